Background: an optimization exercise with open tools, aiming at small area and a short achievable clock period. Do not read the settings as production practice.
RTL that was checked went through simulation tests only; none was proved equivalent to the original.
Runs are listed by start time; runs that overlapped did not see each other's results, and the first one shown may already differ from the original design.
The series may have gaps, and a smaller design here may also do less where the tests do not look.
The RTL of run 2 was laid out without a check of its function.
Power and IR drop assume default switching activity.

## design.v

```verilog
`timescale 1ns / 1ps
module mux2 #(parameter WIDTH = 8)
  (input  [WIDTH-1:0] d0, d1,
   input              s,
   output [WIDTH-1:0] y);
  assign y = s ? d1 : d0;
endmodule
`timescale 1ns / 1ps
module adder(input  [31:0] a, b,
             output [31:0] y);
  assign y = a + b;
endmodule
`timescale 1ns / 1ps
module sl2(input  [31:0] a,
           output [31:0] y);
  assign y = a << 2;
endmodule
`timescale 1ns / 1ps
module signext(input  [15:0] a,
               output [31:0] y);
  assign y = {{16{a[15]}}, a};
endmodule
`timescale 1ns / 1ps
module zeroimm( input [15:0] a,
                output [31:0] y
    );
    assign y = {{16{1'b0}}, a};
endmodule
`timescale 1ns / 1ps
module flopr #(parameter WIDTH = 8)
  (input clk, reset,
   input  [WIDTH-1:0] d,
   output reg [WIDTH-1:0] q);
  always @(posedge clk or posedge reset)
    if (reset)
      q <= 0;
    else
      q <= d;
endmodule
`timescale 1ns / 1ps
module RegisterFile(
        input clk,WE3,
        input [4:0] A1,A2,A3,
        input [31:0] WD3,
        output [31:0] RD1,RD2
    );
    reg [31:0] RegFile[31:0];
    always @(posedge clk)
        if(WE3) RegFile[A3] <= WD3;
    assign RD1 = (A1 !=0 ) ? (RegFile[A1]) : 0;
    assign RD2 = (A2 !=0 ) ? (RegFile[A2]) : 0;
endmodule
`timescale 1ns / 1ps
module ALU(
    input [31:0] A, B,
    input [5:0] ALUControl,    
    input [4:0] shamt,         
    output reg [31:0] result,
    output ZeroFlag
);
    always @(*) begin
        case (ALUControl)
            6'b100000: result = A + B;              
            6'b100001: result = A + B;              
            6'b100010: result = A - B;              
            6'b100011: result = A - B;              
            6'b100100: result = A & B;              
            6'b100101: result = A | B;              
            6'b100110: result = A ^ B;              
            6'b100111: result = ~(A | B);           
            6'b101010: result = ($signed(A) < $signed(B)) ? 32'b1 : 32'b0;  
            6'b000000: result = B << shamt;         
            6'b000010: result = B >> shamt;         
            6'b000011: result = $signed(B) >>> shamt;  
            6'b000100: result = B << A[4:0];        
            6'b000110: result = B >> A[4:0];        
            6'b000111: result = $signed(B) >>> A[4:0];
            default:   result = 32'bx;              
        endcase
    end
    assign ZeroFlag = (result == 32'b0);
endmodule
`timescale 1ns / 1ps
module aludec(
    input [5:0] funct,
    input [1:0] aluop,
    output reg [5:0] alucontrol  
);
    always @(*) 
        case (aluop)
            2'b00: alucontrol = 6'b100000;  
            2'b01: alucontrol = 6'b100010;  
            2'b10: alucontrol = funct;                
            default: alucontrol = 6'bxxxxxx;   
        endcase
endmodule
`timescale 1ns / 1ps
module maindec(
    input  [5:0] op,
    output memtoreg, memwrite,
    output branch, alusrc,
    output regdst, regwrite,
    output jump,
    output [1:0] aluop
);
    reg [8:0] controls;
    assign {regwrite, regdst, alusrc,
            branch, memwrite,
            memtoreg, jump, aluop} = controls;
    always @(*) begin
        case(op)
            6'b000000: controls = 9'b110000010;  
            6'b100011: controls = 9'b101001000;  
            6'b101011: controls = 9'b001010000;  
            6'b000100: controls = 9'b000100001;  
            6'b001000: controls = 9'b101000000;  
            6'b000010: controls = 9'b000000100;  
            default:   controls = 9'bxxxxxxxxx;  
        endcase
    end
endmodule
`timescale 1ns / 1ps
module controller(
    input [5:0] op, funct,
    input zero,
    output memtoreg, memwrite,
    output pcsrc, alusrc,
    output regdst, regwrite,
    output jump,
    output [5:0] alucontrol,
    input [4:0] shamt
);
    wire [1:0] aluop;
    wire branch;
    maindec md(
        .op(op),
        .memtoreg(memtoreg),
        .memwrite(memwrite),
        .branch(branch),
        .alusrc(alusrc),
        .regdst(regdst),
        .regwrite(regwrite),
        .jump(jump),
        .aluop(aluop)
    );
    aludec ad(
        .funct(funct),
        .aluop(aluop),
        .alucontrol(alucontrol)
    );
    assign pcsrc = branch & zero;
endmodule
`timescale 1ns / 1ps
module datapath(
        input clk,reset,
        input memtoreg, pcsrc,
        input alusrc,regdst,
        input regwrite,jump,
        input [5:0] alucontrol,
        output zero,
        output [31:0] pc,
        input [31:0] instr,
        output [31:0] aluout, writedata,
        input [31:0] readdata,
        input [4:0] shamt
    );
    wire [4:0]  writereg;
    wire [31:0] pcnext, pcnextbr, pcplus4, pcbranch;
    wire [31:0] signimm, signimmsh,ZeroImm;
    wire [31:0] srca, srcb;
    wire [31:0] result;
    flopr #(32) pcreg(clk,reset,pcnext,pc);
    adder pcadd1(pc,32'b100,pcplus4);
    sl2 immsh(signimm, signimmsh);
    adder pcadd2(pcplus4, signimmsh, pcbranch);
    mux2 #(32) pcbrmux(pcplus4,pcbranch,pcsrc,pcnextbr);
    mux2 #(32) pcmux(pcnextbr, {pcplus4[31:28],instr[25:0], 2'b00},jump, pcnext);
    RegisterFile rf(clk, regwrite, instr[25:21],instr[20:16], writereg,result, srca, writedata);
    mux2 #(5) wrmux(instr[20:16], instr[15:11],regdst, writereg);
    mux2 #(32) resmux(aluout, readdata, memtoreg, result);
    signext se(instr[15:0], signimm);
    zeroimm ze(instr[15:0], ZeroImm);
    mux2 #(32) srcbmux(writedata, signimm, alusrc,srcb);
    ALU alu(srca, srcb, alucontrol,shamt,aluout, zero);
endmodule
`timescale 1ns / 1ps
module mips(
    input clk, reset,
    output [31:0] pc,
    input [31:0] instr,
    output memwrite,
    output [31:0] aluout, writedata,
    input [31:0] readdata
);
    wire memtoreg, branch;
    wire alusrc, regdst, regwrite, jump;
    wire [5:0] alucontrol;
    wire [4:0] shamt;
    wire pcsrc;
    wire zero;
    assign shamt = (instr[31:26] == 6'b000000) ? instr[10:6] : 5'b00000;
    controller c(
        .op(instr[31:26]),
        .funct(instr[5:0]),
        .zero(zero),
        .memtoreg(memtoreg),
        .memwrite(memwrite),
        .pcsrc(pcsrc),
        .alusrc(alusrc),
        .regdst(regdst),
        .regwrite(regwrite),
        .jump(jump),
        .alucontrol(alucontrol),
        .shamt(shamt)
    );
    datapath dp(
        .clk(clk),
        .reset(reset),
        .memtoreg(memtoreg),
        .pcsrc(pcsrc),
        .alusrc(alusrc),
        .regdst(regdst),
        .regwrite(regwrite),
        .jump(jump),
        .alucontrol(alucontrol),
        .zero(zero),
        .pc(pc),
        .instr(instr),
        .aluout(aluout),
        .writedata(writedata),
        .readdata(readdata),
        .shamt(shamt)
    );
endmodule
```

## run.sh

```bash
#!/bin/bash
# synth_recipe.tcl (not shown) runs the flow's synth.tcl, then flattens the netlist and writes it again
# the make line also repeats each setting of config.mk as NAME=value (left out here)
make -C /OpenROAD-flow-scripts/flow DESIGN_CONFIG=/design/flow/config.mk WORK_HOME=/design/flow/orfs CLKGATE_MAP_FILE= SYNTH_SCRIPT=/design/flow/synth_recipe.tcl finish
```

## config.mk

```make
export PLATFORM = sky130hd
export DESIGN_NAME = mips
export DESIGN_NICKNAME = mips
export VERILOG_FILES = /design/flow/design.v
export SDC_FILE = /design/flow/constraint.sdc
export NUM_CORES = 4
export LEC_CHECK = 0
export CAP_MARGIN = 20
export CORE_MARGIN = 2
export CORE_UTILIZATION = 40
export SETUP_SLACK_MARGIN = 0.3
export SLEW_MARGIN = 20
```

## constraint.sdc

```tcl
create_clock -name core_clock -period 11.5 [get_ports {clk}]
set_input_delay 2.3000 -clock core_clock [delete_from_list [all_inputs] [get_ports {clk}]]
set_output_delay 2.3000 -clock core_clock [all_outputs]
set_load 0.01 [all_outputs]
```

==> results.yml, run 1 <==
run_status:
  status: "timing/DRC/antenna clean"
setup_path:
  crit_start: "instr[16]"
  r2r-start: "dp.rf.RegFile[12][0]$_DFFE_PP_"
  r2r-end: "dp.pcreg.q[28]$_DFF_PP0_"
  crit_required_ps: 9200
  cp-end-kind: "primary output"
  startpoint_type: "primary input"
  timing.critical_path.to: "aluout[31]"
  path_class: "primary input to primary output"
  critPathMaxFanout: 33
  rrSetupSlack_ps: 3770
  cp.arrival_ps: 9030
  reg2regPathDepth: 27
synth:
  synthXorXnorAreaFrac_pct: 1.25
  yosys_warnings: 5
  syn_avg_cell_area_um2: 13.1
  yosysSeqAreaShare_pct: 49.8
  synth-compound-area-share_pct: 11.6
  synth_top_family_by_area: "multiplexers"
  synthSimpleGateAreaFrac_pct: 8.61
  synthCells: 4839
  synth_mux_area_share_pct: 22.5
  synth_fa_ha_area_share_pct: 2.77
  synthFlopType: "edfxtp_1"
  synth_edf_count: 1024
  ys_async_sr_fraction_pct: 2.85
  ys_types: 104
  synth_seq_cells: 1054
  syn-cell-area_mm2: 0.0632
floorplan:
  start_util_pct: 40.4
  die_area_mm2: 0.161
  io_pins: 163
  die_w_um: 402
  coreArea_mm2: 0.157
  rows: 145
  die_h_um: 402
power_and_ir_drop:
  finalPower_mw: 11.9
  ir_worst_vdd_uv: 127
  power_density_mw_per_mm2: 163
  p_leak_nw: 25.6
clock_network:
  insertion_delay_ps: 770
  cts-root-buf: "clkbuf_16"
  cts_buffers: 106
  cts_tree: "yes"
  htree_levels: 3
  cts_num_sinks: 1054
  clk_pin_slew_ps: 60
  holdBufCountCts: 0
  clk_path_buf_depth: 3
timing:
  rsz0062_at_grt: "true"
  slew_headroom_pct: 21.3
  fin_ws_ps: 168
  fin_worst_skew_ps: 57.1
  max_freq_mhz: 88.2
  setup_viol: 0
  worstMarginPinSlew_ps: 1170
  hold_viol_final: 0
  maxSlewViolCount: 0
  setup_tns_ps: 0
  fin_crit_sh_pct: 98.5
  period_needed_ps: 11330
global_route:
  grt_pass1_vias: 46677
  grtUsageTotal_pct: 31.8
  antenna_found_initial: 9
  grt_pass1_wl_um: 362000
  overflow: 0
  grt_max_degree: 72
placement:
  gp_congestion: 1.01
  dp_hpwl_um: 184000
  place_ws_ps: -223
  portBuffers: 160
flow_run:
  max_cap_viol_count: 0
cells_and_area:
  nNetsFinal: 5292
  final_common_cell: "edfxtp_1"
  final_cell_mix: "edfxtp_1 (1024), mux2i_1 (417), mux4_2 (416)"
  utilization_pct: 46.4
  area_growth_pct: 14.9
  layout-drive-gt1-share_pct: 22.4
detailed_routing:
  ant_nets: 0
  drt_iter0_markers: 6069
  via_per_inst: 6.66
  drc: 0
  routedWlPerCell_um: 36.2
  dr.pass1.iters: 7
  num_vias: 48247
  routed_wl_um: 262000
hold_path:
  hp-class: "flip-flop to flip-flop"
area by class of cell:
| cell class | instances | area, µm² |
|---|---|---|
| Clock inverter | 73 | 754 |
| Sequential cell | 1054 | 31500 |
| Inverter | 117 | 440 |
| Tap cell | 2058 | 2570 |
| Multi-Input combinational cell | 3303 | 30100 |
| Fill cell | 13903 | 83900 |
| Timing Repair Buffer | 506 | 4510 |
| Antenna cell | 5 | 12.5 |
| Clock buffer | 123 | 2720 |
sequential cells by signal (all words and copies together), names as in the netlist:
register	cells
dp.rf.RegFile	1024
dp.pcreg.q	30
cells by family after synthesis:
family,count (synthesis)
buf+inv,483
mux,890
xor+xnor,90
fa+ha+maj,138
simple gates,1157
other cells,1
flops,1054
compound gates,1026
metrics by stage:
stage | instances | hold WS (ps) | cell area (µm²)
6_report | 7239 | 622 | 72600
5_1_grt | 7237 | 652 | 72600
4_1_cts | 7232 | 629 | 72600
3_5_place_dp | 7036 | 603 | 69000
3_3_place_gp | 7034 | 589 | 69000
2_1_floorplan | 4840 | 631 | 63200
cell usage after synthesis, types with 29 or more instances:
cell type	instances	area share, %
buf_1	56	0.33
mux2i_1	417	6.6
or3_1	40	0.40
a21oi_1	225	1.8
nor3_1	81	0.64
nand3_1	95	0.75
xor2_1	33	0.46
nor2_1	359	2.1
buf_2	73	0.58
dfrtp_1	30	1.2
a22oi_1	126	1.5
o211ai_1	39	0.46
ha_1	135	2.7
nor2b_1	48	0.47
nand2_1	329	2.0
a221oi_1	61	0.84
nand2b_1	44	0.44
xnor2_1	57	0.79
o221ai_1	40	0.55
o22ai_1	66	0.65
a22o_1	29	0.40
edfxtp_1	1024	49
o21ai_0	83	0.66
a211oi_1	76	0.90
mux4_2	416	15
mux2_2	52	0.93
clkbuf_1	188	1.1
inv_1	104	0.62
a21o_1	37	0.44
worst min path at each step:
stage	from	end	slack [ps]	depth (start not counted)
6_report	dp.pcreg.q[31]$_DFF_PP0_	dp.pcreg.q[31]$_DFF_PP0_	620	2
5_1_grt	dp.pcreg.q[31]$_DFF_PP0_	dp.pcreg.q[31]$_DFF_PP0_	650	2
4_1_cts	dp.pcreg.q[31]$_DFF_PP0_	dp.pcreg.q[31]$_DFF_PP0_	630	2
3_5_place_dp	dp.pcreg.q[31]$_DFF_PP0_	dp.pcreg.q[31]$_DFF_PP0_	600	2
3_3_place_gp	dp.pcreg.q[31]$_DFF_PP0_	dp.pcreg.q[31]$_DFF_PP0_	590	2
2_1_floorplan	dp.pcreg.q[31]$_DFF_PP0_	dp.pcreg.q[31]$_DFF_PP0_	630	2
critical path: stages:
cell and delay (ps):
buf_12 190, buf_12 220, buf_16 250, buf_4 260
mux4_2 540, mux2_2 280, o22ai_1 280, o31a_1 160
buf_4 220, ha_1 350, inv_1 190, o21bai_1 130
a221oi_1 380, nand2_1 110, a21oi_2 200, nor4_1 110
nor3b_2 340, buf_4 180, o41ai_1 70, a21o_1 200
a211o_1 320, a31oi_1 280, xnor2_1 160, a21oi_4 390
buf_12 160, inv_1 50, clkdlybuf4s50_1 470
metal layers:
metal,vias up,wire [µm],global-route usage [%]
met1,24843,97100,39.7
met3,666,22700,5.22
met2,2868,125000,52.6
met4,10,17000,17.6
met5,-,56,0
li1,19860,-,-
repair_timing:
action	4_1_cts	5_1_grt
pin swaps	1	1
buffers inserted	0	2
gates resized for setup	18	4
setup endpoints to repair	3	4
power breakdown:
part	switching [mW]	total [mW]	internal, mW
Clock	1.56	3.49	1.93
Combinational	2.32	3.42	1.10
Sequential	0.0615	4.96	4.90
==> run 2, diff against run 1 <==
==> design.v (replaced) <==
module aoi222(input a0, b0, a1, b1, a2, b2, output y);
    assign y = ~((a0 & b0) | (a1 & b1) | (a2 & b2));
endmodule
module nand2c(input a, b, output y);
    assign y = ~(a & b);
endmodule
module nand4c(input a, b, c, d, output y);
    assign y = ~(a & b & c & d);
endmodule
module or3c(input a, b, c, output y);
    assign y = a | b | c;
endmodule
module rdbit(input [31:1] sel, input [31:1] d, output y);
    wire [10:0] n;
    genvar g;
    generate
        for (g = 0; g < 10; g = g + 1) begin : a
            aoi222 u(.a0(sel[3*g+1]), .b0(d[3*g+1]), .a1(sel[3*g+2]), .b1(d[3*g+2]),
                     .a2(sel[3*g+3]), .b2(d[3*g+3]), .y(n[g]));
        end
    endgenerate
    nand2c u31(.a(sel[31]), .b(d[31]), .y(n[10]));
    wire p0, p1, p2;
    nand4c o0(.a(n[0]), .b(n[1]), .c(n[2]),  .d(n[3]),  .y(p0));
    nand4c o1(.a(n[4]), .b(n[5]), .c(n[6]),  .d(n[7]),  .y(p1));
    nand4c o2(.a(n[8]), .b(n[9]), .c(n[10]), .d(1'b1),  .y(p2));
    or3c   o3(.a(p0), .b(p1), .c(p2), .y(y));
endmodule
module ALU(
    input      [31:0] a, b,
    input      [5:0]  f,
    input             rtype,      
    input             sub,        
    input      [4:0]  sh,         
    output     [31:0] y,
    output            eq          
);
    wire [31:0] bx  = b ^ {32{sub}};
    wire [31:0] sum = a + bx + {31'b0, sub};
    wire        lt  = (a[31] ^ b[31]) ? a[31] : sum[31];
    wire [31:0] x  = a ^ b;
    wire [31:0] o  = a | b;
    wire [31:0] lg = f[1] ? (f[0] ? ~o : x) : (f[0] ? o : (a & b));
    assign eq = ~|x;
    wire        right = f[1];
    wire [31:0] br;
    genvar g;
    generate
        for (g = 0; g < 32; g = g + 1) begin : rev
            assign br[g] = right ? b[g] : b[31-g];
        end
    endgenerate
    wire        fill = f[0] & b[31];
    wire [31:0] s0 = sh[0] ? {fill,       br[31:1]}  : br;
    wire [31:0] s1 = sh[1] ? {{2{fill}},  s0[31:2]}  : s0;
    wire [31:0] s2 = sh[2] ? {{4{fill}},  s1[31:4]}  : s1;
    wire [31:0] s3 = sh[3] ? {{8{fill}},  s2[31:8]}  : s2;
    wire [31:0] s4 = sh[4] ? {{16{fill}}, s3[31:16]} : s3;
    wire [31:0] sl;
    generate
        for (g = 0; g < 32; g = g + 1) begin : rev2
            assign sl[g] = s4[31-g];
        end
    endgenerate
    wire is_sh  = rtype & ~f[5];
    wire is_lg  = rtype & f[5] & f[2];
    wire is_slt = rtype & f[5] & f[3];
    wire is_ar  = ~rtype | (f[5] & ~f[3] & ~f[2]);
    assign y = ({32{is_ar}}           & sum)
             | ({32{is_lg}}           & lg)
             | ({31'b0, is_slt & lt})
             | ({32{is_sh &  right}}  & s4)
             | ({32{is_sh & ~right}}  & sl);
endmodule
module mips(
    input         clk, reset,
    output [31:0] pc,
    input  [31:0] instr,
    output        memwrite,
    output [31:0] aluout, writedata,
    input  [31:0] readdata
);
    wire [5:0] op = instr[31:26];
    wire [5:0] fn = instr[5:0];
    wire rtype = (op == 6'b000000);
    wire lw    = (op == 6'b100011);
    wire sw    = (op == 6'b101011);
    wire beq   = (op == 6'b000100);
    wire addi  = (op == 6'b001000);
    wire jmp   = (op == 6'b000010);
    assign memwrite = sw;
    wire regwrite = rtype | lw | addi;
    wire [31:0] rs, rt;
    wire [4:0]  wa = rtype ? instr[15:11] : instr[20:16];
    wire [31:0] wd = lw ? readdata : aluout;
    reg  [31*32-1:0] rf;    
    wire [31:1] s1, s2;
    genvar g, b;
    generate
        for (g = 1; g < 32; g = g + 1) begin : regs
            always @(posedge clk)
                if (regwrite && wa == g) rf[(g-1)*32 +: 32] <= wd;
            assign s1[g] = (instr[25:21] == g);
            assign s2[g] = (instr[20:16] == g);
        end
        for (b = 0; b < 32; b = b + 1) begin : rd
            wire [31:1] col;
            for (g = 1; g < 32; g = g + 1) begin : c
                assign col[g] = rf[(g-1)*32 + b];
            end
            rdbit r1(.sel(s1), .d(col), .y(rs[b]));
            rdbit r2(.sel(s2), .d(col), .y(rt[b]));
        end
    endgenerate
    assign writedata = rt;
    wire [31:0] simm = {{16{instr[15]}}, instr[15:0]};
    wire [31:0] srcb = rtype | beq ? rt : simm;
    wire        sub  = beq | (rtype & fn[1]);
    wire [4:0]  sh   = fn[2] ? rs[4:0] : instr[10:6];
    wire        eq;
    ALU alu(.a(rs), .b(srcb), .f(fn), .rtype(rtype), .sub(sub), .sh(sh),
            .y(aluout), .eq(eq));
    reg  [31:2] pcr;
    wire [31:2] pcp4 = pcr + 30'd1;
    wire [31:2] pcbr = pcr + simm[29:0] + 30'd1;
    wire [31:2] pcn  = jmp ? {pcp4[31:28], instr[25:0]} :
                       (beq & eq) ? pcbr : pcp4;
    always @(posedge clk or posedge reset)
        if (reset) pcr <= 30'b0;
        else       pcr <= pcn;
    assign pc = {pcr, 2'b00};
endmodule
--- a/config.mk
+++ b/config.mk
@@ -8,5 +8,7 @@
 export CAP_MARGIN = 20
 export CORE_MARGIN = 2
 export CORE_UTILIZATION = 40
-export SETUP_SLACK_MARGIN = 0.3
+export SETUP_SLACK_MARGIN = 3.0
 export SLEW_MARGIN = 20
+export SYNTH_HIERARCHICAL = 1
+export SYNTH_MINIMUM_KEEP_SIZE = 0
==> results.yml, run 2 <==
global_route:
  overflow: 0
  grt_max_degree: 73
  grt_pass1_vias: 40894
  grt_pass1_wl_um: 303000
  grtUsageTotal_pct: 32.3
  antenna_found_initial: 8
placement:
  dp_hpwl_um: 140000
  portBuffers: 160
  gp_congestion: 0.995
  place_area_mm2: 0.0562
  placed_cells: 5631
synth:
  syn_avg_cell_area_um2: 13.5
  ys_top_cells_by_area: "edfxtp_1 (59%), a222oi_1 (13%), ha_1 (3.1%)"
  synthCells: 3773
  synth_edf_count: 992
  synth_most_common_cell: "edfxtp_1"
  synthDominantCellAreaShare_pct: 58.6
  ys_types: 96
  yosysSeqAreaShare_pct: 60.1
  syn-cell-area_mm2: 0.0508
  yosys_warnings: 7
  synth_top_area_cell: "edfxtp_1"
  synth_seq_cells: 1022
  ys_async_sr_fraction_pct: 2.94
  synthFlopType: "edfxtp_1"
  yosys-top-cells-count: "edfxtp_1 (992), a222oi_1 (640), nand2_1 (222)"
setup_path:
  crit_required_ps: 9200
  path_class: "primary input to primary output"
  critPathMaxFanout: 6
  startpoint_type: "primary input"
  crit_slowest_cell: "or3_4"
  cp-end-kind: "primary output"
  cpMostUsedCell: "buf_6"
  rrSetupSlack_ps: 5520
  cp_slowest_stage_delay_ps: 530
  cp.arrival_ps: 7310
  path_cells: "buf_12 > buf_8 > nand2b_4 > nor3_4 > buf_6 > buf_12 > a222oi_1 > nand4_1 > or3_4 > mux2_4 > xor2_1 > ha_2 > nand2_2 > o211ai_1 > a211oi_2 > buf_4 > nor2_4 > a221o_1 > a21oi_2 > mux2_4 > o221ai_4 > buf_6 > buf_6"
timing:
  max_freq_mhz: 104
  hold_viol_final: 0
  maxSlewViolCount: 0
  setup_viol: 0
  rsz0062_at_grt: "true"
  fin_crit_sh_pct: 83.6
  setup_tns_ps: 0
  fin_hold_ws_ps: 661
  slew_headroom_pct: 23.9
  period_needed_ps: 9610
  fin_worst_skew_ps: 39.3
  worstMarginPinSlew_ps: 1140
cells_and_area:
  fillers: 10634
  top_register: "rf"
  ff_latch_area_mm2: 0.0305
  design_area_mm2: 0.0646
  final_common_cell: "edfxtp_1"
  final_cell_mix: "edfxtp_1 (992), a222oi_1 (640), buf_4 (362)"
  utilization_pct: 51.3
  layout-drive-gt1-share_pct: 26.2
  area_growth_pct: 27.0
  final_cells: 6140
  largest_reg_flops: 992
  nNetsFinal: 4588
  multi_input_area_mm2: 0.0219
  reg.largest.list: "rf: 992 flops, pcr: 30 flops"
clock_network:
  insertion_delay_ps: 720
  cts_tree: "yes"
  htree_levels: 3
  clk_path_buf_depth: 3
  cts_num_sinks: 1022
  cts-root-buf: "clkbuf_16"
  cts_buffers: 105
  clk_pin_slew_ps: 60
floorplan:
  start_util_pct: 40.4
  die_w_um: 361
  die_area_mm2: 0.130
  coreArea_mm2: 0.126
  die_h_um: 361
  io_pins: 163
  rows: 130
detailed_routing:
  drt_iter0_markers: 10207
  num_vias: 43619
  drc: 0
  dr.pass1.iters: 12
  ant_nets: 0
  routedWlPerCell_um: 35.5
  via_per_inst: 7.10
  routed_wl_um: 218000
power_and_ir_drop:
  ir_worst_vdd_uv: 113
  p_leak_nw: 21.9
  power_density_mw_per_mm2: 169
run_status:
  status: "timing/DRC/antenna clean"
flow_run:
  max_cap_viol_count: 0
hold_path:
  hp-class: "flip-flop to flip-flop"
## run 2: routing by layer
layer	GRT usage [%]	up-vias	part of all wire, %
met1	43.4	21584	37
met4	17.1	6	6.3
met2	47.7	3626	42
met3	8.61	640	14
met5	0	-	0.016
li1	-	17763	-
## run 2: final cells by class
type                    count  area share, %
clock buffers             113           4.15
diodes                      8         0.0310
repair buffers            626           9.07
multi-input cells        2522           34.0
well taps                1650           3.20
clock inverters            81           1.57
inverters                 118          0.701
flip-flops and latches   1022           47.3
## run 2: worst paths after layout
path                                     end  depth (start not counted)              start
max                               aluout[29]                         23          instr[17]
min                        pcr[29]$_DFF_PP0_                          2  pcr[29]$_DFF_PP0_
max reg2reg                rf[412]$_DFFE_PP_                         19  rf[391]$_DFFE_PP_
min reg2reg                pcr[29]$_DFF_PP0_                          2  pcr[29]$_DFF_PP0_
max in group asynchronous  pcr[27]$_DFF_PP0_                          3              reset
min in group asynchronous  pcr[29]$_DFF_PP0_                          3              reset
## run 2: kinds of logic (layout without fill, tap and decap cells)
family | Yosys count | in the layout | synth area share, %
other cells | 65 | 74 | 0.480
flops | 1022 | 1022 | 60.1
buf+inv | 242 | 938 | 2.02
compound gates | 1151 | 1151 | 19.0
xor+xnor | 104 | 104 | 1.79
mux | 167 | 167 | 4.66
fa+ha+maj | 127 | 127 | 3.15
simple gates | 895 | 907 | 8.84
## run 2: report_power, final
group | internal, mW | switching [mW]
combinational | 0.958 | 1.72
clock | 2.14 | 1.50
sequential | 4.52 | 0.0643
total | 7.62 | 3.28
## run 2: worst max-delay path: cells and delay by family
kind | cells | cell delay [ps]
simple gates | 6 | 1290
xor+xnor | 1 | 160
fa+ha+maj | 1 | 320
mux | 2 | 620
buf+inv | 7 | 1000
compound gates | 6 | 1570
## run 2: Yosys stat by module (local to each module, per instance)
module  copies in the design  flip-flops and latches
mips                       1                    1022
ALU                        1                       0
aoi222                   640                       0
nand4c                   192                       0
or3c                      64                       0
nand2c                    64                       0
rdbit                     64                       0
## run 2: timing repair
item                                    CTS  global route
cloned                                   14             1
setup buffers                           253            39
resized for setup                       598            79
endpoints found under the setup margin  205            32
pin swaps                               262           101
hold buffers                              0             0
## run 2: stage by stage
stage | total power, mW | setup slack (ps)
after floorplan | 5.87 | 2890
after global placement | 6.88 | 203
after detailed placement | 6.89 | 193
after CTS | 10.8 | 1980
after global routing | 11.2 | 1940
final | 10.9 | 1890
==> run 3, diff against run 2 <==
==> design.v (replaced) <==
module aoi222(input a0, b0, a1, b1, a2, b2, output y);
    assign y = ~((a0 & b0) | (a1 & b1) | (a2 & b2));
endmodule
module nand2c(input a, b, output y);
    assign y = ~(a & b);
endmodule
module nand3c(input a, b, c, output y);
    assign y = ~(a & b & c);
endmodule
module nand4c(input a, b, c, d, output y);
    assign y = ~(a & b & c & d);
endmodule
module nor3c(input a, b, c, output y);
    assign y = ~(a | b | c);
endmodule
module rdbit(input [31:1] sel, input [31:1] d, output yn);
    wire [10:0] n;
    genvar g;
    generate
        for (g = 0; g < 10; g = g + 1) begin : a
            aoi222 u(.a0(sel[3*g+1]), .b0(d[3*g+1]), .a1(sel[3*g+2]), .b1(d[3*g+2]),
                     .a2(sel[3*g+3]), .b2(d[3*g+3]), .y(n[g]));
        end
    endgenerate
    nand2c u31(.a(sel[31]), .b(d[31]), .y(n[10]));
    wire p0, p1, p2;
    nand4c o0(.a(n[0]), .b(n[1]), .c(n[2]), .d(n[3]),  .y(p0));
    nand4c o1(.a(n[4]), .b(n[5]), .c(n[6]), .d(n[7]),  .y(p1));
    nand3c o2(.a(n[8]), .b(n[9]), .c(n[10]),           .y(p2));
    nor3c  o3(.a(p0), .b(p1), .c(p2), .y(yn));
endmodule
module mux2c(input s, a1, a0, output y);
    assign y = s ? a1 : a0;
endmodule
module ALU(
    input      [31:0] an, bx,
    input      [5:0]  f,
    input             rtype,      
    input             sub,        
    input      [4:0]  sh,         
    output     [31:0] y,
    output            eq          
);
    wire [31:0] a = ~an;
    wire [31:0] p = a ^ bx;
    wire [31:0] k = a & bx;
    genvar i, l;
    wire [6*32-1:0] G, P;
    assign G[31:0] = {k[31:1], k[0] | (p[0] & sub)};
    assign P[31:0] = p;
    generate
        for (l = 0; l < 5; l = l + 1) begin : lv
            for (i = 0; i < 32; i = i + 1) begin : b
                if (i >= (1 << l)) begin : m
                    assign G[(l+1)*32+i] = G[l*32+i] | (P[l*32+i] & G[l*32+i-(1<<l)]);
                    assign P[(l+1)*32+i] = P[l*32+i] & P[l*32+i-(1<<l)];
                end else begin : c
                    assign G[(l+1)*32+i] = G[l*32+i];
                    assign P[(l+1)*32+i] = P[l*32+i];
                end
            end
        end
    endgenerate
    wire [31:0] c = {G[5*32+30 : 5*32], sub};    
    wire [31:0] o  = a | bx;
    wire [31:0] lg = f[1] ? (f[0] ? ~o : p) : (f[0] ? o : k);
    assign eq = &p;
    wire        right = f[1];
    wire [31:0] br;
    generate
        for (i = 0; i < 32; i = i + 1) begin : rv
            assign br[i] = right ? bx[i] : bx[31-i];
        end
    endgenerate
    wire        fill = f[0] & bx[31];
    wire [31:0] s0 = sh[0] ? {fill,       br[31:1]}  : br;
    wire [31:0] s1 = sh[1] ? {{2{fill}},  s0[31:2]}  : s0;
    wire [31:0] s2 = sh[2] ? {{4{fill}},  s1[31:4]}  : s1;
    wire [31:0] s3 = sh[3] ? {{8{fill}},  s2[31:8]}  : s2;
    wire [31:0] s4 = sh[4] ? {{16{fill}}, s3[31:16]} : s3;
    wire is_sh  = rtype & ~f[5];
    wire is_lg  = rtype & f[5] & f[2];
    wire is_slt = rtype & f[5] & f[3];
    wire is_ar  = ~rtype | (f[5] & ~f[3] & ~f[2]);
    wire [31:0] other;
    generate
        for (i = 0; i < 32; i = i + 1) begin : r
            assign other[i] = (is_lg & lg[i]) | (is_sh & right & s4[i]) | (is_sh & ~right & s4[31-i]);
        end
        for (i = 1; i < 32; i = i + 1) begin : o1
            assign y[i] = c[i] ? ((is_ar & ~p[i]) | other[i]) : ((is_ar & p[i]) | other[i]);
        end
    endgenerate
    wire base0 = (is_ar & (p[0] ^ sub)) | other[0];
    assign y[0] = c[31] ? (base0 | (is_slt & ~p[31] & a[31]))
                        : (base0 | (is_slt & (p[31] | a[31])));
endmodule
module mips(
    input         clk, reset,
    output [31:0] pc,
    input  [31:0] instr,
    output        memwrite,
    output [31:0] aluout, writedata,
    input  [31:0] readdata
);
    wire [5:0] op = instr[31:26];
    wire [5:0] fn = instr[5:0];
    wire rtype = (op == 6'b000000);
    wire lw    = (op == 6'b100011);
    wire sw    = (op == 6'b101011);
    wire beq   = (op == 6'b000100);
    wire addi  = (op == 6'b001000);
    wire jmp   = (op == 6'b000010);
    assign memwrite = sw;
    wire regwrite = rtype | lw | addi;
    wire [31:0] rsn, rtn;    
    wire [31:0] rs = ~rsn, rt = ~rtn;
    wire [4:0]  wa = rtype ? instr[15:11] : instr[20:16];
    wire [31:0] wd = lw ? readdata : aluout;
    reg  [31*32-1:0] rf;    
    wire [31:1] s1, s2;
    genvar g, b;
    generate
        for (g = 1; g < 32; g = g + 1) begin : regs
            always @(posedge clk)
                if (regwrite && wa == g) rf[(g-1)*32 +: 32] <= wd;
            assign s1[g] = (instr[25:21] == g);
            assign s2[g] = (instr[20:16] == g);
        end
        for (b = 0; b < 32; b = b + 1) begin : rd
            wire [31:1] col;
            for (g = 1; g < 32; g = g + 1) begin : c
                assign col[g] = rf[(g-1)*32 + b];
            end
            rdbit r1(.sel(s1), .d(col), .yn(rsn[b]));
            rdbit r2(.sel(s2), .d(col), .yn(rtn[b]));
        end
    endgenerate
    assign writedata = rt;
    wire [31:0] simm = {{16{instr[15]}}, instr[15:0]};
    wire        sub  = beq | (rtype & fn[5] & fn[1] & ~fn[2]);
    wire        usert = rtype | beq;
    wire [31:0] bx, bx0, bx1;    
    assign bx0 = usert ? {32{sub}}  : simm;
    assign bx1 = usert ? {32{~sub}} : simm;
    generate
        for (b = 0; b < 32; b = b + 1) begin : bxm
            mux2c m(.s(rtn[b]), .a1(bx0[b]), .a0(bx1[b]), .y(bx[b]));
        end
    endgenerate
    wire [4:0]  sh   = fn[2] ? rs[4:0] : instr[10:6];
    wire        eq;
    ALU alu(.an(rsn), .bx(bx), .f(fn), .rtype(rtype), .sub(sub), .sh(sh),
            .y(aluout), .eq(eq));
    reg  [31:2] pcr;
    wire [31:2] pcp4 = pcr + 30'd1;
    wire [30:0] pcb1 = {pcr, 1'b1} + {simm[29:0], 1'b1};
    wire [31:2] pcbr = pcb1[30:1];
    wire [31:2] pcn  = jmp ? {pcp4[31:28], instr[25:0]} :
                       (beq & eq) ? pcbr : pcp4;
    always @(posedge clk or posedge reset)
        if (reset) pcr <= 30'b0;
        else       pcr <= pcn;
    assign pc = {pcr, 2'b00};
endmodule
--- a/config.mk
+++ b/config.mk
@@ -8,7 +8,10 @@
 export CAP_MARGIN = 20
 export CORE_MARGIN = 2
 export CORE_UTILIZATION = 40
-export SETUP_SLACK_MARGIN = 3.0
+export CTS_BUF_LIST = sky130_fd_sc_hd__clkbuf_8 sky130_fd_sc_hd__clkbuf_16
+export CTS_CLUSTER_DIAMETER = 100
+export CTS_CLUSTER_SIZE = 30
+export SETUP_SLACK_MARGIN = 2.4
 export SLEW_MARGIN = 20
 export SYNTH_HIERARCHICAL = 1
 export SYNTH_MINIMUM_KEEP_SIZE = 0
==> results.yml, run 3 <==
power_and_ir_drop:
  pwr-share-seq_pct: 46.5
  sw_frac_of_total_pct: 35.0
  p_int_mw: 6.69
  finalPower_mw: 10.3
  switchingPower_mw: 3.60
  clkPwrFrac_pct: 18.3
  p_comb_share_pct: 35.2
  p_leak_nw: 20.9
  power_density_mw_per_mm2: 165
  ir_worst_vdd_uv: 128
synth:
  ys_top_cells_by_area: "edfxtp_1 (58%), a222oi_1 (13%), ha_1 (2.3%)"
  yosysSeqAreaShare_pct: 59.8
  synthXorXnorAreaFrac_pct: 1.18
  yosys_warnings: 7
  syn_avg_cell_area_um2: 13.4
  syn-cell-area_mm2: 0.0511
  ys_types: 105
  synthSimpleGateAreaFrac_pct: 9.47
  synth_most_common_cell: "edfxtp_1"
  ys_async_sr_fraction_pct: 2.94
  synth_top_family_by_area: "compound AO/OA/AOI/OAI gates"
  synth_mux_area_share_pct: 4.92
  synth_seq_cells: 1022
  synthDominantCellAreaShare_pct: 58.3
  synth_edf_count: 992
  yosys-top-cells-count: "edfxtp_1 (992), a222oi_1 (646), nand2_1 (251)"
  synth_fa_ha_area_share_pct: 2.42
  synthCells: 3809
  synthFlopType: "edfxtp_1"
  synth_top_area_cell: "edfxtp_1"
  synth-compound-area-share_pct: 19.8
setup_path:
  crit_slowest_cell: "mux4_2"
  cp-end-kind: "primary output"
  startpoint_type: "primary input"
  cpMostUsedCell: "buf_6"
  crit_start: "instr[20]"
  critPathMaxFanout: 24
  path_class: "primary input to primary output"
  crit_required_ps: 9200
  path_cells: "buf_12 > buf_12 > nand3b_1 > buf_4 > nor2_4 > buf_6 > a222oi_1 > nand4_1 > nor3_2 > buf_6 > mux2_4 > buf_6 > mux4_2 > buf_6 > mux2i_4 > a21boi_4 > a21oi_2 > o32ai_2 > a31oi_1 > o211ai_1 > buf_2"
  rrSetupSlack_ps: 5140
  cp_slowest_stage_delay_ps: 590
  r2r-start: "rf[503]$_DFFE_PP_"
  cp.arrival_ps: 7170
placement:
  place_ws_ps: 162
  portBuffers: 160
  gp_congestion: 1.00
  dp_hpwl_um: 144000
global_route:
  overflow: 0
  antenna_found_initial: 2
  grt_max_degree: 82
  grtUsageTotal_pct: 32.3
  grt_pass1_wl_um: 304000
  grt_pass1_vias: 40395
detailed_routing:
  wl_met1_um: 82100
  drt_iter0_markers: 10513
  routed_wl_um: 220000
  ant_nets: 0
  top_layer_used: "met4"
  num_vias: 43781
  via_per_inst: 7.24
  dr.pass1.iters: 14
  wl_met2_um: 93800
  drc: 0
  routedWlPerCell_um: 36.4
  routed-wl-met3_um: 28800
timing:
  fin_hold_ws_ps: 487
  fin_worst_skew_ps: 40.0
  rsz0062_at_grt: "true"
  max_freq_mhz: 106
  maxSlewViolCount: 0
  fin_crit_sh_pct: 82.4
  slew_headroom_pct: 12.9
  setup_viol: 0
  setup_tns_ps: 0
  hold_viol_final: 0
  fin_ws_ps: 2030
  worstMarginPinSlew_ps: 1310
  period_needed_ps: 9470
cells_and_area:
  nNetsFinal: 4537
  area_growth_pct: 22.2
  largest_reg_flops: 992
  final_common_cell: "edfxtp_1"
  final_cell_mix: "edfxtp_1 (992), a222oi_1 (646), buf_4 (380)"
  layout-drive-gt1-share_pct: 25.9
  reg.largest.list: "rf: 992 flops, pcr: 30 flops"
  top_register: "rf"
clock_network:
  cts-root-buf: "clkbuf_16"
  insertion_delay_ps: 680
  cts_buffers: 42
  clk_pin_slew_ps: 100
  clk_path_buf_depth: 3
  htree_levels: 2
  cts_num_sinks: 1022
  cts_tree: "yes"
flow_run:
  max_cap_viol_count: 0
run_status:
  status: "timing/DRC/antenna clean"
hold_path:
  hp-class: "flip-flop to flip-flop"
  hold_start: "pcr[31]$_DFF_PP0_"
floorplan:
  io_pins: 163
  start_util_pct: 40.1
  coreArea_mm2: 0.127
  rows: 131
  die_w_um: 361
  die_area_mm2: 0.131
  die_h_um: 361
[run 3: cell count changes after synthesis, moves of 34 or more]
cell,previous run,this run
nand4_1,209,146
conb_1,65,1
nand3_1,42,106
nor3_2,0,66
mux2_4,1,35
or3_1,75,9
[run 3: final timing paths]
kind | to | depth (start not counted)
max | aluout[19] | 21
min | pcr[31]$_DFF_PP0_ | 1
max reg2reg | pcr[31]$_DFF_PP0_ | 17
min reg2reg | pcr[31]$_DFF_PP0_ | 1
max in group asynchronous | pcr[13]$_DFF_PP0_ | 3
min in group asynchronous | pcr[30]$_DFF_PP0_ | 3
[run 3: metal layers]
metal	track usage, %	vias up
met4	17.9	0
met5	0	-
met2	48.1	3664
met3	5.63	525
met1	44.8	21874
li1	-	17718
[run 3: cells by family (layout without fill, tap and decap cells)]
logic type | count (synthesis) | in the layout
compound gates | 1217 | 1217
xor+xnor | 69 | 69
fa+ha+maj | 97 | 97
buf+inv | 283 | 846
flops | 1022 | 1022
mux | 180 | 180
other cells | 1 | 3
simple gates | 940 | 949
[run 3: through the flow]
step | std cells | utilization, % | cell area (µm²)
global placement | 5716 | 44.5 | 56600
floorplan | 3810 | - | 51300
detailed placement | 5716 | 44.5 | 56600
global route | 6044 | 49.0 | 62400
finish | 6045 | 49.0 | 62400
CTS | 5971 | 48.2 | 61300
[run 3: area by class of cell]
cell class / count / area (µm²)
diodes: 1 / 2.50
clock buffers: 43 / 1080
clock inverters: 9 / 129
fillers: 11043 / 64800
inverters: 151 / 588
multi-input cells: 2514 / 22000
flip-flops and latches: 1022 / 30500
well taps: 1662 / 2080
repair buffers: 643 / 5950
[run 3: power groups by stage]
stage	Combinational [mW]	Sequential [mW]	Clock, mW
finish	3.62	4.79	1.88
CTS	3.37	4.79	1.89
global route	3.76	4.80	1.99
detailed placement	3.05	4.87	0
global placement	3.04	4.87	0
floorplan	1.62	4.85	0
[run 3: what timing repair did]
action | CTS | global route
pin swaps | 242 | 139
setup buffers | 190 | 71
setup endpoints to repair | 44 | 32
gates resized for setup | 556 | 137
endpoints found under the hold margin | 0 | 0
hold buffers | 0 | 0
cloned | 13 | 2
[run 3: Yosys stat by module (local to each module, per instance), excerpt]
module | cell area [µm²] | cells inside
aoi222 | 10.0 | 1
nor3c | 10.0 | 1
ALU | 7130 | 1056
nand2c | 3.75 | 1
nand4c | 6.26 | 1
mux2c | 15.0 | 1
mips | 35000 | 1761
nand3c | 5.00 | 1
[run 3: worst max-delay path: cells and delay by family]
family                 cells  cell delay, ps
buffers and inverters      8            1280
multiplexers               3            1150
AO/OA/AOI/OAI              6            1340
AND/OR/NAND/NOR            4            1040
==> run 4, diff against run 3 <==
--- a/design.v
+++ b/design.v
@@ -10,30 +10,41 @@
 module nand4c(input a, b, c, d, output y);
     assign y = ~(a & b & c & d);
 endmodule
-module nor3c(input a, b, c, output y);
-    assign y = ~(a | b | c);
-endmodule
-module rdbit(input [31:1] sel, input [31:1] d, output yn);
-    wire [10:0] n;
-    genvar g;
-    generate
-        for (g = 0; g < 10; g = g + 1) begin : a
-            aoi222 u(.a0(sel[3*g+1]), .b0(d[3*g+1]), .a1(sel[3*g+2]), .b1(d[3*g+2]),
-                     .a2(sel[3*g+3]), .b2(d[3*g+3]), .y(n[g]));
-        end
-    endgenerate
-    nand2c u31(.a(sel[31]), .b(d[31]), .y(n[10]));
-    wire p0, p1, p2;
-    nand4c o0(.a(n[0]), .b(n[1]), .c(n[2]), .d(n[3]),  .y(p0));
-    nand4c o1(.a(n[4]), .b(n[5]), .c(n[6]), .d(n[7]),  .y(p1));
-    nand3c o2(.a(n[8]), .b(n[9]), .c(n[10]),           .y(p2));
-    nor3c  o3(.a(p0), .b(p1), .c(p2), .y(yn));
+module mux4c(input [1:0] s, input d0, d1, d2, d3, output y);
+    assign y = s[1] ? (s[0] ? d3 : d2) : (s[0] ? d1 : d0);
 endmodule
 module mux2c(input s, a1, a0, output y);
     assign y = s ? a1 : a0;
 endmodule
+module ao8(input [7:0] h, input [7:0] d, output y);
+    wire n0, n1, n2, n3;
+    aoi222 u0(.a0(h[0]), .b0(d[0]), .a1(h[1]), .b1(d[1]), .a2(h[2]), .b2(d[2]), .y(n0));
+    aoi222 u1(.a0(h[3]), .b0(d[3]), .a1(h[4]), .b1(d[4]), .a2(h[5]), .b2(d[5]), .y(n1));
+    nand2c u2(.a(h[6]), .b(d[6]), .y(n2));
+    nand2c u3(.a(h[7]), .b(d[7]), .y(n3));
+    nand4c u4(.a(n0), .b(n1), .c(n2), .d(n3), .y(y));
+endmodule
+module ao7(input [7:1] h, input [7:1] d, output y);
+    wire n0, n1, n2;
+    aoi222 u0(.a0(h[1]), .b0(d[1]), .a1(h[2]), .b1(d[2]), .a2(h[3]), .b2(d[3]), .y(n0));
+    aoi222 u1(.a0(h[4]), .b0(d[4]), .a1(h[5]), .b1(d[5]), .a2(h[6]), .b2(d[6]), .y(n1));
+    nand2c u2(.a(h[7]), .b(d[7]), .y(n2));
+    nand3c u3(.a(n0), .b(n1), .c(n2), .y(y));
+endmodule
+module ao2222(input l0, q0, l1, q1, l2, q2, l3, q3, output y);
+    assign y = (l0 & q0) | (l1 & q1) | (l2 & q2) | (l3 & q3);
+endmodule
+module rdbit(input [7:0] h, input [3:0] l, input [31:1] d, output y);
+    wire [3:0] q;
+    ao7 g0(.h(h[7:1]), .d({d[28], d[24], d[20], d[16], d[12], d[8], d[4]}), .y(q[0]));
+    ao8 g1(.h(h), .d({d[29], d[25], d[21], d[17], d[13], d[9], d[5], d[1]}), .y(q[1]));
+    ao8 g2(.h(h), .d({d[30], d[26], d[22], d[18], d[14], d[10], d[6], d[2]}), .y(q[2]));
+    ao8 g3(.h(h), .d({d[31], d[27], d[23], d[19], d[15], d[11], d[7], d[3]}), .y(q[3]));
+    ao2222 m(.l0(l[0]), .q0(q[0]), .l1(l[1]), .q1(q[1]), .l2(l[2]), .q2(q[2]), .l3(l[3]), .q3(q[3]), .y(y));
+endmodule
 module ALU(
     input      [31:0] an, bx,
+    input      [31:0] bs,         
     input      [5:0]  f,
     input             rtype,      
     input             sub,        
@@ -69,10 +80,10 @@
     wire [31:0] br;
     generate
         for (i = 0; i < 32; i = i + 1) begin : rv
-            assign br[i] = right ? bx[i] : bx[31-i];
+            assign br[i] = right ? bs[i] : bs[31-i];
         end
     endgenerate
-    wire        fill = f[0] & bx[31];
+    wire        fill = f[0] & bs[31];
     wire [31:0] s0 = sh[0] ? {fill,       br[31:1]}  : br;
     wire [31:0] s1 = sh[1] ? {{2{fill}},  s0[31:2]}  : s0;
     wire [31:0] s2 = sh[2] ? {{4{fill}},  s1[31:4]}  : s1;
@@ -113,27 +124,33 @@
     wire jmp   = (op == 6'b000010);
     assign memwrite = sw;
     wire regwrite = rtype | lw | addi;
-    wire [31:0] rsn, rtn;    
-    wire [31:0] rs = ~rsn, rt = ~rtn;
+    wire [31:0] rs, rt;
     wire [4:0]  wa = rtype ? instr[15:11] : instr[20:16];
     wire [31:0] wd = lw ? readdata : aluout;
     reg  [31*32-1:0] rf;    
-    wire [31:1] s1, s2;
+    wire [7:0]  h1, h2;      
+    wire [3:0]  l1, l2;      
     genvar g, b;
     generate
         for (g = 1; g < 32; g = g + 1) begin : regs
             always @(posedge clk)
                 if (regwrite && wa == g) rf[(g-1)*32 +: 32] <= wd;
-            assign s1[g] = (instr[25:21] == g);
-            assign s2[g] = (instr[20:16] == g);
+        end
+        for (g = 0; g < 8; g = g + 1) begin : hd
+            assign h1[g] = (instr[25:23] == g);
+            assign h2[g] = (instr[20:18] == g);
+        end
+        for (g = 0; g < 4; g = g + 1) begin : ld
+            assign l1[g] = (instr[22:21] == g);
+            assign l2[g] = (instr[17:16] == g);
         end
         for (b = 0; b < 32; b = b + 1) begin : rd
             wire [31:1] col;
             for (g = 1; g < 32; g = g + 1) begin : c
                 assign col[g] = rf[(g-1)*32 + b];
             end
-            rdbit r1(.sel(s1), .d(col), .yn(rsn[b]));
-            rdbit r2(.sel(s2), .d(col), .yn(rtn[b]));
+            rdbit r1(.h(h1), .l(l1), .d(col), .y(rs[b]));
+            rdbit r2(.h(h2), .l(l2), .d(col), .y(rt[b]));
         end
     endgenerate
     assign writedata = rt;
@@ -145,12 +162,12 @@
     assign bx1 = usert ? {32{~sub}} : simm;
     generate
         for (b = 0; b < 32; b = b + 1) begin : bxm
-            mux2c m(.s(rtn[b]), .a1(bx0[b]), .a0(bx1[b]), .y(bx[b]));
+            mux2c m(.s(rt[b]), .a1(bx1[b]), .a0(bx0[b]), .y(bx[b]));
         end
     endgenerate
     wire [4:0]  sh   = fn[2] ? rs[4:0] : instr[10:6];
     wire        eq;
-    ALU alu(.an(rsn), .bx(bx), .f(fn), .rtype(rtype), .sub(sub), .sh(sh),
+    ALU alu(.an(~rs), .bx(bx), .bs(rt), .f(fn), .rtype(rtype), .sub(sub), .sh(sh),
             .y(aluout), .eq(eq));
     reg  [31:2] pcr;
     wire [31:2] pcp4 = pcr + 30'd1;
==> results.yml, run 4 <==
detailed_routing:
  via_per_inst: 7.28
  routed_wl_um: 224000
  routedWlPerCell_um: 36.7
  dr.pass1.iters: 14
  drt_iter0_markers: 11120
  drc: 0
  num_vias: 44540
  ant_nets: 0
timing:
  fin_worst_skew_ps: 27.9
  rsz0062_at_grt: "true"
  setup_tns_ps: 0
  fin_crit_sh_pct: 80.6
  worstMarginPinSlew_ps: 1040
  max_freq_mhz: 108
  maxSlewViolCount: 0
  slew_headroom_pct: 30.6
  hold_viol_final: 0
  period_needed_ps: 9260
  setup_viol: 0
placement:
  portBuffers: 160
  placed_cells: 5952
  gp_congestion: 0.990
  dp_hpwl_um: 131000
synth:
  yosys-top-cells-count: "edfxtp_1 (992), nand2_1 (654), a222oi_1 (518)"
  synth_fa_ha_area_share_pct: 2.40
  synthSimpleGateAreaFrac_pct: 10.9
  synth_most_common_cell: "edfxtp_1"
  synth_top_area_cell: "edfxtp_1"
  ys_async_sr_fraction_pct: 2.94
  syn-cell-area_mm2: 0.0515
  syn_avg_cell_area_um2: 12.7
  ys_top_cells_by_area: "edfxtp_1 (58%), a222oi_1 (10%), nand2_1 (4.8%)"
  synth_edf_count: 992
  synth_top_family_by_area: "compound AO/OA/AOI/OAI gates"
  synthCells: 4058
  ys_types: 85
  synth_mux_area_share_pct: 5.79
  synthXorXnorAreaFrac_pct: 1.26
  synth-compound-area-share_pct: 18.2
  synthDominantCellAreaShare_pct: 57.8
  synthFlopType: "edfxtp_1"
  yosys_warnings: 7
  yosysSeqAreaShare_pct: 59.3
  synth_seq_cells: 1022
global_route:
  grtUsageTotal_pct: 32.3
  grt_max_degree: 67
  grt_pass1_wl_um: 307000
  antenna_found_initial: 12
  grt_pass1_vias: 41185
  overflow: 0
floorplan:
  die_w_um: 363
  rows: 131
  io_pins: 163
  start_util_pct: 40.3
  coreArea_mm2: 0.128
  die_h_um: 363
  die_area_mm2: 0.132
cells_and_area:
  final_cells: 6117
  top_register: "rf"
  nNetsFinal: 4610
  layout-drive-gt1-share_pct: 18.6
  area_growth_pct: 18.5
  utilization_pct: 47.8
  final_common_cell: "edfxtp_1"
  reg.largest.list: "rf: 992 flops, pcr: 30 flops"
  final_cell_mix: "edfxtp_1 (992), nand2_1 (614), a222oi_1 (518)"
  largest_reg_flops: 992
clock_network:
  cts-root-buf: "clkbuf_16"
  insertion_delay_ps: 660
  clk_pin_slew_ps: 110
  htree_levels: 2
  cts_buffers: 41
  cts_num_sinks: 1022
  cts_tree: "yes"
  clk_path_buf_depth: 3
setup_path:
  worst-path-buf-inv: 9
  cp_top_family: "compound AO/OA/AOI/OAI gates"
  path_class: "primary input to primary output"
  cp-end-kind: "primary output"
  crit_start: "instr[20]"
  startpoint_type: "primary input"
  cp.arrival_ps: 6960
  critPathMaxFanout: 20
  cp_slowest_stage_delay_ps: 500
  crit_slowest_cell: "or4_4"
  r2r-start: "rf[416]$_DFFE_PP_"
  crit_required_ps: 9200
  path_cells: "buf_8 > clkinvlp_4 > buf_6 > nor2_4 > buf_12 > buf_6 > a222oi_1 > nand3_1 > a22oi_2 > nand2_2 > mux2_4 > inv_1 > ha_1 > inv_1 > o21ai_0 > nand3_1 > a211oi_2 > nor3_4 > buf_4 > o311a_4 > or4_4 > nand3_4 > clkdlybuf4s15_2"
flow_run:
  max_cap_viol_count: 0
hold_path:
  hp-class: "flip-flop to flip-flop"
  hold_start: "pcr[29]$_DFF_PP0_"
power_and_ir_drop:
  p_leak_nw: 20.3
  ir_worst_vdd_uv: 144
  finalPower_mw: 9.76
  power_density_mw_per_mm2: 160
run_status:
  status: "timing/DRC/antenna clean"
==> run 4: cell types whose count changed in the layout (fill, tap and decap cells not counted), sizes merged, moves of 10 or more <==
cell          change
nand2           +404
buf             -218
a222oi          -128
a22oi           +125
nor3             -86
nor2             -82
nand4            +65
o21ai            -31
mux2             +17
mux4             +15
a21oi            -12
o211ai           -11
dlygate4sd2      +10
dlymetal6s2s     +10
==> run 4: path summary, 6_finish.rpt <==
kind	depth (start not counted)	slack, ps	to
setup / recovery	23	2240	aluout[0]
hold / removal	2	670	pcr[29]$_DFF_PP0_
setup reg to reg	20	6420	rf[446]$_DFFE_PP_
hold reg to reg	2	670	pcr[29]$_DFF_PP0_
max in group asynchronous	3	9150	pcr[27]$_DFF_PP0_
min in group asynchronous	3	2040	pcr[30]$_DFF_PP0_
==> run 4: area by class of cell <==
| type | instances | area [µm²] |
|---|---|---|
| multi-input combinational | 2781 | 21800 |
| clock inverter | 7 | 83.8 |
| clock buffer | 43 | 1080 |
| timing repair buffer | 453 | 4830 |
| tap | 1662 | 2080 |
| sequential | 1022 | 30500 |
| inverter | 148 | 569 |
| fill | 11184 | 66700 |
| antenna | 1 | 2.50 |
==> run 4: per-layer routing <==
layer,vias up,track usage (%),wire [µm]
li1,17873,-,-
met1,22052,43.1,81300
met2,3953,48.6,96600
met3,654,8.88,33700
met4,8,15.2,12700
met5,-,0,96
==> run 4: worst reg2reg max path: cells and delay by family, from the launching register on <==
kind            cells  cell delay, ps
simple gates        6            1060
fa+ha+maj           2             440
flops               1             420
buf+inv             4             480
compound gates      6            1550
mux                 2             870
==> run 4: report_power, final <==
group / total (mW) / internal, mW / switching, mW
Sequential: 4.72 / 4.64 / 0.0738
Clock: 1.84 / 0.692 / 1.15
Combinational: 3.20 / 1.11 / 2.09
Total: 9.76 / 6.45 / 3.31
==> run 4: cell families (layout without fill, tap and decap cells) <==
logic type               after synthesis  count (layout)
AND/OR/NAND/NOR                     1226            1228
AO/OA/AOI/OAI                       1162            1163
flip-flops                          1022            1022
buffers and inverters                267             651
multiplexers                         209             217
adder cells (fa/ha/maj)               97              97
XOR/XNOR                              74              74
other                                  1               3
==> run 4: what timing repair did <==
action,in CTS,in global routing
buffers inserted,62,29
cloned,12,11
hold buffers,0,0
pin swaps,90,103
endpoints found under the setup margin,32,32
gates resized for setup,304,159
==> run 4: per-stage QoR <==
step	hold WS (ps)	setup slack, ps	cell area [µm²]
after global routing	720	2140	61000
after floorplan	643	980	51900
after detailed placement	661	703	57000
final	668	2240	61000
after CTS	677	2310	60000
after global placement	673	698	57000
==> run 4: modules after synthesis, one instance, submodules excluded, excerpt <==
module | area [µm²] | cells | flip-flops and latches
mips | 34600 | 1676 | 1022
ALU | 6840 | 942 | 0
ao2222 | 18.8 | 3 | 0
mux2c | 15.0 | 1 | 0
aoi222 | 10.0 | 1 | 0
nand4c | 6.26 | 1 | 0
nand3c | 5.00 | 1 | 0
nand2c | 3.75 | 1 | 0
==> run 5, diff against run 4 <==
==> flow/run.sh (new file) <==
#!/bin/bash
# The standard layout, except that the port buffers are inserted as
# buf_2 cells (which repair may then resize within the buf family) instead of
# the default delay-buffer cell. Output goes to standard.log.
set -euo pipefail
export BUFFER_PORTS_ARGS="-buffer_cell sky130_fd_sc_hd__buf_2"
bash standard.sh > standard.log 2>&1
==> standard.sh (new file) <==
#!/bin/bash
# synth_recipe.tcl (not shown) runs the flow's synth.tcl, then flattens the netlist and writes it again
# the make line also repeats each setting of config.mk as NAME=value (left out here)
make -C /OpenROAD-flow-scripts/flow DESIGN_CONFIG=/design/flow/config.mk WORK_HOME=/design/flow/orfs CLKGATE_MAP_FILE= SYNTH_SCRIPT=/design/flow/synth_recipe.tcl "${@:-finish}"
removed: run.sh
==> results.yml, run 5 <==
floorplan:
  coreArea_mm2: 0.128
  start_util_pct: 40.3
  rows: 131
  die_h_um: 363
  die_w_um: 363
  die_area_mm2: 0.132
  io_pins: 163
detailed_routing:
  drt_iter0_markers: 11518
  dr.pass1.iters: 14
  routed_wl_um: 228000
  drc: 0
  routedWlPerCell_um: 37.3
  num_vias: 45017
  ant_nets: 0
  via_per_inst: 7.35
run_status:
  status: "timing/DRC/antenna clean"
synth:
  synth_mux_area_share_pct: 5.79
  synth_top_area_cell: "edfxtp_1"
  ys_async_sr_fraction_pct: 2.94
  synth_edf_count: 992
  synth-compound-area-share_pct: 18.2
  yosys-top-cells-count: "edfxtp_1 (992), nand2_1 (654), a222oi_1 (518)"
  synth_most_common_cell: "edfxtp_1"
  syn-cell-area_mm2: 0.0515
  synthDominantCellAreaShare_pct: 57.8
  synthXorXnorAreaFrac_pct: 1.26
  synthFlopType: "edfxtp_1"
  synthCells: 4058
  synthSimpleGateAreaFrac_pct: 10.9
  synth_seq_cells: 1022
  ys_types: 85
  yosysSeqAreaShare_pct: 59.3
  syn_avg_cell_area_um2: 12.7
  synth_top_family_by_area: "compound AO/OA/AOI/OAI gates"
  ys_top_cells_by_area: "edfxtp_1 (58%), a222oi_1 (10%), nand2_1 (4.8%)"
  synth_fa_ha_area_share_pct: 2.40
  yosys_warnings: 7
setup_path:
  cp_top_family: "simple AND/OR/NAND/NOR gates"
  crit_slowest_cell: "nor2b_4"
  cp.arrival_ps: 7060
  worst-path-buf-inv: 5
  cp_slowest_stage_delay_ps: 610
  cp-end-kind: "primary output"
  r2r-end: "rf[586]$_DFFE_PP_"
  path_cells: "buf_2 > nor2b_4 > buf_4 > buf_4 > a22oi_1 > nand2_1 > inv_1 > ha_1 > and3_4 > and2_1 > nand3_1 > a211oi_2 > nor3_4 > o311a_4 > or4_4 > nand3_4 > buf_2"
  startpoint_type: "primary input"
  cp.depth: 17
  rrSetupSlack_ps: 6200
  crit_start: "instr[22]"
  reg2regPathDepth: 14
  crit_required_ps: 9200
  r2r-start: "rf[32]$_DFFE_PP_"
  path_class: "primary input to primary output"
  critPathMaxFanout: 14
cells_and_area:
  reg.largest.list: "rf: 992 flops, pcr: 30 flops"
  multi_input_area_mm2: 0.0215
  design_area_mm2: 0.0600
  final_common_cell: "edfxtp_1"
  fillers: 11221
  layout-drive-gt1-share_pct: 20.7
  final_cell_mix: "edfxtp_1 (992), nand2_1 (616), a222oi_1 (518)"
  final_cells: 6127
  largest_reg_flops: 992
  area_growth_pct: 16.5
  nNetsFinal: 4614
  ff_latch_area_mm2: 0.0305
  top_register: "rf"
hold_path:
  hold_depth: 2
  min_to: "pcr[29]$_DFF_PP0_"
  hp-class: "flip-flop to flip-flop"
  hold_start: "pcr[29]$_DFF_PP0_"
global_route:
  grt_max_degree: 97
  grt_pass1_vias: 41588
  grtUsageTotal_pct: 33.3
  grt_pass1_wl_um: 313000
  overflow: 0
  antenna_found_initial: 11
clock_network:
  insertion_delay_ps: 700
  cts-root-buf: "clkbuf_16"
  cts_tree: "yes"
  clk_pin_slew_ps: 100
  cts_buffers: 42
  clk_path_buf_depth: 3
  cts_num_sinks: 1022
  htree_levels: 2
  holdBufCountCts: 0
timing:
  fin_crit_sh_pct: 81.4
  slew_headroom_pct: 25.5
  fin_worst_skew_ps: 50.4
  rsz0062_at_grt: "true"
  setup_viol: 0
  period_needed_ps: 9360
  worstMarginPinSlew_ps: 1120
  fin_hold_ws_ps: 669
  hold_viol_final: 0
  maxSlewViolCount: 0
  setup_tns_ps: 0
  max_freq_mhz: 107
placement:
  placed_cells: 5944
  dp_hpwl_um: 131000
  gp_congestion: 1.00
  portBuffers: 160
  place_area_mm2: 0.0561
power_and_ir_drop:
  sw_frac_of_total_pct: 34.2
  ir_worst_vdd_uv: 151
  switchingPower_mw: 3.32
  p_comb_share_pct: 31.9
  p_leak_nw: 20.2
  power_density_mw_per_mm2: 162
  p_int_mw: 6.38
  clkPwrFrac_pct: 19.6
  pwr-share-seq_pct: 48.5
  finalPower_mw: 9.71
flow_run:
  max_cap_viol_count: 0
run 5: timing repair:
action | in CTS | in global routing
gates resized for setup | 183 | 93
setup endpoints to repair | 32 | 29
pin swaps | 70 | 80
setup buffers | 91 | 19
cloned | 14 | 1
run 5: kinds of logic after synthesis:
logic type               count (synthesis)
AO/OA/AOI/OAI                         1162
XOR/XNOR                                74
adder cells (fa/ha/maj)                 97
buffers and inverters                  267
flip-flops                            1022
multiplexers                           209
other                                    1
AND/OR/NAND/NOR                       1226
run 5: per-stage QoR:
step,util [%],setup WS [ps]
global route,47.0,2090
finish,47.0,2140
global placement,43.9,1070
CTS,46.5,2270
detailed placement,43.9,1070
floorplan,-,980
run 5: worst max path at each step:
stage                      end  slack [ps]
global placement    aluout[30]        1070
detailed placement  aluout[30]        1070
global route        aluout[23]        2090
finish               aluout[0]        2140
floorplan           aluout[30]         980
CTS                 aluout[30]        2270
run 5: layer usage:
metal  GRT usage, %  up-vias  share of wire [%]
met2           48.7     4104                 42
met4           18.3        6                6.7
met1           43.8    22254                 36
met3           10.4      776                 16
li1               -    17877                  -
met5          0.481        -              0.017
run 5: power groups by stage:
stage               logic, mW  clock network, mW  registers [mW]
finish                   3.09               1.91            4.71
detailed placement       2.69                  0            4.79
global placement         2.69                  0            4.79
global route             3.23               2.01            4.72
CTS                      2.89               1.90            4.71
floorplan                1.60                  0            4.78
run 5: worst reg2reg max path, stage by stage (launching register included):
cell	delay [ps]
edfxtp_1	420
a222oi_1	540
nand4_1	180
a22oi_2	230
nand2_4	150
mux2_8	410
buf_4	200
mux4_2	470
mux2_4	300
a21oi_2	190
mux2i_1	130
nand2b_4	210
a222oi_1	620
o21ai_1	250
mux2_2	580
run 5: cell type report:
class                   count  share of cell area (%)
clock inverters             9                   0.219
repair buffers            460                    6.80
multi-input cells        2777                    35.9
inverters                 148                   0.940
flip-flops and latches   1022                    50.9
well taps                1662                    3.47
clock buffers              43                    1.79
diodes                      6                  0.0250
run 5: per-module statistics from Yosys, one instance, submodules excluded, a selection:
module	flops+latches	copies in the design
nand4c	0	192
nand3c	0	64
mips	1022	1
mux2c	0	32
ALU	0	1
ao2222	0	64
nand2c	0	448
aoi222	0	512
==> run 6, diff against run 5 <==
--- a/design.v
+++ b/design.v
@@ -17,19 +17,10 @@
     assign y = s ? a1 : a0;
 endmodule
 module ao8(input [7:0] h, input [7:0] d, output y);
-    wire n0, n1, n2, n3;
-    aoi222 u0(.a0(h[0]), .b0(d[0]), .a1(h[1]), .b1(d[1]), .a2(h[2]), .b2(d[2]), .y(n0));
-    aoi222 u1(.a0(h[3]), .b0(d[3]), .a1(h[4]), .b1(d[4]), .a2(h[5]), .b2(d[5]), .y(n1));
-    nand2c u2(.a(h[6]), .b(d[6]), .y(n2));
-    nand2c u3(.a(h[7]), .b(d[7]), .y(n3));
-    nand4c u4(.a(n0), .b(n1), .c(n2), .d(n3), .y(y));
+    assign y = |(h & d);
 endmodule
 module ao7(input [7:1] h, input [7:1] d, output y);
-    wire n0, n1, n2;
-    aoi222 u0(.a0(h[1]), .b0(d[1]), .a1(h[2]), .b1(d[2]), .a2(h[3]), .b2(d[3]), .y(n0));
-    aoi222 u1(.a0(h[4]), .b0(d[4]), .a1(h[5]), .b1(d[5]), .a2(h[6]), .b2(d[6]), .y(n1));
-    nand2c u2(.a(h[7]), .b(d[7]), .y(n2));
-    nand3c u3(.a(n0), .b(n1), .c(n2), .y(y));
+    assign y = |(h & d);
 endmodule
 module ao2222(input l0, q0, l1, q1, l2, q2, l3, q3, output y);
     assign y = (l0 & q0) | (l1 & q1) | (l2 & q2) | (l3 & q3);
@@ -42,8 +33,11 @@
     ao8 g3(.h(h), .d({d[31], d[27], d[23], d[19], d[15], d[11], d[7], d[3]}), .y(q[3]));
     ao2222 m(.l0(l[0]), .q0(q[0]), .l1(l[1]), .q1(q[1]), .l2(l[2]), .q2(q[2]), .l3(l[3]), .q3(q[3]), .y(y));
 endmodule
+module hold2(input we, wen, input [1:0] wd, q, output [1:0] d);
+    assign d = (wd & {2{we}}) | (q & {2{wen}});
+endmodule
 module ALU(
-    input      [31:0] an, bx,
+    input      [31:0] a, bx,
     input      [31:0] bs,         
     input      [5:0]  f,
     input             rtype,      
@@ -52,7 +46,6 @@
     output     [31:0] y,
     output            eq          
 );
-    wire [31:0] a = ~an;
     wire [31:0] p = a ^ bx;
     wire [31:0] k = a & bx;
     genvar i, l;
@@ -133,8 +126,14 @@
     genvar g, b;
     generate
         for (g = 1; g < 32; g = g + 1) begin : regs
+            wire        we = regwrite && wa == g;
+            wire [31:0] d;
+            genvar j;
+            for (j = 0; j < 16; j = j + 1) begin : hb
+                hold2 h(.we(we), .wen(~we), .wd(wd[2*j +: 2]), .q(rf[(g-1)*32 + 2*j +: 2]), .d(d[2*j +: 2]));
+            end
             always @(posedge clk)
-                if (regwrite && wa == g) rf[(g-1)*32 +: 32] <= wd;
+                rf[(g-1)*32 +: 32] <= d;
         end
         for (g = 0; g < 8; g = g + 1) begin : hd
             assign h1[g] = (instr[25:23] == g);
@@ -167,7 +166,7 @@
     endgenerate
     wire [4:0]  sh   = fn[2] ? rs[4:0] : instr[10:6];
     wire        eq;
-    ALU alu(.an(~rs), .bx(bx), .bs(rt), .f(fn), .rtype(rtype), .sub(sub), .sh(sh),
+    ALU alu(.a(rs), .bx(bx), .bs(rt), .f(fn), .rtype(rtype), .sub(sub), .sh(sh),
             .y(aluout), .eq(eq));
     reg  [31:2] pcr;
     wire [31:2] pcp4 = pcr + 30'd1;
==> results.yml, run 6 <==
setup_path:
  crit_required_ps: 9200
  rrSetupSlack_ps: 6000
  path_cells: "buf_12 > nand2b_4 > nor2_4 > buf_12 > buf_16 > a222oi_1 > nand3_1 > a22oi_2 > nand2_4 > mux2_4 > inv_2 > ha_4 > nand3_4 > o221a_4 > o41ai_4 > a31oi_4 > o31a_1 > or4_1 > nand4_1 > buf_6 > buf_6"
  worst-path-buf-inv: 6
  cp-end-kind: "primary output"
  path_class: "primary input to primary output"
  timing.critical_path.to: "aluout[26]"
  cp_slowest_stage_delay_ps: 520
  cp.arrival_ps: 6960
  cp_top_family: "compound AO/OA/AOI/OAI gates"
  r2r-start: "rf[480]$_DFF_P_"
  reg2regPathDepth: 18
  startpoint_type: "primary input"
  r2r-end: "rf[956]$_DFF_P_"
  critPathMaxFanout: 13
  crit_start: "instr[19]"
  cp.depth: 21
  crit_slowest_cell: "a22oi_2"
synth:
  synth_most_common_cell: "a22oi_1"
  syn_avg_cell_area_um2: 10.1
  yosysSeqAreaShare_pct: 40.6
  syn-cell-area_mm2: 0.0507
  synth_edf_count: 0
  synthCells: 5049
  ys_async_sr_fraction_pct: 2.94
  yosys_warnings: 7
  ys_top_cells_by_area: "dfxtp_1 (39%), a22o_1 (17%), a22oi_1 (15%)"
  synthFlopType: "dfxtp_1"
  synth_top_area_cell: "dfxtp_1"
  synthDominantCellAreaShare_pct: 39.1
  synth_seq_cells: 1022
  yosys-top-cells-count: "a22oi_1 (1032), a22o_1 (993), dfxtp_1 (992)"
  ys_types: 87
cells_and_area:
  top_register: "rf"
  largest_reg_flops: 992
  utilization_pct: 47.6
  reg.largest.list: "rf: 992 flops, pcr: 30 flops"
  final_cell_mix: "a22o_1 (993), dfxtp_1 (992), a22oi_1 (928)"
  area_growth_pct: 18.0
  layout-drive-gt1-share_pct: 18.7
  final_common_cell: "a22o_1"
  nNetsFinal: 5641
detailed_routing:
  routedWlPerCell_um: 37.0
  wl_met1_um: 97900
  top_layer_used: "met5"
  drt_iter0_markers: 10715
  dr.pass1.iters: 11
  routed_wl_um: 264000
  wl_met2_um: 107000
  routed-wl-met3_um: 38700
  via_per_inst: 7.55
  drc: 0
  num_vias: 53952
  ant_nets: 0
clock_network:
  cts_tree: "yes"
  cts-root-buf: "clkbuf_16"
  htree_levels: 2
  cts_buffers: 43
  holdBufCountCts: 0
  insertion_delay_ps: 700
  clk_pin_slew_ps: 110
  clk_path_buf_depth: 3
  cts_num_sinks: 1022
floorplan:
  die_w_um: 360
  start_util_pct: 40.4
  coreArea_mm2: 0.126
  die_h_um: 360
  die_area_mm2: 0.130
  io_pins: 163
  rows: 130
hold_path:
  hold_depth: 1
  hp-class: "flip-flop to flip-flop"
timing:
  worstMarginPinSlew_ps: 1120
  setup_tns_ps: 0
  maxSlewViolCount: 0
  period_needed_ps: 9260
  setup_viol: 0
  fin_crit_sh_pct: 80.5
  fin_worst_skew_ps: 39.1
  slew_headroom_pct: 25.2
  rsz0062_at_grt: "true"
  hold_viol_final: 0
  fin_ws_ps: 2240
  max_freq_mhz: 108
power_and_ir_drop:
  p_leak_nw: 22.4
  clkPwrFrac_pct: 24.7
  sw_frac_of_total_pct: 35.0
  p_int_mw: 5.20
  finalPower_mw: 8.00
  ir_worst_vdd_uv: 114
  switchingPower_mw: 2.80
  p_comb_share_pct: 25.5
  pwr-share-seq_pct: 49.7
  power_density_mw_per_mm2: 134
run_status:
  status: "timing/DRC/antenna clean"
placement:
  dp_hpwl_um: 157000
  portBuffers: 160
  place_ws_ps: 1300
  gp_congestion: 1.01
global_route:
  grt_pass1_wl_um: 368000
  grt_pass1_vias: 49782
  grtUsageTotal_pct: 38.2
  overflow: 0
  antenna_found_initial: 4
  grt_max_degree: 63
flow_run:
  max_cap_viol_count: 0
run 6: cell families (layout without fill, tap and decap cells):
kind of cell	count (synthesis)	in the layout	synth area share, %
mux	211	216	5.80
xor+xnor	71	71	1.23
fa+ha+maj	97	97	2.44
flops	1022	1022	40.6
buf+inv	259	690	2.09
simple gates	808	810	7.98
compound gates	2580	2580	39.8
other cells	1	7	0.00739
run 6: stage by stage:
| step | instances | cell area (µm²) | hold WS, ps |
|---|---|---|---|
| finish | 7143 | 59900 | 486 |
| global route | 7138 | 59900 | 510 |
| floorplan | 5050 | 51300 | 460 |
| global placement | 6933 | 55400 | 462 |
| detailed placement | 6933 | 55400 | 475 |
| CTS | 7094 | 58900 | 490 |
run 6: modules after synthesis (local to each module, per instance), excerpt:
| module | cell area, µm² | flip-flops and latches | cells | copies in the design |
|---|---|---|---|---|
| mux2c | 15.0 | 0 | 1 | 32 |
| ao7 | 30.0 | 0 | 4 | 64 |
| ao8 | 36.3 | 0 | 5 | 192 |
| hold2 | 17.5 | 0 | 2 | 496 |
| ALU | 6860 | 0 | 960 | 1 |
| mips | 24600 | 1022 | 1657 | 1 |
| ao2222 | 18.8 | 0 | 3 | 64 |
run 6: layout make-up:
| class | count | area [µm²] |
|---|---|---|
| fillers | 11682 | 65800 |
| multi-input cells | 3776 | 30900 |
| flip-flops and latches | 1022 | 20600 |
| repair buffers | 491 | 4470 |
| well taps | 1650 | 2060 |
| clock buffers | 45 | 1100 |
| inverters | 144 | 556 |
| clock inverters | 10 | 159 |
| diodes | 5 | 12.5 |
run 6: how the worst min path moves through the flow:
stage | end | startpoint | slack, ps
global route | pcr[31]$_DFF_PP0_ | pcr[31]$_DFF_PP0_ | 510
CTS | pcr[31]$_DFF_PP0_ | pcr[31]$_DFF_PP0_ | 490
floorplan | rf[103]$_DFF_P_ | rf[103]$_DFF_P_ | 460
detailed placement | pcr[31]$_DFF_PP0_ | pcr[31]$_DFF_PP0_ | 470
global placement | pcr[31]$_DFF_PP0_ | pcr[31]$_DFF_PP0_ | 460
finish | pcr[31]$_DFF_PP0_ | pcr[31]$_DFF_PP0_ | 490
run 6: power by group through the flow:
stage | sequential [mW] | clock [mW] | combinational (mW)
6_report | 3.98 | 1.98 | 2.04
5_1_grt | 4.00 | 2.09 | 2.11
4_1_cts | 3.96 | 1.97 | 1.90
3_5_place_dp | 4.04 | 0 | 1.79
3_3_place_gp | 4.04 | 0 | 1.78
2_1_floorplan | 4.00 | 0 | 1.12
run 6: metal layers:
| metal | GRT usage (%) | vias up |
|---|---|---|
| met5 | 0.148 | - |
| met4 | 25.0 | 4 |
| met3 | 12.1 | 1033 |
| met2 | 54.3 | 4634 |
| met1 | 49.5 | 26363 |
| li1 | - | 21918 |
run 6: repair_timing:
action | 4_1_cts | 5_1_grt
pin swaps | 76 | 116
setup buffers | 91 | 38
setup endpoints to repair | 32 | 24
gates resized for setup | 216 | 131
gates cloned | 15 | 6
==> run 7, diff against run 6 <==
==> run.sh (new file) <==
#!/bin/bash
# synth_recipe.tcl (not shown) runs the flow's synth.tcl, then flattens the netlist and writes it again
# the make line also repeats each setting of config.mk as NAME=value (left out here)
make -C /OpenROAD-flow-scripts/flow DESIGN_CONFIG=/design/flow/config.mk WORK_HOME=/design/flow/orfs CLKGATE_MAP_FILE= SYNTH_SCRIPT=/design/flow/synth_recipe.tcl finish
removed: flow/run.sh
removed: standard.sh
==> results.yml, run 7 <==
run_status:
  status: "timing/DRC/antenna clean"
clock_network:
  htree_levels: 2
  cts_num_sinks: 1022
  clk_pin_slew_ps: 110
  clk_path_buf_depth: 3
  insertion_delay_ps: 700
  cts_tree: "yes"
  cts-root-buf: "clkbuf_16"
  cts_buffers: 44
synth:
  ys_types: 87
  synth_seq_cells: 1022
  synth_edf_count: 0
  synth_most_common_cell: "a22oi_1"
  syn_avg_cell_area_um2: 10.1
  ys_top_cells_by_area: "dfxtp_1 (39%), a22o_1 (17%), a22oi_1 (15%)"
  synth_top_area_cell: "dfxtp_1"
  yosysSeqAreaShare_pct: 40.6
  synthDominantCellAreaShare_pct: 39.1
  ys_async_sr_fraction_pct: 2.94
  syn-cell-area_mm2: 0.0507
  yosys-top-cells-count: "a22oi_1 (1032), a22o_1 (993), dfxtp_1 (992)"
  yosys_warnings: 7
  synthFlopType: "dfxtp_1"
  synthCells: 5049
floorplan:
  io_pins: 163
  die_h_um: 360
  die_w_um: 360
  coreArea_mm2: 0.126
  start_util_pct: 40.4
  die_area_mm2: 0.130
  rows: 130
cells_and_area:
  ff_latch_area_mm2: 0.0206
  multi_input_area_mm2: 0.0309
  reg.largest.list: "rf: 992 flops, pcr: 30 flops"
  final_common_cell: "a22o_1"
  area_growth_pct: 20.2
  largest_reg_flops: 992
  layout-drive-gt1-share_pct: 17.4
  top_register: "rf"
  utilization_pct: 48.5
  final_cell_mix: "a22o_1 (993), dfxtp_1 (992), a22oi_1 (940)"
  fillers: 11542
  nNetsFinal: 5713
timing:
  worstMarginPinSlew_ps: 1310
  fin_crit_sh_pct: 80.5
  max_freq_mhz: 108
  setup_viol: 0
  fin_worst_skew_ps: 62.7
  period_needed_ps: 9250
  slew_headroom_pct: 12.4
  setup_tns_ps: 0
  fin_hold_ws_ps: 490
  hold_viol_final: 0
  maxSlewViolCount: 0
  rsz0062_at_grt: "true"
hold_path:
  hp-class: "flip-flop to flip-flop"
detailed_routing:
  routedWlPerCell_um: 36.6
  dr.pass1.iters: 9
  drc: 0
  ant_nets: 0
  drt_iter0_markers: 10610
  num_vias: 54395
  via_per_inst: 7.53
  routed_wl_um: 265000
placement:
  gp_congestion: 0.973
  portBuffers: 160
  dp_hpwl_um: 159000
setup_path:
  crit_start: "instr[19]"
  cp-end-kind: "primary output"
  reg2regPathDepth: 16
  r2r-start: "rf[735]$_DFF_P_"
  startpoint_type: "primary input"
  cp.arrival_ps: 6950
  path_class: "primary input to primary output"
  rrSetupSlack_ps: 5830
  r2r-end: "pcr[29]$_DFF_PP0_"
  crit_required_ps: 9200
  critPathMaxFanout: 16
  timing.critical_path.to: "aluout[26]"
global_route:
  grt_pass1_wl_um: 372000
  grt_pass1_vias: 50456
  grtUsageTotal_pct: 38.6
  overflow: 0
  grt_max_degree: 76
  antenna_found_initial: 10
power_and_ir_drop:
  power_density_mw_per_mm2: 134
  p_leak_nw: 22.8
  ir_worst_vdd_uv: 143
flow_run:
  max_cap_viol_count: 0
==> run 7: cell counts after synthesis <==
Identical to the previous run, type by type.
==> run 7: layout make-up <==
cell class	count	share of cell area (%)
clock inverter	14	0.341
tap	1650	3.39
clock buffer	47	1.91
sequential	1022	33.8
inverter	144	0.917
timing repair buffer	556	8.89
multi-input combinational	3782	50.7
antenna	4	0.0164
==> run 7: critical path, stage by stage <==
cell and delay (ps):
buf_12 120, nand2b_4 160, nor2_4 420, buf_6 180
buf_8 170, a22oi_1 110, nand4_1 150, a22oi_2 160
nand2_4 160, mux2_4 320, inv_1 110, ha_4 170
and3_4 200, a221oi_4 80, o221a_4 290, o41ai_4 420
a31oi_4 170, o31a_1 310, buf_4 150, or4_1 400
nand4_1 110, buf_6 140, buf_6 100
==> run 7: report_power, final <==
part | total, mW | internal, mW | switching [mW]
combinational | 2.11 | 0.786 | 1.33
clock | 2.05 | 0.769 | 1.28
sequential | 3.98 | 3.76 | 0.218
total | 8.15 | 5.32 | 2.83
==> run 7: through the flow <==
step / power, mW / cell area (µm²) / instances / setup WS [ps]
5_1_grt: 8.36 / 61000 / 7215 / 2220
4_1_cts: 8.00 / 60200 / 7166 / 2260
6_report: 8.15 / 61000 / 7219 / 2250
3_5_place_dp: 5.92 / 56600 / 6987 / 262
3_3_place_gp: 5.91 / 56600 / 6987 / 271
2_1_floorplan: 5.12 / 51300 / 5050 / 861
==> run 7: cells by family after synthesis <==
kind of cell / synth area share, %
compound gates: 39.8
flops: 40.6
simple gates: 7.98
buf+inv: 2.09
mux: 5.80
fa+ha+maj: 2.44
xor+xnor: 1.23
other cells: 0.00739
==> run 7: how the worst min path moves through the flow <==
| stage | to | slack [ps] | cells past startpoint | start |
|---|---|---|---|---|
| final | pcr[31]$_DFF_PP0_ | 490 | 1 | pcr[31]$_DFF_PP0_ |
| after global routing | rf[861]$_DFF_P_ | 520 | 1 | rf[861]$_DFF_P_ |
| after CTS | pcr[31]$_DFF_PP0_ | 500 | 1 | pcr[31]$_DFF_PP0_ |
| after detailed placement | rf[103]$_DFF_P_ | 480 | 1 | rf[103]$_DFF_P_ |
| after global placement | pcr[31]$_DFF_PP0_ | 470 | 1 | pcr[31]$_DFF_PP0_ |
| after floorplan | rf[103]$_DFF_P_ | 460 | 1 | rf[103]$_DFF_P_ |
==> run 7: repair_timing <==
action / 4_1_cts / 5_1_grt
setup buffers: 99 / 48
endpoints found under the setup margin: 32 / 32
hold endpoints to repair: 0 / 0
hold buffers: 0 / 0
gates cloned: 19 / 1
pin swaps: 95 / 104
gates resized for setup: 340 / 123
==> run 7: per-layer routing <==
layer	wire, µm	GRT usage, %	vias to the layer above
met5	81	0	-
met4	20100	24.9	12
met3	39600	12.9	1067
met2	107000	54.2	4801
met1	98100	50.2	26421
li1	-	-	22094
==> run 7: modules after synthesis (local to each module, per instance), excerpt <==
module,cells,flops+latches,times used,cell area [µm²]
ALU,960,0,1,6860
ao2222,3,0,64,18.8
ao7,4,0,64,30.0
ao8,5,0,192,36.3
hold2,2,0,496,17.5
mips,1657,1022,1,24600
mux2c,1,0,32,15.0
==> run 8, diff against run 7 <==
--- a/design.v
+++ b/design.v
@@ -1,17 +1,5 @@
-module aoi222(input a0, b0, a1, b1, a2, b2, output y);
-    assign y = ~((a0 & b0) | (a1 & b1) | (a2 & b2));
-endmodule
 module nand2c(input a, b, output y);
     assign y = ~(a & b);
-endmodule
-module nand3c(input a, b, c, output y);
-    assign y = ~(a & b & c);
-endmodule
-module nand4c(input a, b, c, d, output y);
-    assign y = ~(a & b & c & d);
-endmodule
-module mux4c(input [1:0] s, input d0, d1, d2, d3, output y);
-    assign y = s[1] ? (s[0] ? d3 : d2) : (s[0] ? d1 : d0);
 endmodule
 module mux2c(input s, a1, a0, output y);
     assign y = s ? a1 : a0;
@@ -22,16 +10,19 @@
 module ao7(input [7:1] h, input [7:1] d, output y);
     assign y = |(h & d);
 endmodule
-module ao2222(input l0, q0, l1, q1, l2, q2, l3, q3, output y);
-    assign y = (l0 & q0) | (l1 & q1) | (l2 & q2) | (l3 & q3);
+module nor2c(input a, b, output y);
+    assign y = ~(a | b);
 endmodule
-module rdbit(input [7:0] h, input [3:0] l, input [31:1] d, output y);
+module rdbit(input [31:1] sel, input [31:1] d, output y);
     wire [3:0] q;
-    ao7 g0(.h(h[7:1]), .d({d[28], d[24], d[20], d[16], d[12], d[8], d[4]}), .y(q[0]));
-    ao8 g1(.h(h), .d({d[29], d[25], d[21], d[17], d[13], d[9], d[5], d[1]}), .y(q[1]));
-    ao8 g2(.h(h), .d({d[30], d[26], d[22], d[18], d[14], d[10], d[6], d[2]}), .y(q[2]));
-    ao8 g3(.h(h), .d({d[31], d[27], d[23], d[19], d[15], d[11], d[7], d[3]}), .y(q[3]));
-    ao2222 m(.l0(l[0]), .q0(q[0]), .l1(l[1]), .q1(q[1]), .l2(l[2]), .q2(q[2]), .l3(l[3]), .q3(q[3]), .y(y));
+    wire [1:0] r;
+    ao7 g0(.h(sel[7:1]),   .d(d[7:1]),   .y(q[0]));
+    ao8 g1(.h(sel[15:8]),  .d(d[15:8]),  .y(q[1]));
+    ao8 g2(.h(sel[23:16]), .d(d[23:16]), .y(q[2]));
+    ao8 g3(.h(sel[31:24]), .d(d[31:24]), .y(q[3]));
+    nor2c  o0(.a(q[0]), .b(q[1]), .y(r[0]));
+    nor2c  o1(.a(q[2]), .b(q[3]), .y(r[1]));
+    nand2c o2(.a(r[0]), .b(r[1]), .y(y));
 endmodule
 module hold2(input we, wen, input [1:0] wd, q, output [1:0] d);
     assign d = (wd & {2{we}}) | (q & {2{wen}});
@@ -121,8 +112,7 @@
     wire [4:0]  wa = rtype ? instr[15:11] : instr[20:16];
     wire [31:0] wd = lw ? readdata : aluout;
     reg  [31*32-1:0] rf;    
-    wire [7:0]  h1, h2;      
-    wire [3:0]  l1, l2;      
+    wire [31:1] s1, s2;      
     genvar g, b;
     generate
         for (g = 1; g < 32; g = g + 1) begin : regs
@@ -135,21 +125,17 @@
             always @(posedge clk)
                 rf[(g-1)*32 +: 32] <= d;
         end
-        for (g = 0; g < 8; g = g + 1) begin : hd
-            assign h1[g] = (instr[25:23] == g);
-            assign h2[g] = (instr[20:18] == g);
-        end
-        for (g = 0; g < 4; g = g + 1) begin : ld
-            assign l1[g] = (instr[22:21] == g);
-            assign l2[g] = (instr[17:16] == g);
+        for (g = 1; g < 32; g = g + 1) begin : sd
+            assign s1[g] = (instr[25:21] == g);
+            assign s2[g] = (instr[20:16] == g);
         end
         for (b = 0; b < 32; b = b + 1) begin : rd
             wire [31:1] col;
             for (g = 1; g < 32; g = g + 1) begin : c
                 assign col[g] = rf[(g-1)*32 + b];
             end
-            rdbit r1(.h(h1), .l(l1), .d(col), .y(rs[b]));
-            rdbit r2(.h(h2), .l(l2), .d(col), .y(rt[b]));
+            rdbit r1(.sel(s1), .d(col), .y(rs[b]));
+            rdbit r2(.sel(s2), .d(col), .y(rt[b]));
         end
     endgenerate
     assign writedata = rt;
==> flow/run.sh (new file) <==
#!/bin/bash
# The standard layout, except that the port buffers are inserted as
# buf_2 cells (which repair may then resize within the buf family) instead of
# the default delay-buffer cell. Output goes to standard.log.
set -euo pipefail
export BUFFER_PORTS_ARGS="-buffer_cell sky130_fd_sc_hd__buf_2"
bash standard.sh > standard.log 2>&1
==> standard.sh (new file) <==
#!/bin/bash
# synth_recipe.tcl (not shown) runs the flow's synth.tcl, then flattens the netlist and writes it again
# the make line also repeats each setting of config.mk as NAME=value (left out here)
make -C /OpenROAD-flow-scripts/flow DESIGN_CONFIG=/design/flow/config.mk WORK_HOME=/design/flow/orfs CLKGATE_MAP_FILE= SYNTH_SCRIPT=/design/flow/synth_recipe.tcl "${@:-finish}"
--- a/config.mk
+++ b/config.mk
@@ -9,8 +9,8 @@
 export CORE_MARGIN = 2
 export CORE_UTILIZATION = 40
 export CTS_BUF_LIST = sky130_fd_sc_hd__clkbuf_8 sky130_fd_sc_hd__clkbuf_16
-export CTS_CLUSTER_DIAMETER = 100
-export CTS_CLUSTER_SIZE = 30
+export CTS_CLUSTER_DIAMETER = 90
+export CTS_CLUSTER_SIZE = 24
 export SETUP_SLACK_MARGIN = 2.4
 export SLEW_MARGIN = 20
 export SYNTH_HIERARCHICAL = 1
removed: run.sh
==> results.yml, run 8 <==
setup_path:
  crit_slowest_cell: "nand4_1"
  cp-end-kind: "primary output"
  cpMostUsedCell: "nor2_2"
  reg2regPathDepth: 17
  critPathMaxFanout: 16
  startpoint_type: "primary input"
  path_cells: "buf_16 > nand3b_1 > buf_12 > nor2_4 > buf_4 > a22oi_2 > nand4_1 > nor2_2 > nand2_4 > mux2_4 > inv_1 > ha_4 > a21o_1 > a221oi_4 > buf_6 > nor2_2 > o22ai_2 > o221a_4 > o31a_1 > mux2i_2 > o211ai_1 > buf_2"
  rrSetupSlack_ps: 5890
  r2r-start: "rf[252]$_DFF_P_"
  cp.arrival_ps: 7070
  r2r-end: "pcr[25]$_DFF_PP0_"
  cp_slowest_stage_delay_ps: 520
  cp_top_family: "compound AO/OA/AOI/OAI gates"
  worst-path-buf-inv: 6
  crit_required_ps: 9200
  path_class: "primary input to primary output"
timing:
  slew_headroom_pct: 16.2
  fin_crit_sh_pct: 81.5
  fin_hold_ws_ps: 480
  fin_worst_skew_ps: 53.1
  fin_ws_ps: 2130
  setup_viol: 0
  setup_tns_ps: 0
  worstMarginPinSlew_ps: 1260
  rsz0062_at_grt: "true"
  maxSlewViolCount: 0
  hold_viol_final: 0
  max_freq_mhz: 107
  period_needed_ps: 9370
floorplan:
  coreArea_mm2: 0.125
  die_h_um: 359
  die_w_um: 359
  io_pins: 163
  start_util_pct: 40.1
  rows: 130
  die_area_mm2: 0.129
synth:
  synth_edf_count: 0
  ys_types: 85
  ys_top_cells_by_area: "dfxtp_1 (39%), a22o_1 (17%), a22oi_1 (13%)"
  synth_most_common_cell: "a22o_1"
  synthCells: 5078
  synthDominantCellAreaShare_pct: 39.5
  ys_async_sr_fraction_pct: 2.94
  yosys_warnings: 7
  synth_top_area_cell: "dfxtp_1"
  syn_avg_cell_area_um2: 9.90
  yosys-top-cells-count: "a22o_1 (995), dfxtp_1 (992), a22oi_1 (899)"
  syn-cell-area_mm2: 0.0503
  synthFlopType: "dfxtp_1"
  yosysSeqAreaShare_pct: 41.0
  synth_seq_cells: 1022
cells_and_area:
  layout-drive-gt1-share_pct: 19.3
  top_register: "rf"
  fillers: 11678
  area_growth_pct: 19.4
  nNetsFinal: 5779
  ff_latch_area_mm2: 0.0206
  reg.largest.list: "rf: 992 flops, pcr: 30 flops"
  largest_reg_flops: 992
  multi_input_area_mm2: 0.0307
  design_area_mm2: 0.0600
  final_common_cell: "a22o_1"
  final_cell_mix: "a22o_1 (995), dfxtp_1 (992), a22oi_1 (886)"
detailed_routing:
  routedWlPerCell_um: 34.5
  drt_iter0_markers: 10104
  wl_met1_um: 94400
  via_per_inst: 7.26
  drc: 0
  dr.pass1.iters: 10
  wl_met2_um: 102000
  ant_nets: 0
  top_layer_used: "met4"
  num_vias: 52850
  routed_wl_um: 251000
  routed-wl-met3_um: 36000
hold_path:
  hold_depth: 1
  min_to: "pcr[31]$_DFF_PP0_"
  hp-class: "flip-flop to flip-flop"
  hold_start: "pcr[31]$_DFF_PP0_"
placement:
  gp_congestion: 1.01
  place_ws_ps: 1050
  dp_hpwl_um: 155000
  place_area_mm2: 0.0545
  portBuffers: 160
global_route:
  grtUsageTotal_pct: 36.8
  grt_max_degree: 92
  grt_pass1_vias: 47363
  grt_pass1_wl_um: 348000
  antenna_found_initial: 7
  overflow: 0
power_and_ir_drop:
  p_leak_nw: 23.1
  ir_worst_vdd_uv: 109
  power_density_mw_per_mm2: 130
clock_network:
  insertion_delay_ps: 730
  cts_num_sinks: 1022
  holdBufCountCts: 0
  htree_levels: 2
  clk_path_buf_depth: 3
  cts_buffers: 51
  cts-root-buf: "clkbuf_16"
  clk_pin_slew_ps: 100
  cts_tree: "yes"
flow_run:
  max_cap_viol_count: 0
run_status:
  status: "timing/DRC/antenna clean"
[run 8: layer usage]
metal  vias to the layer above  track usage [%]
li1                      21944                -
met1                     25934             47.8
met2                      4184             51.5
met3                       788             13.2
met4                         0             23.1
met5                         -                0
[run 8: Yosys stat by module (local to each module, per instance), excerpt]
module  cells inside  times used
ALU              920           1
ao7                4          64
ao8                5         192
mips            1726           1
mux2c              1          32
nand2c             1          64
nor2c              1         128
[run 8: cell type report]
type	count	area share, %
flip-flops and latches	1022	34.3
clock buffers	53	2.19
well taps	1650	3.44
clock inverters	11	0.258
diodes	2	0.00834
repair buffers	562	7.80
multi-input cells	3835	51.1
inverters	144	0.909
[run 8: report_power, final]
| part | total, mW | internal [mW] | switching (mW) | leakage [nW] |
|---|---|---|---|---|
| clock network | 2.12 | 0.843 | 1.28 | 0.716 |
| registers | 3.95 | 3.74 | 0.206 | 8.38 |
| logic | 1.73 | 0.591 | 1.14 | 14.0 |
[run 8: worst reg2reg max path, cell delays in order, from the launching register on]
cell and delay, ps:
dfxtp_1 350, a22oi_1 210, nand4_1 350, nor2_2 490, nand2_2 360, mux2_4 300, inv_1 40, ha_1 390
inv_1 130, nor2_1 170, nand3_1 210, or4_1 570, nor4_1 320, buf_4 230, nand3_1 410, nand2_1 540
o22ai_1 280, a21oi_1 190
[run 8: worst max-delay path by stage]
stage / startpoint / endpoint / slack (ps) / cells after the start
finish: instr[20] / aluout[29] / 2130 / 22
global route: instr[20] / aluout[29] / 2160 / 22
CTS: instr[17] / aluout[26] / 2370 / 21
detailed placement: instr[18] / aluout[26] / 1050 / 20
global placement: instr[18] / aluout[20] / 1200 / 20
floorplan: instr[20] / aluout[26] / 2460 / 18
[run 8: per-stage QoR]
| stage | std cells | total power [mW] | utilization [%] |
|---|---|---|---|
| 2_1_floorplan | 5079 | 4.91 | - |
| 3_3_place_gp | 6957 | 5.53 | 43.5 |
| 3_5_place_dp | 6957 | 5.54 | 43.5 |
| 4_1_cts | 7176 | 7.65 | 46.5 |
| 5_1_grt | 7277 | 8.00 | 47.9 |
| 6_report | 7279 | 7.80 | 47.9 |
[run 8: repair_timing]
item | 4_1_cts | 5_1_grt
gates resized for setup | 242 | 186
setup buffers | 133 | 95
endpoints found under the setup margin | 32 | 32
cloned | 22 | 6
pin swaps | 81 | 109
[run 8: cell families after synthesis]
logic type / after synthesis / share of synthesized area [%]
xor gates and xnor gates: 66 / 1.15
DFF: 1022 / 41.0
muxes: 218 / 6.15
other: 1 / 0.00746
adders and majority gates: 97 / 2.46
buffers and inverters: 247 / 2.03
and+or+nand+nor: 1019 / 9.57
AOI/OAI and AO/OA: 2408 / 37.6
==> run 9, diff against run 8 <==
--- a/config.mk
+++ b/config.mk
@@ -11,7 +11,7 @@
 export CTS_BUF_LIST = sky130_fd_sc_hd__clkbuf_8 sky130_fd_sc_hd__clkbuf_16
 export CTS_CLUSTER_DIAMETER = 90
 export CTS_CLUSTER_SIZE = 24
-export SETUP_SLACK_MARGIN = 2.4
+export SETUP_SLACK_MARGIN = 2.6
 export SLEW_MARGIN = 20
 export SYNTH_HIERARCHICAL = 1
 export SYNTH_MINIMUM_KEEP_SIZE = 0
==> results.yml, run 9 <==
clock_network:
  clk_path_buf_depth: 3
  cts_num_sinks: 1022
  cts_buffers: 51
  htree_levels: 2
  clk_pin_slew_ps: 100
  cts_tree: "yes"
  insertion_delay_ps: 710
  cts-root-buf: "clkbuf_16"
setup_path:
  worst-path-buf-inv: 5
  crit_slowest_cell: "fa_2"
  cp_top_family: "compound AO/OA/AOI/OAI gates"
  critPathMaxFanout: 8
  cp_slowest_stage_delay_ps: 390
  path_cells: "buf_12 > nor2b_4 > nand2b_4 > buf_6 > nor2_4 > buf_12 > a22oi_2 > nand4_1 > nor2_2 > nand2_2 > mux2_4 > fa_2 > fa_2 > a211oi_4 > o21bai_4 > o211ai_1 > buf_4 > a21oi_4 > o2111ai_4 > a21boi_2 > mux2i_2 > o221ai_2 > buf_2"
  cp-end-kind: "primary output"
  cp.arrival_ps: 6780
  startpoint_type: "primary input"
  path_class: "primary input to primary output"
  crit_required_ps: 9200
timing:
  maxSlewViolCount: 0
  hold_viol_final: 0
  setup_tns_ps: 0
  fin_worst_skew_ps: 27.9
  rsz0062_at_grt: "true"
  fin_ws_ps: 2420
  period_needed_ps: 9080
  fin_hold_ws_ps: 484
  worstMarginPinSlew_ps: 1260
  setup_viol: 0
  fin_crit_sh_pct: 79.0
  max_freq_mhz: 110
  slew_headroom_pct: 16.2
placement:
  gp_congestion: 1.00
  placed_cells: 6933
  portBuffers: 160
  place_ws_ps: 937
  dp_hpwl_um: 152000
  place_area_mm2: 0.0542
synth:
  ys_async_sr_fraction_pct: 2.94
  syn_avg_cell_area_um2: 9.90
  synthFlopType: "dfxtp_1"
  ys_top_cells_by_area: "dfxtp_1 (39%), a22o_1 (17%), a22oi_1 (13%)"
  synth_edf_count: 0
  synthDominantCellAreaShare_pct: 39.5
  ys_types: 85
  syn-cell-area_mm2: 0.0503
  synth_most_common_cell: "a22o_1"
  synth_seq_cells: 1022
  yosysSeqAreaShare_pct: 41.0
  yosys-top-cells-count: "a22o_1 (995), dfxtp_1 (992), a22oi_1 (899)"
  synthCells: 5078
  synth_top_area_cell: "dfxtp_1"
  yosys_warnings: 7
cells_and_area:
  largest_reg_flops: 992
  fillers: 11645
  layout-drive-gt1-share_pct: 21.3
  multi_input_area_mm2: 0.0313
  design_area_mm2: 0.0608
  final_cell_mix: "a22o_1 (995), dfxtp_1 (992), a22oi_1 (865)"
  nNetsFinal: 5800
  reg.largest.list: "rf: 992 flops, pcr: 30 flops"
  final_cells: 7299
  utilization_pct: 48.6
  final_common_cell: "a22o_1"
  ff_latch_area_mm2: 0.0206
  top_register: "rf"
  area_growth_pct: 21.0
detailed_routing:
  routed_wl_um: 250000
  routedWlPerCell_um: 34.3
  dr.pass1.iters: 10
  via_per_inst: 7.21
  ant_nets: 0
  drc: 0
  drt_iter0_markers: 9598
  num_vias: 52643
run_status:
  status: "timing/DRC/antenna clean"
floorplan:
  die_h_um: 359
  io_pins: 163
  die_w_um: 359
  coreArea_mm2: 0.125
  rows: 130
  die_area_mm2: 0.129
  start_util_pct: 40.1
global_route:
  grt_pass1_vias: 47305
  antenna_found_initial: 9
  grt_max_degree: 101
  overflow: 0
  grtUsageTotal_pct: 36.7
  grt_pass1_wl_um: 347000
power_and_ir_drop:
  ir_worst_vdd_uv: 121
  finalPower_mw: 7.83
  p_leak_nw: 23.3
  power_density_mw_per_mm2: 129
flow_run:
  max_cap_viol_count: 0
hold_path:
  hp-class: "flip-flop to flip-flop"
run 9: cell counts after synthesis:
No cell type changed its count.
run 9: layer usage:
| metal | share of wire (%) | wire length [µm] | vias to the layer above | GRT usage [%] |
|---|---|---|---|---|
| met5 | 0.073 | 184 | - | 0 |
| met4 | 8.1 | 20300 | 4 | 23.4 |
| met3 | 15 | 36600 | 803 | 14.1 |
| met2 | 40 | 101000 | 4110 | 51.7 |
| met1 | 37 | 92700 | 25745 | 46.6 |
| li1 | - | - | 21981 | - |
run 9: power by group:
group	leakage [nW]	switching (mW)	total [mW]	internal, mW
Combinational	14.2	1.15	1.77	0.616
Clock	0.712	1.27	2.11	0.840
Sequential	8.38	0.208	3.95	3.74
Total	23.3	2.63	7.83	5.20
run 9: repair_timing:
action	in CTS	in global routing
resized for setup	350	239
setup buffers	191	79
cloned	24	6
hold buffers	0	0
setup endpoints to repair	32	31
pin swaps	137	177
run 9: worst reg2reg max path: stages, from the launching register on:
cell      delay (ps)
dfxtp_1          340
a22oi_1          190
nand4_1          380
nor2_4           410
nand2_4          250
mux2_4           270
inv_1             40
ha_1             430
nand3_2          150
nor2_1           160
nand3_1          200
or4_1            570
nor4_1           910
and3_1           800
nor2_1           120
a22o_1           270
a211oi_2         220
xnor2_1          140
run 9: logic make-up (layout without fill, tap and decap cells):
family / Yosys count / in the layout / synth area share [%]
AO/OA/AOI/OAI: 2408 / 2408 / 37.6
flip-flops: 1022 / 1022 / 41.0
AND/OR/NAND/NOR: 1019 / 1040 / 9.57
buffers and inverters: 247 / 791 / 2.03
multiplexers: 218 / 222 / 6.15
adder cells (fa/ha/maj): 97 / 97 / 2.46
XOR/XNOR: 66 / 66 / 1.15
other: 1 / 3 / 0.00746
run 9: per-module statistics from Yosys, one instance, submodules excluded, a selection:
| module | copies in the design | flops+latches |
|---|---|---|
| ao8 | 192 | 0 |
| hold2 | 496 | 0 |
| ao7 | 64 | 0 |
| ALU | 1 | 0 |
| mux2c | 32 | 0 |
| nand2c | 64 | 0 |
| mips | 1 | 1022 |
| nor2c | 128 | 0 |
run 9: area by class of cell:
cell class | count | share of cell area (%)
sequential | 1022 | 33.9
inverter | 144 | 0.911
multi-input combinational | 3835 | 51.5
clock buffer | 53 | 2.16
timing repair buffer | 583 | 7.94
tap | 1650 | 3.39
antenna | 1 | 0.00411
clock inverter | 11 | 0.218
run 9: final timing paths:
path / start / endpoint / slack (ps) / cells past startpoint
max: instr[17] / aluout[26] / 2420 / 23
max in group asynchronous: reset / pcr[2]$_DFF_PP0_ / 9460 / 3
min in group asynchronous: reset / pcr[16]$_DFF_PP0_ / 1720 / 3
max reg2reg: rf[411]$_DFF_P_ / pcr[31]$_DFF_PP0_ / 5600 / 17
min reg2reg: pcr[31]$_DFF_PP0_ / pcr[31]$_DFF_PP0_ / 480 / 1
min: pcr[31]$_DFF_PP0_ / pcr[31]$_DFF_PP0_ / 480 / 1
==> run 10, diff against run 9 <==
--- a/design.v
+++ b/design.v
@@ -155,11 +155,10 @@
     ALU alu(.a(rs), .bx(bx), .bs(rt), .f(fn), .rtype(rtype), .sub(sub), .sh(sh),
             .y(aluout), .eq(eq));
     reg  [31:2] pcr;
-    wire [31:2] pcp4 = pcr + 30'd1;
-    wire [30:0] pcb1 = {pcr, 1'b1} + {simm[29:0], 1'b1};
-    wire [31:2] pcbr = pcb1[30:1];
-    wire [31:2] pcn  = jmp ? {pcp4[31:28], instr[25:0]} :
-                       (beq & eq) ? pcbr : pcp4;
+    wire [29:0] boff = {30{beq & eq}} & simm[29:0];
+    wire [30:0] pcs  = {pcr, 1'b1} + {boff, 1'b1};
+    wire [31:2] pcp  = pcs[30:1];
+    wire [31:2] pcn  = jmp ? {pcp[31:28], instr[25:0]} : pcp;
     always @(posedge clk or posedge reset)
         if (reset) pcr <= 30'b0;
         else       pcr <= pcn;
--- a/config.mk
+++ b/config.mk
@@ -11,7 +11,7 @@
 export CTS_BUF_LIST = sky130_fd_sc_hd__clkbuf_8 sky130_fd_sc_hd__clkbuf_16
 export CTS_CLUSTER_DIAMETER = 90
 export CTS_CLUSTER_SIZE = 24
-export SETUP_SLACK_MARGIN = 2.6
+export SETUP_SLACK_MARGIN = 2.4
 export SLEW_MARGIN = 20
 export SYNTH_HIERARCHICAL = 1
 export SYNTH_MINIMUM_KEEP_SIZE = 0
==> results.yml, run 10 <==
cells_and_area:
  ff_latch_area_mm2: 0.0206
  area_growth_pct: 17.6
  top_register: "rf"
  largest_reg_flops: 992
  fillers: 11639
  antennaDiodeCount: 0
  utilization_pct: 47.6
  final_cell_mix: "a22o_1 (993), dfxtp_1 (992), a22oi_1 (896)"
  final_common_cell: "a22o_1"
  nNetsFinal: 5682
  design_area_mm2: 0.0590
  layout-drive-gt1-share_pct: 18.7
  reg.largest.list: "rf: 992 flops, pcr: 30 flops"
  multi_input_area_mm2: 0.0303
timing:
  worstMarginPinSlew_ps: 1280
  setup_tns_ps: 0
  maxSlewViolCount: 0
  max_freq_mhz: 108
  rsz0062_at_grt: "true"
  hold_viol_final: 0
  setup_viol: 0
  fin_worst_skew_ps: 86.0
  period_needed_ps: 9280
  slew_headroom_pct: 14.5
  fin_crit_sh_pct: 80.7
clock_network:
  clk_pin_slew_ps: 90
  holdBufCountCts: 0
  cts-root-buf: "clkbuf_16"
  htree_levels: 2
  cts_tree: "yes"
  cts_num_sinks: 1022
  insertion_delay_ps: 760
  cts_buffers: 52
  clk_path_buf_depth: 3
synth:
  ys_async_sr_fraction_pct: 2.94
  syn-cell-area_mm2: 0.0501
  syn_avg_cell_area_um2: 9.85
  yosys_warnings: 7
  synth_top_area_cell: "dfxtp_1"
  synth_edf_count: 0
  synthDominantCellAreaShare_pct: 39.6
  yosysSeqAreaShare_pct: 41.1
  synth_seq_cells: 1022
  ys_top_cells_by_area: "dfxtp_1 (40%), a22o_1 (17%), a22oi_1 (14%)"
  synthCells: 5088
  yosys-top-cells-count: "a22o_1 (993), dfxtp_1 (992), a22oi_1 (904)"
  ys_types: 84
  synthFlopType: "dfxtp_1"
  synth_most_common_cell: "a22o_1"
detailed_routing:
  drt_iter0_markers: 9829
  ant_nets: 0
  routed_wl_um: 248000
  dr.pass1.iters: 10
  drc: 0
  num_vias: 52217
  routedWlPerCell_um: 34.5
  via_per_inst: 7.27
floorplan:
  start_util_pct: 40.4
  die_h_um: 358
  io_pins: 163
  coreArea_mm2: 0.124
  die_w_um: 358
  die_area_mm2: 0.128
  rows: 129
global_route:
  grtUsageTotal_pct: 36.8
  overflow: 0
  grt_pass1_wl_um: 348000
  grt_pass1_vias: 46961
  antenna_found_initial: 2
  grt_max_degree: 65
power_and_ir_drop:
  ir_worst_vdd_uv: 128
  p_leak_nw: 22.9
  power_density_mw_per_mm2: 131
setup_path:
  path_cells: "clkbuf_4 > or3b_4 > nor2_4 > buf_4 > a22oi_1 > nand4_1 > nor2_2 > nand2_2 > mux2_4 > buf_4 > mux4_2 > mux2_2 > o211ai_1 > nor3_1 > a221oi_1 > o211ai_1 > buf_4 > buf_2"
  startpoint_type: "primary input"
  critPathMaxFanout: 9
  crit_slowest_cell: "mux4_2"
  path_class: "primary input to primary output"
  cp-end-kind: "primary output"
  cpMostUsedCell: "buf_4"
  crit_required_ps: 9200
  cp_slowest_stage_delay_ps: 530
  cp.arrival_ps: 6980
run_status:
  status: "timing/DRC/antenna clean"
placement:
  place_area_mm2: 0.0546
  gp_congestion: 1.04
  portBuffers: 160
  dp_hpwl_um: 161000
flow_run:
  max_cap_viol_count: 0
hold_path:
  hp-class: "flip-flop to flip-flop"
run 10: cell count changes in the layout (fill, tap and decap cells not counted), sizes merged, moves of 8 or more:
cell	previous run	this run
xnor2	47	24
nor2	346	302
nand3	100	112
o31ai	16	5
inv	146	138
nor3	26	40
nand2	262	276
and2	8	28
ha	94	79
nand2b	31	20
o211ai	12	22
o22ai	27	9
buf	579	506
o21a	12	23
run 10: logic make-up (layout without fill, tap and decap cells):
| kind of cell | Yosys count | after routing | synth area share [%] |
|---|---|---|---|
| buffers and inverters | 263 | 712 | 2.15 |
| other | 1 | 2 | 0.00748 |
| adder cells (fa/ha/maj) | 82 | 82 | 2.09 |
| AO/OA/AOI/OAI | 2399 | 2399 | 37.6 |
| flip-flops | 1022 | 1022 | 41.1 |
| XOR/XNOR | 39 | 39 | 0.682 |
| AND/OR/NAND/NOR | 1063 | 1066 | 10.2 |
| multiplexers | 219 | 226 | 6.12 |
run 10: modules after synthesis, one instance, submodules excluded, excerpt:
module / cells inside / area [µm²]
ALU: 997 / 7020
hold2: 2 / 17.5
mips: 1659 / 24300
ao8: 5 / 36.3
ao7: 4 / 30.0
nand2c: 1 / 3.75
nor2c: 1 / 3.75
mux2c: 1 / 15.0
run 10: final cells by class:
| type | count | share of cell area, % |
|---|---|---|
| Multi-Input combinational cell | 3814 | 51.4 |
| Sequential cell | 1022 | 35.0 |
| Timing Repair Buffer | 510 | 6.77 |
| Tap cell | 1637 | 3.47 |
| Clock buffer | 55 | 2.30 |
| Inverter | 134 | 0.857 |
| Clock inverter | 13 | 0.295 |
run 10: critical path: cells and delay by family:
kind                   cells  cell delay (ps)
AND/OR/NAND/NOR            6             1470
AO/OA/AOI/OAI              4             1060
multiplexers               3             1190
buffers and inverters      5              930
run 10: through the flow:
stage	hold slack, ps	instances	setup slack, ps	power (mW)
final	473	7185	2220	7.75
after CTS	473	7151	2360	7.62
after detailed placement	461	6973	999	5.48
after global routing	496	7185	2310	7.95
after global placement	456	6973	1050	5.47
after floorplan	460	5089	2420	4.82
run 10: timing repair:
action	in CTS	in global routing
endpoints found under the setup margin	50	45
setup buffers	102	31
endpoints found under the hold margin	0	0
pin swaps	64	100
gates resized for setup	216	159
gates cloned	8	3
run 10: where the power goes:
part	switching (mW)	leakage (nW)	internal [mW]	total, mW
registers	0.202	8.41	3.76	3.97
clock network	1.30	0.754	0.869	2.17
logic	1.11	13.7	0.509	1.62
total	2.60	22.9	5.14	7.75
run 10: final timing paths:
check	startpoint	end	slack [ps]	cells past startpoint
setup / recovery	instr[22]	aluout[20]	2220	18
hold / removal	pcr[31]$_DFF_PP0_	pcr[31]$_DFF_PP0_	470	1
setup reg to reg	rf[27]$_DFF_P_	pcr[28]$_DFF_PP0_	4740	23
hold reg to reg	pcr[31]$_DFF_PP0_	pcr[31]$_DFF_PP0_	470	1
max in group asynchronous	reset	pcr[17]$_DFF_PP0_	9430	3
min in group asynchronous	reset	pcr[11]$_DFF_PP0_	1720	3
run 10: routing by layer:
layer,up-vias,track usage [%],share of wire (%)
met4,4,21.3,7.1
met5,-,0,0.0093
li1,21791,-,-
met3,691,11.3,14
met2,4158,52.3,41
met1,25573,48.9,38
==> run 11, diff against run 10 <==
--- a/config.mk
+++ b/config.mk
@@ -11,7 +11,7 @@
 export CTS_BUF_LIST = sky130_fd_sc_hd__clkbuf_8 sky130_fd_sc_hd__clkbuf_16
 export CTS_CLUSTER_DIAMETER = 90
 export CTS_CLUSTER_SIZE = 24
-export SETUP_SLACK_MARGIN = 2.4
+export SETUP_SLACK_MARGIN = 2.6
 export SLEW_MARGIN = 20
 export SYNTH_HIERARCHICAL = 1
 export SYNTH_MINIMUM_KEEP_SIZE = 0
==> results.yml, run 11 <==
timing:
  fin_hold_ws_ps: 506
  period_needed_ps: 9100
  setup_viol: 0
  fin_crit_sh_pct: 79.1
  setup_tns_ps: 0
  slew_headroom_pct: 19.2
  maxSlewViolCount: 0
  worstMarginPinSlew_ps: 1210
  hold_viol_final: 0
  fin_worst_skew_ps: 53.0
  max_freq_mhz: 110
  rsz0062_at_grt: "true"
cells_and_area:
  top_register: "rf"
  design_area_mm2: 0.0616
  reg.largest.list: "rf: 992 flops, pcr: 30 flops"
  final_cell_mix: "a22o_1 (993), dfxtp_1 (992), a22oi_1 (874)"
  nNetsFinal: 5845
  final_common_cell: "a22o_1"
  area_growth_pct: 22.9
  utilization_pct: 49.7
  largest_reg_flops: 992
  layout-drive-gt1-share_pct: 23.1
global_route:
  grt_pass1_vias: 48223
  grt_max_degree: 70
  antenna_found_initial: 9
  overflow: 0
  grt_pass1_wl_um: 364000
  grtUsageTotal_pct: 38.8
setup_path:
  rrSetupSlack_ps: 4910
  r2r-end: "pcr[28]$_DFF_PP0_"
  cp.arrival_ps: 6800
  reg2regPathDepth: 24
  r2r-start: "rf[23]$_DFF_P_"
  critPathMaxFanout: 8
  cp-end-kind: "primary output"
  crit_required_ps: 9200
  startpoint_type: "primary input"
  path_class: "primary input to primary output"
synth:
  synth-compound-area-share_pct: 37.6
  synthFlopType: "dfxtp_1"
  ys_types: 84
  synthDominantCellAreaShare_pct: 39.6
  syn-cell-area_mm2: 0.0501
  syn_avg_cell_area_um2: 9.85
  yosysSeqAreaShare_pct: 41.1
  synthXorXnorAreaFrac_pct: 0.682
  synthCells: 5088
  synthSimpleGateAreaFrac_pct: 10.2
  ys_async_sr_fraction_pct: 2.94
  synth_seq_cells: 1022
  synth_top_area_cell: "dfxtp_1"
  yosys-top-cells-count: "a22o_1 (993), dfxtp_1 (992), a22oi_1 (904)"
  synth_mux_area_share_pct: 6.12
  ys_top_cells_by_area: "dfxtp_1 (40%), a22o_1 (17%), a22oi_1 (14%)"
  synth_top_family_by_area: "compound AO/OA/AOI/OAI gates"
  yosys_warnings: 7
  synth_most_common_cell: "a22o_1"
  synth_fa_ha_area_share_pct: 2.09
  synth_edf_count: 0
power_and_ir_drop:
  power_density_mw_per_mm2: 127
  ir_worst_vdd_uv: 151
  p_leak_nw: 23.9
  finalPower_mw: 7.81
flow_run:
  max_cap_viol_count: 0
detailed_routing:
  drc: 0
  via_per_inst: 7.32
  ant_nets: 0
  num_vias: 53791
  routedWlPerCell_um: 35.7
  dr.pass1.iters: 10
  drt_iter0_markers: 10346
  routed_wl_um: 262000
placement:
  dp_hpwl_um: 161000
  portBuffers: 160
  place_area_mm2: 0.0545
  gp_congestion: 1.07
clock_network:
  holdBufCountCts: 0
  cts_tree: "yes"
  cts-root-buf: "clkbuf_16"
  cts_num_sinks: 1022
  insertion_delay_ps: 720
  clk_path_buf_depth: 3
  cts_buffers: 51
  htree_levels: 2
  clk_pin_slew_ps: 100
floorplan:
  start_util_pct: 40.4
  rows: 129
  die_h_um: 358
  die_w_um: 358
  coreArea_mm2: 0.124
  io_pins: 163
  die_area_mm2: 0.128
hold_path:
  hold_depth: 1
  hp-class: "flip-flop to flip-flop"
  min_to: "pcr[31]$_DFF_PP0_"
  hold_start: "pcr[31]$_DFF_PP0_"
run_status:
  status: "timing/DRC/antenna clean"
==> run 11: how the worst max path moves through the flow <==
stage / start / end / cells after the start
after detailed placement: instr[18] / pcr[30]$_DFF_PP0_ / 25
after global routing: instr[16] / aluout[22] / 22
final: instr[16] / aluout[22] / 23
after global placement: instr[18] / pcr[29]$_DFF_PP0_ / 23
after CTS: instr[17] / aluout[27] / 19
after floorplan: instr[22] / aluout[12] / 16
==> run 11: report_power, final <==
group	total (mW)	switching (mW)	leakage (nW)	internal, mW
logic	1.73	1.16	14.8	0.575
clock network	2.11	1.27	0.708	0.840
registers	3.97	0.206	8.41	3.76
total	7.81	2.63	23.9	5.18
==> run 11: layer usage <==
metal | vias to the layer above | wire (µm) | GRT usage (%) | part of all wire, %
li1 | 22148 | - | - | -
met1 | 26398 | 99000 | 50.6 | 38
met2 | 4378 | 104000 | 53.5 | 40
met3 | 853 | 38900 | 15.1 | 15
met4 | 14 | 20200 | 23.2 | 7.7
met5 | - | 315 | 1.22 | 0.12
==> run 11: cell families (layout without fill, tap and decap cells) <==
logic type,Yosys count,after routing
AO/OA/AOI/OAI,2399,2399
AND/OR/NAND/NOR,1063,1083
flip-flops,1022,1022
buffers and inverters,263,857
multiplexers,219,224
adder cells (fa/ha/maj),82,82
XOR/XNOR,39,39
other,1,5
==> run 11: area by class of cell <==
type                            count  area (µm²)
Inverter                          134         510
Sequential cell                  1022       20600
Multi-Input combinational cell   3829       31400
Fill cell                       11343       62400
Tap cell                         1637        2050
Clock buffer                       53        1320
Clock inverter                     11         120
Antenna cell                        3        7.51
Timing Repair Buffer              659        5590
==> run 11: worst max-delay path, stage by stage <==
cell	delay, ps
buf_16	110
buf_12	150
nor2_4	50
nand2_4	100
nor2_4	90
buf_12	160
a22oi_2	160
nand4_1	230
nor2_4	360
nand2_4	120
mux2_4	350
fa_2	370
fa_2	350
a21o_1	210
a21oi_4	210
o21ai_4	100
a21oi_2	200
o21ai_1	110
buf_4	170
nor3_4	270
xnor2_1	110
a211o_1	330
buf_2	150
==> run 11: per-stage QoR <==
stage               instances  setup slack [ps]
floorplan                5089              2620
global placement         6951               866
detailed placement       6951               642
CTS                      7251              2570
global route             7346              2310
finish                   7348              2400
==> run 11: Yosys stat by module, one instance, submodules excluded, excerpt <==
module / times used / cells / flops+latches / cell area [µm²]
nor2c: 128 / 1 / 0 / 3.75
mips: 1 / 1659 / 1022 / 24300
ao7: 64 / 4 / 0 / 30.0
ao8: 192 / 5 / 0 / 36.3
mux2c: 32 / 1 / 0 / 15.0
ALU: 1 / 997 / 0 / 7020
nand2c: 64 / 1 / 0 / 3.75
hold2: 496 / 2 / 0 / 17.5
==> run 11: what timing repair did <==
action | CTS | global route
setup endpoints to repair | 58 | 47
resized for setup | 377 | 244
pin swaps | 144 | 170
setup buffers | 213 | 85
cloned | 23 | 8
==> run 12, diff against run 11 <==
--- a/design.v
+++ b/design.v
@@ -27,6 +27,10 @@
 module hold2(input we, wen, input [1:0] wd, q, output [1:0] d);
     assign d = (wd & {2{we}}) | (q & {2{wen}});
 endmodule
+module halfadd(input a, b, output s, c);
+    assign s = a ^ b;
+    assign c = a & b;
+endmodule
 module ALU(
     input      [31:0] a, bx,
     input      [31:0] bs,         
@@ -37,9 +41,13 @@
     output     [31:0] y,
     output            eq          
 );
-    wire [31:0] p = a ^ bx;
-    wire [31:0] k = a & bx;
+    wire [31:0] p, k;
     genvar i, l;
+    generate
+        for (i = 0; i < 32; i = i + 1) begin : pk
+            halfadd h(.a(a[i]), .b(bx[i]), .s(p[i]), .c(k[i]));
+        end
+    endgenerate
     wire [6*32-1:0] G, P;
     assign G[31:0] = {k[31:1], k[0] | (p[0] & sub)};
     assign P[31:0] = p;
@@ -155,10 +163,11 @@
     ALU alu(.a(rs), .bx(bx), .bs(rt), .f(fn), .rtype(rtype), .sub(sub), .sh(sh),
             .y(aluout), .eq(eq));
     reg  [31:2] pcr;
-    wire [29:0] boff = {30{beq & eq}} & simm[29:0];
-    wire [30:0] pcs  = {pcr, 1'b1} + {boff, 1'b1};
-    wire [31:2] pcp  = pcs[30:1];
-    wire [31:2] pcn  = jmp ? {pcp[31:28], instr[25:0]} : pcp;
+    wire [31:2] pcp4 = pcr + 30'd1;
+    wire [30:0] pcb1 = {pcr, 1'b1} + {simm[29:0], 1'b1};
+    wire [31:2] pcbr = pcb1[30:1];
+    wire [31:2] pcn  = jmp ? {pcp4[31:28], instr[25:0]} :
+                       (beq & eq) ? pcbr : pcp4;
     always @(posedge clk or posedge reset)
         if (reset) pcr <= 30'b0;
         else       pcr <= pcn;
--- a/config.mk
+++ b/config.mk
@@ -11,7 +11,7 @@
 export CTS_BUF_LIST = sky130_fd_sc_hd__clkbuf_8 sky130_fd_sc_hd__clkbuf_16
 export CTS_CLUSTER_DIAMETER = 90
 export CTS_CLUSTER_SIZE = 24
-export SETUP_SLACK_MARGIN = 2.6
+export SETUP_SLACK_MARGIN = 2.4
 export SLEW_MARGIN = 20
 export SYNTH_HIERARCHICAL = 1
 export SYNTH_MINIMUM_KEEP_SIZE = 0
==> results.yml, run 12 <==
global_route:
  grtUsageTotal_pct: 37.6
  grt_pass1_vias: 48242
  antenna_found_initial: 13
  grt_max_degree: 81
  overflow: 0
  grt_pass1_wl_um: 359000
hold_path:
  hp-class: "flip-flop to flip-flop"
  hold_depth: 1
cells_and_area:
  layout-drive-gt1-share_pct: 19.6
  nNetsFinal: 5712
  top_register: "rf"
  ff_latch_area_mm2: 0.0206
  fillers: 11812
  final_common_cell: "a22o_1"
  multi_input_area_mm2: 0.0311
  final_cell_mix: "a22o_1 (995), dfxtp_1 (992), a22oi_1 (887)"
  largest_reg_flops: 992
  utilization_pct: 47.7
  final_cells: 7241
  area_growth_pct: 18.5
  reg.largest.list: "rf: 992 flops, pcr: 30 flops"
synth:
  syn_avg_cell_area_um2: 9.94
  synthFlopType: "dfxtp_1"
  yosysSeqAreaShare_pct: 40.8
  syn-cell-area_mm2: 0.0505
  yosys_warnings: 7
  ys_top_cells_by_area: "dfxtp_1 (39%), a22o_1 (17%), a22oi_1 (13%)"
  synth_edf_count: 0
  yosys-top-cells-count: "a22o_1 (995), dfxtp_1 (992), a22oi_1 (901)"
  synthDominantCellAreaShare_pct: 39.3
  synth_top_area_cell: "dfxtp_1"
  synth_seq_cells: 1022
  ys_async_sr_fraction_pct: 2.94
  synthCells: 5078
  synth_most_common_cell: "a22o_1"
  ys_types: 95
floorplan:
  die_w_um: 359
  die_h_um: 359
  coreArea_mm2: 0.125
  die_area_mm2: 0.129
  start_util_pct: 40.3
  io_pins: 163
  rows: 130
timing:
  period_needed_ps: 9310
  setup_viol: 0
  rsz0062_at_grt: "true"
  setup_tns_ps: 0
  maxSlewViolCount: 0
  fin_crit_sh_pct: 80.9
  worstMarginPinSlew_ps: 1310
  fin_worst_skew_ps: 37.1
  hold_viol_final: 0
  max_freq_mhz: 107
  slew_headroom_pct: 12.8
clock_network:
  clk_pin_slew_ps: 100
  holdBufCountCts: 0
  cts-root-buf: "clkbuf_16"
  cts_num_sinks: 1022
  clk_path_buf_depth: 3
  htree_levels: 2
  cts_buffers: 50
  cts_tree: "yes"
  insertion_delay_ps: 700
setup_path:
  cp.arrival_ps: 7010
  startpoint_type: "primary input"
  cp_slowest_stage_delay_ps: 840
  crit_required_ps: 9200
  worst-path-buf-inv: 6
  cp-end-kind: "primary output"
  reg2regPathDepth: 15
  path_class: "primary input to primary output"
  cp.depth: 18
  critPathMaxFanout: 17
  cp_top_family: "simple AND/OR/NAND/NOR gates"
  crit_slowest_cell: "nor2_1"
  path_cells: "buf_6 > inv_1 > or3_4 > nor2_4 > buf_4 > buf_4 > a22oi_1 > nand4_1 > nor2_1 > nand2_1 > ha_4 > nand4_1 > inv_2 > nand3_4 > o221ai_2 > xor2_1 > a221o_1 > buf_2"
placement:
  dp_hpwl_um: 161000
  portBuffers: 160
  placed_cells: 6964
  gp_congestion: 1.03
power_and_ir_drop:
  power_density_mw_per_mm2: 130
  p_comb_share_pct: 22.7
  p_int_mw: 5.19
  pwr-share-seq_pct: 50.6
  clkPwrFrac_pct: 26.7
  sw_frac_of_total_pct: 33.5
  p_leak_nw: 22.7
  ir_worst_vdd_uv: 135
  switchingPower_mw: 2.61
detailed_routing:
  drc: 0
  routedWlPerCell_um: 35.5
  routed_wl_um: 257000
  drt_iter0_markers: 10041
  via_per_inst: 7.36
  num_vias: 53324
  ant_nets: 0
  dr.pass1.iters: 13
run_status:
  status: "timing/DRC/antenna clean"
flow_run:
  max_cap_viol_count: 0
==> run 12: cell types whose count changed after synthesis, sizes merged, moves of 20 or more <==
cell	before	now
inv	134	71
nand2b	20	40
xnor2	24	44
nand2	276	253
o21ai	131	106
nor2	299	332
==> run 12: worst register-to-register path: cells and delay by family, from the launching register on <==
| family | cells | cell delay [ps] |
|---|---|---|
| multiplexers | 3 | 1700 |
| flip-flops | 1 | 350 |
| AND/OR/NAND/NOR | 6 | 1440 |
| AO/OA/AOI/OAI | 5 | 1370 |
| adder cells (fa/ha/maj) | 1 | 430 |
==> run 12: power groups by stage <==
stage / Combinational (mW) / Sequential, mW / Clock, mW
after floorplan: 0.967 / 3.98 / 0
after global placement: 1.56 / 4.01 / 0
after detailed placement: 1.57 / 4.01 / 0
after CTS: 1.65 / 3.94 / 2.08
after global routing: 1.84 / 3.97 / 2.19
final: 1.77 / 3.95 / 2.08
==> run 12: stage by stage <==
stage                     setup WS (ps)  total power, mW  hold WS [ps]  cell area (µm²)
after floorplan                    2330             4.94           460            50800
after global placement              889             5.57           474            54700
after detailed placement            772             5.58           478            54700
after CTS                          2360             7.66           505            58700
after global routing               2340             8.00           518            59800
final                              2190             7.80           508            59800
==> run 12: cell families after synthesis <==
group                    synth area share (%)
other                                 0.00743
flip-flops                               40.8
multiplexers                             6.28
AND/OR/NAND/NOR                          10.4
AO/OA/AOI/OAI                            38.0
adder cells (fa/ha/maj)                  1.63
buffers and inverters                    1.67
XOR/XNOR                                 1.13
==> run 12: layer usage <==
metal,global-route usage [%],share of wire [%],vias up
met5,0.148,0.025,-
met4,25.0,8.0,10
met3,12.1,14,811
met2,52.3,40,4276
met1,49.2,38,26164
li1,-,-,22063
==> run 12: layout make-up <==
cell class	instances	share of cell area, %
Clock inverter	9	0.195
Inverter	71	0.450
Clock buffer	52	2.16
Sequential cell	1022	34.5
Timing Repair Buffer	549	7.19
Multi-Input combinational cell	3887	52.1
Antenna cell	1	0.00418
Tap cell	1650	3.45
==> run 12: timing repair <==
action | in CTS | in global routing
gates cloned | 14 | 2
buffers inserted | 161 | 37
endpoints found under the hold margin | 0 | 0
gates resized for setup | 271 | 153
pin swaps | 95 | 93
setup endpoints to repair | 32 | 29
==> run 12: path summary, 6_finish.rpt <==
path,to,startpoint,slack [ps]
max,aluout[28],instr[22],2190
min,rf[399]$_DFF_P_,rf[399]$_DFF_P_,510
max reg2reg,rf[505]$_DFF_P_,rf[11]$_DFF_P_,6140
min reg2reg,rf[399]$_DFF_P_,rf[399]$_DFF_P_,510
max in group asynchronous,pcr[20]$_DFF_PP0_,reset,9490
min in group asynchronous,pcr[14]$_DFF_PP0_,reset,1700
==> run 12: per-module statistics from Yosys (local to each module, per instance), a selection <==
module,cells,times used
ao7,4,64
mux2c,1,32
hold2,2,496
ALU,888,1
ao8,5,192
nand2c,1,64
mips,1726,1
nor2c,1,128
halfadd,1,32
==> run 13, diff against run 12 <==
--- a/design.v
+++ b/design.v
@@ -85,18 +85,19 @@
     wire is_lg  = rtype & f[5] & f[2];
     wire is_slt = rtype & f[5] & f[3];
     wire is_ar  = ~rtype | (f[5] & ~f[3] & ~f[2]);
-    wire [31:0] other;
+    wire [31:0] lgo, sho;    
     generate
         for (i = 0; i < 32; i = i + 1) begin : r
-            assign other[i] = (is_lg & lg[i]) | (is_sh & right & s4[i]) | (is_sh & ~right & s4[31-i]);
+            assign lgo[i] = is_lg & lg[i];
+            assign sho[i] = (is_sh & right & s4[i]) | (is_sh & ~right & s4[31-i]);
         end
         for (i = 1; i < 32; i = i + 1) begin : o1
-            assign y[i] = c[i] ? ((is_ar & ~p[i]) | other[i]) : ((is_ar & p[i]) | other[i]);
+            assign y[i] = (c[i] ? ((is_ar & ~p[i]) | lgo[i]) : ((is_ar & p[i]) | lgo[i])) | sho[i];
         end
     endgenerate
-    wire base0 = (is_ar & (p[0] ^ sub)) | other[0];
-    assign y[0] = c[31] ? (base0 | (is_slt & ~p[31] & a[31]))
-                        : (base0 | (is_slt & (p[31] | a[31])));
+    wire base0 = (is_ar & (p[0] ^ sub)) | lgo[0];
+    assign y[0] = (c[31] ? (base0 | (is_slt & ~p[31] & a[31]))
+                         : (base0 | (is_slt & (p[31] | a[31])))) | sho[0];
 endmodule
 module mips(
     input         clk, reset,
==> results.yml, run 13 <==
synth:
  ys_types: 92
  synth_top_area_cell: "dfxtp_1"
  syn_avg_cell_area_um2: 9.98
  yosys-top-cells-count: "a22o_1 (994), dfxtp_1 (992), a22oi_1 (900)"
  ys_top_cells_by_area: "dfxtp_1 (40%), a22o_1 (17%), a22oi_1 (13%)"
  synth_most_common_cell: "a22o_1"
  synthDominantCellAreaShare_pct: 39.6
  ys_async_sr_fraction_pct: 2.94
  synthFlopType: "dfxtp_1"
  syn-cell-area_mm2: 0.0502
  synth_edf_count: 0
  synth_seq_cells: 1022
  yosys_warnings: 7
  yosysSeqAreaShare_pct: 41.1
  synthCells: 5027
power_and_ir_drop:
  ir_worst_vdd_uv: 125
  power_density_mw_per_mm2: 132
  p_leak_nw: 22.9
floorplan:
  io_pins: 163
  coreArea_mm2: 0.124
  die_w_um: 358
  die_area_mm2: 0.128
  die_h_um: 358
  start_util_pct: 40.4
  rows: 129
cells_and_area:
  top_register: "rf"
  final_cell_mix: "a22o_1 (994), dfxtp_1 (992), a22oi_1 (891)"
  utilization_pct: 48.1
  largest_reg_flops: 992
  area_growth_pct: 19.0
  final_common_cell: "a22o_1"
  layout-drive-gt1-share_pct: 20.1
  design_area_mm2: 0.0597
  final_cells: 7195
  nNetsFinal: 5667
  reg.largest.list: "rf: 992 flops, pcr: 30 flops"
global_route:
  overflow: 0
  grt_pass1_wl_um: 355000
  grtUsageTotal_pct: 37.8
  grt_max_degree: 64
  grt_pass1_vias: 47810
  antenna_found_initial: 9
timing:
  maxSlewViolCount: 0
  max_freq_mhz: 109
  setup_tns_ps: 0
  period_needed_ps: 9160
  slew_headroom_pct: 15.5
  rsz0062_at_grt: "true"
  worstMarginPinSlew_ps: 1270
  fin_worst_skew_ps: 64.5
  fin_hold_ws_ps: 480
  hold_viol_final: 0
  setup_viol: 0
  fin_crit_sh_pct: 79.7
setup_path:
  startpoint_type: "primary input"
  path_class: "primary input to primary output"
  cp.arrival_ps: 6860
  cp-end-kind: "primary output"
  crit_required_ps: 9200
  critPathMaxFanout: 13
clock_network:
  clk_path_buf_depth: 3
  cts_num_sinks: 1022
  holdBufCountCts: 0
  cts_tree: "yes"
  cts-root-buf: "clkbuf_16"
  cts_buffers: 53
  insertion_delay_ps: 730
  clk_pin_slew_ps: 80
  htree_levels: 2
placement:
  place_area_mm2: 0.0545
  dp_hpwl_um: 165000
  portBuffers: 160
  gp_congestion: 1.04
  placed_cells: 6915
detailed_routing:
  drc: 0
  routedWlPerCell_um: 35.3
  drt_iter0_markers: 9680
  via_per_inst: 7.31
  dr.pass1.iters: 8
  num_vias: 52583
  ant_nets: 0
  routed_wl_um: 254000
run_status:
  status: "timing/DRC/antenna clean"
flow_run:
  max_cap_viol_count: 0
hold_path:
  hp-class: "flip-flop to flip-flop"
==> run 13: changes by cell type after synthesis, sizes merged, moves of 5 or more <==
cell    before  now
mux2i       58   37
nand3      119  101
nor2       332  317
nor3        40   25
a21oi      130  139
o21ai      106  113
o21bai      14    8
a221o        9    4
a221oi       7   12
and2        13    8
mux2       101  106
nand2b      40   45
==> run 13: worst max-delay path: stages <==
cell      delay (ps)
buf_4            190
nor2_1           120
nand2_4          190
nor2_4            80
buf_12           160
buf_4            170
buf_4            170
a22oi_2          160
nand4_1          390
nor2_2           310
nand2_4          130
mux2_4           330
ha_2             400
nor3_2            70
a211oi_4         350
nand2b_4          80
o211ai_1         170
buf_4            170
buf_4            110
a21oi_1           70
xnor2_1          130
a21oi_1          280
o21ai_1          150
buf_2            160
==> run 13: path summary, 6_finish.rpt <==
kind	from	endpoint	slack [ps]	depth (start not counted)
setup reg to reg	rf[0]$_DFF_P_	rf[60]$_DFF_P_	6110	19
max in group asynchronous	reset	pcr[28]$_DFF_PP0_	9450	3
setup / recovery	instr[17]	aluout[14]	2340	24
hold reg to reg	pcr[31]$_DFF_PP0_	pcr[31]$_DFF_PP0_	480	1
hold / removal	pcr[31]$_DFF_PP0_	pcr[31]$_DFF_PP0_	480	1
min in group asynchronous	reset	pcr[10]$_DFF_PP0_	1690	3
==> run 13: per-stage QoR <==
| step | total power, mW | setup WS, ps |
|---|---|---|
| 2_1_floorplan | 4.92 | 2400 |
| 3_3_place_gp | 5.53 | 787 |
| 3_5_place_dp | 5.55 | 767 |
| 4_1_cts | 7.77 | 2390 |
| 5_1_grt | 8.11 | 2330 |
| 6_report | 7.89 | 2340 |
==> run 13: repair_timing <==
action	CTS	global route
setup buffers	147	44
resized for setup	251	154
gates cloned	11	0
setup endpoints to repair	32	32
pin swaps	89	108
endpoints found under the hold margin	0	0
==> run 13: power breakdown <==
group / switching [mW] / leakage (nW) / internal, mW
combinational: 1.13 / 13.7 / 0.587
sequential: 0.200 / 8.38 / 3.74
clock: 1.31 / 0.786 / 0.924
total: 2.64 / 22.9 / 5.25
==> run 13: cells by family (layout without fill, tap and decap cells) <==
logic type,after synthesis,in the layout,synth area share [%]
compound gates,2429,2429,38.2
other cells,1,9,0.00748
buf+inv,184,696,1.64
flops,1022,1022,41.1
simple gates,1056,1063,10.2
xor+xnor,68,68,1.19
mux,202,206,6.07
fa+ha+maj,65,65,1.64
==> run 13: layout make-up <==
class                           count  area, µm²
Tap cell                         1637       2050
Clock inverter                     13        194
Inverter                           71        272
Multi-Input combinational cell   3833      30800
Clock buffer                       57       1400
Fill cell                       11561      64400
Antenna cell                        7       17.5
Timing Repair Buffer              555       4300
Sequential cell                  1022      20600
==> run 13: Yosys stat by module (local to each module, per instance), a selection <==
module | area, µm² | cells inside
ALU | 6160 | 837
ao8 | 36.3 | 5
hold2 | 17.5 | 2
mips | 24800 | 1726
nand2c | 3.75 | 1
nor2c | 3.75 | 1
==> run 13: per-layer routing <==
layer	GRT usage (%)	part of all wire (%)	vias to the layer above
li1	-	-	21860
met1	49.0	38	25721
met3	12.1	14	784
met4	24.5	7.9	8
met2	53.7	41	4210
met5	0	0.087	-
==> run 14, diff against run 13 <==
--- a/design.v
+++ b/design.v
@@ -92,12 +92,15 @@
             assign sho[i] = (is_sh & right & s4[i]) | (is_sh & ~right & s4[31-i]);
         end
         for (i = 1; i < 32; i = i + 1) begin : o1
-            assign y[i] = (c[i] ? ((is_ar & ~p[i]) | lgo[i]) : ((is_ar & p[i]) | lgo[i])) | sho[i];
+            wire ys;
+            mux2c m(.s(c[i]), .a1((is_ar & ~p[i]) | lgo[i]), .a0((is_ar & p[i]) | lgo[i]), .y(ys));
+            assign y[i] = ys | sho[i];
         end
     endgenerate
     wire base0 = (is_ar & (p[0] ^ sub)) | lgo[0];
-    assign y[0] = (c[31] ? (base0 | (is_slt & ~p[31] & a[31]))
-                         : (base0 | (is_slt & (p[31] | a[31])))) | sho[0];
+    wire y0s;
+    mux2c m0(.s(c[31]), .a1(base0 | (is_slt & ~p[31] & a[31])), .a0(base0 | (is_slt & (p[31] | a[31]))), .y(y0s));
+    assign y[0] = y0s | sho[0];
 endmodule
 module mips(
     input         clk, reset,
==> results.yml, run 14 <==
run_status:
  status: "timing/DRC/antenna clean"
synth:
  ys_async_sr_fraction_pct: 2.94
  ys_types: 98
  syn_avg_cell_area_um2: 9.79
  synth_most_common_cell: "a22o_1"
  yosys_warnings: 7
  synth_seq_cells: 1022
  synthFlopType: "dfxtp_1"
  synthDominantCellAreaShare_pct: 38.8
  synth_top_area_cell: "dfxtp_1"
  synthCells: 5234
  ys_top_cells_by_area: "dfxtp_1 (39%), a22o_1 (17%), a22oi_1 (13%)"
  syn-cell-area_mm2: 0.0512
  yosys-top-cells-count: "a22o_1 (995), dfxtp_1 (992), a22oi_1 (903)"
  synth_edf_count: 0
  yosysSeqAreaShare_pct: 40.2
placement:
  gp_congestion: 1.04
  portBuffers: 160
  placed_cells: 7148
  dp_hpwl_um: 165000
timing:
  max_freq_mhz: 106
  fin_crit_sh_pct: 82.0
  rsz0062_at_grt: "true"
  fin_hold_ws_ps: 471
  worstMarginPinSlew_ps: 1270
  hold_viol_final: 0
  maxSlewViolCount: 0
  setup_tns_ps: 0
  setup_viol: 0
  slew_headroom_pct: 15.6
  period_needed_ps: 9430
  fin_worst_skew_ps: 65.0
detailed_routing:
  routed_wl_um: 265000
  num_vias: 55067
  dr.pass1.iters: 13
  drc: 0
  routedWlPerCell_um: 35.0
  via_per_inst: 7.27
  ant_nets: 0
  drt_iter0_markers: 9799
power_and_ir_drop:
  ir_worst_vdd_uv: 139
  pwr-share-seq_pct: 50.6
  power_density_mw_per_mm2: 123
  clkPwrFrac_pct: 27.3
  p_comb_share_pct: 22.1
  p_int_mw: 5.20
  p_leak_nw: 24.3
  sw_frac_of_total_pct: 32.8
  switchingPower_mw: 2.54
global_route:
  grt_pass1_wl_um: 373000
  overflow: 0
  grt_max_degree: 97
  grt_pass1_vias: 50721
  grtUsageTotal_pct: 38.4
  antenna_found_initial: 6
cells_and_area:
  top_register: "rf"
  final_cell_mix: "a22o_1 (995), dfxtp_1 (992), a22oi_1 (886)"
  area_growth_pct: 22.4
  layout-drive-gt1-share_pct: 22.8
  final_common_cell: "a22o_1"
  largest_reg_flops: 992
  reg.largest.list: "rf: 992 flops, pcr: 30 flops"
  final_cells: 7579
  nNetsFinal: 6032
  fillers: 11710
hold_path:
  hold_start: "pcr[31]$_DFF_PP0_"
  hp-class: "flip-flop to flip-flop"
setup_path:
  rrSetupSlack_ps: 5850
  worst-path-buf-inv: 5
  crit_slowest_cell: "nor2_4"
  crit_required_ps: 9200
  critPathMaxFanout: 12
  path_class: "primary input to primary output"
  cp_top_family: "simple AND/OR/NAND/NOR gates"
  cp.arrival_ps: 7130
  cp-end-kind: "primary output"
  startpoint_type: "primary input"
  cp_slowest_stage_delay_ps: 540
  crit_start: "instr[25]"
  path_cells: "buf_4 > or3_4 > nor2_4 > buf_4 > a22oi_1 > nand4_1 > nor2_2 > nand2_1 > ha_1 > buf_6 > o21a_1 > nor2_1 > or2_4 > o22ai_4 > nor2_4 > buf_6 > o221ai_4 > mux2_4 > a21oi_2 > o21ai_1 > a221o_1 > buf_2"
  r2r-start: "rf[337]$_DFF_P_"
clock_network:
  holdBufCountCts: 0
  cts-root-buf: "clkbuf_16"
  cts_num_sinks: 1022
  clk_path_buf_depth: 3
  cts_tree: "yes"
  cts_buffers: 51
  insertion_delay_ps: 730
  clk_pin_slew_ps: 80
  htree_levels: 2
floorplan:
  start_util_pct: 40.2
  die_w_um: 362
  die_area_mm2: 0.131
  rows: 131
  io_pins: 163
  die_h_um: 362
  coreArea_mm2: 0.127
flow_run:
  max_cap_viol_count: 0
run 14: cell types whose count changed after synthesis, moves of 15 or more:
cell,before,now
nand2_1,256,348
o21ai_0,93,135
nor2_1,316,350
a21oi_1,136,103
mux2_4,38,65
o21a_1,16,42
a31oi_1,15,39
mux4_2,56,34
nand3_1,100,116
mux2i_1,37,52
run 14: worst paths after layout:
check,to,cells after the start
min reg2reg,pcr[31]$_DFF_PP0_,1
max in group asynchronous,pcr[31]$_DFF_PP0_,3
min,pcr[31]$_DFF_PP0_,1
min in group asynchronous,pcr[10]$_DFF_PP0_,3
max reg2reg,rf[217]$_DFF_P_,18
max,aluout[28],22
run 14: repair_timing:
| item | 4_1_cts | 5_1_grt |
|---|---|---|
| gates cloned | 30 | 1 |
| buffers inserted | 260 | 70 |
| setup endpoints to repair | 32 | 32 |
| resized for setup | 419 | 119 |
| hold endpoints to repair | 0 | 0 |
| pin swaps | 178 | 99 |
run 14: worst reg2reg max path, delay by kind of cell, from the launching register on:
family	cells	cell delay, ps
AND/OR/NAND/NOR	7	2040
flip-flops	1	350
AO/OA/AOI/OAI	4	1100
multiplexers	3	1330
adder cells (fa/ha/maj)	1	290
buffers and inverters	3	410
run 14: cells by family (layout without fill, tap and decap cells):
logic type / Yosys count / in the layout / synth area share, %
buffers and inverters: 190 / 839 / 1.70
xor gates and xnor gates: 46 / 46 / 0.786
and+or+nand+nor: 1203 / 1232 / 11.1
AOI/OAI and AO/OA: 2472 / 2472 / 38.0
DFF: 1022 / 1022 / 40.2
muxes: 236 / 238 / 6.67
other: 1 / 4 / 0.00732
adders and majority gates: 64 / 64 / 1.58
run 14: layout make-up:
cell class	instances	area [µm²]	share of cell area [%]
multi-input cells	4054	32400	51.7
repair buffers	705	5860	9.34
well taps	1662	2080	3.32
clock inverters	13	136	0.218
flip-flops and latches	1022	20600	32.9
diodes	2	5.00	0.00798
clock buffers	53	1320	2.10
inverters	68	265	0.423
run 14: power by group through the flow:
stage	combinational (mW)	sequential (mW)	clock, mW
2_1_floorplan	0.919	3.95	0
3_3_place_gp	1.44	3.98	0
3_5_place_dp	1.46	3.99	0
4_1_cts	1.59	3.91	2.11
5_1_grt	1.79	3.94	2.23
6_report	1.71	3.92	2.11
run 14: metal layers:
layer	share of wire (%)	track usage, %	vias to the layer above
met1	37	48.3	26795
li1	-	-	22951
met5	0.017	0	-
met2	41	55.6	4385
met4	8.1	25.3	6
met3	14	13.1	930
run 14: per-stage QoR:
| stage | setup WS, ps | area (µm²) | power, mW | utilization (%) |
|---|---|---|---|---|
| final | 2070 | 62700 | 7.74 | 49.2 |
| after global routing | 1980 | 62700 | 7.96 | 49.2 |
| after CTS | 2320 | 61500 | 7.61 | 48.3 |
| after detailed placement | 839 | 55600 | 5.44 | 43.7 |
| after global placement | 851 | 55600 | 5.43 | 43.7 |
| after floorplan | 2400 | 51500 | 4.87 | - |
run 14: per-module statistics from Yosys (local to each module, per instance), a selection:
| module | cells | flops+latches |
|---|---|---|
| mux2c | 1 | 0 |
| nor2c | 1 | 0 |
| hold2 | 2 | 0 |
| halfadd | 1 | 0 |
| ALU | 1012 | 0 |
| nand2c | 1 | 0 |
| mips | 1726 | 1022 |
| ao8 | 5 | 0 |
| ao7 | 4 | 0 |
==> run 15, diff against run 14 <==
--- a/design.v
+++ b/design.v
@@ -92,15 +92,12 @@
             assign sho[i] = (is_sh & right & s4[i]) | (is_sh & ~right & s4[31-i]);
         end
         for (i = 1; i < 32; i = i + 1) begin : o1
-            wire ys;
-            mux2c m(.s(c[i]), .a1((is_ar & ~p[i]) | lgo[i]), .a0((is_ar & p[i]) | lgo[i]), .y(ys));
-            assign y[i] = ys | sho[i];
+            assign y[i] = (c[i] ? ((is_ar & ~p[i]) | lgo[i]) : ((is_ar & p[i]) | lgo[i])) | sho[i];
         end
     endgenerate
     wire base0 = (is_ar & (p[0] ^ sub)) | lgo[0];
-    wire y0s;
-    mux2c m0(.s(c[31]), .a1(base0 | (is_slt & ~p[31] & a[31])), .a0(base0 | (is_slt & (p[31] | a[31]))), .y(y0s));
-    assign y[0] = y0s | sho[0];
+    assign y[0] = (c[31] ? (base0 | (is_slt & ~p[31] & a[31]))
+                         : (base0 | (is_slt & (p[31] | a[31])))) | sho[0];
 endmodule
 module mips(
     input         clk, reset,
--- a/config.mk
+++ b/config.mk
@@ -11,7 +11,7 @@
 export CTS_BUF_LIST = sky130_fd_sc_hd__clkbuf_8 sky130_fd_sc_hd__clkbuf_16
 export CTS_CLUSTER_DIAMETER = 90
 export CTS_CLUSTER_SIZE = 24
-export SETUP_SLACK_MARGIN = 2.4
+export SETUP_SLACK_MARGIN = 2.6
 export SLEW_MARGIN = 20
 export SYNTH_HIERARCHICAL = 1
 export SYNTH_MINIMUM_KEEP_SIZE = 0
==> results.yml, run 15 <==
timing:
  hold_viol_final: 0
  worstMarginPinSlew_ps: 1250
  setup_viol: 0
  rsz0062_at_grt: "true"
  fin_worst_skew_ps: 50.3
  max_freq_mhz: 108
  fin_crit_sh_pct: 80.2
  maxSlewViolCount: 0
  setup_tns_ps: 0
  period_needed_ps: 9220
  slew_headroom_pct: 16.9
synth:
  syn_avg_cell_area_um2: 9.98
  ys_types: 92
  synthCells: 5027
  ys_top_cells_by_area: "dfxtp_1 (40%), a22o_1 (17%), a22oi_1 (13%)"
  synth_seq_cells: 1022
  synthDominantCellAreaShare_pct: 39.6
  synth_most_common_cell: "a22o_1"
  yosys-top-cells-count: "a22o_1 (994), dfxtp_1 (992), a22oi_1 (900)"
  yosysSeqAreaShare_pct: 41.1
  synth_top_area_cell: "dfxtp_1"
  yosys_warnings: 7
  syn-cell-area_mm2: 0.0502
  ys_async_sr_fraction_pct: 2.94
  synthFlopType: "dfxtp_1"
  synth_edf_count: 0
detailed_routing:
  via_per_inst: 7.36
  drt_iter0_markers: 9644
  num_vias: 53558
  dr.pass1.iters: 9
  routed_wl_um: 259000
  drc: 0
  routedWlPerCell_um: 35.6
  ant_nets: 0
flow_run:
  max_cap_viol_count: 0
power_and_ir_drop:
  p_leak_nw: 23.4
  ir_worst_vdd_uv: 108
  power_density_mw_per_mm2: 129
floorplan:
  die_area_mm2: 0.128
  rows: 129
  start_util_pct: 40.4
  die_w_um: 358
  die_h_um: 358
  io_pins: 163
  coreArea_mm2: 0.124
global_route:
  overflow: 0
  grt_pass1_vias: 48807
  grt_pass1_wl_um: 362000
  grtUsageTotal_pct: 38.3
  grt_max_degree: 73
  antenna_found_initial: 6
clock_network:
  htree_levels: 2
  insertion_delay_ps: 720
  clk_path_buf_depth: 3
  holdBufCountCts: 0
  cts_buffers: 52
  cts_num_sinks: 1022
  clk_pin_slew_ps: 70
  cts-root-buf: "clkbuf_16"
  cts_tree: "yes"
setup_path:
  critPathMaxFanout: 11
  cp-end-kind: "primary output"
  startpoint_type: "primary input"
  cp.arrival_ps: 6920
  path_class: "primary input to primary output"
  crit_required_ps: 9200
cells_and_area:
  largest_reg_flops: 992
  top_register: "rf"
  layout-drive-gt1-share_pct: 22.4
  final_common_cell: "a22o_1"
  final_cell_mix: "a22o_1 (994), dfxtp_1 (992), a22oi_1 (887)"
  reg.largest.list: "rf: 992 flops, pcr: 30 flops"
  nNetsFinal: 5757
  utilization_pct: 49.4
  area_growth_pct: 22.2
  fillers: 11449
placement:
  dp_hpwl_um: 160000
  portBuffers: 160
  gp_congestion: 1.06
hold_path:
  hp-class: "flip-flop to flip-flop"
run_status:
  status: "timing/DRC/antenna clean"
run 15: cell count changes after synthesis, sizes merged, moves of 24 or more:
cell / before / now
o21ai: 142 / 113
o21a: 42 / 16
a21oi: 105 / 139
nor2: 350 / 317
nand2: 348 / 256
a31oi: 39 / 15
mux2: 136 / 106
run 15: critical path: stages:
cell and delay (ps):
buf_4 180, nand3b_1 200, buf_4 160, nor2_4 70, buf_4 210, buf_4 210, a22oi_1 240, nand4_1 220
nor2_1 700, nand2_1 380, ha_1 540, nor2b_1 190, o21ai_0 170, a21oi_1 120, a221oi_1 270, o221ai_1 180
a21oi_1 270, nand3_2 130, buf_6 140
run 15: per-layer routing:
layer / track usage [%] / up-vias / part of all wire, %
met5: 0.0741 / - / 0.044
met4: 25.5 / 8 / 8.5
met3: 13.5 / 966 / 14
met2: 54.1 / 4381 / 40
met1: 49.0 / 26148 / 37
li1: - / 22055 / -
run 15: what timing repair did:
action / CTS / global route
setup buffers: 219 / 72
cloned: 28 / 2
gates resized for setup: 366 / 174
pin swaps: 118 / 85
endpoints found under the setup margin: 32 / 32
endpoints found under the hold margin: 0 / 0
run 15: worst paths after layout:
check,from,to,slack (ps),cells after the start
worst max register to register,rf[0]$_DFF_P_,rf[446]$_DFF_P_,5960,19
worst min-delay path,rf[622]$_DFF_P_,rf[622]$_DFF_P_,510,1
max in group asynchronous,reset,pcr[5]$_DFF_PP0_,9500,3
worst min register to register,rf[622]$_DFF_P_,rf[622]$_DFF_P_,510,1
min in group asynchronous,reset,pcr[15]$_DFF_PP0_,1680,3
worst max-delay path,instr[21],aluout[30],2280,19
run 15: per-stage QoR:
step	cell area [µm²]	std cells	hold WS, ps	worst slack, ps	power (mW)
2_1_floorplan	50600	5028	460	2610	4.92
3_3_place_gp	54400	6888	460	986	5.53
3_5_place_dp	54400	6888	479	944	5.54
4_1_cts	59800	7204	502	2510	7.75
5_1_grt	61300	7279	515	2360	8.11
6_report	61300	7281	506	2280	7.91
run 15: cell families (layout without fill, tap and decap cells):
family	count (synthesis)	after routing	synth area share, %
multiplexers	202	205	6.07
XOR/XNOR	68	68	1.19
AND/OR/NAND/NOR	1056	1081	10.2
flip-flops	1022	1022	41.1
other	1	5	0.00748
buffers and inverters	184	769	1.64
AO/OA/AOI/OAI	2429	2429	38.2
adder cells (fa/ha/maj)	65	65	1.64
run 15: power by group:
group / switching [mW] / total [mW] / internal, mW / leakage, nW
combinational: 1.16 / 1.79 / 0.624 / 14.3
sequential: 0.203 / 3.94 / 3.74 / 8.38
clock: 1.27 / 2.18 / 0.908 / 0.765
total: 2.64 / 7.91 / 5.27 / 23.4
run 15: final cells by class:
type                    instances  area [µm²]  area share [%]
diodes                          3        7.51          0.0122
clock buffers                  55        1350            2.21
clock inverters                14         181           0.296
inverters                      71         269           0.439
multi-input cells            3850       31400            51.3
flip-flops and latches       1022       20600            33.6
well taps                    1637        2050            3.34
repair buffers                629        5400            8.81
run 15: Yosys stat by module, one instance, submodules excluded, excerpt:
module,cell area [µm²],flops+latches,copies in the design,cells
mux2c,15.0,0,32,1
mips,24800,1022,1,1726
nor2c,3.75,0,128,1
ALU,6160,0,1,837
ao8,36.3,0,192,5
nand2c,3.75,0,64,1
hold2,17.5,0,496,2
ao7,30.0,0,64,4
halfadd,12.5,0,32,1

==> what the ideal ports hide <==
No port has a modelled driver above. Below, the same layouts with a new extraction and two added sets of constraints.
Step 1: set_driving_cell puts a clkbuf_16 on clk and a buf_2 on each other input, an assumption about the parent block.
Step 2 moves the port delays by t, midway between the first and last clock arrival at a register: inputs arrive t later, outputs are due t later. That takes back most of the time a late clock gives input paths.
Three values: no drivers, after step 1, after step 2; two values: the first two.
| run | shift t [ns] | setup slack, ns | pins driven straight from the clock port |
|---|---|---|---|
| run 1 | 0.828 | 0.168 / 0.058 / 0.058 | 1 |
| run 2 | 0.791 | 1.888 / 1.796 / 1.796 | 1 |
| run 3 | 0.729 | 2.029 / 1.979 / 1.979 | 1 |
| run 4 | 0.724 | 2.236 / 2.156 / 2.156 | 1 |
| run 5 | 0.759 | 2.138 / 2.106 / 2.106 | 1 |
| run 6 | 0.752 | 2.238 / 2.175 / 2.175 | 1 |
| run 7 | 0.754 | 2.246 / 2.193 / 2.193 | 1 |
| run 8 | 0.782 | 2.132 / 2.023 / 2.023 | 1 |
| run 9 | 0.774 | 2.417 / 2.300 / 2.300 | 1 |
| run 10 | 0.795 | 2.220 / 2.194 / 1.891 | 1 |
| run 11 | 0.762 | 2.403 / 2.235 / 1.959 | 1 |
| run 12 | 0.756 | 2.193 / 2.046 / 2.046 | 1 |
| run 13 | 0.783 | 2.338 / 2.212 / 2.212 | 1 |
| run 14 | 0.774 | 2.066 / 2.016 / 2.016 | 1 |
| run 15 | 0.774 | 2.276 / 2.249 / 2.249 | 1 |
After both steps setup and hold are still met in every run listed. The setup slack of run 11, which loses most, moves by -0.168 ns with the drivers and by -0.444 ns with both steps.
